Source: an optimization exercise on an open RTL-to-GDS flow (aim: small area). Production flows keep margins and buffers that such runs may drop.
The RTL was checked by simulation tests, not by an equivalence proof against the original design.
Order is by start time. A run may have started before the one above it ended, and the first run may already hold edits.
The series may have gaps, and a smaller design here may also do less where the tests do not look.
The clock port is modelled as an ideal driver; clocking choices that lean on that would not hold on a real chip.
Power figures rest on the tool's default switching activity, not on a simulated workload.

==> design/flow/run.sh <==
#!/bin/bash
# synth_recipe.tcl (not shown) runs the flow's synth.tcl, then flattens the netlist and writes it again
# the make line also repeats each setting of config.mk as NAME=value (left out here)
make -C /OpenROAD-flow-scripts/flow DESIGN_CONFIG=/design/flow/config.mk WORK_HOME=/design/flow/orfs CLKGATE_MAP_FILE= SYNTH_SCRIPT=/design/flow/synth_recipe.tcl finish
==> design/flow/config.mk <==
export PLATFORM = sky130hd
export DESIGN_NAME = simon
export DESIGN_NICKNAME = simon
export VERILOG_FILES = /design/flow/design.v
export SDC_FILE = /design/flow/constraint.sdc
export NUM_CORES = 4
export LEC_CHECK = 0
export CAP_MARGIN = 20
export CORE_MARGIN = 2
export CORE_UTILIZATION = 40
export PLACE_DENSITY = 0.6
export SLEW_MARGIN = 20
==> design/flow/constraint.sdc <==
create_clock -name core_clock -period 12.0 [get_ports {clk}]
set_input_delay 2.4000 -clock core_clock [delete_from_list [all_inputs] [get_ports {clk}]]
set_output_delay 2.4000 -clock core_clock [all_outputs]
set_load 0.01 [all_outputs]
==> design/flow/design.v <==
`timescale 1ns / 1ps
module debounce(input [4:0] pb, input clk, input reset, output [4:0] pb_out);
    wire slow_clk_en;
    wire [4:0] Q1, Q2, Q2_bar, Q0;
    clock_enable u1(clk, reset, slow_clk_en);
    my_dff_en d0(clk, reset, slow_clk_en, pb[0], Q0[0]);
    my_dff_en d1(clk, reset, slow_clk_en, pb[1], Q0[1]);
    my_dff_en d2(clk, reset, slow_clk_en, pb[2], Q0[2]);
    my_dff_en d3(clk, reset, slow_clk_en, pb[3], Q0[3]);
    my_dff_en d12(clk, reset, slow_clk_en, pb[4], Q0[4]);
    my_dff_en d4(clk, reset, slow_clk_en, Q0[0], Q1[0]);
    my_dff_en d5(clk, reset, slow_clk_en, Q0[1], Q1[1]);
    my_dff_en d6(clk, reset, slow_clk_en, Q0[2], Q1[2]);
    my_dff_en d7(clk, reset, slow_clk_en, Q0[3], Q1[3]);
    my_dff_en d13(clk, reset, slow_clk_en, Q0[4], Q1[4]);
    my_dff_en d8(clk, reset, slow_clk_en, Q1[0], Q2[0]);
    my_dff_en d9(clk, reset, slow_clk_en, Q1[1], Q2[1]);
    my_dff_en d10(clk, reset, slow_clk_en,Q1[2], Q2[2]);
    my_dff_en d11(clk, reset, slow_clk_en,Q1[3], Q2[3]);
    my_dff_en d14(clk, reset, slow_clk_en,Q1[4], Q2[4]);
    assign Q2_bar = ~Q2;
    assign pb_out = Q1 & Q2_bar;
endmodule
module clock_enable(input Clk_100M, input reset, output slow_clk_en);
    localparam DB_PERIOD = 4;
    reg [26:0]counter;
    always @(posedge Clk_100M)
    begin
       if (reset)
          counter <= 0;
       else
          counter <= (counter>=DB_PERIOD-1)?0:counter+1;
    end
    assign slow_clk_en = (counter == DB_PERIOD-1)?1'b1:1'b0;
endmodule
module my_dff_en(input DFF_CLOCK, input reset, input clock_enable, input D, output reg Q);
    always @ (posedge DFF_CLOCK) begin
        if (reset)
           Q <= 1'b0;
        else if(clock_enable==1) 
           Q <= D;
    end
endmodule
`timescale 1ns / 1ps
module simon(
    input clk,
    input reset,
    input [4:0] buttons,
    output reg[3:0] led,
    output reg[5:0] state_led,
    output reg [6:0] out, 
    output reg [3:0] anod
    );
    integer i;
    integer j;
    reg [31:0] row_control;
    reg [31:0] counter;
    reg slow_clk;
    reg [3:0] matrix[31:0];
    reg [3:0] gamer_matrix[31:0];
    reg [31:0]user_index;
    wire [4:0]r_buttons;
    reg [31:0] random_counter;
    reg [1:0] rnd;
    reg [13:0] whichRow;
    reg isGameFinished;
    reg [31:0] inputControl;
    reg isPressed;
    reg buttons_any_q;
    reg r_buttons_any_q;
    reg [9:0] refresh_counter;
    reg [3:0] led_bcd;
    reg [13:0] checked_row;
    reg [3:0] a_bcd;
    reg [3:0] b_bcd;
    reg [3:0] c_bcd;
    reg [3:0] d_bcd;
    localparam b_down = 5'b01000, b_up = 5'b00001, b_left = 5'b00010, b_right = 5'b00100, b_start = 5'b10000;
    localparam ld6_down = 4'b0001, ld9_up = 4'b1000, ld8_left = 4'b0100, ld7_right = 4'b0010, reset_led = 4'b0000;
    localparam RANDOM_ON_STATE = 4'b0001;
    localparam RANDOM_OFF_STATE = 4'b0010;
    localparam INPUT_STATE = 4'b0011;
    localparam CHECK_STATE = 4'b0100;
    localparam LED_STATE = 4'b0110;
    localparam GAME_OVER_STATE = 4'b0101;
    localparam MATRIX_OFF_STATE = 4'b0111;
    localparam LED_OFF_STATE = 4'b1000;
    localparam SLOW_HALF = 16;
    localparam MAX_ROWS = 32;
    reg [3:0] STATE;
    reg [3:0] STATE_NEXT;
    debounce db(buttons,clk,reset,r_buttons);
    wire buttons_rise   = (|buttons) & ~buttons_any_q;
    wire r_buttons_rise = (|r_buttons) & ~r_buttons_any_q;
    wire slow_tick      = (counter == SLOW_HALF) && !slow_clk;
    wire [3:0] cur_state = (STATE == 0) ? STATE_NEXT : STATE;
    reg [3:0] new_row;
    always @(*) begin
        case(rnd)
            0: new_row = ld9_up;
            1: new_row = ld8_left;
            2: new_row = ld7_right;
            default: new_row = ld6_down;
        endcase
    end
    always @(*) begin
        isGameFinished = 0;
        for(i=0; i<32; i=i+1) begin
            if(matrix[i] != gamer_matrix[i])
                isGameFinished = 1;
        end
        checked_row = isGameFinished ? 14'd0 : whichRow;
    end
    wire [3:0] shown_row = matrix[row_control[4:0]];
    wire [31:0] next_row_control = row_control + 1;
    wire repeat_row = (row_control < 30) && (matrix[next_row_control[4:0]] == shown_row);
    wire [31:0] next_input_control = inputControl + 1;
    always @(posedge clk) begin
        if (reset) begin
            buttons_any_q <= 0;
            rnd <= 0;
        end
        else begin
            buttons_any_q <= |buttons;
            if (buttons_rise)
                rnd <= random_counter%4;
        end
    end
    always @(posedge clk) begin
        if (reset)
            isPressed <= 0;
        else if(buttons == b_start)
            isPressed <= 1;
        else
            isPressed <= 0;
    end
    always @(posedge clk) begin
        if (reset) begin
            r_buttons_any_q <= 0;
            STATE_NEXT <= 0;
            user_index <= 0;
            for(j=0; j<32; j=j+1)
                gamer_matrix[j] <= 0;
        end
        else begin
            r_buttons_any_q <= |r_buttons;
            if (r_buttons_rise) begin
                if(buttons == b_start && STATE == 0) begin
                    STATE_NEXT <= RANDOM_ON_STATE;
                end
                if(STATE == GAME_OVER_STATE && buttons == b_start) begin
                    user_index <= 0;
                    STATE_NEXT <= RANDOM_ON_STATE;
                    for(j=0; j<32; j=j+1) begin
                         gamer_matrix[j] <= 0;
                    end        
                end
                if(STATE == INPUT_STATE) begin
                    case(buttons)
                        b_down :  gamer_matrix[user_index[4:0]] <= ld6_down;
                        b_up :    gamer_matrix[user_index[4:0]] <= ld9_up;
                        b_left :  gamer_matrix[user_index[4:0]] <= ld8_left;
                        b_right : gamer_matrix[user_index[4:0]] <= ld7_right;
                        default : ;
                    endcase
                    if(user_index + 1 >= whichRow)
                        user_index <= 0;
                    else
                        user_index <= user_index + 1;
                end
            end
        end
    end
    always @(posedge clk) begin
        if (reset) begin
            STATE <= 0;
            state_led <= 0;
            led <= reset_led;
            whichRow <= 0;
            row_control <= 0;
            inputControl <= 0;
            a_bcd <= 0;
            b_bcd <= 0;
            c_bcd <= 0;
            d_bcd <= 0;
            for(i=0; i<32; i=i+1)
                matrix[i] <= 0;
        end
        else if (slow_tick) begin
            STATE <= cur_state;
            case(cur_state)
                RANDOM_ON_STATE :
                begin
                    state_led <= 6'b000001;
                    matrix[whichRow[4:0]] <= new_row;
                    led <= new_row;
                    whichRow <= whichRow + 1;
                    STATE <= RANDOM_OFF_STATE;
                end
                RANDOM_OFF_STATE :
                begin
                    state_led <= 6'b000010;
                    led <= reset_led;
                    STATE <= INPUT_STATE;
                end
                INPUT_STATE :
                begin                    
                    state_led <= 6'b000100;
                    if(next_input_control >= 2*whichRow) begin
                        STATE <= CHECK_STATE;
                        inputControl <= 0;
                    end
                    else
                        inputControl <= next_input_control;
                end
                CHECK_STATE :
                begin
                    state_led <= 6'b001000; 
                    if(isGameFinished == 1 || whichRow >= MAX_ROWS)
                        STATE <= GAME_OVER_STATE;
                    else
                        STATE <= LED_STATE; 
                    whichRow <= checked_row;
                    a_bcd <= checked_row % 10;
                    b_bcd <= (checked_row/10)%10;
                    c_bcd <= (checked_row/100) % 10;
                    d_bcd <= (checked_row/1000)%10;
                end
                GAME_OVER_STATE :
                begin
                    state_led <= 6'b010000;
                    whichRow <= 0;
                    for(i=0; i<32; i=i+1)
                        matrix[i] <= 0;  
                    if(isPressed)
                        STATE <= 0;     
                end
                LED_STATE :
                begin                   
                    led <= shown_row;
                    if(repeat_row) begin
                        STATE <= MATRIX_OFF_STATE;
                    end
                    else if(next_row_control >= whichRow) begin
                        row_control <= 0;
                        STATE <= LED_OFF_STATE;
                    end
                    else
                        row_control <= next_row_control;
                end
                MATRIX_OFF_STATE :
                begin                        
                    led <= reset_led;                        
                    row_control <= next_row_control;                        
                    STATE <= LED_STATE;                        
                end
                LED_OFF_STATE :
                begin                       
                    led <= reset_led;                        
                    STATE <= RANDOM_ON_STATE;                        
                end 
                default : ;
           endcase
        end
    end    
    always @(posedge clk) begin
        if (reset) begin
            random_counter <= 0;
            counter <= 0;
            slow_clk <= 0;
        end
        else begin
            random_counter <= random_counter + 1; 
            if(counter == SLOW_HALF) begin
                counter <= 1;
                slow_clk <= ~slow_clk;
            end
            else
                counter <= counter + 1;
        end
    end
    always @(*) begin
        case(refresh_counter[9:8])
        2'b00: begin
            anod = 4'b1110; 
            led_bcd = a_bcd;
        end
        2'b01: begin
            anod = 4'b1101; 
            led_bcd = b_bcd;
        end
        2'b10: begin
            anod = 4'b1011; 
            led_bcd = c_bcd;
        end
        default: begin
            anod = 4'b0111; 
            led_bcd = d_bcd;
        end
        endcase
    end
    always @(*) begin
        case(led_bcd)
            4'b0000: out = 7'b0000001;  
            4'b0001: out = 7'b1001111;  
            4'b0010: out = 7'b0010010;  
            4'b0011: out = 7'b0000110;  
            4'b0100: out = 7'b1001100;  
            4'b0101: out = 7'b0100100;  
            4'b0110: out = 7'b0100000;  
            4'b0111: out = 7'b0001111;  
            4'b1000: out = 7'b0000000;  
            4'b1001: out = 7'b0000100;  
            default: out = 7'b0000001;  
        endcase
    end
    always @(posedge clk) begin 
        if (reset)
            refresh_counter <= 0;
        else
            refresh_counter <= refresh_counter + 1;
    end 
endmodule
==> impl_results.html, run 1 <==
<table>
<tr><th>Metric</th><th>Value</th></tr>
<tr><th colspan="2">Global route</th></tr>
<tr><td>Wire length of the first global-routing pass</td><td>148000 um</td></tr>
<tr><td>Total gr overflow</td><td>0</td></tr>
<tr><td>Number of global-route vias before repair</td><td>24400</td></tr>
<tr><td>Maximum number of pins on one net before global-route repair</td><td>62</td></tr>
<tr><td>Number of antenna violations at the first check in global routing</td><td>1</td></tr>
<tr><td>Global-route usage over all layers</td><td>23.9%</td></tr>
<tr><th colspan="2">Route</th></tr>
<tr><td>Via density</td><td>5.96</td></tr>
<tr><td>Residual DRC</td><td>0</td></tr>
<tr><td>Top layer in use</td><td>met4</td></tr>
<tr><td>ANT nets after route</td><td>0</td></tr>
<tr><td>Drt first pass iters</td><td>6</td></tr>
<tr><td>Routed wire length</td><td>97200 um</td></tr>
<tr><td>Sum of met3 wire segment lengths after detailed routing</td><td>around 9300 um</td></tr>
<tr><td>Amount of wire on met2 after detailed routing</td><td>43000 um</td></tr>
<tr><td>Wire length the detailed router placed on met1</td><td>41300 um</td></tr>
<tr><td>Vias</td><td>26400</td></tr>
<tr><td>Starting DRT DRC Count</td><td>~3200</td></tr>
<tr><td>Average wire per cell in the routed design</td><td>about 22 um</td></tr>
<tr><th colspan="2">Yosys</th></tr>
<tr><td>Top flip-flop cell by instance count after synthesis</td><td>edfxtp_1</td></tr>
<tr><td>Yosys warning total</td><td>3</td></tr>
<tr><td>Number of flops mapped to enable cells by yosys</td><td>roughly 260</td></tr>
<tr><td>Cells after Synth</td><td>3407</td></tr>
<tr><td>Number of different library cells in the post-synthesis netlist</td><td>128</td></tr>
<tr><td>Async S/R FF share, synth</td><td>0%</td></tr>
<tr><td>Top cell type's share of synthesized area</td><td>24.8%</td></tr>
<tr><td>Most common cell in the netlist</td><td>nor2_1</td></tr>
<tr><td>Post-synthesis sequential element count</td><td>just under 500</td></tr>
<tr><td>Cell taking the most area after synthesis</td><td>edfxtp_1</td></tr>
<tr><td>Proportion of synthesized chip area in sequential cells</td><td>40.0%</td></tr>
<tr><td>Cells taking the most area after synthesis</td><td>edfxtp_1 (25%), dfxtp_1 (15%), mux4_2 (6.2%), nor2_1 (6.0%), xor2_1 (5.0%)</td></tr>
<tr><td>Leading cell types by count after synthesis</td><td>nor2_1 (493), nand2_1 (267), edfxtp_1 (256)</td></tr>
<tr><td>Syn avg cell area</td><td>9.12 um2</td></tr>
<tr><td>Area of the mapped netlist</td><td>31100 um2</td></tr>
<tr><th colspan="2">Timing</th></tr>
<tr><td>Period utilisation layout</td><td>94.4%</td></tr>
<tr><td>Headroom to the max-slew limit</td><td>between 15 and 20%</td></tr>
<tr><td>Number of pins exceeding their max-slew limit in the final report</td><td>0</td></tr>
<tr><td>Final TNS setup</td><td>0 ns</td></tr>
<tr><td>Peak clock frequency supported by timing</td><td>0.0883 GHz</td></tr>
<tr><td>Final critical path time including I/O delays and setup</td><td>between 10 and 15 ns</td></tr>
<tr><td>Setup Viol. Count Final</td><td>0</td></tr>
<tr><td>Unrepaired setup endpoints after global routing</td><td>false</td></tr>
<tr><td>Final setup skew</td><td>approximately 0.027 ns</td></tr>
<tr><td>Number of hold-slack violations in the final timing report</td><td>0</td></tr>
<tr><td>Worst-margin pin slew</td><td>1.21 ns</td></tr>
<tr><th colspan="2">Clock tree</th></tr>
<tr><td>Buffer levels on the longest clock path</td><td>3</td></tr>
<tr><td>CTS Hold Bufs</td><td>0</td></tr>
<tr><td>Deepest level of the CTS H-tree</td><td>2</td></tr>
<tr><td>Post-CTS resize count</td><td>0</td></tr>
<tr><td>TritonCTS Buffers</td><td>55</td></tr>
<tr><td>Clock latency of the later-clocked register in the worst-skew pair</td><td>0.64 ns</td></tr>
<tr><td>TritonCTS clock tree</td><td>done</td></tr>
<tr><td>Clock sink total</td><td>493</td></tr>
<tr><td>Setup fix buffers added after clock tree synthesis</td><td>0</td></tr>
<tr><td>Master cell of the clock root buffer</td><td>clkbuf_16</td></tr>
<tr><td>CTS clk-pin slew, worst paths</td><td>around 0.080 ns</td></tr>
<tr><th colspan="2">Setup path</th></tr>
<tr><td>Required time of the critical path</td><td>12.56 ns</td></tr>
<tr><td>CP Capture Type</td><td>flop</td></tr>
<tr><td>Endpoint of the worst register-to-register path</td><td>b_bcd[3]</td></tr>
<tr><td>Arrival time at the worst endpoint</td><td>11.89 ns</td></tr>
<tr><td>Critical Path Start Type</td><td>flop</td></tr>
<tr><td>Highest net fanout along the worst path</td><td>41</td></tr>
<tr><td>R2r startpoint</td><td>matrix[4][3]</td></tr>
<tr><td>Slowest CP cell</td><td>nor4_2</td></tr>
<tr><td>Worst-case register-to-register setup slack</td><td>0.67 ns</td></tr>
<tr><td>Peak per-stage delay on the critical path</td><td>0.80 ns</td></tr>
<tr><td>Crit path top cell by count</td><td>a211oi_2</td></tr>
<tr><td>Critical path type</td><td>flop to flop</td></tr>
<tr><td>R2r worst-path depth</td><td>32</td></tr>
<tr><th colspan="2">Pwr</th></tr>
<tr><td>Combinational cell fraction of total power</td><td>3.4%</td></tr>
<tr><td>Share of total power in sequential cells</td><td>49.3%</td></tr>
<tr><td>Largest vdd supply drop</td><td>0.000120 V</td></tr>
<tr><td>Clock network fraction of total power</td><td>47.4%</td></tr>
<tr><td>Pwr Total</td><td>0.00375 W</td></tr>
<tr><td>Leakage component of the power</td><td>11.7 nW</td></tr>
<tr><td>Power density relative to cell area</td><td>110 nW/um2</td></tr>
<tr><td>Switching power as a share of total power</td><td>23.0%</td></tr>
<tr><td>Switching pwr</td><td>0.000864 W</td></tr>
<tr><td>Design internal power</td><td>approximately 0.0029 W</td></tr>
<tr><th colspan="2">Hold path</th></tr>
<tr><td>Capture endpoint of the worst hold path</td><td>c_bcd[3]</td></tr>
<tr><td>Critical hold path startpoint</td><td>c_bcd[3]</td></tr>
<tr><td>Class of the most critical hold timing path</td><td>flop to flop</td></tr>
<tr><td>Hold Path Cell Cnt</td><td>2</td></tr>
<tr><th colspan="2">Cells and area</th></tr>
<tr><td>Area added between synthesis and finish</td><td>9.75%</td></tr>
<tr><td>Number of filler instances in the final layout</td><td>7515</td></tr>
<tr><td>N_diodes</td><td>0</td></tr>
<tr><td>Area taken by multi-input logic gates</td><td>17600 um2</td></tr>
<tr><td>Sequential cell area</td><td>12400 um2</td></tr>
<tr><td>Share of cells above drive strength 1</td><td>a little under a tenth</td></tr>
<tr><td>Number of nets at the end of the flow</td><td>3427</td></tr>
<tr><th colspan="2">Place</th></tr>
<tr><td>Port buffer count</td><td>26</td></tr>
<tr><td>Placer's final routability congestion estimate</td><td>1.05</td></tr>
<tr><td>DP HPWL</td><td>68300 um</td></tr>
<tr><th colspan="2">Die</th></tr>
<tr><td>Starting density of the core</td><td>approximately two fifths</td></tr>
<tr><td>Number of top-level design ports</td><td>28</td></tr>
<tr><td>Die Wd</td><td>between 200 and 300 um</td></tr>
<tr><td>Standard cell core area</td><td>a little under 80000 um2</td></tr>
<tr><td>Die area</td><td>roughly 80000 um2</td></tr>
<tr><td>Height of the die</td><td>283 um</td></tr>
<tr><td>Standard-cell row count</td><td>102</td></tr>
<tr><th colspan="2">Flow run</th></tr>
<tr><td>Number of maximum-capacitance constraint violations</td><td>0</td></tr>
<tr><th colspan="2">Run status</th></tr>
<tr><td>Result of the run</td><td>complete, no violations</td></tr>
</table>
==> flip-flops by register name (all words and copies together), names as in the netlist, 4 cells and up, named ones only <==
signal and count:
whichRow 14, db.u1.counter 27, inputControl 32, a_bcd 4, STATE 4, row_control 32
matrix 128, b_bcd 4, counter 32, refresh_counter 10, led 4, c_bcd 4
state_led 5, user_index 32, gamer_matrix 128, d_bcd 4
==> cell type report <==
class                      count  area share (%)
multi-input combinational   2648            51.6
clock inverter                31            1.03
sequential                   493            36.5
tap                         1040            3.82
inverter                      77           0.848
timing repair buffer          72            1.77
clock buffer                  69            4.50
==> cell usage in the layout (no fill, tap or decap), drive strengths merged, types with 38 or more instances in the layout <==
cell / instances
nor2b: 38
a22oi: 40
o21ai: 214
xnor2: 98
mux4: 85
clkbuf: 69
dfxtp: 237
xor2: 178
ha: 73
a21oi: 162
mux2i: 49
nor3: 146
edfxtp: 256
and2: 60
nand4: 60
inv: 74
and3: 42
buf: 47
nand3: 117
nor2: 500
nor4: 68
nand2: 268
==> layer usage <==
layer	track usage [%]	vias up
met5	0	-
met4	8.49	0
met3	4.92	209
met2	36.8	1271
met1	33.4	12600
li1	-	12300
==> per-stage QoR <==
| step | hold WS [ns] | std cells | util, % | worst slack, ns | cell area (um2) |
|---|---|---|---|---|---|
| 6_report | 0.449 | 4430 | 44.1 | 0.670 | 34100 |
| 5_1_grt | 0.479 | 4430 | 44.1 | 0.00594 | 34100 |
| 4_1_cts | 0.450 | 4430 | 44.1 | 0.797 | 34100 |
| 3_5_place_dp | 0.442 | 4330 | 41.7 | 0.864 | 32200 |
| 3_3_place_gp | 0.433 | 4330 | 41.7 | 1.06 | 32200 |
| 2_1_floorplan | 0.413 | 3432 | - | 2.65 | 31200 |
==> worst max path at each step <==
stage                     cells past startpoint        to          start  slack (ns)
after floorplan                              43  b_bcd[3]   matrix[2][3]        2.65
after global placement                       36  b_bcd[3]  matrix[12][2]        1.06
after detailed placement                     36  b_bcd[3]  matrix[12][2]        0.86
after CTS                                    36  b_bcd[3]  matrix[12][2]        0.80
after global routing                         36  b_bcd[2]   matrix[4][3]       0.006
final                                        32  b_bcd[3]   matrix[4][3]        0.67
==> power groups by stage <==
stage	clock (W)	sequential, W	combinational [W]
6_report	0.00178	0.00185	0.000127
5_1_grt	0.00186	0.00185	0.000132
4_1_cts	0.00180	0.00185	0.000122
3_5_place_dp	0	0.00188	0.000121
3_3_place_gp	0	0.00188	0.000122
2_1_floorplan	0	0.00187	0.0000746
==> cell families after synthesis <==
kind of cell,after synthesis,synth area share [%]
AO/OA/AOI/OAI,695,14.8
flip-flops,493,40.0
other,1,0.0121
AND/OR/NAND/NOR,1435,22.4
adder cells (fa/ha/maj),75,3.01
XOR/XNOR,277,7.93
multiplexers,140,7.97
buffers and inverters,291,3.80
==> critical path, delay by kind of cell (launching register included) <==
kind                     cells  cell delay [ns]
adder cells (fa/ha/maj)      1             0.35
flip-flops                   1             0.42
AND/OR/NAND/NOR             12             5.52
buffers and inverters        1             0.31
multiplexers                 1             0.20
AO/OA/AOI/OAI               15             3.75
XOR/XNOR                     2             0.66
==> run 2, diff against run 1 <==
==> design/flow/design.v (replaced) <==
`timescale 1ns / 1ps
module debounce(
    input [4:0] pb,
    input clk,
    input reset,
    input en,
    output any_out
    );
    reg [4:0] q0;
    reg r1;
    reg r2;
    always @(posedge clk) begin
        if (reset) begin
            q0 <= 0;
            r1 <= 0;
            r2 <= 0;
        end
        else if (en) begin
            q0 <= pb;
            r1 <= |(pb & ~q0);
            r2 <= r1;
        end
    end
    assign any_out = r2;
endmodule
`timescale 1ns / 1ps
module simon(
    input clk,
    input reset,
    input [4:0] buttons,
    output reg[3:0] led,
    output reg[5:0] state_led,
    output reg [6:0] out,
    output reg [3:0] anod
    );
    localparam [3:0] S_IDLE0  = 4'd0,    
                     S_IDLE1  = 4'd1,    
                     S_IDLEGO = 4'd2,    
                     S_RON    = 4'd3,    
                     S_ROFF   = 4'd4,    
                     S_IN1    = 4'd5,    
                     S_INE    = 4'd6,    
                     S_INO    = 4'd7,    
                     S_CHK    = 4'd8,    
                     S_GO1    = 4'd9,    
                     S_GO     = 4'd10,   
                     S_LED    = 4'd11,   
                     S_LEDON  = 4'd12,   
                     S_MOFF   = 4'd13,   
                     S_LOFF   = 4'd14;   
    reg [3:0] S;
    reg [4:0] j;
    reg [4:0] hi;
    always @(posedge clk) begin
        if (reset) begin
            j <= 5'd15;
            hi <= 0;
        end
        else begin
            j <= j + 1'b1;
            if (j == 5'd14)
                hi <= hi + 1'b1;
        end
    end
    wire tick = (j == 5'd31);
    wire db_en = (j[1:0] == 2'd2);
    wire [1:0] rnd_src = {j[1] ^ j[0], ~j[0]};
    wire r_any;
    debounce db(buttons, clk, reset, db_en, r_any);
    reg r_any_q;
    reg buttons_any_q;
    reg isPressed;
    reg [1:0] rnd;
    always @(posedge clk) begin
        r_any_q <= r_any;
        buttons_any_q <= |buttons;
        isPressed <= (buttons == 5'b10000);
        if (reset)
            rnd <= 0;
        else if ((|buttons) & ~buttons_any_q)
            rnd <= rnd_src;
    end
    wire r_rise = r_any & ~r_any_q;
    wire is_start = (buttons == 5'b10000);
    wire dir_ok = (buttons == 5'b00001) | (buttons == 5'b00010) |
                  (buttons == 5'b00100) | (buttons == 5'b01000);
    wire [1:0] benc = {buttons[2] | buttons[3], buttons[1] | buttons[3]};
    reg [5:0] wr;       
    reg [4:0] rc;       
    reg [4:0] ui;       
    reg [1:0] color;    
    reg [1:0] cur;      
    reg eq;             
    reg [3:0] sa;       
    reg [1:0] sb;       
    reg pend;
    reg [1:0] wbuf;
    reg clr_p;
    reg mm;
    reg [63:0] mr;
    reg [95:0] gr;
    wire inS = (S == S_IN1) | (S == S_INE) | (S == S_INO);
    wire goS = (S == S_GO1) | (S == S_GO);
    wire ledS = (S == S_LED) | (S == S_LEDON);
    wire req = r_rise & inS;
    wire wreq = req & dir_ok;
    wire pass = (j[2:0] == ui[2:0]);
    wire exec = (pend | wreq) & pass;
    wire [1:0] wcol = pend ? wbuf : benc;
    wire upd = (req & ~dir_ok) | exec;
    wire [5:0] ui1 = ui + 1'b1;
    wire goclr = r_rise & goS & is_start;
    wire clrwin = clr_p & (S == S_ROFF);
    wire [1:0] mhead = mr[1:0];
    wire mwe = (S == S_ROFF) & (j == wr[4:0]);
    wire [1:0] min = mwe ? color : mhead;
    wire [11:0] gin;
    genvar gb;
    generate
        for (gb = 0; gb < 4; gb = gb + 1) begin : lane
            wire we = exec & (ui[4:3] == gb);
            assign gin[gb*3 +: 3] = we ? {1'b1, wcol} : {gr[gb*24+2] & ~clrwin, gr[gb*24 +: 2]};
        end
    endgenerate
    wire [2:0] gsel = gin[j[4:3]*3 +: 3];
    wire mv = ({1'b0, j} < wr);
    wire mis = gsel[2] ? (~mv | (gsel[1:0] != mhead)) : mv;
    wire fin = mm | mis;
    wire [5:0] wr_ones = wr % 6'd10;
    wire [5:0] wr_tens = wr / 6'd10;
    wire [5:0] rc1 = rc + 1'b1;
    wire last = (rc1 >= wr);
    always @(posedge clk) begin
        mr <= {min, mr[63:2]};
        gr <= {gin[11:9], gr[95:75], gin[8:6], gr[71:51], gin[5:3], gr[47:27], gin[2:0], gr[23:3]};
        mm <= (S == S_CHK) & fin;
        if (j == rc) begin
            cur <= mr[1:0];
            eq <= (mr[3:2] == mr[1:0]);
        end
        wbuf <= wcol;
    end
    always @(posedge clk) begin
        if (reset) begin
            pend <= 0;
            ui <= 0;
            clr_p <= 1;
        end
        else begin
            pend <= (pend | wreq) & ~pass;
            if (goclr)
                ui <= 0;
            else if (upd)
                ui <= (ui1 >= wr) ? 5'd0 : ui1[4:0];
            if (goclr)
                clr_p <= 1;
            else if (tick && S == S_ROFF)
                clr_p <= 0;
        end
    end
    always @(posedge clk) begin
        if (reset) begin
            S <= S_IDLE0;
            wr <= 0;
            rc <= 0;
            sa <= 0;
            sb <= 0;
        end
        else begin
            if (tick) begin
                case (S)
                    S_IDLE1, S_IDLEGO, S_RON: begin
                        color <= rnd;
                        S <= S_ROFF;
                    end
                    S_ROFF: begin
                        wr <= wr + 1'b1;
                        S <= S_IN1;
                    end
                    S_IN1, S_INE: S <= S_INO;
                    S_INO: begin
                        if (last) begin
                            rc <= 0;
                            S <= S_CHK;
                        end
                        else begin
                            rc <= rc1[4:0];
                            S <= S_INE;
                        end
                    end
                    S_CHK: begin
                        if (fin || wr[5])
                            S <= S_GO1;
                        else
                            S <= S_LED;
                        if (fin) begin
                            wr <= 0;
                            sa <= 0;
                            sb <= 0;
                        end
                        else begin
                            sa <= wr_ones[3:0];
                            sb <= wr_tens[1:0];
                        end
                    end
                    S_GO1, S_GO: begin
                        wr <= 0;
                        S <= isPressed ? S_IDLEGO : S_GO;
                    end
                    S_LED, S_LEDON: begin
                        color <= cur;
                        if (last) begin
                            rc <= 0;
                            S <= S_LOFF;
                        end
                        else if (eq)
                            S <= S_MOFF;
                        else begin
                            rc <= rc1[4:0];
                            S <= S_LEDON;
                        end
                    end
                    S_MOFF: begin
                        rc <= rc1[4:0];
                        S <= S_LED;
                    end
                    S_LOFF: S <= S_RON;
                    default: ;
                endcase
            end
            if (S == S_IDLE0 && r_rise && is_start)
                S <= S_IDLE1;
        end
    end
    wire led_on = (S == S_ROFF) | (S == S_LEDON) | (S == S_MOFF) | (S == S_LOFF);
    always @(*) begin
        led = {led_on & (color == 2'd0), led_on & (color == 2'd1),
               led_on & (color == 2'd2), led_on & (color == 2'd3)};
        state_led = {1'b0,
                     (S == S_IDLEGO) | (S == S_GO),
                     (S == S_GO1) | (S == S_LED) | (S == S_LEDON) | (S == S_MOFF) | (S == S_LOFF) | (S == S_RON),
                     (S == S_INE) | (S == S_INO) | (S == S_CHK),
                     (S == S_IN1),
                     (S == S_ROFF)};
    end
    reg [3:0] led_bcd;
    always @(*) begin
        case (hi[4:3])
            2'b00: begin anod = 4'b1110; led_bcd = sa; end
            2'b01: begin anod = 4'b1101; led_bcd = {2'b00, sb}; end
            2'b10: begin anod = 4'b1011; led_bcd = 4'd0; end
            default: begin anod = 4'b0111; led_bcd = 4'd0; end
        endcase
    end
    always @(*) begin
        case (led_bcd)
            4'd0: out = 7'b0000001;
            4'd1: out = 7'b1001111;
            4'd2: out = 7'b0010010;
            4'd3: out = 7'b0000110;
            4'd4: out = 7'b1001100;
            4'd5: out = 7'b0100100;
            4'd6: out = 7'b0100000;
            4'd7: out = 7'b0001111;
            4'd8: out = 7'b0000000;
            4'd9: out = 7'b0000100;
            default: out = 7'b0000001;
        endcase
    end
endmodule
==> impl_results.html, run 2 <==
<table>
<tr><th>Metric</th><th>Value</th></tr>
<tr><th colspan="2">Route</th></tr>
<tr><td>Routed wire length</td><td>14800 um (was 97200 um)</td></tr>
<tr><td>Vias</td><td>5143 (was 26400)</td></tr>
<tr><td>Residual DRC</td><td>0 (unchanged)</td></tr>
<tr><td>Drt first pass iters</td><td>5 (was 6)</td></tr>
<tr><td>Via density</td><td>5.08 (was 5.96)</td></tr>
<tr><td>Average wire per cell in the routed design</td><td>14.6 um (was 21.9 um)</td></tr>
<tr><td>Starting DRT DRC Count</td><td>329 (was 3234)</td></tr>
<tr><td>ANT nets after route</td><td>0 (unchanged)</td></tr>
<tr><th colspan="2">Global route</th></tr>
<tr><td>Number of global-route vias before repair</td><td>4901 (was 24400)</td></tr>
<tr><td>Maximum number of pins on one net before global-route repair</td><td>34 (was 62)</td></tr>
<tr><td>Number of antenna violations at the first check in global routing</td><td>0 (was 1)</td></tr>
<tr><td>Total gr overflow</td><td>0 (unchanged)</td></tr>
<tr><td>Global-route usage over all layers</td><td>14.6% (was 23.9%)</td></tr>
<tr><td>Wire length of the first global-routing pass</td><td>24200 um (was 148000 um)</td></tr>
<tr><th colspan="2">Setup path</th></tr>
<tr><td>R2r worst-path depth</td><td>9 (was 32)</td></tr>
<tr><td>Required time of the critical path</td><td>12.44 ns (was 12.56 ns)</td></tr>
<tr><td>Critical path type</td><td>primary input to flop (was flop to flop)</td></tr>
<tr><td>Worst-case register-to-register setup slack</td><td>8.11 ns (was 0.67 ns)</td></tr>
<tr><td>Cell Chain, Critical Path</td><td>clkdlybuf4s50_1, nor4b_1, a211oi_2, o31a_1, nor2_1, mux2_2, a2111o_1, and3_4, o32a_4, o21ai_2</td></tr>
<tr><td>Slowest CP cell</td><td>clkdlybuf4s50_1 (was nor4_2)</td></tr>
<tr><td>CP Capture Type</td><td>flop (unchanged)</td></tr>
<tr><td>R2r startpoint</td><td>S[0] (was matrix[4][3])</td></tr>
<tr><td>Critical Path Start Type</td><td>primary input (was flop)</td></tr>
<tr><td>Arrival time at the worst endpoint</td><td>5.70 ns (was 11.89 ns)</td></tr>
<tr><td>Peak per-stage delay on the critical path</td><td>0.55 ns (was 0.80 ns)</td></tr>
<tr><td>Launch point of the worst path</td><td>buttons[3] (was matrix[4][3])</td></tr>
<tr><td>Highest net fanout along the worst path</td><td>11 (was 41)</td></tr>
<tr><th colspan="2">Clock tree</th></tr>
<tr><td>Master cell of the clock root buffer</td><td>clkbuf_16 (unchanged)</td></tr>
<tr><td>TritonCTS clock tree</td><td>done (unchanged)</td></tr>
<tr><td>Clock sink total</td><td>218 (was 493)</td></tr>
<tr><td>TritonCTS Buffers</td><td>22 (was 55)</td></tr>
<tr><td>Clock latency of the later-clocked register in the worst-skew pair</td><td>0.50 ns (was 0.64 ns)</td></tr>
<tr><td>Buffer levels on the longest clock path</td><td>3 (unchanged)</td></tr>
<tr><td>Deepest level of the CTS H-tree</td><td>1 (was 2)</td></tr>
<tr><td>Post-CTS resize count</td><td>0 (unchanged)</td></tr>
<tr><td>CTS clk-pin slew, worst paths</td><td>0.06 ns (was 0.08 ns)</td></tr>
<tr><td>Setup fix buffers added after clock tree synthesis</td><td>0 (unchanged)</td></tr>
<tr><td>CTS Hold Bufs</td><td>0 (unchanged)</td></tr>
<tr><th colspan="2">Yosys</th></tr>
<tr><td>Post-synthesis sequential element count</td><td>218 (was 493)</td></tr>
<tr><td>Number of different library cells in the post-synthesis netlist</td><td>70 (was 128)</td></tr>
<tr><td>Number of flops mapped to enable cells by yosys</td><td>5 (was 256)</td></tr>
<tr><td>Top cell type's share of synthesized area</td><td>55.3% (was 24.8%)</td></tr>
<tr><td>Async S/R FF share, synth</td><td>0% (unchanged)</td></tr>
<tr><td>Cells taking the most area after synthesis</td><td>dfxtp_1 (55%), ha_1 (5.4%), nor2_1 (3.0%), nand2_1 (2.5%), mux2i_1 (2.2%) (was edfxtp_1 (25%), dfxtp_1 (15%), mux4_2 (6.2%), nor2_1 (6.0%), xor2_1 (5.0%))</td></tr>
<tr><td>Most common cell in the netlist</td><td>dfxtp_1 (was nor2_1)</td></tr>
<tr><td>Top flip-flop cell by instance count after synthesis</td><td>dfxtp_1 (was edfxtp_1)</td></tr>
<tr><td>Cells after Synth</td><td>719 (was 3407)</td></tr>
<tr><td>Syn avg cell area</td><td>10.7 um2 (was 9.12 um2)</td></tr>
<tr><td>Area of the mapped netlist</td><td>7720 um2 (was 31100 um2)</td></tr>
<tr><td>Leading cell types by count after synthesis</td><td>dfxtp_1 (213), nor2_1 (62), nand2_1 (52) (was nor2_1 (493), nand2_1 (267), edfxtp_1 (256))</td></tr>
<tr><td>Yosys warning total</td><td>2 (was 3)</td></tr>
<tr><td>Proportion of synthesized chip area in sequential cells</td><td>57.2% (was 40.0%)</td></tr>
<tr><td>Cell taking the most area after synthesis</td><td>dfxtp_1 (was edfxtp_1)</td></tr>
<tr><th colspan="2">Cells and area</th></tr>
<tr><td>Number of filler instances in the final layout</td><td>1699 (was 7515)</td></tr>
<tr><td>Area added between synthesis and finish</td><td>15.4% (was 9.75%)</td></tr>
<tr><td>N_diodes</td><td>0 (unchanged)</td></tr>
<tr><td>Most flop-heavy register</td><td>gr</td></tr>
<tr><td>Largest registers</td><td>gr (96), mr (64), wr (6) (was gamer_matrix (128), matrix (128))</td></tr>
<tr><td>Largest register FFs</td><td>96</td></tr>
<tr><td>Most frequent cells in the layout</td><td>dfxtp_1 (213), nor2_1 (62), nand2_1 (52) (was nor2_1 (492), nand2_1 (266), edfxtp_1 (256))</td></tr>
<tr><td>Share of cells above drive strength 1</td><td>9.43% (was 9.26%)</td></tr>
<tr><td>Commonest non-fill, non-tap cell in the layout</td><td>dfxtp_1 (was nor2_1)</td></tr>
<tr><td>Area taken by multi-input logic gates</td><td>3050 um2 (was 17600 um2)</td></tr>
<tr><td>Cell Count, Final, Fillers Out</td><td>1013 (was 4430)</td></tr>
<tr><td>Number of nets at the end of the flow</td><td>778 (was 3427)</td></tr>
<tr><td>Sequential cell area</td><td>4410 um2 (was 12400 um2)</td></tr>
<tr><th colspan="2">Timing</th></tr>
<tr><td>Worst-margin pin slew</td><td>0.809 ns (was 1.21 ns)</td></tr>
<tr><td>Number of hold-slack violations in the final timing report</td><td>0 (unchanged)</td></tr>
<tr><td>Headroom to the max-slew limit</td><td>46.1% (was 19.3%)</td></tr>
<tr><td>Final TNS setup</td><td>0 ns (unchanged)</td></tr>
<tr><td>Final critical path time including I/O delays and setup</td><td>5.27 ns (was 11.33 ns)</td></tr>
<tr><td>Peak clock frequency supported by timing</td><td>0.190 GHz (was 0.0883 GHz)</td></tr>
<tr><td>Period utilisation layout</td><td>43.9% (was 94.4%)</td></tr>
<tr><td>Unrepaired setup endpoints after global routing</td><td>false (unchanged)</td></tr>
<tr><td>Setup Viol. Count Final</td><td>0 (unchanged)</td></tr>
<tr><td>Number of pins exceeding their max-slew limit in the final report</td><td>0 (unchanged)</td></tr>
<tr><td>Final setup skew</td><td>0.0232 ns (was 0.0275 ns)</td></tr>
<tr><th colspan="2">Hold path</th></tr>
<tr><td>Hold Path Cell Cnt</td><td>0 (was 2)</td></tr>
<tr><td>Class of the most critical hold timing path</td><td>flop to flop (unchanged)</td></tr>
<tr><td>Critical hold path startpoint</td><td>gr[9] (was c_bcd[3])</td></tr>
<tr><th colspan="2">Run status</th></tr>
<tr><td>Result of the run</td><td>complete, no violations (unchanged)</td></tr>
<tr><th colspan="2">Place</th></tr>
<tr><td>Port buffer count</td><td>26 (unchanged)</td></tr>
<tr><td>DP HPWL</td><td>9960 um (was 68300 um)</td></tr>
<tr><td>Placer's final routability congestion estimate</td><td>0.833 (was 1.05)</td></tr>
<tr><td>Placed cell count</td><td>974 (was 4330)</td></tr>
<tr><th colspan="2">Pwr</th></tr>
<tr><td>Largest vdd supply drop</td><td>0.000129 V (was 0.000120 V)</td></tr>
<tr><td>Leakage component of the power</td><td>3.44 nW (was 11.7 nW)</td></tr>
<tr><td>Power density relative to cell area</td><td>167 nW/um2 (was 110 nW/um2)</td></tr>
<tr><th colspan="2">Die</th></tr>
<tr><td>Standard cell core area</td><td>18800 um2 (was 77200 um2)</td></tr>
<tr><td>Number of top-level design ports</td><td>28 (unchanged)</td></tr>
<tr><td>Die area</td><td>20400 um2 (was 79900 um2)</td></tr>
<tr><td>Die Wd</td><td>143 um (was 283 um)</td></tr>
<tr><td>Starting density of the core</td><td>41.0% (was 40.2%)</td></tr>
<tr><td>Standard-cell row count</td><td>50 (was 102)</td></tr>
<tr><td>Height of the die</td><td>143 um (was 283 um)</td></tr>
<tr><th colspan="2">Flow run</th></tr>
<tr><td>Number of maximum-capacitance constraint violations</td><td>0 (unchanged)</td></tr>
</table>
## run 2: routing by layer
layer  GRT usage [%]  vias up  part of all wire, %
met5               0        -                    0
met4            5.99        0                  3.1
met1            19.6     2441                   48
met3            2.85       40                  4.5
met2            23.1      114                   45
li1                -     2548                    -
## run 2: logic make-up after synthesis
group | count (synthesis) | share of synthesized area (%)
XOR/XNOR | 27 | 3.06
multiplexers | 27 | 3.86
buffers and inverters | 59 | 3.32
other | 1 | 0.0486
AO/OA/AOI/OAI | 146 | 13.7
AND/OR/NAND/NOR | 208 | 13.5
adder cells (fa/ha/maj) | 33 | 5.35
flip-flops | 218 | 57.2
## run 2: worst max-delay path: cells and delay by family
family / cells / cell delay, ns
buffers and inverters: 1 / 0.55
AOI/OAI and AO/OA: 5 / 1.51
muxes: 1 / 0.39
and+or+nand+nor: 3 / 0.85
## run 2: path summary, 6_finish.rpt
kind | end
worst max-delay path | sa[1]
worst min-delay path | gr[6]
worst max register to register | sa[1]
worst min register to register | gr[6]
## run 2: area by class of cell
cell class	count	share of cell area (%)
Clock buffer	29	7.16
Clock inverter	10	1.14
Inverter	25	1.05
Multi-Input combinational cell	442	34.3
Sequential cell	218	49.6
Tap cell	260	3.65
Timing Repair Buffer	29	3.17
## run 2: power by group
part	total, W	leakage [nW]	switching (W)	internal, W
clock	0.000680	0.369	0.000278	0.000402
sequential	0.000749	1.77	0.0000157	0.000733
combinational	0.0000617	1.30	0.0000363	0.0000254
total	0.00149	3.44	0.000330	0.00116
## run 2: metrics by stage
step | cell area (um2) | setup WS (ns) | hold WS, ns | util [%] | total power (W)
4_1_cts | 8910 | 6.76 | 0.301 | 47.3 | 0.00151
2_1_floorplan | 7720 | 7.07 | 0.310 | - | 0.000809
6_report | 8910 | 6.73 | 0.306 | 47.3 | 0.00149
3_3_place_gp | 8170 | 6.33 | 0.310 | 43.4 | 0.000823
5_1_grt | 8910 | 6.62 | 0.312 | 47.3 | 0.00155
3_5_place_dp | 8170 | 6.26 | 0.312 | 43.4 | 0.000826
==> run 3, diff against run 2 <==
==> design/flow/design.v (replaced) <==
`timescale 1ns / 1ps
module debounce(
    input [4:0] pb,
    input clk,
    input reset,
    input en,
    output any_out
    );
    reg [4:0] q0;
    reg r1;
    reg r2;
    always @(posedge clk) begin
        if (reset) begin
            q0 <= 0;
            r1 <= 0;
            r2 <= 0;
        end
        else if (en) begin
            q0 <= pb;
            r1 <= |(pb & ~q0);
            r2 <= r1;
        end
    end
    assign any_out = r2;
endmodule
`timescale 1ns / 1ps
module simon(
    input clk,
    input reset,
    input [4:0] buttons,
    output reg[3:0] led,
    output reg[5:0] state_led,
    output reg [6:0] out,
    output reg [3:0] anod
    );
    localparam [3:0] S_IDLE0  = 4'd0,    
                     S_IDLE1  = 4'd1,    
                     S_IDLEGO = 4'd2,    
                     S_ROFF   = 4'd4,    
                     S_IN1    = 4'd5,    
                     S_INE    = 4'd6,    
                     S_INO    = 4'd7,    
                     S_CHK    = 4'd8,    
                     S_GO1    = 4'd9,    
                     S_GO     = 4'd10,   
                     S_LEDD   = 4'd11,   
                     S_LEDS   = 4'd12;   
    reg [3:0] S;
    reg [4:0] j;
    reg [4:0] hi;
    always @(posedge clk) begin
        if (reset) begin
            j <= 5'd15;
            hi <= 0;
        end
        else begin
            j <= j + 1'b1;
            if (j == 5'd14)
                hi <= hi + 1'b1;
        end
    end
    wire tick = (j == 5'd31);
    wire db_en = (j[1:0] == 2'd2);
    wire [1:0] rnd_src = {j[1] ^ j[0], ~j[0]};
    wire r_any;
    debounce db(buttons, clk, reset, db_en, r_any);
    reg r_any_q;
    reg buttons_any_q;
    reg isPressed;
    reg [1:0] rnd;
    always @(posedge clk) begin
        r_any_q <= r_any;
        buttons_any_q <= |buttons;
        isPressed <= (buttons == 5'b10000);
        if (reset)
            rnd <= 0;
        else if ((|buttons) & ~buttons_any_q)
            rnd <= rnd_src;
    end
    wire r_rise = r_any & ~r_any_q;
    wire is_start = (buttons == 5'b10000);
    wire dir_ok = (buttons == 5'b00001) | (buttons == 5'b00010) |
                  (buttons == 5'b00100) | (buttons == 5'b01000);
    wire [1:0] benc = {buttons[2] | buttons[3], buttons[1] | buttons[3]};
    reg [4:0] W;        
    reg f32;            
    reg [4:0] P;        
    reg [4:0] ui;       
    reg [1:0] color;    
    reg [1:0] cur;      
    reg pend;
    reg [1:0] wbuf;
    reg clr_p;
    reg mm;
    reg vf;
    reg [63:0] mr;
    reg [95:0] gr;
    wire inS = (S == S_IN1) | (S == S_INE) | (S == S_INO);
    wire goS = (S == S_GO1) | (S == S_GO);
    wire req = r_rise & inS;
    wire wreq = req & dir_ok;
    wire pass = (j[2:0] == ui[2:0]);
    wire exec = (pend | wreq) & pass;
    wire [1:0] wcol = pend ? wbuf : benc;
    wire upd = (req & ~dir_ok) | exec;
    wire goclr = r_rise & goS & is_start;
    wire clrwin = clr_p & (S == S_ROFF);
    wire [1:0] wpt = ui[4:3] - j[4:3];    
    wire eqW = (j == W);
    wire [1:0] mhead = mr[1:0];
    wire mwe = (S == S_ROFF) & eqW;
    wire [1:0] min = mwe ? color : mhead;
    wire [2:0] g_tail = (exec && wpt == 2'd0) ? {1'b1, wcol} : {gr[2] & ~clrwin, gr[1:0]};
    wire [2:0] g_8  = (exec && wpt == 2'd1) ? {1'b1, wcol} : gr[26:24];
    wire [2:0] g_16 = (exec && wpt == 2'd2) ? {1'b1, wcol} : gr[50:48];
    wire [2:0] g_24 = (exec && wpt == 2'd3) ? {1'b1, wcol} : gr[74:72];
    wire mis = g_tail[2] ? (~vf | (g_tail[1:0] != mhead)) : vf;
    wire fin = mm | mis;
    wire last = (P == W);
    wire [4:0] P1 = P + 1'b1;
    always @(posedge clk) begin
        mr <= {min, mr[63:2]};
        gr <= {g_tail, gr[95:75], g_24, gr[71:51], g_16, gr[47:27], g_8, gr[23:3]};
        mm <= (S == S_CHK) & fin;
        vf <= tick | (vf & ~eqW);
        if (j == P)
            cur <= mr[1:0];
        wbuf <= wcol;
    end
    always @(posedge clk) begin
        if (reset) begin
            pend <= 0;
            ui <= 0;
            clr_p <= 1;
        end
        else begin
            pend <= (pend | wreq) & ~pass;
            if (goclr)
                ui <= 0;
            else if (upd)
                ui <= (ui >= W) ? 5'd0 : ui + 1'b1;
            if (goclr)
                clr_p <= 1;
            else if (tick && S == S_ROFF)
                clr_p <= 0;
        end
    end
    always @(posedge clk) begin
        if (reset) begin
            S <= S_IDLE0;
            W <= 0;
            P <= 0;
            f32 <= 0;
        end
        else begin
            if (tick) begin
                case (S)
                    S_IDLE1, S_IDLEGO: begin
                        color <= rnd;
                        S <= S_ROFF;
                    end
                    S_ROFF: S <= S_IN1;
                    S_IN1, S_INE: S <= S_INO;
                    S_INO: begin
                        if (last) begin
                            P <= 0;
                            S <= S_CHK;
                        end
                        else begin
                            P <= P1;
                            S <= S_INE;
                        end
                    end
                    S_CHK: begin
                        if (fin) begin
                            W <= 0;
                            f32 <= 0;
                            S <= S_GO1;
                        end
                        else begin
                            W <= W + 1'b1;
                            f32 <= (W == 5'd31);
                            S <= (W == 5'd31) ? S_GO1 : S_LEDD;
                        end
                    end
                    S_GO1, S_GO: S <= isPressed ? S_IDLEGO : S_GO;
                    S_LEDD: begin
                        if (last) begin
                            color <= rnd;
                            P <= 0;
                            S <= S_ROFF;
                        end
                        else begin
                            color <= cur;
                            P <= P1;
                            S <= S_LEDS;
                        end
                    end
                    S_LEDS: begin
                        if (last || cur == color)
                            S <= S_LEDD;
                        else begin
                            color <= cur;
                            P <= P1;
                        end
                    end
                    default: ;
                endcase
            end
            if (S == S_IDLE0 && r_rise && is_start)
                S <= S_IDLE1;
        end
    end
    wire led_on = (S == S_ROFF) | (S == S_LEDS);
    always @(*) begin
        led = {led_on & (color == 2'd0), led_on & (color == 2'd1),
               led_on & (color == 2'd2), led_on & (color == 2'd3)};
        state_led = {1'b0,
                     (S == S_IDLEGO) | (S == S_GO),
                     (S == S_GO1) | (S == S_LEDD) | (S == S_LEDS),
                     (S == S_INE) | (S == S_INO) | (S == S_CHK),
                     (S == S_IN1),
                     (S == S_ROFF)};
    end
    wire [4:0] w_ones = W % 5'd10;
    wire [4:0] w_tens = W / 5'd10;
    reg [3:0] led_bcd;
    always @(*) begin
        case (hi[4:3])
            2'b00: begin anod = 4'b1110; led_bcd = f32 ? 4'd2 : w_ones[3:0]; end
            2'b01: begin anod = 4'b1101; led_bcd = f32 ? 4'd3 : {2'b00, w_tens[1:0]}; end
            2'b10: begin anod = 4'b1011; led_bcd = 4'd0; end
            default: begin anod = 4'b0111; led_bcd = 4'd0; end
        endcase
    end
    always @(*) begin
        case (led_bcd)
            4'd0: out = 7'b0000001;
            4'd1: out = 7'b1001111;
            4'd2: out = 7'b0010010;
            4'd3: out = 7'b0000110;
            4'd4: out = 7'b1001100;
            4'd5: out = 7'b0100100;
            4'd6: out = 7'b0100000;
            4'd7: out = 7'b0001111;
            4'd8: out = 7'b0000000;
            4'd9: out = 7'b0000100;
            default: out = 7'b0000001;
        endcase
    end
endmodule
==> impl_results.html, run 3 <==
<table>
<tr><th>Metric</th><th>Value</th></tr>
<tr><th colspan="2">Global route</th></tr>
<tr><td>Global routing met3 resource utilization</td><td>3.00% (was 2.85%)</td></tr>
<tr><td>Maximum number of pins on one net before global-route repair</td><td>34 (unchanged)</td></tr>
<tr><td>Global-route usage over all layers</td><td>13.7% (was 14.6%)</td></tr>
<tr><td>Total gr overflow</td><td>0 (unchanged)</td></tr>
<tr><td>Most congested layer reported by global routing</td><td>met2 (unchanged)</td></tr>
<tr><td>Number of global-route vias before repair</td><td>4162 (was 4901)</td></tr>
<tr><td>Number of antenna violations at the first check in global routing</td><td>0 (unchanged)</td></tr>
<tr><td>GR Layer Usage met2</td><td>21.8% (was 23.1%)</td></tr>
<tr><td>GRT met1 Usage</td><td>18.2% (was 19.6%)</td></tr>
<tr><td>Wire length of the first global-routing pass</td><td>20200 um (was 24200 um)</td></tr>
<tr><th colspan="2">Timing</th></tr>
<tr><td>Final TNS setup</td><td>0 ns (unchanged)</td></tr>
<tr><td>Period utilisation layout</td><td>58.0% (was 43.9%)</td></tr>
<tr><td>Setup Viol. Count Final</td><td>0 (unchanged)</td></tr>
<tr><td>Headroom to the max-slew limit</td><td>50.6% (was 46.1%)</td></tr>
<tr><td>Worst-margin pin slew</td><td>0.733 ns (was 0.809 ns)</td></tr>
<tr><td>Final setup skew</td><td>0.0259 ns (was 0.0232 ns)</td></tr>
<tr><td>Number of pins exceeding their max-slew limit in the final report</td><td>0 (unchanged)</td></tr>
<tr><td>Unrepaired setup endpoints after global routing</td><td>false (unchanged)</td></tr>
<tr><td>Final critical path time including I/O delays and setup</td><td>6.96 ns (was 5.27 ns)</td></tr>
<tr><td>Peak clock frequency supported by timing</td><td>0.144 GHz (was 0.190 GHz)</td></tr>
<tr><td>Number of hold-slack violations in the final timing report</td><td>0 (unchanged)</td></tr>
<tr><th colspan="2">Place</th></tr>
<tr><td>DP HPWL</td><td>8000 um (was 9960 um)</td></tr>
<tr><td>Cell area after placement</td><td>7300 um2 (was 8170 um2)</td></tr>
<tr><td>Port buffer count</td><td>26 (unchanged)</td></tr>
<tr><td>Placer's final routability congestion estimate</td><td>0.846 (was 0.833)</td></tr>
<tr><th colspan="2">Clock tree</th></tr>
<tr><td>Clock latency of the later-clocked register in the worst-skew pair</td><td>0.51 ns (was 0.50 ns)</td></tr>
<tr><td>Buffer levels on the longest clock path</td><td>3 (unchanged)</td></tr>
<tr><td>Clock sink total</td><td>212 (was 218)</td></tr>
<tr><td>Deepest level of the CTS H-tree</td><td>1 (unchanged)</td></tr>
<tr><td>CTS Hold Bufs</td><td>0 (unchanged)</td></tr>
<tr><td>Post-CTS resize count</td><td>0 (unchanged)</td></tr>
<tr><td>TritonCTS clock tree</td><td>done (unchanged)</td></tr>
<tr><td>TritonCTS Buffers</td><td>22 (unchanged)</td></tr>
<tr><td>Master cell of the clock root buffer</td><td>clkbuf_16 (unchanged)</td></tr>
<tr><td>CTS clk-pin slew, worst paths</td><td>0.06 ns (about the same)</td></tr>
<tr><td>Setup fix buffers added after clock tree synthesis</td><td>0 (unchanged)</td></tr>
<tr><th colspan="2">Route</th></tr>
<tr><td>Average wire per cell in the routed design</td><td>13.8 um (was 14.6 um)</td></tr>
<tr><td>Vias</td><td>4242 (was 5143)</td></tr>
<tr><td>Residual DRC</td><td>0 (unchanged)</td></tr>
<tr><td>Via density</td><td>4.86 (was 5.08)</td></tr>
<tr><td>Drt first pass iters</td><td>5 (unchanged)</td></tr>
<tr><td>ANT nets after route</td><td>0 (unchanged)</td></tr>
<tr><td>Starting DRT DRC Count</td><td>198 (was 329)</td></tr>
<tr><td>Routed wire length</td><td>12100 um (was 14800 um)</td></tr>
<tr><th colspan="2">Yosys</th></tr>
<tr><td>Number of flops mapped to enable cells by yosys</td><td>4 (was 5)</td></tr>
<tr><td>Syn avg cell area</td><td>11.2 um2 (was 10.7 um2)</td></tr>
<tr><td>Top cell type's share of synthesized area</td><td>60.6% (was 55.3%)</td></tr>
<tr><td>Most common cell in the netlist</td><td>dfxtp_1 (unchanged)</td></tr>
<tr><td>Cells taking the most area after synthesis</td><td>dfxtp_1 (61%), ha_1 (4.0%), nor2_1 (2.6%), xor2_1 (2.5%), xnor2_1 (2.3%) (was dfxtp_1 (55%), ha_1 (5.4%), nor2_1 (3.0%), nand2_1 (2.5%), mux2i_1 (2.2%))</td></tr>
<tr><td>Leading cell types by count after synthesis</td><td>dfxtp_1 (208), nor2_1 (48), nand2_1 (35) (was dfxtp_1 (213), nor2_1 (62), nand2_1 (52))</td></tr>
<tr><td>Top flip-flop cell by instance count after synthesis</td><td>dfxtp_1 (unchanged)</td></tr>
<tr><td>Number of different library cells in the post-synthesis netlist</td><td>62 (was 70)</td></tr>
<tr><td>Yosys warning total</td><td>2 (unchanged)</td></tr>
<tr><td>Cell taking the most area after synthesis</td><td>dfxtp_1 (unchanged)</td></tr>
<tr><td>Proportion of synthesized chip area in sequential cells</td><td>62.3% (was 57.2%)</td></tr>
<tr><td>Area of the mapped netlist</td><td>6880 um2 (was 7720 um2)</td></tr>
<tr><td>Cells after Synth</td><td>614 (was 719)</td></tr>
<tr><td>Post-synthesis sequential element count</td><td>212 (was 218)</td></tr>
<tr><td>Async S/R FF share, synth</td><td>0% (unchanged)</td></tr>
<tr><th colspan="2">Pwr</th></tr>
<tr><td>Clock network fraction of total power</td><td>47.1% (was 45.6%)</td></tr>
<tr><td>Largest vdd supply drop</td><td>0.000123 V (was 0.000129 V)</td></tr>
<tr><td>Share of total power in sequential cells</td><td>49.2% (was 50.2%)</td></tr>
<tr><td>Leakage component of the power</td><td>3.16 nW (was 3.44 nW)</td></tr>
<tr><td>Power density relative to cell area</td><td>183 nW/um2 (was 167 nW/um2)</td></tr>
<tr><td>Design internal power</td><td>0.00115 W (was 0.00116 W)</td></tr>
<tr><td>Pwr Total</td><td>0.00148 W (was 0.00149 W)</td></tr>
<tr><td>Switching power as a share of total power</td><td>21.9% (was 22.1%)</td></tr>
<tr><td>Combinational cell fraction of total power</td><td>3.8% (was 4.1%)</td></tr>
<tr><td>Switching pwr</td><td>0.000324 W (was 0.000330 W)</td></tr>
<tr><th colspan="2">Setup path</th></tr>
<tr><td>R2r startpoint</td><td>S[0] (unchanged)</td></tr>
<tr><td>Arrival time at the worst endpoint</td><td>4.56 ns (was 5.70 ns)</td></tr>
<tr><td>Endpoint of the worst register-to-register path</td><td>f32 (was sa[1])</td></tr>
<tr><td>Worst-case register-to-register setup slack</td><td>8.69 ns (was 8.11 ns)</td></tr>
<tr><td>Critical path type</td><td>flop to primary output (was primary input to flop)</td></tr>
<tr><td>Required time of the critical path</td><td>9.60 ns (was 12.44 ns)</td></tr>
<tr><td>Critical Path Start Type</td><td>flop (was primary input)</td></tr>
<tr><td>CP Capture Type</td><td>primary output (was flop)</td></tr>
<tr><td>Highest net fanout along the worst path</td><td>18 (was 11)</td></tr>
<tr><td>R2r worst-path depth</td><td>8 (was 9)</td></tr>
<tr><th colspan="2">Cells and area</th></tr>
<tr><td>Share of cells above drive strength 1</td><td>9.36% (was 9.43%)</td></tr>
<tr><td>Largest register FFs</td><td>96 (unchanged)</td></tr>
<tr><td>Area taken by multi-input logic gates</td><td>2390 um2 (was 3050 um2)</td></tr>
<tr><td>N_diodes</td><td>0 (unchanged)</td></tr>
<tr><td>Number of nets at the end of the flow</td><td>665 (was 778)</td></tr>
<tr><td>Most flop-heavy register</td><td>gr (unchanged)</td></tr>
<tr><td>Sequential cell area</td><td>4280 um2 (was 4410 um2)</td></tr>
<tr><td>Largest registers</td><td>gr (96), mr (64) (was gr (96), mr (64), wr (6))</td></tr>
<tr><td>Number of filler instances in the final layout</td><td>1514 (was 1699)</td></tr>
<tr><td>Summed area of non-filler cells in the final layout</td><td>8080 um2 (was 8910 um2)</td></tr>
<tr><td>Area added between synthesis and finish</td><td>17.5% (was 15.4%)</td></tr>
<tr><td>Most frequent cells in the layout</td><td>dfxtp_1 (208), nor2_1 (48), nand2_1 (35) (was dfxtp_1 (213), nor2_1 (62), nand2_1 (52))</td></tr>
<tr><td>Commonest non-fill, non-tap cell in the layout</td><td>dfxtp_1 (unchanged)</td></tr>
<tr><th colspan="2">Die</th></tr>
<tr><td>Standard-cell row count</td><td>47 (was 50)</td></tr>
<tr><td>Die area</td><td>18300 um2 (was 20400 um2)</td></tr>
<tr><td>Standard cell core area</td><td>16700 um2 (was 18800 um2)</td></tr>
<tr><td>Number of top-level design ports</td><td>28 (unchanged)</td></tr>
<tr><td>Die Wd</td><td>135 um (was 143 um)</td></tr>
<tr><td>Height of the die</td><td>135 um (was 143 um)</td></tr>
<tr><td>Starting density of the core</td><td>41.2% (was 41.0%)</td></tr>
<tr><th colspan="2">Run status</th></tr>
<tr><td>Result of the run</td><td>complete, no violations (unchanged)</td></tr>
<tr><th colspan="2">Hold path</th></tr>
<tr><td>Capture endpoint of the worst hold path</td><td>gr[12] (was gr[6])</td></tr>
<tr><td>Critical hold path startpoint</td><td>gr[15] (was gr[9])</td></tr>
<tr><td>Class of the most critical hold timing path</td><td>flop to flop (unchanged)</td></tr>
<tr><td>Hold Path Cell Cnt</td><td>0 (unchanged)</td></tr>
<tr><th colspan="2">Flow run</th></tr>
<tr><td>Number of maximum-capacitance constraint violations</td><td>0 (unchanged)</td></tr>
</table>
==> run 3: cell types whose count changed in the layout (fill, tap and decap cells not counted), sizes merged, moves of 6 or more <==
| cell | delta |
|---|---|
| nand2 | -17 |
| nor2 | -15 |
| nor3 | +7 |
| xnor2 | +6 |
| ha | -11 |
| a21o | -8 |
| o21ai | -17 |
| or2 | +6 |
| a21boi | -6 |
| nand3 | -7 |
==> run 3: worst max path at each step <==
stage | end | cells past startpoint | startpoint
final | out[2] | 15 | W[2]
after global routing | out[2] | 15 | W[2]
after CTS | out[2] | 15 | W[2]
after detailed placement | out[2] | 15 | W[2]
after global placement | out[2] | 15 | W[2]
after floorplan | out[2] | 16 | W[3]
==> run 3: cells by family after synthesis <==
kind of cell / after synthesis / synth area share [%]
buffers and inverters: 51 / 2.89
XOR/XNOR: 38 / 4.84
multiplexers: 25 / 3.84
AO/OA/AOI/OAI: 91 / 9.01
AND/OR/NAND/NOR: 174 / 13.0
other: 1 / 0.0545
adder cells (fa/ha/maj): 22 / 4.00
flip-flops: 212 / 62.3
==> run 3: final cells by class <==
type	count	area share, %
multi-input combinational	351	29.6
tap	220	3.41
timing repair buffer	27	3.32
clock inverter	12	2.00
clock buffer	28	7.59
inverter	22	1.02
sequential	212	53.0
==> run 3: stage by stage <==
stage | std cells | setup slack (ns) | utilization (%) | hold WS (ns)
floorplan | 614 | 6.51 | - | 0.310
global placement | 832 | 6.05 | 43.7 | 0.311
detailed placement | 832 | 5.68 | 43.7 | 0.312
CTS | 872 | 5.15 | 48.4 | 0.298
global route | 872 | 4.79 | 48.4 | 0.314
finish | 872 | 5.04 | 48.4 | 0.313
==> run 3: layer usage <==
layer  share of wire (%)  vias up
met5                   0        -
met4                 3.0        0
met3                 4.8       29
met2                  43      103
met1                  49     1966
li1                    -     2144
==> run 3: critical path: stages, from the launching register on <==
cell and delay, ns:
dfxtp_1 0.66, nor2b_1 0.32, a21oi_1 0.10, ha_1 0.24
or2_2 0.34, a311oi_1 0.38, a211oi_1 0.11, a21oi_1 0.16
a21oi_1 0.06, o21bai_1 0.34, inv_1 0.12, ha_1 0.21
nor3_1 0.20, a31oi_1 0.08, o22ai_1 0.18, clkdlybuf4s50_1 0.56
==> run 3: power groups by stage <==
stage / logic, W / registers [W] / clock network [W]
3_5_place_dp: 0.0000553 / 0.000741 / 0
6_report: 0.0000554 / 0.000725 / 0.000695
4_1_cts: 0.0000557 / 0.000725 / 0.000712
2_1_floorplan: 0.0000465 / 0.000735 / 0
3_3_place_gp: 0.0000537 / 0.000741 / 0
5_1_grt: 0.0000619 / 0.000726 / 0.000746
==> run 4, diff against run 3 <==
--- a/design/flow/config.mk
+++ b/design/flow/config.mk
@@ -9,4 +9,5 @@
 export CORE_MARGIN = 2
 export CORE_UTILIZATION = 40
+export CTS_BUF_LIST = sky130_fd_sc_hd__clkbuf_4
 export PLACE_DENSITY = 0.6
 export SLEW_MARGIN = 20
==> impl_results.html, run 4 <==
<table>
<tr><th>Metric</th><th>Value</th></tr>
<tr><th colspan="2">Global route</th></tr>
<tr><td>GRT met1 Usage</td><td>18.2% (about the same)</td></tr>
<tr><td>Number of antenna violations at the first check in global routing</td><td>1 (was 0)</td></tr>
<tr><td>Wire length of the first global-routing pass</td><td>20700 um (was 20200 um)</td></tr>
<tr><td>Maximum number of pins on one net before global-route repair</td><td>34 (unchanged)</td></tr>
<tr><td>GR Layer Usage met2</td><td>21.8% (about the same)</td></tr>
<tr><td>Global routing met3 resource utilization</td><td>3.94% (was 3.00%)</td></tr>
<tr><td>Global-route usage over all layers</td><td>14.1% (was 13.7%)</td></tr>
<tr><td>Number of global-route vias before repair</td><td>4363 (was 4162)</td></tr>
<tr><td>Most congested layer reported by global routing</td><td>met2 (unchanged)</td></tr>
<tr><td>Total gr overflow</td><td>0 (unchanged)</td></tr>
<tr><th colspan="2">Timing</th></tr>
<tr><td>Worst-margin pin slew</td><td>0.723 ns (was 0.733 ns)</td></tr>
<tr><td>Final critical path time including I/O delays and setup</td><td>7.11 ns (was 6.96 ns)</td></tr>
<tr><td>Headroom to the max-slew limit</td><td>51.3% (was 50.6%)</td></tr>
<tr><td>Period utilisation layout</td><td>59.3% (was 58.0%)</td></tr>
<tr><td>Peak clock frequency supported by timing</td><td>0.141 GHz (was 0.144 GHz)</td></tr>
<tr><td>Final setup skew</td><td>0.0490 ns (was 0.0259 ns)</td></tr>
<tr><td>Final critical-path setup slack</td><td>4.89 ns (was 5.04 ns)</td></tr>
<tr><td>Number of hold-slack violations in the final timing report</td><td>0 (unchanged)</td></tr>
<tr><td>Number of pins exceeding their max-slew limit in the final report</td><td>0 (unchanged)</td></tr>
<tr><td>Setup Viol. Count Final</td><td>0 (unchanged)</td></tr>
<tr><td>Unrepaired setup endpoints after global routing</td><td>false (unchanged)</td></tr>
<tr><td>Final TNS setup</td><td>0 ns (unchanged)</td></tr>
<tr><th colspan="2">Place</th></tr>
<tr><td>DP HPWL</td><td>8000 um (unchanged)</td></tr>
<tr><td>Cell area after placement</td><td>7300 um2 (unchanged)</td></tr>
<tr><td>Minimum setup slack after placement</td><td>5.68 ns (unchanged)</td></tr>
<tr><td>Placed cell count</td><td>832 (unchanged)</td></tr>
<tr><td>Placer's final routability congestion estimate</td><td>0.846 (unchanged)</td></tr>
<tr><td>Port buffer count</td><td>26 (unchanged)</td></tr>
<tr><th colspan="2">Cells and area</th></tr>
<tr><td>Commonest non-fill, non-tap cell in the layout</td><td>dfxtp_1 (unchanged)</td></tr>
<tr><td>Largest register FFs</td><td>96 (unchanged)</td></tr>
<tr><td>Share of cells above drive strength 1</td><td>13.9% (was 9.36%)</td></tr>
<tr><td>Cell Count, Final, Fillers Out</td><td>911 (was 872)</td></tr>
<tr><td>Most flop-heavy register</td><td>gr (unchanged)</td></tr>
<tr><td>Most frequent cells in the layout</td><td>dfxtp_1 (208), clkbuf_4 (70), nor2_1 (48) (was dfxtp_1 (208), nor2_1 (48), nand2_1 (35))</td></tr>
<tr><td>Summed area of non-filler cells in the final layout</td><td>7880 um2 (was 8080 um2)</td></tr>
<tr><td>Largest registers</td><td>gr (96), mr (64) (unchanged)</td></tr>
<tr><td>Area added between synthesis and finish</td><td>14.6% (was 17.5%)</td></tr>
<tr><td>Number of nets at the end of the flow</td><td>695 (was 665)</td></tr>
<tr><th colspan="2">Die</th></tr>
<tr><td>Height of the die</td><td>135 um (unchanged)</td></tr>
<tr><td>Standard-cell row count</td><td>47 (unchanged)</td></tr>
<tr><td>Die area</td><td>18300 um2 (unchanged)</td></tr>
<tr><td>Number of top-level design ports</td><td>28 (unchanged)</td></tr>
<tr><td>Die Wd</td><td>135 um (unchanged)</td></tr>
<tr><td>Starting density of the core</td><td>41.2% (unchanged)</td></tr>
<tr><td>Standard cell core area</td><td>16700 um2 (unchanged)</td></tr>
<tr><th colspan="2">Flow run</th></tr>
<tr><td>Number of maximum-capacitance constraint violations</td><td>0 (unchanged)</td></tr>
<tr><th colspan="2">Route</th></tr>
<tr><td>Via density</td><td>4.82 (was 4.86)</td></tr>
<tr><td>Drt first pass iters</td><td>5 (unchanged)</td></tr>
<tr><td>Average wire per cell in the routed design</td><td>13.7 um (was 13.8 um)</td></tr>
<tr><td>Routed wire length</td><td>12500 um (was 12100 um)</td></tr>
<tr><td>Vias</td><td>4394 (was 4242)</td></tr>
<tr><td>Starting DRT DRC Count</td><td>167 (was 198)</td></tr>
<tr><td>ANT nets after route</td><td>0 (unchanged)</td></tr>
<tr><td>Residual DRC</td><td>0 (unchanged)</td></tr>
<tr><th colspan="2">Pwr</th></tr>
<tr><td>Leakage component of the power</td><td>3.13 nW (was 3.16 nW)</td></tr>
<tr><td>Combinational cell fraction of total power</td><td>4.3% (was 3.8%)</td></tr>
<tr><td>Largest vdd supply drop</td><td>0.000109 V (was 0.000123 V)</td></tr>
<tr><td>Switching pwr</td><td>0.000302 W (was 0.000324 W)</td></tr>
<tr><td>Power density relative to cell area</td><td>166 nW/um2 (was 183 nW/um2)</td></tr>
<tr><td>Switching power as a share of total power</td><td>23.1% (was 21.9%)</td></tr>
<tr><td>Design internal power</td><td>0.00101 W (was 0.00115 W)</td></tr>
<tr><td>Clock network fraction of total power</td><td>40.3% (was 47.1%)</td></tr>
<tr><td>Share of total power in sequential cells</td><td>55.5% (was 49.2%)</td></tr>
<tr><th colspan="2">Yosys</th></tr>
<tr><td>Number of different library cells in the post-synthesis netlist</td><td>62 (unchanged)</td></tr>
<tr><td>Top flip-flop cell by instance count after synthesis</td><td>dfxtp_1 (unchanged)</td></tr>
<tr><td>Cell taking the most area after synthesis</td><td>dfxtp_1 (unchanged)</td></tr>
<tr><td>Leading cell types by count after synthesis</td><td>dfxtp_1 (208), nor2_1 (48), nand2_1 (35) (unchanged)</td></tr>
<tr><td>Cells after Synth</td><td>614 (unchanged)</td></tr>
<tr><td>Number of flops mapped to enable cells by yosys</td><td>4 (unchanged)</td></tr>
<tr><td>Yosys warning total</td><td>2 (unchanged)</td></tr>
<tr><td>Most common cell in the netlist</td><td>dfxtp_1 (unchanged)</td></tr>
<tr><td>Syn avg cell area</td><td>11.2 um2 (unchanged)</td></tr>
<tr><td>Proportion of synthesized chip area in sequential cells</td><td>62.3% (unchanged)</td></tr>
<tr><td>Top cell type's share of synthesized area</td><td>60.6% (unchanged)</td></tr>
<tr><td>Async S/R FF share, synth</td><td>0% (unchanged)</td></tr>
<tr><td>Area of the mapped netlist</td><td>6880 um2 (unchanged)</td></tr>
<tr><td>Post-synthesis sequential element count</td><td>212 (unchanged)</td></tr>
<tr><td>Cells taking the most area after synthesis</td><td>dfxtp_1 (61%), ha_1 (4.0%), nor2_1 (2.6%), xor2_1 (2.5%), xnor2_1 (2.3%) (unchanged)</td></tr>
<tr><th colspan="2">Hold path</th></tr>
<tr><td>Class of the most critical hold timing path</td><td>flop to flop (unchanged)</td></tr>
<tr><th colspan="2">Clock tree</th></tr>
<tr><td>Clock sink total</td><td>212 (unchanged)</td></tr>
<tr><td>Setup fix buffers added after clock tree synthesis</td><td>0 (unchanged)</td></tr>
<tr><td>Deepest level of the CTS H-tree</td><td>2 (was 1)</td></tr>
<tr><td>Buffer levels on the longest clock path</td><td>3 (unchanged)</td></tr>
<tr><td>Clock latency of the later-clocked register in the worst-skew pair</td><td>0.65 ns (was 0.51 ns)</td></tr>
<tr><td>Master cell of the clock root buffer</td><td>clkbuf_4 (was clkbuf_16)</td></tr>
<tr><td>TritonCTS Buffers</td><td>52 (was 22)</td></tr>
<tr><td>CTS Hold Bufs</td><td>0 (unchanged)</td></tr>
<tr><td>Post-CTS resize count</td><td>0 (unchanged)</td></tr>
<tr><td>CTS clk-pin slew, worst paths</td><td>0.06 ns (about the same)</td></tr>
<tr><td>TritonCTS clock tree</td><td>done (unchanged)</td></tr>
<tr><th colspan="2">Setup path</th></tr>
<tr><td>Critical path type</td><td>flop to primary output (unchanged)</td></tr>
<tr><td>Required time of the critical path</td><td>9.60 ns (about the same)</td></tr>
<tr><td>Arrival time at the worst endpoint</td><td>4.71 ns (was 4.56 ns)</td></tr>
<tr><td>Highest net fanout along the worst path</td><td>18 (unchanged)</td></tr>
<tr><td>CP Capture Type</td><td>primary output (unchanged)</td></tr>
<tr><td>Critical Path Start Type</td><td>flop (unchanged)</td></tr>
<tr><td>Cell Chain, Critical Path</td><td>nor2b_1, a21oi_1, ha_1, or2_2, a311oi_1, a211oi_1, a21oi_1, a21oi_1, o21bai_1, inv_1, ha_1, nor3_1, a31oi_1, o22ai_1, clkdlybuf4s50_1 (unchanged)</td></tr>
<tr><td>Crit-path leading delay family</td><td>compound AO/OA/AOI/OAI gates (unchanged)</td></tr>
<tr><td>Slowest CP cell</td><td>dfxtp_1 (unchanged)</td></tr>
<tr><td>Buf+Inv Stages, Crit Path</td><td>2 (unchanged)</td></tr>
<tr><td>Peak per-stage delay on the critical path</td><td>0.68 ns (was 0.66 ns)</td></tr>
<tr><td>Crit path top cell by count</td><td>a21oi_1 (unchanged)</td></tr>
<tr><th colspan="2">Run status</th></tr>
<tr><td>Result of the run</td><td>complete, no violations (unchanged)</td></tr>
</table>
==> run 4: cell counts after synthesis <==
Identical to the previous run, type by type.
==> run 4: final timing paths <==
kind | from | end | slack [ns] | cells past startpoint
max | W[2] | out[2] | 4.89 | 15
min | gr[17] | gr[14] | 0.31 | 0
max reg2reg | S[0] | f32 | 8.66 | 8
min reg2reg | gr[17] | gr[14] | 0.31 | 0
==> run 4: layout make-up <==
cell class / count / area, um2
Sequential cell: 212 / 4280
Multi-Input combinational cell: 351 / 2390
Tap cell: 220 / 275
Clock buffer: 70 / 526
Antenna cell: 2 / 5.00
Fill cell: 1556 / 8820
Timing Repair Buffer: 27 / 268
Clock inverter: 7 / 48.8
Inverter: 22 / 82.6
==> run 4: logic make-up (layout without fill, tap and decap cells) <==
| logic type | count (synthesis) | count (layout) | synth area share [%] |
|---|---|---|---|
| xor gates and xnor gates | 38 | 38 | 4.84 |
| adders and majority gates | 22 | 22 | 4.00 |
| and+or+nand+nor | 174 | 174 | 13.0 |
| DFF | 212 | 212 | 62.3 |
| muxes | 25 | 25 | 3.84 |
| buffers and inverters | 51 | 126 | 2.89 |
| other | 1 | 3 | 0.0545 |
| AOI/OAI and AO/OA | 91 | 91 | 9.01 |
==> run 4: power by group through the flow <==
stage | clock network [W] | logic, W | registers [W]
finish | 0.000527 | 0.0000556 | 0.000726
detailed placement | 0 | 0.0000553 | 0.000741
global placement | 0 | 0.0000537 | 0.000741
global route | 0.000593 | 0.0000617 | 0.000726
CTS | 0.000551 | 0.0000557 | 0.000725
floorplan | 0 | 0.0000465 | 0.000735
==> run 4: routing by layer <==
| layer | wire length (um) | up-vias | part of all wire (%) |
|---|---|---|---|
| met2 | 5570 | 114 | 45 |
| met4 | 273 | 0 | 2.2 |
| met5 | 0 | - | 0 |
| met3 | 623 | 29 | 5.0 |
| li1 | - | 2222 | - |
| met1 | 6030 | 2029 | 48 |
==> run 4: through the flow <==
step	utilization (%)	hold WS [ns]	total power, W
final	47.2	0.308	0.00131
after global routing	47.2	0.324	0.00138
after floorplan	-	0.310	0.000782
after detailed placement	43.7	0.312	0.000796
after global placement	43.7	0.311	0.000795
after CTS	47.2	0.315	0.00133
==> run 5, diff against run 4 <==
--- a/design/flow/design.v
+++ b/design/flow/design.v
@@ -91,9 +91,11 @@
     reg pend;
     reg [1:0] wbuf;
-    reg clr_p;
     reg mm;
     reg vf;
+    reg v0;             
+    reg [1:0] g0c;      
+    reg x1;             
     reg [63:0] mr;
-    reg [95:0] gr;
+    reg [31:0] br;
     wire inS = (S == S_IN1) | (S == S_INE) | (S == S_INO);
     wire goS = (S == S_GO1) | (S == S_GO);
@@ -105,5 +107,4 @@
     wire upd = (req & ~dir_ok) | exec;
     wire goclr = r_rise & goS & is_start;
-    wire clrwin = clr_p & (S == S_ROFF);
     wire [1:0] wpt = ui[4:3] - j[4:3];    
     wire eqW = (j == W);
@@ -111,16 +112,28 @@
     wire mwe = (S == S_ROFF) & eqW;
     wire [1:0] min = mwe ? color : mhead;
-    wire [2:0] g_tail = (exec && wpt == 2'd0) ? {1'b1, wcol} : {gr[2] & ~clrwin, gr[1:0]};
-    wire [2:0] g_8  = (exec && wpt == 2'd1) ? {1'b1, wcol} : gr[26:24];
-    wire [2:0] g_16 = (exec && wpt == 2'd2) ? {1'b1, wcol} : gr[50:48];
-    wire [2:0] g_24 = (exec && wpt == 2'd3) ? {1'b1, wcol} : gr[74:72];
-    wire mis = g_tail[2] ? (~vf | (g_tail[1:0] != mhead)) : vf;
-    wire fin = mm | mis;
+    reg [1:0] m_at;
+    always @(*) begin
+        case (wpt)
+            2'd0: m_at = mr[1:0];
+            2'd1: m_at = mr[17:16];
+            2'd2: m_at = mr[33:32];
+            default: m_at = mr[49:48];
+        endcase
+    end
+    wire wdiff = (wcol != m_at);
+    wire w0 = (W == 5'd0);
+    wire b_new = ~w0 | ~v0 | (g0c != color);
+    wire b_tail = (exec && wpt == 2'd0) ? wdiff : (mwe ? b_new : br[0]);
+    wire b_8  = (exec && wpt == 2'd1) ? wdiff : br[8];
+    wire b_16 = (exec && wpt == 2'd2) ? wdiff : br[16];
+    wire b_24 = (exec && wpt == 2'd3) ? wdiff : br[24];
+    wire mis = vf & b_tail;
+    wire fin = mm | mis | (w0 & x1);
     wire last = (P == W);
     wire [4:0] P1 = P + 1'b1;
     always @(posedge clk) begin
         mr <= {min, mr[63:2]};
-        gr <= {g_tail, gr[95:75], g_24, gr[71:51], g_16, gr[47:27], g_8, gr[23:3]};
-        mm <= (S == S_CHK) & fin;
+        br <= {b_tail, br[31:25], b_24, br[23:17], b_16, br[15:9], b_8, br[7:1]};
+        mm <= (S == S_CHK) & (mm | mis);
         vf <= tick | (vf & ~eqW);
         if (j == P)
@@ -132,5 +145,6 @@
             pend <= 0;
             ui <= 0;
-            clr_p <= 1;
+            v0 <= 0;
+            x1 <= 0;
         end
         else begin
@@ -140,9 +154,17 @@
             else if (upd)
                 ui <= (ui >= W) ? 5'd0 : ui + 1'b1;
-            if (goclr)
-                clr_p <= 1;
-            else if (tick && S == S_ROFF)
-                clr_p <= 0;
-        end
+            if (goclr) begin
+                v0 <= 0;
+                x1 <= 0;
+            end
+            else if (exec) begin
+                if (ui == 5'd0)
+                    v0 <= 1;
+                else
+                    x1 <= 1;
+            end
+        end
+        if (exec && ui == 5'd0)
+            g0c <= wcol;
     end
     always @(posedge clk) begin
--- a/design/flow/config.mk
+++ b/design/flow/config.mk
@@ -9,5 +9,4 @@
 export CORE_MARGIN = 2
 export CORE_UTILIZATION = 40
-export CTS_BUF_LIST = sky130_fd_sc_hd__clkbuf_4
 export PLACE_DENSITY = 0.6
 export SLEW_MARGIN = 20
==> impl_results.html, run 5 <==
<table>
<tr><th>Metric</th><th>Value</th></tr>
<tr><th colspan="2">Global route</th></tr>
<tr><td>Wire length of the first global-routing pass</td><td>17400 um (was 20700 um)</td></tr>
<tr><td>Global-route usage over all layers</td><td>14.9% (was 14.1%)</td></tr>
<tr><td>Number of global-route vias before repair</td><td>3606 (was 4363)</td></tr>
<tr><td>Total gr overflow</td><td>0 (unchanged)</td></tr>
<tr><td>Number of antenna violations at the first check in global routing</td><td>0 (was 1)</td></tr>
<tr><td>Maximum number of pins on one net before global-route repair</td><td>34 (unchanged)</td></tr>
<tr><th colspan="2">Timing</th></tr>
<tr><td>Final setup skew</td><td>0.00981 ns (was 0.0490 ns)</td></tr>
<tr><td>Peak clock frequency supported by timing</td><td>0.153 GHz (was 0.141 GHz)</td></tr>
<tr><td>Final TNS setup</td><td>0 ns (unchanged)</td></tr>
<tr><td>Period utilisation layout</td><td>54.5% (was 59.3%)</td></tr>
<tr><td>Worst hold slack</td><td>0.324 ns (was 0.308 ns)</td></tr>
<tr><td>Final critical path time including I/O delays and setup</td><td>6.53 ns (was 7.11 ns)</td></tr>
<tr><td>Worst-margin pin slew</td><td>0.670 ns (was 0.723 ns)</td></tr>
<tr><td>Setup Viol. Count Final</td><td>0 (unchanged)</td></tr>
<tr><td>Headroom to the max-slew limit</td><td>55.3% (was 51.3%)</td></tr>
<tr><td>Number of pins exceeding their max-slew limit in the final report</td><td>0 (unchanged)</td></tr>
<tr><td>Number of hold-slack violations in the final timing report</td><td>0 (unchanged)</td></tr>
<tr><td>Unrepaired setup endpoints after global routing</td><td>false (unchanged)</td></tr>
<tr><th colspan="2">Cells and area</th></tr>
<tr><td>Share of cells above drive strength 1</td><td>10.1% (was 13.9%)</td></tr>
<tr><td>Most flop-heavy register</td><td>mr (was gr)</td></tr>
<tr><td>Most frequent cells in the layout</td><td>dfxtp_1 (145), nor2_1 (48), nand2_1 (36) (was dfxtp_1 (208), clkbuf_4 (70), nor2_1 (48))</td></tr>
<tr><td>Cell Count, Final, Fillers Out</td><td>752 (was 911)</td></tr>
<tr><td>Commonest non-fill, non-tap cell in the layout</td><td>dfxtp_1 (unchanged)</td></tr>
<tr><td>Largest register FFs</td><td>64 (was 96)</td></tr>
<tr><td>N_diodes</td><td>0 (was 2)</td></tr>
<tr><td>Area added between synthesis and finish</td><td>16.3% (was 14.6%)</td></tr>
<tr><td>Post-Route Utilization</td><td>47.5% (was 47.2%)</td></tr>
<tr><td>Number of nets at the end of the flow</td><td>589 (was 695)</td></tr>
<tr><td>Largest registers</td><td>mr (64), br (32) (was gr (96), mr (64))</td></tr>
<tr><th colspan="2">Setup path</th></tr>
<tr><td>Crit-path leading delay family</td><td>compound AO/OA/AOI/OAI gates (unchanged)</td></tr>
<tr><td>R2r worst-path depth</td><td>9 (was 8)</td></tr>
<tr><td>Highest net fanout along the worst path</td><td>13 (was 18)</td></tr>
<tr><td>Critical Path Start Type</td><td>flop (unchanged)</td></tr>
<tr><td>Crit path top cell by count</td><td>a21oi_1 (unchanged)</td></tr>
<tr><td>Peak per-stage delay on the critical path</td><td>0.59 ns (was 0.68 ns)</td></tr>
<tr><td>CP Capture Type</td><td>primary output (unchanged)</td></tr>
<tr><td>Arrival time at the worst endpoint</td><td>4.13 ns (was 4.71 ns)</td></tr>
<tr><td>Slowest CP cell</td><td>dfxtp_1 (unchanged)</td></tr>
<tr><td>Critical path type</td><td>flop to primary output (unchanged)</td></tr>
<tr><td>Buf+Inv Stages, Crit Path</td><td>3 (was 2)</td></tr>
<tr><td>Stages on worst setup path</td><td>15 (unchanged)</td></tr>
<tr><td>Cell Chain, Critical Path</td><td>inv_1, nor2_1, a21oi_1, ha_1, or2_2, a311o_1, a21oi_1, a221oi_1, o21bai_1, inv_1, ha_1, nor2_1, a21oi_1, o22ai_1, clkdlybuf4s50_1 (was nor2b_1, a21oi_1, ha_1, or2_2, a311oi_1, a211oi_1, a21oi_1, a21oi_1, o21bai_1, inv_1, ha_1, nor3_1, a31oi_1, o22ai_1, clkdlybuf4s50_1)</td></tr>
<tr><td>Required time of the critical path</td><td>9.60 ns (about the same)</td></tr>
<tr><th colspan="2">Yosys</th></tr>
<tr><td>Async S/R FF share, synth</td><td>0% (unchanged)</td></tr>
<tr><td>Proportion of synthesized chip area in sequential cells</td><td>54.4% (was 62.3%)</td></tr>
<tr><td>Number of flops mapped to enable cells by yosys</td><td>6 (was 4)</td></tr>
<tr><td>Leading cell types by count after synthesis</td><td>dfxtp_1 (145), nor2_1 (48), nand2_1 (36) (was dfxtp_1 (208), nor2_1 (48), nand2_1 (35))</td></tr>
<tr><td>Cells after Synth</td><td>543 (was 614)</td></tr>
<tr><td>Most common cell in the netlist</td><td>dfxtp_1 (unchanged)</td></tr>
<tr><td>Top cell type's share of synthesized area</td><td>51.2% (was 60.6%)</td></tr>
<tr><td>Syn avg cell area</td><td>10.4 um2 (was 11.2 um2)</td></tr>
<tr><td>Cell taking the most area after synthesis</td><td>dfxtp_1 (unchanged)</td></tr>
<tr><td>Post-synthesis sequential element count</td><td>151 (was 212)</td></tr>
<tr><td>Area of the mapped netlist</td><td>5670 um2 (was 6880 um2)</td></tr>
<tr><td>Top flip-flop cell by instance count after synthesis</td><td>dfxtp_1 (unchanged)</td></tr>
<tr><td>Cells taking the most area after synthesis</td><td>dfxtp_1 (51%), ha_1 (5.1%), xor2_1 (3.9%), edfxtp_1 (3.2%), nor2_1 (3.2%) (was dfxtp_1 (61%), ha_1 (4.0%), nor2_1 (2.6%), xor2_1 (2.5%), xnor2_1 (2.3%))</td></tr>
<tr><td>Number of different library cells in the post-synthesis netlist</td><td>62 (unchanged)</td></tr>
<tr><td>Yosys warning total</td><td>2 (unchanged)</td></tr>
<tr><th colspan="2">Clock tree</th></tr>
<tr><td>Buffer levels on the longest clock path</td><td>2 (was 3)</td></tr>
<tr><td>Deepest level of the CTS H-tree</td><td>4 (was 2)</td></tr>
<tr><td>TritonCTS clock tree</td><td>done (unchanged)</td></tr>
<tr><td>CTS Hold Bufs</td><td>0 (unchanged)</td></tr>
<tr><td>Master cell of the clock root buffer</td><td>clkbuf_16 (was clkbuf_4)</td></tr>
<tr><td>TritonCTS Buffers</td><td>17 (was 52)</td></tr>
<tr><td>Post-CTS resize count</td><td>0 (unchanged)</td></tr>
<tr><td>Clock sink total</td><td>151 (was 212)</td></tr>
<tr><td>Setup fix buffers added after clock tree synthesis</td><td>0 (unchanged)</td></tr>
<tr><td>Clock latency of the later-clocked register in the worst-skew pair</td><td>0.42 ns (was 0.65 ns)</td></tr>
<tr><td>CTS clk-pin slew, worst paths</td><td>0.06 ns (about the same)</td></tr>
<tr><th colspan="2">Route</th></tr>
<tr><td>Average wire per cell in the routed design</td><td>13.8 um (was 13.7 um)</td></tr>
<tr><td>Drt first pass iters</td><td>6 (was 5)</td></tr>
<tr><td>Via density</td><td>4.97 (was 4.82)</td></tr>
<tr><td>Starting DRT DRC Count</td><td>242 (was 167)</td></tr>
<tr><td>Vias</td><td>3735 (was 4394)</td></tr>
<tr><td>Routed wire length</td><td>10400 um (was 12500 um)</td></tr>
<tr><td>Residual DRC</td><td>0 (unchanged)</td></tr>
<tr><td>ANT nets after route</td><td>0 (unchanged)</td></tr>
<tr><th colspan="2">Pwr</th></tr>
<tr><td>Share of total power in sequential cells</td><td>47.6% (was 55.5%)</td></tr>
<tr><td>Design internal power</td><td>0.000851 W (was 0.00101 W)</td></tr>
<tr><td>Pwr Total</td><td>0.00111 W (was 0.00131 W)</td></tr>
<tr><td>Switching pwr</td><td>0.000256 W (was 0.000302 W)</td></tr>
<tr><td>Power density relative to cell area</td><td>168 nW/um2 (was 166 nW/um2)</td></tr>
<tr><td>Largest vdd supply drop</td><td>0.000106 V (was 0.000109 V)</td></tr>
<tr><td>Switching power as a share of total power</td><td>23.1% (about the same)</td></tr>
<tr><td>Clock network fraction of total power</td><td>46.2% (was 40.3%)</td></tr>
<tr><td>Leakage component of the power</td><td>2.56 nW (was 3.13 nW)</td></tr>
<tr><td>Combinational cell fraction of total power</td><td>6.1% (was 4.3%)</td></tr>
<tr><th colspan="2">Die</th></tr>
<tr><td>Height of the die</td><td>123 um (was 135 um)</td></tr>
<tr><td>Die Wd</td><td>123 um (was 135 um)</td></tr>
<tr><td>Number of top-level design ports</td><td>28 (unchanged)</td></tr>
<tr><td>Standard-cell row count</td><td>43 (was 47)</td></tr>
<tr><td>Starting density of the core</td><td>40.9% (was 41.2%)</td></tr>
<tr><td>Standard cell core area</td><td>13900 um2 (was 16700 um2)</td></tr>
<tr><td>Die area</td><td>15100 um2 (was 18300 um2)</td></tr>
<tr><th colspan="2">Hold path</th></tr>
<tr><td>Hold Path Cell Cnt</td><td>0 (unchanged)</td></tr>
<tr><td>Class of the most critical hold timing path</td><td>flop to flop (unchanged)</td></tr>
<tr><th colspan="2">Place</th></tr>
<tr><td>DP HPWL</td><td>7040 um (was 8000 um)</td></tr>
<tr><td>Port buffer count</td><td>26 (unchanged)</td></tr>
<tr><td>Placer's final routability congestion estimate</td><td>0.789 (was 0.846)</td></tr>
<tr><td>Placed cell count</td><td>720 (was 832)</td></tr>
<tr><th colspan="2">Run status</th></tr>
<tr><td>Result of the run</td><td>complete, no violations (unchanged)</td></tr>
<tr><th colspan="2">Flow run</th></tr>
<tr><td>Number of maximum-capacitance constraint violations</td><td>0 (unchanged)</td></tr>
</table>
==> run 5: area by class of cell <==
class                      instances  area, um2
inverter                          20       75.1
fill                            1286       7290
multi-input combinational        342       2360
timing repair buffer              27        268
clock buffer                      21        470
clock inverter                    11        109
tap                              180        225
sequential                       151       3080
==> run 5: cell families after synthesis <==
logic type | Yosys count | share of synthesized area [%]
AOI/OAI and AO/OA | 79 | 9.27
adders and majority gates | 23 | 5.08
buffers and inverters | 50 | 3.93
muxes | 22 | 4.55
other | 1 | 0.0661
DFF | 151 | 54.4
and+or+nand+nor | 175 | 16.0
xor gates and xnor gates | 42 | 6.75
==> run 5: power groups by stage <==
stage | Clock, W | Combinational, W | Sequential, W
2_1_floorplan | 0 | 0.0000571 | 0.000530
3_3_place_gp | 0 | 0.0000658 | 0.000538
3_5_place_dp | 0 | 0.0000675 | 0.000538
4_1_cts | 0.000525 | 0.0000683 | 0.000527
5_1_grt | 0.000548 | 0.0000752 | 0.000528
6_report | 0.000512 | 0.0000679 | 0.000527
==> run 5: metrics by stage <==
step | setup WS (ns) | instance area, um2
5_1_grt | 5.14 | 6600
3_5_place_dp | 5.92 | 6020
2_1_floorplan | 6.64 | 5670
3_3_place_gp | 6.07 | 6020
4_1_cts | 5.46 | 6600
6_report | 5.47 | 6600
==> run 5: worst paths after layout <==
| check | startpoint | endpoint | slack [ns] |
|---|---|---|---|
| max | W[4] | out[2] | 5.47 |
| min | mr[22] | mr[20] | 0.32 |
| max reg2reg | ui[3] | W[2] | 9.18 |
| min reg2reg | mr[22] | mr[20] | 0.32 |
==> run 5: worst reg2reg max path, stage by stage, from the launching register on <==
cell and delay [ns]:
dfxtp_1 0.35, inv_1 0.11, ha_1 0.20, xnor3_2 0.32, mux4_2 0.53, xor2_1 0.17
or4_4 0.53, o211ai_4 0.18, nand4b_1 0.15, a31oi_1 0.20
==> run 5: per-layer routing <==
metal	GRT usage, %	wire length, um	vias to the layer above
li1	-	-	1896
met1	19.1	5160	1733
met5	0	0	-
met3	4.34	381	16
met2	23.3	4690	90
met4	7.03	172	0
==> run 6, diff against run 5 <==
==> design/flow/flow/run.sh (new file) <==
#!/bin/bash
# Standard ORFS layout (standard.sh), with two changes:
#  - ports are buffered with the smallest buffer (buf_1) instead of the default choice;
#  - clock tree: clkbuf_8 buffers, no dummy loads.
# make's output goes to standard.log; each ORFS step logs under orfs/logs/.
set -euo pipefail
export BUFFER_PORTS_ARGS="-buffer_cell sky130_fd_sc_hd__buf_1"
export CTS_ARGS="-sink_clustering_enable -repair_clock_nets -dont_use_dummy_load -buf_list sky130_fd_sc_hd__clkbuf_8 -sink_clustering_size 30 -sink_clustering_max_diameter 100"
bash standard.sh > standard.log 2>&1
==> design/flow/standard.sh (new file) <==
#!/bin/bash
# synth_recipe.tcl (not shown) runs the flow's synth.tcl, then flattens the netlist and writes it again
# the make line also repeats each setting of config.mk as NAME=value (left out here)
make -C /OpenROAD-flow-scripts/flow DESIGN_CONFIG=/design/flow/config.mk WORK_HOME=/design/flow/orfs CLKGATE_MAP_FILE= SYNTH_SCRIPT=/design/flow/synth_recipe.tcl "${@:-finish}"
--- a/design/flow/config.mk
+++ b/design/flow/config.mk
@@ -6,4 +6,5 @@
 export NUM_CORES = 4
 export LEC_CHECK = 0
+export ABC_AREA = 1
 export CAP_MARGIN = 20
 export CORE_MARGIN = 2
removed: design/flow/run.sh
==> impl_results.html, run 6 <==
<table>
<tr><th>Metric</th><th>Value</th></tr>
<tr><th colspan="2">Cells and area</th></tr>
<tr><td>Most flop-heavy register</td><td>mr (unchanged)</td></tr>
<tr><td>Commonest non-fill, non-tap cell in the layout</td><td>dfxtp_1 (unchanged)</td></tr>
<tr><td>Largest register FFs</td><td>64 (unchanged)</td></tr>
<tr><td>N_diodes</td><td>0 (unchanged)</td></tr>
<tr><td>Area added between synthesis and finish</td><td>9.19% (was 16.3%)</td></tr>
<tr><td>Number of nets at the end of the flow</td><td>684 (was 589)</td></tr>
<tr><td>Share of cells above drive strength 1</td><td>7.21% (was 10.1%)</td></tr>
<tr><td>Largest registers</td><td>mr (64), br (32) (unchanged)</td></tr>
<tr><td>Number of filler instances in the final layout</td><td>1370 (was 1286)</td></tr>
<tr><td>Most frequent cells in the layout</td><td>dfxtp_1 (145), nand2_1 (100), inv_1 (81) (was dfxtp_1 (145), nor2_1 (48), nand2_1 (36))</td></tr>
<tr><th colspan="2">Setup path</th></tr>
<tr><td>CP Capture Type</td><td>primary output (unchanged)</td></tr>
<tr><td>R2r worst-path depth</td><td>9 (unchanged)</td></tr>
<tr><td>Highest net fanout along the worst path</td><td>7 (was 13)</td></tr>
<tr><td>Required time of the critical path</td><td>9.60 ns (about the same)</td></tr>
<tr><td>Arrival time at the worst endpoint</td><td>3.32 ns (was 4.13 ns)</td></tr>
<tr><td>Critical Path Start Type</td><td>flop (unchanged)</td></tr>
<tr><td>Critical path type</td><td>flop to primary output (unchanged)</td></tr>
<tr><td>R2r startpoint</td><td>j[0] (was ui[3])</td></tr>
<tr><td>Endpoint of the worst register-to-register path</td><td>hi[4] (was W[2])</td></tr>
<tr><td>Worst-case register-to-register setup slack</td><td>9.42 ns (was 9.18 ns)</td></tr>
<tr><th colspan="2">Yosys</th></tr>
<tr><td>Leading cell types by count after synthesis</td><td>dfxtp_1 (145), nand2_1 (100), inv_1 (81) (was dfxtp_1 (145), nor2_1 (48), nand2_1 (36))</td></tr>
<tr><td>Cells taking the most area after synthesis</td><td>dfxtp_1 (52%), nand2_1 (6.8%), inv_1 (5.5%), ha_1 (5.2%), a21oi_1 (3.5%) (was dfxtp_1 (51%), ha_1 (5.1%), xor2_1 (3.9%), edfxtp_1 (3.2%), nor2_1 (3.2%))</td></tr>
<tr><td>Area of the mapped netlist</td><td>5540 um2 (was 5670 um2)</td></tr>
<tr><td>Proportion of synthesized chip area in sequential cells</td><td>55.6% (was 54.4%)</td></tr>
<tr><td>Cells after Synth</td><td>617 (was 543)</td></tr>
<tr><td>Top cell type's share of synthesized area</td><td>52.4% (was 51.2%)</td></tr>
<tr><td>Async S/R FF share, synth</td><td>0% (unchanged)</td></tr>
<tr><td>Number of flops mapped to enable cells by yosys</td><td>6 (unchanged)</td></tr>
<tr><td>Number of different library cells in the post-synthesis netlist</td><td>46 (was 62)</td></tr>
<tr><td>Top flip-flop cell by instance count after synthesis</td><td>dfxtp_1 (unchanged)</td></tr>
<tr><td>Syn avg cell area</td><td>8.99 um2 (was 10.4 um2)</td></tr>
<tr><td>Most common cell in the netlist</td><td>dfxtp_1 (unchanged)</td></tr>
<tr><td>Cell taking the most area after synthesis</td><td>dfxtp_1 (unchanged)</td></tr>
<tr><td>Yosys warning total</td><td>2 (unchanged)</td></tr>
<tr><td>Post-synthesis sequential element count</td><td>151 (unchanged)</td></tr>
<tr><th colspan="2">Pwr</th></tr>
<tr><td>Clock network fraction of total power</td><td>32.5% (was 46.2%)</td></tr>
<tr><td>Power density relative to cell area</td><td>141 nW/um2 (was 168 nW/um2)</td></tr>
<tr><td>Design internal power</td><td>0.000655 W (was 0.000851 W)</td></tr>
<tr><td>Largest vdd supply drop</td><td>0.000118 V (was 0.000106 V)</td></tr>
<tr><td>Leakage component of the power</td><td>2.54 nW (was 2.56 nW)</td></tr>
<tr><td>Switching pwr</td><td>0.000196 W (was 0.000256 W)</td></tr>
<tr><td>Combinational cell fraction of total power</td><td>6.2% (was 6.1%)</td></tr>
<tr><td>Share of total power in sequential cells</td><td>61.2% (was 47.6%)</td></tr>
<tr><td>Switching power as a share of total power</td><td>23.0% (was 23.1%)</td></tr>
<tr><th colspan="2">Die</th></tr>
<tr><td>Standard cell core area</td><td>13700 um2 (was 13900 um2)</td></tr>
<tr><td>Height of the die</td><td>122 um (was 123 um)</td></tr>
<tr><td>Starting density of the core</td><td>40.4% (was 40.9%)</td></tr>
<tr><td>Die Wd</td><td>122 um (was 123 um)</td></tr>
<tr><td>Die area</td><td>14800 um2 (was 15100 um2)</td></tr>
<tr><td>Standard-cell row count</td><td>43 (unchanged)</td></tr>
<tr><td>Number of top-level design ports</td><td>28 (unchanged)</td></tr>
<tr><th colspan="2">Route</th></tr>
<tr><td>Vias</td><td>4007 (was 3735)</td></tr>
<tr><td>Routed wire length</td><td>10800 um (was 10400 um)</td></tr>
<tr><td>Residual DRC</td><td>0 (unchanged)</td></tr>
<tr><td>Via density</td><td>4.82 (was 4.97)</td></tr>
<tr><td>Starting DRT DRC Count</td><td>220 (was 242)</td></tr>
<tr><td>Drt first pass iters</td><td>5 (was 6)</td></tr>
<tr><td>Average wire per cell in the routed design</td><td>13.0 um (was 13.8 um)</td></tr>
<tr><td>ANT nets after route</td><td>0 (unchanged)</td></tr>
<tr><th colspan="2">Place</th></tr>
<tr><td>Port buffer count</td><td>26 (unchanged)</td></tr>
<tr><td>DP HPWL</td><td>7940 um (was 7040 um)</td></tr>
<tr><td>Placer's final routability congestion estimate</td><td>0.916 (was 0.789)</td></tr>
<tr><td>Minimum setup slack after placement</td><td>6.75 ns (was 5.92 ns)</td></tr>
<tr><th colspan="2">Clock tree</th></tr>
<tr><td>CTS clk-pin slew, worst paths</td><td>0.08 ns (was 0.06 ns)</td></tr>
<tr><td>Clock latency of the later-clocked register in the worst-skew pair</td><td>0.45 ns (was 0.42 ns)</td></tr>
<tr><td>TritonCTS clock tree</td><td>done (unchanged)</td></tr>
<tr><td>Post-CTS resize count</td><td>0 (unchanged)</td></tr>
<tr><td>TritonCTS Buffers</td><td>17 (unchanged)</td></tr>
<tr><td>Setup fix buffers added after clock tree synthesis</td><td>0 (unchanged)</td></tr>
<tr><td>Buffer levels on the longest clock path</td><td>2 (unchanged)</td></tr>
<tr><td>Clock sink total</td><td>151 (unchanged)</td></tr>
<tr><td>CTS Hold Bufs</td><td>0 (unchanged)</td></tr>
<tr><td>Master cell of the clock root buffer</td><td>clkbuf_8 (was clkbuf_16)</td></tr>
<tr><td>Deepest level of the CTS H-tree</td><td>4 (unchanged)</td></tr>
<tr><th colspan="2">Global route</th></tr>
<tr><td>Total gr overflow</td><td>0 (unchanged)</td></tr>
<tr><td>Number of antenna violations at the first check in global routing</td><td>0 (unchanged)</td></tr>
<tr><td>Global-route usage over all layers</td><td>16.2% (was 14.9%)</td></tr>
<tr><td>Wire length of the first global-routing pass</td><td>18500 um (was 17400 um)</td></tr>
<tr><td>Number of global-route vias before repair</td><td>3969 (was 3606)</td></tr>
<tr><td>Maximum number of pins on one net before global-route repair</td><td>20 (was 34)</td></tr>
<tr><th colspan="2">Timing</th></tr>
<tr><td>Final critical path time including I/O delays and setup</td><td>5.72 ns (was 6.53 ns)</td></tr>
<tr><td>Number of hold-slack violations in the final timing report</td><td>0 (unchanged)</td></tr>
<tr><td>Unrepaired setup endpoints after global routing</td><td>false (unchanged)</td></tr>
<tr><td>Setup Viol. Count Final</td><td>0 (unchanged)</td></tr>
<tr><td>Final TNS setup</td><td>0 ns (unchanged)</td></tr>
<tr><td>Headroom to the max-slew limit</td><td>49.7% (was 55.3%)</td></tr>
<tr><td>Period utilisation layout</td><td>47.7% (was 54.5%)</td></tr>
<tr><td>Number of pins exceeding their max-slew limit in the final report</td><td>0 (unchanged)</td></tr>
<tr><td>Worst-margin pin slew</td><td>0.748 ns (was 0.670 ns)</td></tr>
<tr><td>Peak clock frequency supported by timing</td><td>0.175 GHz (was 0.153 GHz)</td></tr>
<tr><td>Final critical-path setup slack</td><td>6.28 ns (was 5.47 ns)</td></tr>
<tr><td>Final setup skew</td><td>0.0288 ns (was 0.00981 ns)</td></tr>
<tr><th colspan="2">Hold path</th></tr>
<tr><td>Hold Path Cell Cnt</td><td>0 (unchanged)</td></tr>
<tr><td>Critical hold path startpoint</td><td>br[6] (was mr[22])</td></tr>
<tr><td>Class of the most critical hold timing path</td><td>flop to flop (unchanged)</td></tr>
<tr><td>Capture endpoint of the worst hold path</td><td>br[5] (was mr[20])</td></tr>
<tr><th colspan="2">Run status</th></tr>
<tr><td>Result of the run</td><td>complete, no violations (unchanged)</td></tr>
<tr><th colspan="2">Flow run</th></tr>
<tr><td>Number of maximum-capacitance constraint violations</td><td>0 (unchanged)</td></tr>
</table>
## run 6: area by class of cell
| cell class | instances | area (um2) | share of cell area (%) |
|---|---|---|---|
| sequential | 151 | 3080 | 50.9 |
| multi-input combinational | 373 | 2090 | 34.6 |
| inverter | 85 | 319 | 5.27 |
| clock buffer | 17 | 234 | 3.87 |
| tap | 180 | 225 | 3.72 |
| timing repair buffer | 26 | 97.6 | 1.61 |
## run 6: how the worst max path moves through the flow
stage | start | endpoint | slack [ns] | depth (start not counted)
6_report | W[4] | out[3] | 6.28 | 15
3_5_place_dp | W[4] | out[3] | 6.75 | 15
5_1_grt | W[4] | out[3] | 5.97 | 15
3_3_place_gp | W[4] | out[3] | 7.02 | 15
2_1_floorplan | W[4] | out[3] | 7.24 | 14
4_1_cts | W[4] | out[3] | 6.25 | 15
## run 6: worst max-delay path, stage by stage, from the launching register on
cell and delay [ns]:
dfxtp_1 0.52, inv_2 0.08, nor2_1 0.14, nand2_1 0.10, o21ai_2 0.12, inv_1 0.09, ha_1 0.22, o31ai_4 0.27
a21oi_1 0.10, o31ai_1 0.33, nand2_1 0.16, inv_1 0.11, ha_1 0.18, o21ai_0 0.15, a21oi_1 0.15, buf_1 0.16
## run 6: kinds of logic (layout without fill, tap and decap cells)
family	count (synthesis)	in the layout	synth area share (%)
AND/OR/NAND/NOR	232	232	19.4
AO/OA/AOI/OAI	99	99	10.2
buffers and inverters	93	128	6.61
other	1	1	0.0676
multiplexers	2	2	0.406
XOR/XNOR	16	16	2.53
flip-flops	151	151	55.6
adder cells (fa/ha/maj)	23	23	5.19
## run 6: metal layers
metal	up-vias	part of all wire [%]	track usage (%)
li1	2059	-	-
met1	1841	48	20.7
met2	93	46	25.5
met3	14	4.4	4.21
met4	0	1.9	7.61
met5	-	0	0
## run 6: stage by stage
step / cell area, um2 / instances / util (%) / hold WS [ns] / power [W]
6_report: 6050 / 832 / 44.1 / 0.309 / 0.000851
2_1_floorplan: 5540 / 617 / - / 0.310 / 0.000573
5_1_grt: 6050 / 832 / 44.1 / 0.308 / 0.000890
3_5_place_dp: 5820 / 815 / 42.4 / 0.312 / 0.000585
3_3_place_gp: 5820 / 815 / 42.4 / 0.311 / 0.000584
4_1_cts: 6050 / 832 / 44.1 / 0.306 / 0.000863
## run 6: power groups by stage
stage	Sequential (W)	Combinational (W)	Clock, W
2_1_floorplan	0.000528	0.0000442	0
3_3_place_gp	0.000532	0.0000515	0
3_5_place_dp	0.000532	0.0000529	0
4_1_cts	0.000521	0.0000531	0.000288
5_1_grt	0.000522	0.0000608	0.000307
6_report	0.000521	0.0000531	0.000277
==> run 7, diff against run 6 <==
==> design/flow/flow/run.sh (replaced) <==
#!/bin/bash
# The standard layout (standard.sh) with these changes:
#  - synthesis: synth_recipe.tcl unchanged except for the ABC script used to map the
#    combinational logic (flow/area.abc, area-oriented); registers are mapped as before;
#  - ports are buffered with the smallest buffer (buf_1);
#  - clock tree: clkbuf_8 buffers, no dummy loads.
# make's output goes to standard.log; each ORFS step logs under orfs/logs/.
set -euo pipefail
W=$(pwd)
sed "s#SYNTH_SCRIPT=[^ ]*#SYNTH_SCRIPT=$W/flow/synth_wrap.tcl#" standard.sh > my_standard.sh
export MY_ABC_SCRIPT=$W/flow/area.abc
export FLOW_SYNTH_TCL=$W/synth_recipe.tcl
export BUFFER_PORTS_ARGS="-buffer_cell sky130_fd_sc_hd__buf_1"
export CTS_ARGS="-sink_clustering_enable -repair_clock_nets -dont_use_dummy_load -buf_list sky130_fd_sc_hd__clkbuf_8 -sink_clustering_size 30 -sink_clustering_max_diameter 100"
bash my_standard.sh > standard.log 2>&1
==> design/flow/flow/area.abc (new file) <==
strash
&get -n
&deepsyn -T 30
&put
dch -f
amap
==> design/flow/flow/synth_wrap.tcl (new file) <==
# synth_recipe.tcl (the standard flow's synthesis) with the ABC script for the combinational logic
# replaced by MY_ABC_SCRIPT; everything else, registers included, is unchanged.
# Re-run of the standard flow's synthesis with another ABC script for the combinational logic.
proc abc {args} {
  set new {}
  set skip 0
  foreach a $args {
    if {$skip} { set skip 0; lappend new $::env(MY_ABC_SCRIPT); continue }
    if {$a eq "-script"} { set skip 1 }
    lappend new $a
  }
  yosys abc {*}$new
}
source $::env(FLOW_SYNTH_TCL)
==> impl_results.html, run 7 <==
<table>
<tr><th>Metric</th><th>Value</th></tr>
<tr><th colspan="2">Run status</th></tr>
<tr><td>Result of the run</td><td>complete, no violations (unchanged)</td></tr>
<tr><th colspan="2">Clock tree</th></tr>
<tr><td>Master cell of the clock root buffer</td><td>clkbuf_8 (unchanged)</td></tr>
<tr><td>Clock latency of the later-clocked register in the worst-skew pair</td><td>0.44 ns (was 0.45 ns)</td></tr>
<tr><td>Clock sink total</td><td>151 (unchanged)</td></tr>
<tr><td>Buffer levels on the longest clock path</td><td>2 (unchanged)</td></tr>
<tr><td>CTS clk-pin slew, worst paths</td><td>0.09 ns (was 0.08 ns)</td></tr>
<tr><td>Post-CTS resize count</td><td>0 (unchanged)</td></tr>
<tr><td>CTS Hold Bufs</td><td>0 (unchanged)</td></tr>
<tr><td>Setup fix buffers added after clock tree synthesis</td><td>0 (unchanged)</td></tr>
<tr><td>TritonCTS clock tree</td><td>done (unchanged)</td></tr>
<tr><td>Deepest level of the CTS H-tree</td><td>4 (unchanged)</td></tr>
<tr><td>TritonCTS Buffers</td><td>17 (unchanged)</td></tr>
<tr><th colspan="2">Setup path</th></tr>
<tr><td>Cell Chain, Critical Path</td><td>clkinv_1, nor3_1, nor2_1, ha_1, nor4_1, nor2_1, o21ai_0, nor2_1, o32ai_1, clkinv_1, ha_1, o21ai_0, buf_1 (was inv_2, nor2_1, nand2_1, o21ai_2, inv_1, ha_1, o31ai_4, a21oi_1, o31ai_1, nand2_1, inv_1, ha_1, o21ai_0, a21oi_1, buf_1)</td></tr>
<tr><td>Highest net fanout along the worst path</td><td>8 (was 7)</td></tr>
<tr><td>Arrival time at the worst endpoint</td><td>3.84 ns (was 3.32 ns)</td></tr>
<tr><td>Crit-path leading delay family</td><td>simple AND/OR/NAND/NOR gates (was compound AO/OA/AOI/OAI gates)</td></tr>
<tr><td>Peak per-stage delay on the critical path</td><td>0.48 ns (was 0.52 ns)</td></tr>
<tr><td>Slowest CP cell</td><td>o32ai_1 (was dfxtp_1)</td></tr>
<tr><td>Crit path top cell by count</td><td>nor2_1</td></tr>
<tr><td>Critical path type</td><td>flop to primary output (unchanged)</td></tr>
<tr><td>Buf+Inv Stages, Crit Path</td><td>3 (was 4)</td></tr>
<tr><td>CP Capture Type</td><td>primary output (unchanged)</td></tr>
<tr><td>Critical Path Start Type</td><td>flop (unchanged)</td></tr>
<tr><td>Required time of the critical path</td><td>9.60 ns (about the same)</td></tr>
<tr><th colspan="2">Pwr</th></tr>
<tr><td>Clock network fraction of total power</td><td>32.7% (was 32.5%)</td></tr>
<tr><td>Combinational cell fraction of total power</td><td>5.7% (was 6.2%)</td></tr>
<tr><td>Largest vdd supply drop</td><td>0.0000730 V (was 0.000118 V)</td></tr>
<tr><td>Leakage component of the power</td><td>2.09 nW (was 2.54 nW)</td></tr>
<tr><td>Power density relative to cell area</td><td>148 nW/um2 (was 141 nW/um2)</td></tr>
<tr><td>Switching power as a share of total power</td><td>22.2% (was 23.0%)</td></tr>
<tr><td>Share of total power in sequential cells</td><td>61.5% (was 61.2%)</td></tr>
<tr><td>Switching pwr</td><td>0.000187 W (was 0.000196 W)</td></tr>
<tr><td>Design internal power</td><td>0.000653 W (was 0.000655 W)</td></tr>
<tr><th colspan="2">Yosys</th></tr>
<tr><td>Area of the mapped netlist</td><td>5110 um2 (was 5540 um2)</td></tr>
<tr><td>Async S/R FF share, synth</td><td>0% (unchanged)</td></tr>
<tr><td>Cells after Synth</td><td>512 (was 617)</td></tr>
<tr><td>Syn avg cell area</td><td>9.99 um2 (was 8.99 um2)</td></tr>
<tr><td>Cells taking the most area after synthesis</td><td>dfxtp_1 (57%), ha_1 (5.6%), clkinv_1 (5.1%), nor2_1 (5.0%), edfxtp_1 (3.5%) (was dfxtp_1 (52%), nand2_1 (6.8%), inv_1 (5.5%), ha_1 (5.2%), a21oi_1 (3.5%))</td></tr>
<tr><td>Top flip-flop cell by instance count after synthesis</td><td>dfxtp_1 (unchanged)</td></tr>
<tr><td>Post-synthesis sequential element count</td><td>151 (unchanged)</td></tr>
<tr><td>Most common cell in the netlist</td><td>dfxtp_1 (unchanged)</td></tr>
<tr><td>Cell taking the most area after synthesis</td><td>dfxtp_1 (unchanged)</td></tr>
<tr><td>Yosys warning total</td><td>2 (unchanged)</td></tr>
<tr><td>Proportion of synthesized chip area in sequential cells</td><td>60.3% (was 55.6%)</td></tr>
<tr><td>Leading cell types by count after synthesis</td><td>dfxtp_1 (145), clkinv_1 (70), nor2_1 (68) (was dfxtp_1 (145), nand2_1 (100), inv_1 (81))</td></tr>
<tr><td>Number of flops mapped to enable cells by yosys</td><td>6 (unchanged)</td></tr>
<tr><td>Number of different library cells in the post-synthesis netlist</td><td>41 (was 46)</td></tr>
<tr><td>Top cell type's share of synthesized area</td><td>56.8% (was 52.4%)</td></tr>
<tr><th colspan="2">Route</th></tr>
<tr><td>Drt first pass iters</td><td>5 (unchanged)</td></tr>
<tr><td>Vias</td><td>3596 (was 4007)</td></tr>
<tr><td>Average wire per cell in the routed design</td><td>13.6 um (was 13.0 um)</td></tr>
<tr><td>Starting DRT DRC Count</td><td>238 (was 220)</td></tr>
<tr><td>Residual DRC</td><td>0 (unchanged)</td></tr>
<tr><td>Routed wire length</td><td>9850 um (was 10800 um)</td></tr>
<tr><td>ANT nets after route</td><td>0 (unchanged)</td></tr>
<tr><td>Via density</td><td>4.95 (was 4.82)</td></tr>
<tr><th colspan="2">Cells and area</th></tr>
<tr><td>N_diodes</td><td>0 (unchanged)</td></tr>
<tr><td>Commonest non-fill, non-tap cell in the layout</td><td>dfxtp_1 (unchanged)</td></tr>
<tr><td>Number of nets at the end of the flow</td><td>587 (was 684)</td></tr>
<tr><td>Area added between synthesis and finish</td><td>10.7% (was 9.19%)</td></tr>
<tr><td>Most frequent cells in the layout</td><td>dfxtp_1 (145), clkinv_1 (70), nor2_1 (68) (was dfxtp_1 (145), nand2_1 (100), inv_1 (81))</td></tr>
<tr><td>Number of filler instances in the final layout</td><td>1209 (was 1370)</td></tr>
<tr><td>Share of cells above drive strength 1</td><td>3.24% (was 7.21%)</td></tr>
<tr><td>Most flop-heavy register</td><td>mr (unchanged)</td></tr>
<tr><td>Largest registers</td><td>mr (64), br (32) (unchanged)</td></tr>
<tr><td>Cell Count, Final, Fillers Out</td><td>727 (was 832)</td></tr>
<tr><td>Largest register FFs</td><td>64 (unchanged)</td></tr>
<tr><th colspan="2">Timing</th></tr>
<tr><td>Unrepaired setup endpoints after global routing</td><td>false (unchanged)</td></tr>
<tr><td>Period utilisation layout</td><td>52.0% (was 47.7%)</td></tr>
<tr><td>Peak clock frequency supported by timing</td><td>0.160 GHz (was 0.175 GHz)</td></tr>
<tr><td>Final TNS setup</td><td>0 ns (unchanged)</td></tr>
<tr><td>Number of hold-slack violations in the final timing report</td><td>0 (unchanged)</td></tr>
<tr><td>Final setup skew</td><td>0.0308 ns (was 0.0288 ns)</td></tr>
<tr><td>Number of pins exceeding their max-slew limit in the final report</td><td>0 (unchanged)</td></tr>
<tr><td>Final critical-path setup slack</td><td>5.76 ns (was 6.28 ns)</td></tr>
<tr><td>Final critical path time including I/O delays and setup</td><td>6.24 ns (was 5.72 ns)</td></tr>
<tr><td>Setup Viol. Count Final</td><td>0 (unchanged)</td></tr>
<tr><td>Worst-margin pin slew</td><td>0.715 ns (was 0.748 ns)</td></tr>
<tr><td>Headroom to the max-slew limit</td><td>51.8% (was 49.7%)</td></tr>
<tr><th colspan="2">Place</th></tr>
<tr><td>Port buffer count</td><td>26 (unchanged)</td></tr>
<tr><td>Minimum setup slack after placement</td><td>6.21 ns (was 6.75 ns)</td></tr>
<tr><td>Placer's final routability congestion estimate</td><td>0.827 (was 0.916)</td></tr>
<tr><td>Placed cell count</td><td>710 (was 815)</td></tr>
<tr><td>DP HPWL</td><td>7300 um (was 7940 um)</td></tr>
<tr><th colspan="2">Global route</th></tr>
<tr><td>Maximum number of pins on one net before global-route repair</td><td>17 (was 20)</td></tr>
<tr><td>Number of global-route vias before repair</td><td>3442 (was 3969)</td></tr>
<tr><td>Global-route usage over all layers</td><td>15.9% (was 16.2%)</td></tr>
<tr><td>Total gr overflow</td><td>0 (unchanged)</td></tr>
<tr><td>Wire length of the first global-routing pass</td><td>16400 um (was 18500 um)</td></tr>
<tr><td>Number of antenna violations at the first check in global routing</td><td>0 (unchanged)</td></tr>
<tr><th colspan="2">Die</th></tr>
<tr><td>Standard-cell row count</td><td>41 (was 43)</td></tr>
<tr><td>Die area</td><td>13700 um2 (was 14800 um2)</td></tr>
<tr><td>Standard cell core area</td><td>12600 um2 (was 13700 um2)</td></tr>
<tr><td>Number of top-level design ports</td><td>28 (unchanged)</td></tr>
<tr><td>Starting density of the core</td><td>40.7% (was 40.4%)</td></tr>
<tr><td>Height of the die</td><td>117 um (was 122 um)</td></tr>
<tr><td>Die Wd</td><td>117 um (was 122 um)</td></tr>
<tr><th colspan="2">Hold path</th></tr>
<tr><td>Class of the most critical hold timing path</td><td>flop to flop (unchanged)</td></tr>
<tr><th colspan="2">Flow run</th></tr>
<tr><td>Number of maximum-capacitance constraint violations</td><td>0 (unchanged)</td></tr>
</table>
==> run 7: final timing paths <==
kind / from / endpoint / cells after the start / slack (ns)
hold / removal: mr[40] / mr[38] / 0 / 0.30
hold reg to reg: mr[40] / mr[38] / 0 / 0.30
setup reg to reg: ui[3] / W[0] / 18 / 7.86
setup / recovery: W[3] / out[3] / 13 / 5.76
==> run 7: power groups by stage <==
stage               sequential (W)  combinational, W  clock (W)
floorplan                 0.000526         0.0000356          0
global placement          0.000528         0.0000470          0
detailed placement        0.000528         0.0000482          0
CTS                       0.000517         0.0000484   0.000284
global route              0.000518         0.0000558   0.000305
finish                    0.000517         0.0000480   0.000275
==> run 7: kinds of logic (layout without fill, tap and decap cells) <==
logic type               after synthesis  after routing  share of synthesized area (%)
flip-flops                           151            151                           60.3
AO/OA/AOI/OAI                        121            121                           16.1
buffers and inverters                 71            114                           5.29
other                                  1              1                         0.0734
adder cells (fa/ha/maj)               23             23                           5.63
AND/OR/NAND/NOR                      145            145                           12.6
==> run 7: per-stage QoR <==
stage | hold WS (ns) | utilization, % | cell area [um2] | total power, W
after global routing | 0.305 | 45.0 | 5660 | 0.000879
after CTS | 0.306 | 45.0 | 5660 | 0.000849
after global placement | 0.310 | 43.2 | 5430 | 0.000575
after detailed placement | 0.312 | 43.2 | 5430 | 0.000576
final | 0.301 | 45.0 | 5660 | 0.000840
after floorplan | 0.310 | - | 5110 | 0.000561
==> run 7: per-layer routing <==
metal	routed length [um]	track usage [%]	part of all wire [%]
met5	0	0	0
met4	144	7.37	1.5
met3	411	5.51	4.2
met2	4110	22.9	42
met1	5180	21.5	53
==> run 7: worst reg2reg max path: stages (launching register included) <==
cell and delay, ns:
dfxtp_1 0.35, clkinv_1 0.15, ha_1 0.23, a21oi_1 0.20, nor2_1 0.06, a21oi_1 0.29, clkinv_1 0.13, nand2_1 0.15
clkinv_1 0.07, a2111oi_0 0.58, nor2_1 0.08, a221oi_1 0.22, o211ai_1 0.21, o21a_1 0.25, a21oi_1 0.19, o211ai_1 0.15
nor3_1 0.41, clkinv_1 0.17, a22oi_1 0.18
==> run 7: area by class of cell <==
cell class                 count  area (um2)  share of cell area (%)
multi-input combinational    290        1760                    31.1
timing repair buffer          27         105                    1.86
tap                          172         215                    3.80
clock buffer                  17         234                    4.13
sequential                   151        3080                    54.5
inverter                      70         263                    4.64
==> run 8, diff against run 7 <==
--- a/design/flow/flow/run.sh
+++ b/design/flow/flow/run.sh
@@ -1,6 +1,7 @@
 #!/bin/bash
 # The standard layout (standard.sh) with these changes:
-#  - synthesis: synth_recipe.tcl unchanged except for the ABC script used to map the
-#    combinational logic (flow/area.abc, area-oriented); registers are mapped as before;
+#  - synthesis: synth_recipe.tcl, except that the combinational logic (adders and
+#    comparators included) is mapped by ABC with flow/area.abc (area-oriented); registers
+#    are mapped as before;
 #  - ports are buffered with the smallest buffer (buf_1);
 #  - clock tree: clkbuf_8 buffers, no dummy loads.
==> design/flow/flow/synth_wrap.tcl (replaced) <==
# synth_recipe.tcl (the standard flow's synthesis) with two changes for the combinational logic:
# adders and comparators are left to ABC instead of being mapped to half/full adder
# cells first, and ABC runs MY_ABC_SCRIPT (area-oriented).  Registers are mapped as
# before (same cells, same names).
proc abc {args} {
  set new {}
  set skip 0
  foreach a $args {
    if {$skip} { set skip 0; lappend new $::env(MY_ABC_SCRIPT); continue }
    if {$a eq "-script"} { set skip 1 }
    lappend new $a
  }
  yosys abc {*}$new
}
set ::env(ADDER_MAP_FILE) ""
source $::env(FLOW_SYNTH_TCL)
==> impl_results.html, run 8 <==
<table>
<tr><th>Metric</th><th>Value</th></tr>
<tr><th colspan="2">Clock tree</th></tr>
<tr><td>TritonCTS clock tree</td><td>done (unchanged)</td></tr>
<tr><td>TritonCTS Buffers</td><td>17 (unchanged)</td></tr>
<tr><td>Setup fix buffers added after clock tree synthesis</td><td>0 (unchanged)</td></tr>
<tr><td>CTS Hold Bufs</td><td>0 (unchanged)</td></tr>
<tr><td>Deepest level of the CTS H-tree</td><td>4 (unchanged)</td></tr>
<tr><td>Buffer levels on the longest clock path</td><td>2 (unchanged)</td></tr>
<tr><td>Clock latency of the later-clocked register in the worst-skew pair</td><td>0.43 ns (was 0.44 ns)</td></tr>
<tr><td>Post-CTS resize count</td><td>0 (unchanged)</td></tr>
<tr><td>Master cell of the clock root buffer</td><td>clkbuf_8 (unchanged)</td></tr>
<tr><td>Clock sink total</td><td>151 (unchanged)</td></tr>
<tr><td>CTS clk-pin slew, worst paths</td><td>0.07 ns (was 0.09 ns)</td></tr>
<tr><th colspan="2">Route</th></tr>
<tr><td>ANT nets after route</td><td>0 (unchanged)</td></tr>
<tr><td>Starting DRT DRC Count</td><td>206 (was 238)</td></tr>
<tr><td>Routed wire length</td><td>9610 um (was 9850 um)</td></tr>
<tr><td>Average wire per cell in the routed design</td><td>14.1 um (was 13.6 um)</td></tr>
<tr><td>Vias</td><td>3574 (was 3596)</td></tr>
<tr><td>Via density</td><td>5.26 (was 4.95)</td></tr>
<tr><td>Residual DRC</td><td>0 (unchanged)</td></tr>
<tr><td>Drt first pass iters</td><td>21 (was 5)</td></tr>
<tr><th colspan="2">Timing</th></tr>
<tr><td>Peak clock frequency supported by timing</td><td>0.168 GHz (was 0.160 GHz)</td></tr>
<tr><td>Number of hold-slack violations in the final timing report</td><td>0 (unchanged)</td></tr>
<tr><td>Headroom to the max-slew limit</td><td>49.4% (was 51.8%)</td></tr>
<tr><td>Final TNS setup</td><td>0 ns (unchanged)</td></tr>
<tr><td>Final setup skew</td><td>0.0296 ns (was 0.0308 ns)</td></tr>
<tr><td>Unrepaired setup endpoints after global routing</td><td>false (unchanged)</td></tr>
<tr><td>Setup Viol. Count Final</td><td>0 (unchanged)</td></tr>
<tr><td>Number of pins exceeding their max-slew limit in the final report</td><td>0 (unchanged)</td></tr>
<tr><td>Worst-margin pin slew</td><td>0.751 ns (was 0.715 ns)</td></tr>
<tr><td>Final critical path time including I/O delays and setup</td><td>5.94 ns (was 6.24 ns)</td></tr>
<tr><td>Period utilisation layout</td><td>49.5% (was 52.0%)</td></tr>
<tr><th colspan="2">Place</th></tr>
<tr><td>Port buffer count</td><td>26 (unchanged)</td></tr>
<tr><td>Placer's final routability congestion estimate</td><td>0.892 (was 0.827)</td></tr>
<tr><td>DP HPWL</td><td>7020 um (was 7300 um)</td></tr>
<tr><td>Cell area after placement</td><td>5020 um2 (was 5430 um2)</td></tr>
<tr><td>Placed cell count</td><td>663 (was 710)</td></tr>
<tr><th colspan="2">Pwr</th></tr>
<tr><td>Combinational cell fraction of total power</td><td>3.4% (was 5.7%)</td></tr>
<tr><td>Leakage component of the power</td><td>1.88 nW (was 2.09 nW)</td></tr>
<tr><td>Switching power as a share of total power</td><td>20.8% (was 22.2%)</td></tr>
<tr><td>Share of total power in sequential cells</td><td>63.4% (was 61.5%)</td></tr>
<tr><td>Design internal power</td><td>0.000642 W (was 0.000653 W)</td></tr>
<tr><td>Clock network fraction of total power</td><td>33.2% (was 32.7%)</td></tr>
<tr><td>Switching pwr</td><td>0.000169 W (was 0.000187 W)</td></tr>
<tr><td>Largest vdd supply drop</td><td>0.000132 V (was 0.0000730 V)</td></tr>
<tr><td>Power density relative to cell area</td><td>154 nW/um2 (was 148 nW/um2)</td></tr>
<tr><th colspan="2">Cells and area</th></tr>
<tr><td>Cell Count, Final, Fillers Out</td><td>680 (was 727)</td></tr>
<tr><td>Share of cells above drive strength 1</td><td>3.17% (was 3.24%)</td></tr>
<tr><td>Most frequent cells in the layout</td><td>dfxtp_1 (145), nor2_1 (72), clkinv_1 (70) (was dfxtp_1 (145), clkinv_1 (70), nor2_1 (68))</td></tr>
<tr><td>Largest registers</td><td>mr (64), br (32) (unchanged)</td></tr>
<tr><td>Area added between synthesis and finish</td><td>10.6% (was 10.7%)</td></tr>
<tr><td>N_diodes</td><td>0 (unchanged)</td></tr>
<tr><td>Most flop-heavy register</td><td>mr (unchanged)</td></tr>
<tr><td>Number of filler instances in the final layout</td><td>1127 (was 1209)</td></tr>
<tr><td>Number of nets at the end of the flow</td><td>546 (was 587)</td></tr>
<tr><td>Sequential cell area</td><td>3080 um2 (unchanged)</td></tr>
<tr><td>Area taken by multi-input logic gates</td><td>1400 um2 (was 1760 um2)</td></tr>
<tr><td>Largest register FFs</td><td>64 (unchanged)</td></tr>
<tr><td>Summed area of non-filler cells in the final layout</td><td>5260 um2 (was 5660 um2)</td></tr>
<tr><td>Commonest non-fill, non-tap cell in the layout</td><td>dfxtp_1 (unchanged)</td></tr>
<tr><th colspan="2">Global route</th></tr>
<tr><td>Number of global-route vias before repair</td><td>3224 (was 3442)</td></tr>
<tr><td>Number of antenna violations at the first check in global routing</td><td>0 (unchanged)</td></tr>
<tr><td>Maximum number of pins on one net before global-route repair</td><td>17 (unchanged)</td></tr>
<tr><td>Wire length of the first global-routing pass</td><td>15800 um (was 16400 um)</td></tr>
<tr><td>Global-route usage over all layers</td><td>16.0% (was 15.9%)</td></tr>
<tr><td>Total gr overflow</td><td>0 (unchanged)</td></tr>
<tr><th colspan="2">Die</th></tr>
<tr><td>Starting density of the core</td><td>41.3% (was 40.7%)</td></tr>
<tr><td>Height of the die</td><td>113 um (was 117 um)</td></tr>
<tr><td>Standard cell core area</td><td>11500 um2 (was 12600 um2)</td></tr>
<tr><td>Standard-cell row count</td><td>39 (was 41)</td></tr>
<tr><td>Die Wd</td><td>113 um (was 117 um)</td></tr>
<tr><td>Number of top-level design ports</td><td>28 (unchanged)</td></tr>
<tr><td>Die area</td><td>12800 um2 (was 13700 um2)</td></tr>
<tr><th colspan="2">Setup path</th></tr>
<tr><td>CP Capture Type</td><td>primary output (unchanged)</td></tr>
<tr><td>Critical Path Start Type</td><td>flop (unchanged)</td></tr>
<tr><td>Worst-case register-to-register setup slack</td><td>8.30 ns (was 7.86 ns)</td></tr>
<tr><td>Critical path type</td><td>flop to primary output (unchanged)</td></tr>
<tr><td>Highest net fanout along the worst path</td><td>6 (was 8)</td></tr>
<tr><td>Required time of the critical path</td><td>9.60 ns (about the same)</td></tr>
<tr><td>Arrival time at the worst endpoint</td><td>3.54 ns (was 3.84 ns)</td></tr>
<tr><th colspan="2">Yosys</th></tr>
<tr><td>Number of different library cells in the post-synthesis netlist</td><td>30 (was 41)</td></tr>
<tr><td>Cells taking the most area after synthesis</td><td>dfxtp_1 (61%), nor2_1 (5.7%), clkinv_1 (5.5%), edfxtp_1 (3.8%), o22ai_1 (3.6%) (was dfxtp_1 (57%), ha_1 (5.6%), clkinv_1 (5.1%), nor2_1 (5.0%), edfxtp_1 (3.5%))</td></tr>
<tr><td>Post-synthesis sequential element count</td><td>151 (unchanged)</td></tr>
<tr><td>Cell taking the most area after synthesis</td><td>dfxtp_1 (unchanged)</td></tr>
<tr><td>Most common cell in the netlist</td><td>dfxtp_1 (unchanged)</td></tr>
<tr><td>Top cell type's share of synthesized area</td><td>61.1% (was 56.8%)</td></tr>
<tr><td>Top flip-flop cell by instance count after synthesis</td><td>dfxtp_1 (unchanged)</td></tr>
<tr><td>Yosys warning total</td><td>2 (unchanged)</td></tr>
<tr><td>Number of flops mapped to enable cells by yosys</td><td>6 (unchanged)</td></tr>
<tr><td>Area of the mapped netlist</td><td>4750 um2 (was 5110 um2)</td></tr>
<tr><td>Leading cell types by count after synthesis</td><td>dfxtp_1 (145), nor2_1 (72), clkinv_1 (70) (was dfxtp_1 (145), clkinv_1 (70), nor2_1 (68))</td></tr>
<tr><td>Syn avg cell area</td><td>9.60 um2 (was 9.99 um2)</td></tr>
<tr><td>Cells after Synth</td><td>495 (was 512)</td></tr>
<tr><td>Proportion of synthesized chip area in sequential cells</td><td>64.9% (was 60.3%)</td></tr>
<tr><td>Async S/R FF share, synth</td><td>0% (unchanged)</td></tr>
<tr><th colspan="2">Flow run</th></tr>
<tr><td>Number of maximum-capacitance constraint violations</td><td>0 (unchanged)</td></tr>
<tr><th colspan="2">Hold path</th></tr>
<tr><td>Class of the most critical hold timing path</td><td>flop to flop (unchanged)</td></tr>
<tr><th colspan="2">Run status</th></tr>
<tr><td>Result of the run</td><td>complete, no violations (unchanged)</td></tr>
</table>
==> run 8: cell types whose count changed after synthesis, sizes merged, moves of 5 or more <==
cell   previous run  this run
o22a              5         0
ha               23         0
o21ai            24        31
a22oi             9         1
nand2            26        35
a21oi            17        31
o22ai            17        27
nor2b             9         3
o21a              8         2
==> run 8: power by group through the flow <==
stage          clock network (W)  registers, W   logic, W
6_report                0.000269      0.000514  0.0000274
5_1_grt                 0.000299      0.000514  0.0000312
4_1_cts                 0.000281      0.000514  0.0000273
3_5_place_dp                   0      0.000525  0.0000271
3_3_place_gp                   0      0.000525  0.0000267
2_1_floorplan                  0      0.000524  0.0000193
==> run 8: cell type report <==
class	instances	share of cell area [%]
clock buffer	17	4.45
inverter	70	5.00
multi-input combinational	273	26.6
sequential	151	58.7
tap	143	3.40
timing repair buffer	26	1.86
==> run 8: kinds of logic after synthesis <==
group / after synthesis / synth area share (%)
AO/OA/AOI/OAI: 125 / 16.3
AND/OR/NAND/NOR: 147 / 13.0
flip-flops: 151 / 64.9
buffers and inverters: 71 / 5.69
other: 1 / 0.0789
==> run 8: worst paths after layout <==
path         startpoint     end  cells past startpoint
max                W[4]  out[2]                     18
min              br[26]  br[25]                      0
max reg2reg        j[4]    W[3]                     13
min reg2reg      br[26]  br[25]                      0
==> run 8: per-layer routing <==
metal	vias up	track usage [%]	share of wire [%]
met3	17	5.09	6.5
met4	0	6.50	1.8
met5	-	0	0
li1	1779	-	-
met2	134	23.3	44
met1	1644	22.0	48
==> run 8: worst max-delay path, cell delays in order (launching register included) <==
cell      delay [ns]
dfxtp_1         0.45
clkinv_1        0.23
nor2_1          0.22
a21oi_1         0.13
o21ai_0         0.12
nor2b_1         0.21
a21oi_1         0.11
nor2_1          0.20
nor2_1          0.08
a21oi_1         0.18
clkinv_1        0.11
nor2_1          0.15
nor2_1          0.06
nor2_1          0.13
a21oi_1         0.08
o22ai_1         0.23
clkinv_1        0.12
or2_0           0.20
buf_1           0.13
==> run 8: metrics by stage <==
stage / total power, W / hold slack (ns) / setup WS, ns / util, %
5_1_grt: 0.000844 / 0.312 / 5.57 / 45.6
4_1_cts: 0.000821 / 0.310 / 6.00 / 45.6
3_3_place_gp: 0.000552 / 0.310 / 6.76 / 43.6
2_1_floorplan: 0.000543 / 0.310 / 6.81 / -
3_5_place_dp: 0.000552 / 0.312 / 6.49 / 43.6
6_report: 0.000811 / 0.306 / 6.06 / 45.6
==> run 9, diff against run 8 <==
--- a/design/flow/design.v
+++ b/design/flow/design.v
@@ -5,5 +5,6 @@
     input reset,
     input en,
-    output any_out
+    output any_out,
+    output [4:0] sample
     );
     reg [4:0] q0;
@@ -23,4 +24,5 @@
     end
     assign any_out = r2;
+    assign sample = q0;
 endmodule
 `timescale 1ns / 1ps
@@ -64,13 +66,13 @@
     wire [1:0] rnd_src = {j[1] ^ j[0], ~j[0]};
     wire r_any;
-    debounce db(buttons, clk, reset, db_en, r_any);
+    wire [4:0] sample;
+    debounce db(buttons, clk, reset, db_en, r_any, sample);
+    wire isPressed = (sample == 5'b10000);
     reg r_any_q;
     reg buttons_any_q;
-    reg isPressed;
     reg [1:0] rnd;
     always @(posedge clk) begin
         r_any_q <= r_any;
         buttons_any_q <= |buttons;
-        isPressed <= (buttons == 5'b10000);
         if (reset)
             rnd <= 0;
@@ -90,5 +92,4 @@
     reg [1:0] cur;      
     reg pend;
-    reg [1:0] wbuf;
     reg mm;
     reg vf;
@@ -104,5 +105,5 @@
     wire pass = (j[2:0] == ui[2:0]);
     wire exec = (pend | wreq) & pass;
-    wire [1:0] wcol = pend ? wbuf : benc;
+    wire [1:0] wcol = pend ? color : benc;
     wire upd = (req & ~dir_ok) | exec;
     wire goclr = r_rise & goS & is_start;
@@ -139,5 +140,4 @@
         if (j == P)
             cur <= mr[1:0];
-        wbuf <= wcol;
     end
     always @(posedge clk) begin
@@ -176,4 +176,6 @@
         end
         else begin
+            if (inS || S == S_CHK)
+                color <= wcol;
             if (tick) begin
                 case (S)
--- a/design/flow/flow/run.sh
+++ b/design/flow/flow/run.sh
@@ -5,5 +5,6 @@
 #    are mapped as before;
 #  - ports are buffered with the smallest buffer (buf_1);
-#  - clock tree: clkbuf_8 buffers, no dummy loads.
+#  - clock tree: clkbuf_4 buffers, no dummy loads; then (flow/post_cts.tcl) the
+#    buffers whose output slew is over 110 ps become clkbuf_8.
 # make's output goes to standard.log; each ORFS step logs under orfs/logs/.
 set -euo pipefail
@@ -13,4 +14,6 @@
 export FLOW_SYNTH_TCL=$W/synth_recipe.tcl
 export BUFFER_PORTS_ARGS="-buffer_cell sky130_fd_sc_hd__buf_1"
-export CTS_ARGS="-sink_clustering_enable -repair_clock_nets -dont_use_dummy_load -buf_list sky130_fd_sc_hd__clkbuf_8 -sink_clustering_size 30 -sink_clustering_max_diameter 100"
+export CTS_ARGS="-sink_clustering_enable -repair_clock_nets -dont_use_dummy_load -buf_list sky130_fd_sc_hd__clkbuf_4"
+export FLOW_DIR_OWN=$W/flow
+export POST_CTS_TCL=$W/flow/post_cts.tcl
 bash my_standard.sh > standard.log 2>&1
==> design/flow/flow/post_cts.tcl (new file) <==
# Sourced by ORFS's cts.tcl (POST_CTS_TCL) after clock tree synthesis: clock buffers
# whose output slew is over 110 ps are upsized from clkbuf_4 to clkbuf_8, then the
# placement is legalized again.
source $::env(FLOW_DIR_OWN)/upsize_clk.tcl
upsize_clock_buffers 0.110 sky130_fd_sc_hd__clkbuf_4 sky130_fd_sc_hd__clkbuf_8
==> design/flow/flow/upsize_clk.tcl (new file) <==
# Upsize clock buffers whose output slew (placement estimate) is over CLK_SLEW_LIMIT ns.
proc upsize_clock_buffers {limit from to} {
  set db [ord::get_db]
  set block [ord::get_db_block]
  set tomaster [$db findMaster $to]
  estimate_parasitics -placement
  set swapped {}
  foreach inst [$block getInsts] {
    if {[[$inst getMaster] getName] ne $from} { continue }
    set pin [get_pins [$inst getName]/X]
    set s [get_property $pin slew_max]
    if {$s > $limit} { lappend swapped [list [$inst getName] $s] }
  }
  foreach x $swapped {
    set inst [$block findInst [lindex $x 0]]
    $inst swapMaster $tomaster
  }
  puts "upsize_clock_buffers: [llength $swapped] of $from to $to: $swapped"
  if {[llength $swapped]} { detailed_placement; estimate_parasitics -placement }
}
==> impl_results.html, run 9 <==
<table>
<tr><th>Metric</th><th>Value</th></tr>
<tr><th colspan="2">Timing</th></tr>
<tr><td>Final TNS setup</td><td>0 ns (unchanged)</td></tr>
<tr><td>Final critical-path setup slack</td><td>6.50 ns (was 6.06 ns)</td></tr>
<tr><td>Worst-margin pin slew</td><td>0.807 ns (was 0.751 ns)</td></tr>
<tr><td>Final critical path time including I/O delays and setup</td><td>5.50 ns (was 5.94 ns)</td></tr>
<tr><td>Setup Viol. Count Final</td><td>0 (unchanged)</td></tr>
<tr><td>Unrepaired setup endpoints after global routing</td><td>false (unchanged)</td></tr>
<tr><td>Number of hold-slack violations in the final timing report</td><td>0 (unchanged)</td></tr>
<tr><td>Peak clock frequency supported by timing</td><td>0.182 GHz (was 0.168 GHz)</td></tr>
<tr><td>Period utilisation layout</td><td>45.8% (was 49.5%)</td></tr>
<tr><td>Final setup skew</td><td>0.0253 ns (was 0.0296 ns)</td></tr>
<tr><td>Number of pins exceeding their max-slew limit in the final report</td><td>0 (unchanged)</td></tr>
<tr><td>Headroom to the max-slew limit</td><td>44.8% (was 49.4%)</td></tr>
<tr><th colspan="2">Yosys</th></tr>
<tr><td>Number of flops mapped to enable cells by yosys</td><td>6 (unchanged)</td></tr>
<tr><td>Cells taking the most area after synthesis</td><td>dfxtp_1 (60%), nor2_1 (6.3%), clkinv_1 (5.4%), edfxtp_1 (3.8%), o22ai_1 (3.4%) (was dfxtp_1 (61%), nor2_1 (5.7%), clkinv_1 (5.5%), edfxtp_1 (3.8%), o22ai_1 (3.6%))</td></tr>
<tr><td>Leading cell types by count after synthesis</td><td>dfxtp_1 (142), nor2_1 (80), clkinv_1 (68) (was dfxtp_1 (145), nor2_1 (72), clkinv_1 (70))</td></tr>
<tr><td>Cell taking the most area after synthesis</td><td>dfxtp_1 (unchanged)</td></tr>
<tr><td>Most common cell in the netlist</td><td>dfxtp_1 (unchanged)</td></tr>
<tr><td>Area of the mapped netlist</td><td>4740 um2 (was 4750 um2)</td></tr>
<tr><td>Proportion of synthesized chip area in sequential cells</td><td>63.8% (was 64.9%)</td></tr>
<tr><td>Post-synthesis sequential element count</td><td>148 (was 151)</td></tr>
<tr><td>Top flip-flop cell by instance count after synthesis</td><td>dfxtp_1 (unchanged)</td></tr>
<tr><td>Async S/R FF share, synth</td><td>0% (unchanged)</td></tr>
<tr><td>Cells after Synth</td><td>490 (was 495)</td></tr>
<tr><td>Number of different library cells in the post-synthesis netlist</td><td>38 (was 30)</td></tr>
<tr><td>Syn avg cell area</td><td>9.67 um2 (was 9.60 um2)</td></tr>
<tr><td>Top cell type's share of synthesized area</td><td>60.0% (was 61.1%)</td></tr>
<tr><td>Yosys warning total</td><td>2 (unchanged)</td></tr>
<tr><th colspan="2">Setup path</th></tr>
<tr><td>Critical Path Start Type</td><td>flop (unchanged)</td></tr>
<tr><td>Slowest CP cell</td><td>dfxtp_1 (unchanged)</td></tr>
<tr><td>Required time of the critical path</td><td>9.60 ns (about the same)</td></tr>
<tr><td>Crit-path leading delay family</td><td>simple AND/OR/NAND/NOR gates (unchanged)</td></tr>
<tr><td>Cell Chain, Critical Path</td><td>clkinv_1, nor2_1, clkinv_1, nand2_1, nor2_1, a21oi_1, nor2_1, a311oi_1, or3_1, o21ai_0, o21ai_0, clkinv_1, or2_0, buf_1 (was clkinv_1, nor2_1, a21oi_1, o21ai_0, nor2b_1, a21oi_1, nor2_1, nor2_1, a21oi_1, clkinv_1, nor2_1, nor2_1, nor2_1, a21oi_1, o22ai_1, clkinv_1, or2_0, buf_1)</td></tr>
<tr><td>Peak per-stage delay on the critical path</td><td>0.43 ns (was 0.45 ns)</td></tr>
<tr><td>Critical path type</td><td>flop to primary output (unchanged)</td></tr>
<tr><td>Worst-case register-to-register setup slack</td><td>8.40 ns (was 8.30 ns)</td></tr>
<tr><td>CP Capture Type</td><td>primary output (unchanged)</td></tr>
<tr><td>Arrival time at the worst endpoint</td><td>3.10 ns (was 3.54 ns)</td></tr>
<tr><td>Highest net fanout along the worst path</td><td>9 (was 6)</td></tr>
<tr><td>Buf+Inv Stages, Crit Path</td><td>4 (unchanged)</td></tr>
<tr><th colspan="2">Global route</th></tr>
<tr><td>Maximum number of pins on one net before global-route repair</td><td>17 (unchanged)</td></tr>
<tr><td>Wire length of the first global-routing pass</td><td>16000 um (was 15800 um)</td></tr>
<tr><td>Number of global-route vias before repair</td><td>3332 (was 3224)</td></tr>
<tr><td>Global-route usage over all layers</td><td>16.0% (about the same)</td></tr>
<tr><td>Total gr overflow</td><td>0 (unchanged)</td></tr>
<tr><td>Number of antenna violations at the first check in global routing</td><td>0 (unchanged)</td></tr>
<tr><th colspan="2">Cells and area</th></tr>
<tr><td>Summed area of non-filler cells in the final layout</td><td>5180 um2 (was 5260 um2)</td></tr>
<tr><td>Largest registers</td><td>mr (64), br (32) (unchanged)</td></tr>
<tr><td>Most flop-heavy register</td><td>mr (unchanged)</td></tr>
<tr><td>Most frequent cells in the layout</td><td>dfxtp_1 (142), nor2_1 (80), clkinv_1 (68) (was dfxtp_1 (145), nor2_1 (72), clkinv_1 (70))</td></tr>
<tr><td>Largest register FFs</td><td>64 (unchanged)</td></tr>
<tr><td>Number of filler instances in the final layout</td><td>1124 (was 1127)</td></tr>
<tr><td>Number of nets at the end of the flow</td><td>541 (was 546)</td></tr>
<tr><td>Share of cells above drive strength 1</td><td>3.20% (was 3.17%)</td></tr>
<tr><td>N_diodes</td><td>0 (unchanged)</td></tr>
<tr><td>Cell Count, Final, Fillers Out</td><td>675 (was 680)</td></tr>
<tr><td>Area added between synthesis and finish</td><td>9.29% (was 10.6%)</td></tr>
<tr><td>Commonest non-fill, non-tap cell in the layout</td><td>dfxtp_1 (unchanged)</td></tr>
<tr><th colspan="2">Place</th></tr>
<tr><td>Port buffer count</td><td>26 (unchanged)</td></tr>
<tr><td>DP HPWL</td><td>6930 um (was 7020 um)</td></tr>
<tr><td>Cell area after placement</td><td>5010 um2 (was 5020 um2)</td></tr>
<tr><td>Placed cell count</td><td>658 (was 663)</td></tr>
<tr><td>Placer's final routability congestion estimate</td><td>0.888 (was 0.892)</td></tr>
<tr><td>Minimum setup slack after placement</td><td>6.72 ns (was 6.49 ns)</td></tr>
<tr><th colspan="2">Flow run</th></tr>
<tr><td>Number of maximum-capacitance constraint violations</td><td>0 (unchanged)</td></tr>
<tr><th colspan="2">Die</th></tr>
<tr><td>Die Wd</td><td>113 um (about the same)</td></tr>
<tr><td>Die area</td><td>12700 um2 (was 12800 um2)</td></tr>
<tr><td>Starting density of the core</td><td>41.3% (about the same)</td></tr>
<tr><td>Standard cell core area</td><td>11500 um2 (about the same)</td></tr>
<tr><td>Number of top-level design ports</td><td>28 (unchanged)</td></tr>
<tr><td>Height of the die</td><td>113 um (about the same)</td></tr>
<tr><td>Standard-cell row count</td><td>39 (unchanged)</td></tr>
<tr><th colspan="2">Clock tree</th></tr>
<tr><td>TritonCTS clock tree</td><td>done (unchanged)</td></tr>
<tr><td>Clock sink total</td><td>148 (was 151)</td></tr>
<tr><td>Clock latency of the later-clocked register in the worst-skew pair</td><td>0.40 ns (was 0.43 ns)</td></tr>
<tr><td>CTS clk-pin slew, worst paths</td><td>0.09 ns (was 0.07 ns)</td></tr>
<tr><th colspan="2">Route</th></tr>
<tr><td>Starting DRT DRC Count</td><td>242 (was 206)</td></tr>
<tr><td>Drt first pass iters</td><td>4 (was 21)</td></tr>
<tr><td>Average wire per cell in the routed design</td><td>14.0 um (was 14.1 um)</td></tr>
<tr><td>Residual DRC</td><td>0 (unchanged)</td></tr>
<tr><td>Via density</td><td>5.19 (was 5.26)</td></tr>
<tr><td>ANT nets after route</td><td>0 (unchanged)</td></tr>
<tr><td>Vias</td><td>3504 (was 3574)</td></tr>
<tr><td>Routed wire length</td><td>9450 um (was 9610 um)</td></tr>
<tr><th colspan="2">Pwr</th></tr>
<tr><td>Power density relative to cell area</td><td>148 nW/um2 (was 154 nW/um2)</td></tr>
<tr><td>Largest vdd supply drop</td><td>0.000122 V (was 0.000132 V)</td></tr>
<tr><td>Leakage component of the power</td><td>1.85 nW (was 1.88 nW)</td></tr>
<tr><th colspan="2">Hold path</th></tr>
<tr><td>Class of the most critical hold timing path</td><td>flop to flop (unchanged)</td></tr>
<tr><th colspan="2">Run status</th></tr>
<tr><td>Result of the run</td><td>complete, no violations (unchanged)</td></tr>
</table>
-- run 9: cell count changes after synthesis, moves of 3 or more --
cell	delta
nand2_1	-4
o21ai_0	-5
dfxtp_1	-3
nand3_1	+3
o32a_1	+3
nor2_1	+8
a22oi_1	+11
a222oi_1	-4
a21oi_1	-20
-- run 9: cell type report --
class / count / area, um2 / area share (%)
flip-flops and latches: 148 / 3020 / 58.4
multi-input cells: 273 / 1450 / 28.1
inverters: 68 / 255 / 4.93
well taps: 143 / 179 / 3.45
clock buffers: 17 / 171 / 3.31
repair buffers: 26 / 97.6 / 1.88
-- run 9: layer usage --
layer | wire length [um] | GRT usage [%]
met1 | 4650 | 21.5
met2 | 4210 | 24.4
met3 | 441 | 4.34
met4 | 148 | 6.59
met5 | 0 | 0
-- run 9: kinds of logic after synthesis --
| kind of cell | count (synthesis) | synth area share, % |
|---|---|---|
| buf+inv | 69 | 5.54 |
| compound gates | 115 | 16.4 |
| simple gates | 156 | 14.0 |
| other cells | 1 | 0.0791 |
| flops | 148 | 63.8 |
| xor+xnor | 1 | 0.185 |
-- run 9: final timing paths --
kind                            cells past startpoint   from  endpoint
worst max-delay path                               14   W[4]    out[2]
worst max register to register                     13   j[4]      S[1]
worst min register to register                      0  mr[6]     mr[4]
worst min-delay path                                0  mr[6]     mr[4]
-- run 9: worst register-to-register path, stage by stage, from the launching register on --
cell and delay (ns):
dfxtp_1 0.41, clkinv_1 0.22, o22ai_1 0.34, nor3_1 0.08, a31oi_1 0.42, nand2_1 0.22, o21ai_0 0.26, nor2_1 0.06
a211o_1 0.34, a32o_1 0.30, a21oi_1 0.18, o21ai_0 0.14, or4_1 0.40, a31oi_1 0.17
-- run 9: report_power, final --
part           internal [W]  switching, W  leakage [nW]   total, W
logic            0.00000846     0.0000206         0.548  0.0000290
clock network     0.0000908      0.000145        0.0963   0.000236
registers          0.000499    0.00000491          1.21   0.000504
total              0.000598      0.000171          1.85   0.000769
-- run 9: per-stage QoR --
step                      total power, W  utilization, %  hold WS (ns)
final                           0.000769            45.2         0.306
after global routing            0.000804            45.2         0.309
after detailed placement        0.000544            43.7         0.312
after global placement          0.000543            43.7         0.311
after floorplan                 0.000534               -         0.310
==> run 10, diff against run 9 <==
--- a/design/flow/design.v
+++ b/design/flow/design.v
@@ -74,8 +74,6 @@
     always @(posedge clk) begin
         r_any_q <= r_any;
-        buttons_any_q <= |buttons;
-        if (reset)
-            rnd <= 0;
-        else if ((|buttons) & ~buttons_any_q)
+        buttons_any_q <= ~reset & (|buttons);
+        if ((|buttons) & ~buttons_any_q)
             rnd <= rnd_src;
     end
@@ -92,6 +90,6 @@
     reg [1:0] cur;      
     reg pend;
-    reg mm;
-    reg vf;
+    wire mm = cur[0];   
+    wire vf = cur[1];   
     reg v0;             
     reg [1:0] g0c;      
@@ -136,7 +134,9 @@
         mr <= {min, mr[63:2]};
         br <= {b_tail, br[31:25], b_24, br[23:17], b_16, br[15:9], b_8, br[7:1]};
-        mm <= (S == S_CHK) & (mm | mis);
-        vf <= tick | (vf & ~eqW);
-        if (j == P)
+        if (tick)
+            cur <= 2'b10;
+        else if (S == S_CHK)
+            cur <= {vf & ~eqW, mm | mis};
+        else if (j == P)
             cur <= mr[1:0];
     end
--- a/design/flow/flow/run.sh
+++ b/design/flow/flow/run.sh
@@ -6,5 +6,5 @@
 #  - ports are buffered with the smallest buffer (buf_1);
 #  - clock tree: clkbuf_4 buffers, no dummy loads; then (flow/post_cts.tcl) the
-#    buffers whose output slew is over 110 ps become clkbuf_8.
+#    buffers whose output slew is over 125 ps become clkbuf_8.
 # make's output goes to standard.log; each ORFS step logs under orfs/logs/.
 set -euo pipefail
==> design/flow/flow/post_cts.tcl (replaced) <==
# Sourced by ORFS's cts.tcl (POST_CTS_TCL) after clock tree synthesis: clock buffers
# whose output slew is over 125 ps are upsized from clkbuf_4 to clkbuf_8, then the
# placement is legalized again.
source $::env(FLOW_DIR_OWN)/upsize_clk.tcl
upsize_clock_buffers 0.125 sky130_fd_sc_hd__clkbuf_4 sky130_fd_sc_hd__clkbuf_8
==> impl_results.html, run 10 <==
<table>
<tr><th>Metric</th><th>Value</th></tr>
<tr><th colspan="2">Yosys</th></tr>
<tr><td>Cells after Synth</td><td>485 (was 490)</td></tr>
<tr><td>Async S/R FF share, synth</td><td>0% (unchanged)</td></tr>
<tr><td>Cells taking the most area after synthesis</td><td>dfxtp_1 (60%), nor2_1 (6.4%), clkinv_1 (5.2%), edfxtp_1 (3.8%), o21ai_0 (3.2%) (was dfxtp_1 (60%), nor2_1 (6.3%), clkinv_1 (5.4%), edfxtp_1 (3.8%), o22ai_1 (3.4%))</td></tr>
<tr><td>Top flip-flop cell by instance count after synthesis</td><td>dfxtp_1 (unchanged)</td></tr>
<tr><td>Number of flops mapped to enable cells by yosys</td><td>6 (unchanged)</td></tr>
<tr><td>Top cell type's share of synthesized area</td><td>59.7% (was 60.0%)</td></tr>
<tr><td>Yosys warning total</td><td>2 (unchanged)</td></tr>
<tr><td>Syn avg cell area</td><td>9.68 um2 (was 9.67 um2)</td></tr>
<tr><td>Proportion of synthesized chip area in sequential cells</td><td>63.5% (was 63.8%)</td></tr>
<tr><td>Most common cell in the netlist</td><td>dfxtp_1 (unchanged)</td></tr>
<tr><td>Number of different library cells in the post-synthesis netlist</td><td>38 (unchanged)</td></tr>
<tr><td>Post-synthesis sequential element count</td><td>146 (was 148)</td></tr>
<tr><td>Leading cell types by count after synthesis</td><td>dfxtp_1 (140), nor2_1 (80), clkinv_1 (65) (was dfxtp_1 (142), nor2_1 (80), clkinv_1 (68))</td></tr>
<tr><td>Cell taking the most area after synthesis</td><td>dfxtp_1 (unchanged)</td></tr>
<tr><td>Area of the mapped netlist</td><td>4700 um2 (was 4740 um2)</td></tr>
<tr><th colspan="2">Global route</th></tr>
<tr><td>Number of antenna violations at the first check in global routing</td><td>0 (unchanged)</td></tr>
<tr><td>Global-route usage over all layers</td><td>15.8% (was 16.0%)</td></tr>
<tr><td>Number of global-route vias before repair</td><td>3237 (was 3332)</td></tr>
<tr><td>Maximum number of pins on one net before global-route repair</td><td>17 (unchanged)</td></tr>
<tr><td>Wire length of the first global-routing pass</td><td>15600 um (was 16000 um)</td></tr>
<tr><td>Total gr overflow</td><td>0 (unchanged)</td></tr>
<tr><th colspan="2">Setup path</th></tr>
<tr><td>Buf+Inv Stages, Crit Path</td><td>3 (was 4)</td></tr>
<tr><td>CP Capture Type</td><td>primary output (unchanged)</td></tr>
<tr><td>Critical Path Start Type</td><td>flop (unchanged)</td></tr>
<tr><td>Crit-path leading delay family</td><td>simple AND/OR/NAND/NOR gates (unchanged)</td></tr>
<tr><td>Crit path top cell by count</td><td>nor2_1</td></tr>
<tr><td>Required time of the critical path</td><td>9.60 ns (about the same)</td></tr>
<tr><td>Arrival time at the worst endpoint</td><td>3.07 ns (was 3.10 ns)</td></tr>
<tr><td>Slowest CP cell</td><td>dfxtp_1 (unchanged)</td></tr>
<tr><td>Critical path type</td><td>flop to primary output (unchanged)</td></tr>
<tr><td>Cell Chain, Critical Path</td><td>clkinv_1, nor2_1, o21ai_0, nor2_1, nor2_1, o32ai_1, clkinv_1, and3_1, or2_0, nor2_1, buf_1 (was clkinv_1, nor2_1, clkinv_1, nand2_1, nor2_1, a21oi_1, nor2_1, a311oi_1, or3_1, o21ai_0, o21ai_0, clkinv_1, or2_0, buf_1)</td></tr>
<tr><td>Peak per-stage delay on the critical path</td><td>0.47 ns (was 0.43 ns)</td></tr>
<tr><td>Highest net fanout along the worst path</td><td>7 (was 9)</td></tr>
<tr><th colspan="2">Cells and area</th></tr>
<tr><td>Share of cells above drive strength 1</td><td>3.23% (was 3.20%)</td></tr>
<tr><td>Commonest non-fill, non-tap cell in the layout</td><td>dfxtp_1 (unchanged)</td></tr>
<tr><td>Most flop-heavy register</td><td>mr (unchanged)</td></tr>
<tr><td>Number of filler instances in the final layout</td><td>1111 (was 1124)</td></tr>
<tr><td>Largest register FFs</td><td>64 (unchanged)</td></tr>
<tr><td>Number of nets at the end of the flow</td><td>536 (was 541)</td></tr>
<tr><td>Largest registers</td><td>mr (64), br (32) (unchanged)</td></tr>
<tr><td>Most frequent cells in the layout</td><td>dfxtp_1 (140), nor2_1 (80), clkinv_1 (65) (was dfxtp_1 (142), nor2_1 (80), clkinv_1 (68))</td></tr>
<tr><td>Area added between synthesis and finish</td><td>8.71% (was 9.29%)</td></tr>
<tr><td>Summed area of non-filler cells in the final layout</td><td>5100 um2 (was 5180 um2)</td></tr>
<tr><td>N_diodes</td><td>0 (unchanged)</td></tr>
<tr><th colspan="2">Timing</th></tr>
<tr><td>Final critical-path setup slack</td><td>6.53 ns (was 6.50 ns)</td></tr>
<tr><td>Headroom to the max-slew limit</td><td>33.0% (was 44.8%)</td></tr>
<tr><td>Unrepaired setup endpoints after global routing</td><td>false (unchanged)</td></tr>
<tr><td>Worst-margin pin slew</td><td>0.980 ns (was 0.807 ns)</td></tr>
<tr><td>Peak clock frequency supported by timing</td><td>0.183 GHz (was 0.182 GHz)</td></tr>
<tr><td>Period utilisation layout</td><td>45.6% (was 45.8%)</td></tr>
<tr><td>Number of hold-slack violations in the final timing report</td><td>0 (unchanged)</td></tr>
<tr><td>Final setup skew</td><td>0.0336 ns (was 0.0253 ns)</td></tr>
<tr><td>Final critical path time including I/O delays and setup</td><td>5.47 ns (was 5.50 ns)</td></tr>
<tr><td>Final TNS setup</td><td>0 ns (unchanged)</td></tr>
<tr><td>Setup Viol. Count Final</td><td>0 (unchanged)</td></tr>
<tr><td>Number of pins exceeding their max-slew limit in the final report</td><td>0 (unchanged)</td></tr>
<tr><th colspan="2">Route</th></tr>
<tr><td>Starting DRT DRC Count</td><td>281 (was 242)</td></tr>
<tr><td>Drt first pass iters</td><td>5 (was 4)</td></tr>
<tr><td>Average wire per cell in the routed design</td><td>13.9 um (was 14.0 um)</td></tr>
<tr><td>Via density</td><td>5.20 (was 5.19)</td></tr>
<tr><td>Routed wire length</td><td>9310 um (was 9450 um)</td></tr>
<tr><td>Vias</td><td>3487 (was 3504)</td></tr>
<tr><td>ANT nets after route</td><td>0 (unchanged)</td></tr>
<tr><td>Residual DRC</td><td>0 (unchanged)</td></tr>
<tr><th colspan="2">Die</th></tr>
<tr><td>Number of top-level design ports</td><td>28 (unchanged)</td></tr>
<tr><td>Standard cell core area</td><td>11400 um2 (was 11500 um2)</td></tr>
<tr><td>Starting density of the core</td><td>41.1% (was 41.3%)</td></tr>
<tr><td>Die area</td><td>12600 um2 (was 12700 um2)</td></tr>
<tr><td>Standard-cell row count</td><td>39 (unchanged)</td></tr>
<tr><td>Die Wd</td><td>112 um (was 113 um)</td></tr>
<tr><td>Height of the die</td><td>112 um (was 113 um)</td></tr>
<tr><th colspan="2">Clock tree</th></tr>
<tr><td>CTS clk-pin slew, worst paths</td><td>0.11 ns (was 0.09 ns)</td></tr>
<tr><td>Clock latency of the later-clocked register in the worst-skew pair</td><td>0.41 ns (was 0.40 ns)</td></tr>
<tr><td>Clock sink total</td><td>146 (was 148)</td></tr>
<tr><td>TritonCTS clock tree</td><td>done (unchanged)</td></tr>
<tr><th colspan="2">Hold path</th></tr>
<tr><td>Class of the most critical hold timing path</td><td>flop to flop (unchanged)</td></tr>
<tr><th colspan="2">Run status</th></tr>
<tr><td>Result of the run</td><td>complete, no violations (unchanged)</td></tr>
<tr><th colspan="2">Place</th></tr>
<tr><td>Port buffer count</td><td>26 (unchanged)</td></tr>
<tr><td>Minimum setup slack after placement</td><td>6.79 ns (was 6.72 ns)</td></tr>
<tr><td>Cell area after placement</td><td>4960 um2 (was 5010 um2)</td></tr>
<tr><td>Placer's final routability congestion estimate</td><td>0.865 (was 0.888)</td></tr>
<tr><td>DP HPWL</td><td>6950 um (was 6930 um)</td></tr>
<tr><th colspan="2">Pwr</th></tr>
<tr><td>Power density relative to cell area</td><td>146 nW/um2 (was 148 nW/um2)</td></tr>
<tr><td>Largest vdd supply drop</td><td>0.0000953 V (was 0.000122 V)</td></tr>
<tr><td>Leakage component of the power</td><td>1.81 nW (was 1.85 nW)</td></tr>
<tr><th colspan="2">Flow run</th></tr>
<tr><td>Number of maximum-capacitance constraint violations</td><td>0 (unchanged)</td></tr>
</table>
[run 10: cell count changes after synthesis, moves of 4 or more]
cell      previous run  this run
a22oi_1             12         3
a211oi_1            13         7
a21oi_1             11        16
o22ai_1             26        21
nor3_1              19        14
nand3_1              9         5
o22a_1               1         6
o21ai_0             26        30
[run 10: layout make-up]
type | count | area [um2] | area share (%)
flip-flops and latches | 146 | 2980 | 58.4
multi-input cells | 273 | 1460 | 28.6
inverters | 65 | 244 | 4.78
well taps | 143 | 179 | 3.50
clock buffers | 17 | 140 | 2.75
repair buffers | 26 | 97.6 | 1.91
[run 10: worst reg2reg max path: cells and delay by family (launching register included)]
kind / cells / cell delay [ns]
and+or+nand+nor: 3 / 0.46
buffers and inverters: 2 / 0.45
DFF: 1 / 0.45
AOI/OAI and AO/OA: 8 / 2.38
[run 10: cells by family after synthesis]
kind of cell,Yosys count,synth area share (%)
AOI/OAI and AO/OA,121,17.3
and+or+nand+nor,151,13.7
DFF,146,63.5
other,1,0.0799
buffers and inverters,66,5.36
[run 10: power by group]
group / switching [W] / internal (W)
clock network: 0.000134 / 0.0000731
logic: 0.0000243 / 0.0000115
registers: 0.00000607 / 0.000494
[run 10: layer usage]
layer | up-vias | part of all wire [%] | track usage, %
met5 | - | 0 | 0
met4 | 0 | 1.8 | 6.02
met3 | 17 | 5.3 | 5.62
met2 | 98 | 44 | 23.6
met1 | 1610 | 48 | 21.2
li1 | 1762 | - | -
[run 10: final timing paths]
check	slack, ns	cells past startpoint	end	start
max reg2reg	8.13	13	W[3]	W[2]
min reg2reg	0.30	0	mr[36]	mr[38]
min	0.30	0	mr[36]	mr[38]
max	6.53	11	out[5]	W[4]
[run 10: stage by stage]
step           utilization [%]  instances  hold slack, ns  total power (W)
3_5_place_dp              43.5        653           0.312         0.000547
5_1_grt                   44.7        670           0.303         0.000781
2_1_floorplan                -        485           0.310         0.000536
3_3_place_gp              43.5        653           0.310         0.000546
6_report                  44.7        670           0.302         0.000743
==> run 11, diff against run 10 <==
--- a/design/flow/config.mk
+++ b/design/flow/config.mk
@@ -9,5 +9,5 @@
 export CAP_MARGIN = 20
 export CORE_MARGIN = 2
-export CORE_UTILIZATION = 40
-export PLACE_DENSITY = 0.6
+export CORE_UTILIZATION = 65
+export PLACE_DENSITY = 0.8
 export SLEW_MARGIN = 20
==> impl_results.html, run 11 <==
<table>
<tr><th>Metric</th><th>Value</th></tr>
<tr><th colspan="2">Setup path</th></tr>
<tr><td>Cell Chain, Critical Path</td><td>clkinv_1, nor2_1, o21ai_0, nor2_1, nor2_1, o32ai_1, clkinv_1, and3_1, or2_0, nor2_1, buf_1 (unchanged)</td></tr>
<tr><td>Slowest CP cell</td><td>dfxtp_1 (unchanged)</td></tr>
<tr><td>Crit path top cell by count</td><td>nor2_1 (unchanged)</td></tr>
<tr><td>Launch point of the worst path</td><td>W[4] (unchanged)</td></tr>
<tr><td>Required time of the critical path</td><td>9.60 ns (about the same)</td></tr>
<tr><td>CP Capture Type</td><td>primary output (unchanged)</td></tr>
<tr><td>Critical path type</td><td>flop to primary output (unchanged)</td></tr>
<tr><td>Worst-case register-to-register setup slack</td><td>8.08 ns (was 8.13 ns)</td></tr>
<tr><td>Arrival time at the worst endpoint</td><td>2.99 ns (was 3.07 ns)</td></tr>
<tr><td>Peak per-stage delay on the critical path</td><td>0.46 ns (was 0.47 ns)</td></tr>
<tr><td>R2r startpoint</td><td>W[2] (unchanged)</td></tr>
<tr><td>Critical Path Start Type</td><td>flop (unchanged)</td></tr>
<tr><td>Highest net fanout along the worst path</td><td>7 (unchanged)</td></tr>
<tr><th colspan="2">Run status</th></tr>
<tr><td>Result of the run</td><td>complete, no violations (unchanged)</td></tr>
<tr><th colspan="2">Timing</th></tr>
<tr><td>Peak clock frequency supported by timing</td><td>0.185 GHz (was 0.183 GHz)</td></tr>
<tr><td>Period utilisation layout</td><td>44.9% (was 45.6%)</td></tr>
<tr><td>Setup Viol. Count Final</td><td>0 (unchanged)</td></tr>
<tr><td>Headroom to the max-slew limit</td><td>29.3% (was 33.0%)</td></tr>
<tr><td>Final setup skew</td><td>0.0246 ns (was 0.0336 ns)</td></tr>
<tr><td>Unrepaired setup endpoints after global routing</td><td>false (unchanged)</td></tr>
<tr><td>Final TNS setup</td><td>0 ns (unchanged)</td></tr>
<tr><td>Number of hold-slack violations in the final timing report</td><td>0 (unchanged)</td></tr>
<tr><td>Number of pins exceeding their max-slew limit in the final report</td><td>0 (unchanged)</td></tr>
<tr><td>Final critical path time including I/O delays and setup</td><td>5.39 ns (was 5.47 ns)</td></tr>
<tr><td>Worst-margin pin slew</td><td>1.03 ns (was 0.980 ns)</td></tr>
<tr><th colspan="2">Hold path</th></tr>
<tr><td>Class of the most critical hold timing path</td><td>flop to flop (unchanged)</td></tr>
<tr><td>Critical hold path startpoint</td><td>br[5] (was mr[38])</td></tr>
<tr><th colspan="2">Die</th></tr>
<tr><td>Standard-cell row count</td><td>30 (was 39)</td></tr>
<tr><td>Die area</td><td>7920 um2 (was 12600 um2)</td></tr>
<tr><td>Number of top-level design ports</td><td>28 (unchanged)</td></tr>
<tr><td>Starting density of the core</td><td>68.0% (was 41.1%)</td></tr>
<tr><td>Die Wd</td><td>89.0 um (was 112 um)</td></tr>
<tr><td>Height of the die</td><td>89.0 um (was 112 um)</td></tr>
<tr><td>Standard cell core area</td><td>6910 um2 (was 11400 um2)</td></tr>
<tr><th colspan="2">Cells and area</th></tr>
<tr><td>Number of nets at the end of the flow</td><td>536 (unchanged)</td></tr>
<tr><td>Post-Route Utilization</td><td>73.2% (was 44.7%)</td></tr>
<tr><td>Cell Count, Final, Fillers Out</td><td>623 (was 670)</td></tr>
<tr><td>Share of cells above drive strength 1</td><td>3.23% (unchanged)</td></tr>
<tr><td>Commonest non-fill, non-tap cell in the layout</td><td>dfxtp_1 (unchanged)</td></tr>
<tr><td>Number of filler instances in the final layout</td><td>519 (was 1111)</td></tr>
<tr><td>Most flop-heavy register</td><td>mr (unchanged)</td></tr>
<tr><td>Most frequent cells in the layout</td><td>dfxtp_1 (140), nor2_1 (80), clkinv_1 (65) (unchanged)</td></tr>
<tr><td>N_diodes</td><td>0 (unchanged)</td></tr>
<tr><td>Largest registers</td><td>mr (64), br (32) (unchanged)</td></tr>
<tr><td>Area added between synthesis and finish</td><td>7.62% (was 8.71%)</td></tr>
<tr><td>Largest register FFs</td><td>64 (unchanged)</td></tr>
<tr><th colspan="2">Route</th></tr>
<tr><td>Routed wire length</td><td>9210 um (was 9310 um)</td></tr>
<tr><td>ANT nets after route</td><td>0 (unchanged)</td></tr>
<tr><td>Drt first pass iters</td><td>5 (unchanged)</td></tr>
<tr><td>Average wire per cell in the routed design</td><td>14.8 um (was 13.9 um)</td></tr>
<tr><td>Residual DRC</td><td>0 (unchanged)</td></tr>
<tr><td>Starting DRT DRC Count</td><td>232 (was 281)</td></tr>
<tr><td>Via density</td><td>5.74 (was 5.20)</td></tr>
<tr><td>Vias</td><td>3578 (was 3487)</td></tr>
<tr><th colspan="2">Clock tree</th></tr>
<tr><td>TritonCTS clock tree</td><td>done (unchanged)</td></tr>
<tr><td>Clock sink total</td><td>146 (unchanged)</td></tr>
<tr><td>CTS clk-pin slew, worst paths</td><td>0.10 ns (was 0.11 ns)</td></tr>
<tr><td>Clock latency of the later-clocked register in the worst-skew pair</td><td>0.40 ns (was 0.41 ns)</td></tr>
<tr><th colspan="2">Yosys</th></tr>
<tr><td>Syn avg cell area</td><td>9.68 um2 (unchanged)</td></tr>
<tr><td>Leading cell types by count after synthesis</td><td>dfxtp_1 (140), nor2_1 (80), clkinv_1 (65) (unchanged)</td></tr>
<tr><td>Post-synthesis sequential element count</td><td>146 (unchanged)</td></tr>
<tr><td>Yosys warning total</td><td>2 (unchanged)</td></tr>
<tr><td>Proportion of synthesized chip area in sequential cells</td><td>63.5% (unchanged)</td></tr>
<tr><td>Number of flops mapped to enable cells by yosys</td><td>6 (unchanged)</td></tr>
<tr><td>Number of different library cells in the post-synthesis netlist</td><td>38 (unchanged)</td></tr>
<tr><td>Top cell type's share of synthesized area</td><td>59.7% (unchanged)</td></tr>
<tr><td>Cells after Synth</td><td>485 (unchanged)</td></tr>
<tr><td>Cells taking the most area after synthesis</td><td>dfxtp_1 (60%), nor2_1 (6.4%), clkinv_1 (5.2%), edfxtp_1 (3.8%), o21ai_0 (3.2%) (unchanged)</td></tr>
<tr><td>Cell taking the most area after synthesis</td><td>dfxtp_1 (unchanged)</td></tr>
<tr><td>Top flip-flop cell by instance count after synthesis</td><td>dfxtp_1 (unchanged)</td></tr>
<tr><td>Most common cell in the netlist</td><td>dfxtp_1 (unchanged)</td></tr>
<tr><td>Area of the mapped netlist</td><td>4700 um2 (unchanged)</td></tr>
<tr><td>Async S/R FF share, synth</td><td>0% (unchanged)</td></tr>
<tr><th colspan="2">Global route</th></tr>
<tr><td>Number of antenna violations at the first check in global routing</td><td>0 (unchanged)</td></tr>
<tr><td>Global-route usage over all layers</td><td>25.2% (was 15.8%)</td></tr>
<tr><td>Number of global-route vias before repair</td><td>3163 (was 3237)</td></tr>
<tr><td>Wire length of the first global-routing pass</td><td>14800 um (was 15600 um)</td></tr>
<tr><td>Maximum number of pins on one net before global-route repair</td><td>17 (unchanged)</td></tr>
<tr><td>Total gr overflow</td><td>0 (unchanged)</td></tr>
<tr><th colspan="2">Flow run</th></tr>
<tr><td>Number of maximum-capacitance constraint violations</td><td>0 (unchanged)</td></tr>
<tr><th colspan="2">Pwr</th></tr>
<tr><td>Power density relative to cell area</td><td>148 nW/um2 (was 146 nW/um2)</td></tr>
<tr><td>Leakage component of the power</td><td>1.81 nW (about the same)</td></tr>
<tr><td>Largest vdd supply drop</td><td>0.000143 V (was 0.0000953 V)</td></tr>
<tr><th colspan="2">Place</th></tr>
<tr><td>Port buffer count</td><td>26 (unchanged)</td></tr>
<tr><td>DP HPWL</td><td>6670 um (was 6950 um)</td></tr>
<tr><td>Placed cell count</td><td>606 (was 653)</td></tr>
<tr><td>Placer's final routability congestion estimate</td><td>0.941 (was 0.865)</td></tr>
</table>
[run 11: path summary, 6_finish.rpt]
kind,endpoint,cells after the start
setup / recovery,out[5],11
hold / removal,br[4],0
setup reg to reg,W[3],13
hold reg to reg,br[4],0
[run 11: stage by stage]
step	area, um2	worst slack [ns]	total power, W	hold WS, ns
2_1_floorplan	4700	7.34	0.000536	0.310
3_3_place_gp	4910	6.99	0.000545	0.310
3_5_place_dp	4910	6.80	0.000546	0.312
5_1_grt	5050	6.23	0.000775	0.305
6_report	5050	6.61	0.000750	0.309
[run 11: cells by family (layout without fill, tap and decap cells)]
group           Yosys count  count (layout)  share of synthesized area [%]
simple gates            151             151                           13.7
flops                   146             146                           63.5
buf+inv                  66             108                           5.36
other cells               1               1                         0.0799
compound gates          121             121                           17.3
[run 11: final cells by class]
cell class | instances | area [um2] | area share, %
Sequential cell | 146 | 2980 | 59.0
Multi-Input combinational cell | 273 | 1460 | 28.9
Inverter | 65 | 244 | 4.83
Clock buffer | 17 | 146 | 2.90
Tap cell | 96 | 120 | 2.38
Timing Repair Buffer | 26 | 97.6 | 1.93
[run 11: metal layers]
metal	up-vias	GRT usage, %	wire length [um]
met2	144	39.6	4150
met5	-	0	0
met1	1644	33.8	4210
met4	0	8.96	189
met3	20	7.20	657
li1	1770	-	-
[run 11: where the power goes]
part           internal [W]  switching (W)
clock             0.0000767       0.000137
combinational     0.0000115      0.0000245
sequential         0.000494     0.00000622
total              0.000582       0.000168
[run 11: worst max-delay path: cells and delay by family (launching register included)]
family                 cells  cell delay [ns]
buffers and inverters      3             0.58
DFF                        1             0.46
and+or+nand+nor            6             0.99
AOI/OAI and AO/OA          2             0.54
==> run 12, diff against run 11 <==
--- a/design/flow/design.v
+++ b/design/flow/design.v
@@ -107,7 +107,7 @@
     wire goclr = r_rise & goS & is_start;
     wire [1:0] wpt = ui[4:3] - j[4:3];    
-    wire eqW = (j == W);
+    wire eqP = (j == P);
     wire [1:0] mhead = mr[1:0];
-    wire mwe = (S == S_ROFF) & eqW;
+    wire mwe = (S == S_ROFF) & eqP;
     wire [1:0] min = mwe ? color : mhead;
     reg [1:0] m_at;
@@ -137,6 +137,6 @@
             cur <= 2'b10;
         else if (S == S_CHK)
-            cur <= {vf & ~eqW, mm | mis};
-        else if (j == P)
+            cur <= {vf & ~eqP, mm | mis};
+        else if (eqP)
             cur <= mr[1:0];
     end
@@ -184,11 +184,12 @@
                         S <= S_ROFF;
                     end
-                    S_ROFF: S <= S_IN1;
+                    S_ROFF: begin
+                        P <= 0;
+                        S <= S_IN1;
+                    end
                     S_IN1, S_INE: S <= S_INO;
                     S_INO: begin
-                        if (last) begin
-                            P <= 0;
+                        if (last)
                             S <= S_CHK;
-                        end
                         else begin
                             P <= P1;
@@ -197,4 +198,5 @@
                     end
                     S_CHK: begin
+                        P <= 0;
                         if (fin) begin
                             W <= 0;
@@ -212,5 +214,4 @@
                         if (last) begin
                             color <= rnd;
-                            P <= 0;
                             S <= S_ROFF;
                         end
--- a/design/flow/config.mk
+++ b/design/flow/config.mk
@@ -9,5 +9,5 @@
 export CAP_MARGIN = 20
 export CORE_MARGIN = 2
-export CORE_UTILIZATION = 65
-export PLACE_DENSITY = 0.8
+export CORE_UTILIZATION = 40
+export PLACE_DENSITY = 0.6
 export SLEW_MARGIN = 20
==> impl_results.html, run 12 <==
<table>
<tr><th>Metric</th><th>Value</th></tr>
<tr><th colspan="2">Run status</th></tr>
<tr><td>Result of the run</td><td>complete, no violations (unchanged)</td></tr>
<tr><th colspan="2">Cells and area</th></tr>
<tr><td>Number of nets at the end of the flow</td><td>540 (was 536)</td></tr>
<tr><td>Area added between synthesis and finish</td><td>8.78% (was 7.62%)</td></tr>
<tr><td>Summed area of non-filler cells in the final layout</td><td>5080 um2 (was 5050 um2)</td></tr>
<tr><td>Largest registers</td><td>mr (64), br (32) (unchanged)</td></tr>
<tr><td>N_diodes</td><td>0 (unchanged)</td></tr>
<tr><td>Commonest non-fill, non-tap cell in the layout</td><td>dfxtp_1 (unchanged)</td></tr>
<tr><td>Most flop-heavy register</td><td>mr (unchanged)</td></tr>
<tr><td>Share of cells above drive strength 1</td><td>3.20% (was 3.23%)</td></tr>
<tr><td>Largest register FFs</td><td>64 (unchanged)</td></tr>
<tr><td>Most frequent cells in the layout</td><td>dfxtp_1 (140), clkinv_1 (78), nor2_1 (73) (was dfxtp_1 (140), nor2_1 (80), clkinv_1 (65))</td></tr>
<tr><th colspan="2">Yosys</th></tr>
<tr><td>Cell taking the most area after synthesis</td><td>dfxtp_1 (unchanged)</td></tr>
<tr><td>Number of flops mapped to enable cells by yosys</td><td>6 (unchanged)</td></tr>
<tr><td>Top flip-flop cell by instance count after synthesis</td><td>dfxtp_1 (unchanged)</td></tr>
<tr><td>Number of different library cells in the post-synthesis netlist</td><td>38 (unchanged)</td></tr>
<tr><td>Leading cell types by count after synthesis</td><td>dfxtp_1 (140), clkinv_1 (78), nor2_1 (73) (was dfxtp_1 (140), nor2_1 (80), clkinv_1 (65))</td></tr>
<tr><td>Top cell type's share of synthesized area</td><td>60.0% (was 59.7%)</td></tr>
<tr><td>Area of the mapped netlist</td><td>4670 um2 (was 4700 um2)</td></tr>
<tr><td>Cells taking the most area after synthesis</td><td>dfxtp_1 (60%), clkinv_1 (6.3%), nor2_1 (5.9%), o22ai_1 (4.0%), edfxtp_1 (3.9%) (was dfxtp_1 (60%), nor2_1 (6.4%), clkinv_1 (5.2%), edfxtp_1 (3.8%), o21ai_0 (3.2%))</td></tr>
<tr><td>Post-synthesis sequential element count</td><td>146 (unchanged)</td></tr>
<tr><td>Cells after Synth</td><td>489 (was 485)</td></tr>
<tr><td>Syn avg cell area</td><td>9.56 um2 (was 9.68 um2)</td></tr>
<tr><td>Most common cell in the netlist</td><td>dfxtp_1 (unchanged)</td></tr>
<tr><td>Proportion of synthesized chip area in sequential cells</td><td>63.8% (was 63.5%)</td></tr>
<tr><td>Async S/R FF share, synth</td><td>0% (unchanged)</td></tr>
<tr><td>Yosys warning total</td><td>2 (unchanged)</td></tr>
<tr><th colspan="2">Clock tree</th></tr>
<tr><td>CTS clk-pin slew, worst paths</td><td>0.11 ns (was 0.10 ns)</td></tr>
<tr><td>Clock sink total</td><td>146 (unchanged)</td></tr>
<tr><td>TritonCTS clock tree</td><td>done (unchanged)</td></tr>
<tr><td>Clock latency of the later-clocked register in the worst-skew pair</td><td>0.41 ns (was 0.40 ns)</td></tr>
<tr><th colspan="2">Hold path</th></tr>
<tr><td>Capture endpoint of the worst hold path</td><td>mr[48] (was br[4])</td></tr>
<tr><td>Critical hold path startpoint</td><td>mr[50] (was br[5])</td></tr>
<tr><td>Class of the most critical hold timing path</td><td>flop to flop (unchanged)</td></tr>
<tr><td>Hold Path Cell Cnt</td><td>0 (unchanged)</td></tr>
<tr><th colspan="2">Place</th></tr>
<tr><td>Placer's final routability congestion estimate</td><td>0.891 (was 0.941)</td></tr>
<tr><td>DP HPWL</td><td>6970 um (was 6670 um)</td></tr>
<tr><td>Cell area after placement</td><td>4940 um2 (was 4910 um2)</td></tr>
<tr><td>Port buffer count</td><td>26 (unchanged)</td></tr>
<tr><th colspan="2">Pwr</th></tr>
<tr><td>Power density relative to cell area</td><td>148 nW/um2 (about the same)</td></tr>
<tr><td>Largest vdd supply drop</td><td>0.0000968 V (was 0.000143 V)</td></tr>
<tr><td>Leakage component of the power</td><td>1.82 nW (was 1.81 nW)</td></tr>
<tr><th colspan="2">Setup path</th></tr>
<tr><td>R2r startpoint</td><td>ui[4] (was W[2])</td></tr>
<tr><td>CP Capture Type</td><td>primary output (unchanged)</td></tr>
<tr><td>Worst-case register-to-register setup slack</td><td>8.29 ns (was 8.08 ns)</td></tr>
<tr><td>Required time of the critical path</td><td>9.60 ns (about the same)</td></tr>
<tr><td>Endpoint of the worst register-to-register path</td><td>W[0] (was W[3])</td></tr>
<tr><td>Highest net fanout along the worst path</td><td>8 (was 7)</td></tr>
<tr><td>R2r worst-path depth</td><td>15 (was 13)</td></tr>
<tr><td>Critical Path Start Type</td><td>flop (unchanged)</td></tr>
<tr><td>Critical path type</td><td>flop to primary output (unchanged)</td></tr>
<tr><td>Arrival time at the worst endpoint</td><td>2.90 ns (was 2.99 ns)</td></tr>
<tr><th colspan="2">Timing</th></tr>
<tr><td>Number of pins exceeding their max-slew limit in the final report</td><td>0 (unchanged)</td></tr>
<tr><td>Headroom to the max-slew limit</td><td>38.6% (was 29.3%)</td></tr>
<tr><td>Final TNS setup</td><td>0 ns (unchanged)</td></tr>
<tr><td>Final setup skew</td><td>0.0404 ns (was 0.0246 ns)</td></tr>
<tr><td>Worst-margin pin slew</td><td>0.919 ns (was 1.03 ns)</td></tr>
<tr><td>Setup Viol. Count Final</td><td>0 (unchanged)</td></tr>
<tr><td>Final critical path time including I/O delays and setup</td><td>5.30 ns (was 5.39 ns)</td></tr>
<tr><td>Period utilisation layout</td><td>44.2% (was 44.9%)</td></tr>
<tr><td>Peak clock frequency supported by timing</td><td>0.189 GHz (was 0.185 GHz)</td></tr>
<tr><td>Number of hold-slack violations in the final timing report</td><td>0 (unchanged)</td></tr>
<tr><td>Unrepaired setup endpoints after global routing</td><td>false (unchanged)</td></tr>
<tr><th colspan="2">Route</th></tr>
<tr><td>Routed wire length</td><td>9590 um (was 9210 um)</td></tr>
<tr><td>Via density</td><td>5.33 (was 5.74)</td></tr>
<tr><td>Starting DRT DRC Count</td><td>182 (was 232)</td></tr>
<tr><td>Drt first pass iters</td><td>5 (unchanged)</td></tr>
<tr><td>Vias</td><td>3590 (was 3578)</td></tr>
<tr><td>Average wire per cell in the routed design</td><td>14.2 um (was 14.8 um)</td></tr>
<tr><td>ANT nets after route</td><td>0 (unchanged)</td></tr>
<tr><td>Residual DRC</td><td>0 (unchanged)</td></tr>
<tr><th colspan="2">Global route</th></tr>
<tr><td>Total gr overflow</td><td>0 (unchanged)</td></tr>
<tr><td>Maximum number of pins on one net before global-route repair</td><td>19 (was 17)</td></tr>
<tr><td>Number of global-route vias before repair</td><td>3223 (was 3163)</td></tr>
<tr><td>GR Layer Usage met2</td><td>24.0% (was 39.6%)</td></tr>
<tr><td>Global routing met3 resource utilization</td><td>4.27% (was 7.20%)</td></tr>
<tr><td>GRT met1 Usage</td><td>21.3% (was 33.8%)</td></tr>
<tr><td>Wire length of the first global-routing pass</td><td>15600 um (was 14800 um)</td></tr>
<tr><td>Number of antenna violations at the first check in global routing</td><td>0 (unchanged)</td></tr>
<tr><td>Most congested layer reported by global routing</td><td>met2 (unchanged)</td></tr>
<tr><td>Global-route usage over all layers</td><td>15.7% (was 25.2%)</td></tr>
<tr><th colspan="2">Flow run</th></tr>
<tr><td>Number of maximum-capacitance constraint violations</td><td>0 (unchanged)</td></tr>
<tr><th colspan="2">Die</th></tr>
<tr><td>Die area</td><td>12600 um2 (was 7920 um2)</td></tr>
<tr><td>Die Wd</td><td>112 um (was 89.0 um)</td></tr>
<tr><td>Standard cell core area</td><td>11400 um2 (was 6910 um2)</td></tr>
<tr><td>Height of the die</td><td>112 um (was 89.0 um)</td></tr>
<tr><td>Number of top-level design ports</td><td>28 (unchanged)</td></tr>
<tr><td>Starting density of the core</td><td>40.9% (was 68.0%)</td></tr>
<tr><td>Standard-cell row count</td><td>39 (was 30)</td></tr>
</table>
## run 12: changes by cell type in the layout (fill, tap and decap cells not counted), moves of 5 or more
cell      change
clkinv_1     +13
nor2_1        -7
nor3_1        +8
o21ai_0       -5
o22a_1        -6
o22ai_1       +9
## run 12: worst max path at each step
stage	from	to	slack (ns)	cells after the start
after global routing	W[4]	out[5]	6.37	13
after detailed placement	buttons[3]	W[3]	7.00	11
after floorplan	W[3]	out[5]	7.28	12
final	W[3]	out[5]	6.70	13
after global placement	buttons[3]	W[3]	7.14	11
## run 12: power breakdown
group | internal, W | switching, W | leakage, nW
clock network | 0.0000732 | 0.000140 | 0.0834
registers | 0.000494 | 0.00000532 | 1.19
logic | 0.0000127 | 0.0000262 | 0.550
total | 0.000580 | 0.000171 | 1.82
## run 12: metrics by stage
stage / setup slack (ns) / power [W] / util (%) / cells / hold WS, ns
floorplan: 7.28 / 0.000537 / - / 489 / 0.310
finish: 6.70 / 0.000751 / 44.5 / 674 / 0.303
global placement: 7.14 / 0.000547 / 43.3 / 657 / 0.310
detailed placement: 7.00 / 0.000549 / 43.3 / 657 / 0.312
global route: 6.37 / 0.000787 / 44.5 / 674 / 0.299
## run 12: critical path, cell delays in order, from the launching register on
cell,delay (ns)
dfxtp_1,0.48
clkinv_1,0.26
o22ai_1,0.24
nor2_1,0.08
nor2_1,0.12
nor2_1,0.05
nor3_1,0.25
or2_0,0.22
nor2_1,0.07
nor3_1,0.26
clkinv_1,0.09
o21ai_0,0.21
nor2_1,0.06
buf_1,0.12
## run 12: final cells by class
| cell class | count | area (um2) |
|---|---|---|
| fill | 1132 | 6330 |
| sequential | 146 | 2980 |
| multi-input combinational | 264 | 1390 |
| clock buffer | 17 | 140 |
| tap | 143 | 179 |
| inverter | 78 | 293 |
| timing repair buffer | 26 | 97.6 |
## run 12: cell families (layout without fill, tap and decap cells)
family | Yosys count | after routing | share of synthesized area, %
AO/OA/AOI/OAI | 116 | 116 | 16.4
other | 1 | 1 | 0.0802
buffers and inverters | 79 | 121 | 6.42
flip-flops | 146 | 146 | 63.8
AND/OR/NAND/NOR | 147 | 147 | 13.3
## run 12: metal layers
layer,part of all wire (%),vias up
met5,0,-
met4,1.8,0
met3,6.5,19
met2,45,134
met1,47,1674
li1,-,1763
==> run 13, diff against run 12 <==
--- a/design/flow/design.v
+++ b/design/flow/design.v
@@ -36,17 +36,19 @@
     output reg [3:0] anod
     );
-    localparam [3:0] S_IDLE0  = 4'd0,    
-                     S_IDLE1  = 4'd1,    
-                     S_IDLEGO = 4'd2,    
-                     S_ROFF   = 4'd4,    
-                     S_IN1    = 4'd5,    
-                     S_INE    = 4'd6,    
-                     S_INO    = 4'd7,    
-                     S_CHK    = 4'd8,    
-                     S_GO1    = 4'd9,    
-                     S_GO     = 4'd10,   
-                     S_LEDD   = 4'd11,   
-                     S_LEDS   = 4'd12;   
-    reg [3:0] S;
+    localparam [3:0] S_IDLE0  = 4'b0001,   
+                     S_IDLE1  = 4'b0000,   
+                     S_IDLEGO = 4'b0010,   
+                     S_ROFF   = 4'b0101,   
+                     S_GO1    = 4'b0011,   
+                     S_GO     = 4'b0100,   
+                     S_LEDD   = 4'b0110,   
+                     S_LEDS   = 4'b0111,   
+                     S_IN1    = 4'b1000,   
+                     S_INE    = 4'b1011,   
+                     S_INO    = 4'b1010,   
+                     S_CHK    = 4'b1001;   
+    reg [3:0] Sr;
+    wire [3:0] S = {Sr[3], Sr[2] & ~Sr[3], Sr[1:0]};
+    wire pend = Sr[3] & Sr[2];
     reg [4:0] j;
     reg [4:0] hi;
@@ -89,5 +91,4 @@
     reg [1:0] color;    
     reg [1:0] cur;      
-    reg pend;
     wire mm = cur[0];   
     wire vf = cur[1];   
@@ -143,5 +144,4 @@
     always @(posedge clk) begin
         if (reset) begin
-            pend <= 0;
             ui <= 0;
             v0 <= 0;
@@ -149,5 +149,4 @@
         end
         else begin
-            pend <= (pend | wreq) & ~pass;
             if (goclr)
                 ui <= 0;
@@ -170,5 +169,5 @@
     always @(posedge clk) begin
         if (reset) begin
-            S <= S_IDLE0;
+            Sr <= S_IDLE0;
             W <= 0;
             P <= 0;
@@ -182,17 +181,17 @@
                     S_IDLE1, S_IDLEGO: begin
                         color <= rnd;
-                        S <= S_ROFF;
+                        Sr <= S_ROFF;
                     end
                     S_ROFF: begin
                         P <= 0;
-                        S <= S_IN1;
-                    end
-                    S_IN1, S_INE: S <= S_INO;
+                        Sr <= S_IN1;
+                    end
+                    S_IN1, S_INE: Sr <= S_INO;
                     S_INO: begin
                         if (last)
-                            S <= S_CHK;
+                            Sr <= S_CHK;
                         else begin
                             P <= P1;
-                            S <= S_INE;
+                            Sr <= S_INE;
                         end
                     end
@@ -202,27 +201,27 @@
                             W <= 0;
                             f32 <= 0;
-                            S <= S_GO1;
+                            Sr <= S_GO1;
                         end
                         else begin
                             W <= W + 1'b1;
                             f32 <= (W == 5'd31);
-                            S <= (W == 5'd31) ? S_GO1 : S_LEDD;
-                        end
-                    end
-                    S_GO1, S_GO: S <= isPressed ? S_IDLEGO : S_GO;
+                            Sr <= (W == 5'd31) ? S_GO1 : S_LEDD;
+                        end
+                    end
+                    S_GO1, S_GO: Sr <= isPressed ? S_IDLEGO : S_GO;
                     S_LEDD: begin
                         if (last) begin
                             color <= rnd;
-                            S <= S_ROFF;
+                            Sr <= S_ROFF;
                         end
                         else begin
                             color <= cur;
                             P <= P1;
-                            S <= S_LEDS;
+                            Sr <= S_LEDS;
                         end
                     end
                     S_LEDS: begin
                         if (last || cur == color)
-                            S <= S_LEDD;
+                            Sr <= S_LEDD;
                         else begin
                             color <= cur;
@@ -234,5 +233,7 @@
             end
             if (S == S_IDLE0 && r_rise && is_start)
-                S <= S_IDLE1;
+                Sr <= S_IDLE1;
+            if (Sr[3] && !(tick && S == S_CHK))
+                Sr[2] <= (pend | wreq) & ~pass;
         end
     end
==> impl_results.html, run 13 <==
<table>
<tr><th>Metric</th><th>Value</th></tr>
<tr><th colspan="2">Yosys</th></tr>
<tr><td>Number of flops mapped to enable cells by yosys</td><td>6 (unchanged)</td></tr>
<tr><td>Yosys warning total</td><td>2 (unchanged)</td></tr>
<tr><td>Most common cell in the netlist</td><td>dfxtp_1 (unchanged)</td></tr>
<tr><td>Top flip-flop cell by instance count after synthesis</td><td>dfxtp_1 (unchanged)</td></tr>
<tr><td>Async S/R FF share, synth</td><td>0% (unchanged)</td></tr>
<tr><td>Leading cell types by count after synthesis</td><td>dfxtp_1 (139), nor2_1 (82), clkinv_1 (55) (was dfxtp_1 (140), clkinv_1 (78), nor2_1 (73))</td></tr>
<tr><td>Proportion of synthesized chip area in sequential cells</td><td>64.4% (was 63.8%)</td></tr>
<tr><td>Cell taking the most area after synthesis</td><td>dfxtp_1 (unchanged)</td></tr>
<tr><td>Syn avg cell area</td><td>9.76 um2 (was 9.56 um2)</td></tr>
<tr><td>Cells taking the most area after synthesis</td><td>dfxtp_1 (61%), nor2_1 (6.7%), clkinv_1 (4.5%), edfxtp_1 (3.9%), o22ai_1 (3.8%) (was dfxtp_1 (60%), clkinv_1 (6.3%), nor2_1 (5.9%), o22ai_1 (4.0%), edfxtp_1 (3.9%))</td></tr>
<tr><td>Area of the mapped netlist</td><td>4600 um2 (was 4670 um2)</td></tr>
<tr><td>Number of different library cells in the post-synthesis netlist</td><td>35 (was 38)</td></tr>
<tr><td>Top cell type's share of synthesized area</td><td>60.5% (was 60.0%)</td></tr>
<tr><td>Post-synthesis sequential element count</td><td>145 (was 146)</td></tr>
<tr><td>Cells after Synth</td><td>471 (was 489)</td></tr>
<tr><th colspan="2">Setup path</th></tr>
<tr><td>Critical Path Start Type</td><td>flop (unchanged)</td></tr>
<tr><td>Launch point of the worst path</td><td>W[4] (was W[3])</td></tr>
<tr><td>Slowest CP cell</td><td>dfxtp_1 (unchanged)</td></tr>
<tr><td>Worst-case register-to-register setup slack</td><td>7.79 ns (was 8.29 ns)</td></tr>
<tr><td>Cell Chain, Critical Path</td><td>clkinv_1, a22oi_1, nor2_1, a2111oi_0, nor2_1, clkinv_1, o21ai_0, o21a_1, or2_0, o21a_1, buf_1 (was clkinv_1, o22ai_1, nor2_1, nor2_1, nor2_1, nor3_1, or2_0, nor2_1, nor3_1, clkinv_1, o21ai_0, nor2_1, buf_1)</td></tr>
<tr><td>CP Capture Type</td><td>primary output (unchanged)</td></tr>
<tr><td>Peak per-stage delay on the critical path</td><td>0.50 ns (was 0.48 ns)</td></tr>
<tr><td>Arrival time at the worst endpoint</td><td>2.84 ns (was 2.90 ns)</td></tr>
<tr><td>Critical path type</td><td>flop to primary output (unchanged)</td></tr>
<tr><td>Crit-path leading delay family</td><td>compound AO/OA/AOI/OAI gates (was simple AND/OR/NAND/NOR gates)</td></tr>
<tr><td>Highest net fanout along the worst path</td><td>8 (unchanged)</td></tr>
<tr><td>Endpoint of the worst register-to-register path</td><td>W[2] (was W[0])</td></tr>
<tr><td>R2r startpoint</td><td>ui[4] (unchanged)</td></tr>
<tr><td>Stages on worst setup path</td><td>11 (was 13)</td></tr>
<tr><td>Required time of the critical path</td><td>9.60 ns (about the same)</td></tr>
<tr><td>Worst setup path end</td><td>out[1] (was out[5])</td></tr>
<tr><td>R2r worst-path depth</td><td>13 (was 15)</td></tr>
<tr><td>Buf+Inv Stages, Crit Path</td><td>3 (unchanged)</td></tr>
<tr><th colspan="2">Cells and area</th></tr>
<tr><td>Sequential cell area</td><td>2960 um2 (was 2980 um2)</td></tr>
<tr><td>Share of cells above drive strength 1</td><td>3.31% (was 3.20%)</td></tr>
<tr><td>Area added between synthesis and finish</td><td>8.90% (was 8.78%)</td></tr>
<tr><td>Largest registers</td><td>mr (64), br (32) (unchanged)</td></tr>
<tr><td>Area taken by multi-input logic gates</td><td>1420 um2 (was 1390 um2)</td></tr>
<tr><td>Number of filler instances in the final layout</td><td>1110 (was 1132)</td></tr>
<tr><td>Largest register FFs</td><td>64 (unchanged)</td></tr>
<tr><td>Number of nets at the end of the flow</td><td>522 (was 540)</td></tr>
<tr><td>Most frequent cells in the layout</td><td>dfxtp_1 (139), nor2_1 (82), clkinv_1 (55) (was dfxtp_1 (140), clkinv_1 (78), nor2_1 (73))</td></tr>
<tr><td>N_diodes</td><td>0 (unchanged)</td></tr>
<tr><td>Most flop-heavy register</td><td>mr (unchanged)</td></tr>
<tr><td>Commonest non-fill, non-tap cell in the layout</td><td>dfxtp_1 (unchanged)</td></tr>
<tr><th colspan="2">Route</th></tr>
<tr><td>Residual DRC</td><td>0 (unchanged)</td></tr>
<tr><td>ANT nets after route</td><td>0 (unchanged)</td></tr>
<tr><td>Vias</td><td>3447 (was 3590)</td></tr>
<tr><td>Via density</td><td>5.25 (was 5.33)</td></tr>
<tr><td>Wire length the detailed router placed on met1</td><td>4460 um (was 4470 um)</td></tr>
<tr><td>Amount of wire on met2 after detailed routing</td><td>4150 um (was 4320 um)</td></tr>
<tr><td>Top layer in use</td><td>met4 (unchanged)</td></tr>
<tr><td>Starting DRT DRC Count</td><td>227 (was 182)</td></tr>
<tr><td>Average wire per cell in the routed design</td><td>14.2 um (about the same)</td></tr>
<tr><td>Sum of met3 wire segment lengths after detailed routing</td><td>572 um (was 621 um)</td></tr>
<tr><td>Routed wire length</td><td>9330 um (was 9590 um)</td></tr>
<tr><td>Drt first pass iters</td><td>5 (unchanged)</td></tr>
<tr><th colspan="2">Timing</th></tr>
<tr><td>Final setup skew</td><td>0.0343 ns (was 0.0404 ns)</td></tr>
<tr><td>Period utilisation layout</td><td>43.6% (was 44.2%)</td></tr>
<tr><td>Final critical-path setup slack</td><td>6.76 ns (was 6.70 ns)</td></tr>
<tr><td>Number of hold-slack violations in the final timing report</td><td>0 (unchanged)</td></tr>
<tr><td>Unrepaired setup endpoints after global routing</td><td>false (unchanged)</td></tr>
<tr><td>Number of pins exceeding their max-slew limit in the final report</td><td>0 (unchanged)</td></tr>
<tr><td>Peak clock frequency supported by timing</td><td>0.191 GHz (was 0.189 GHz)</td></tr>
<tr><td>Final TNS setup</td><td>0 ns (unchanged)</td></tr>
<tr><td>Setup Viol. Count Final</td><td>0 (unchanged)</td></tr>
<tr><td>Headroom to the max-slew limit</td><td>61.0% (was 38.6%)</td></tr>
<tr><td>Final critical path time including I/O delays and setup</td><td>5.24 ns (was 5.30 ns)</td></tr>
<tr><td>Worst-margin pin slew</td><td>0.585 ns (was 0.919 ns)</td></tr>
<tr><th colspan="2">Clock tree</th></tr>
<tr><td>TritonCTS clock tree</td><td>done (unchanged)</td></tr>
<tr><td>Clock sink total</td><td>145 (was 146)</td></tr>
<tr><td>CTS clk-pin slew, worst paths</td><td>0.11 ns (about the same)</td></tr>
<tr><td>Clock latency of the later-clocked register in the worst-skew pair</td><td>0.41 ns (about the same)</td></tr>
<tr><th colspan="2">Pwr</th></tr>
<tr><td>Pwr Total</td><td>0.000741 W (was 0.000751 W)</td></tr>
<tr><td>Leakage component of the power</td><td>1.77 nW (was 1.82 nW)</td></tr>
<tr><td>Largest vdd supply drop</td><td>0.0000773 V (was 0.0000968 V)</td></tr>
<tr><td>Power density relative to cell area</td><td>148 nW/um2 (about the same)</td></tr>
<tr><th colspan="2">Die</th></tr>
<tr><td>Standard-cell row count</td><td>39 (unchanged)</td></tr>
<tr><td>Number of top-level design ports</td><td>28 (unchanged)</td></tr>
<tr><td>Starting density of the core</td><td>40.6% (was 40.9%)</td></tr>
<tr><td>Die area</td><td>12400 um2 (was 12600 um2)</td></tr>
<tr><td>Height of the die</td><td>111 um (was 112 um)</td></tr>
<tr><td>Standard cell core area</td><td>11300 um2 (was 11400 um2)</td></tr>
<tr><td>Die Wd</td><td>111 um (was 112 um)</td></tr>
<tr><th colspan="2">Place</th></tr>
<tr><td>Minimum setup slack after placement</td><td>6.87 ns (was 7.00 ns)</td></tr>
<tr><td>DP HPWL</td><td>6770 um (was 6970 um)</td></tr>
<tr><td>Port buffer count</td><td>26 (unchanged)</td></tr>
<tr><td>Placer's final routability congestion estimate</td><td>0.919 (was 0.891)</td></tr>
<tr><th colspan="2">Global route</th></tr>
<tr><td>Number of antenna violations at the first check in global routing</td><td>0 (unchanged)</td></tr>
<tr><td>Number of global-route vias before repair</td><td>3196 (was 3223)</td></tr>
<tr><td>Maximum number of pins on one net before global-route repair</td><td>17 (was 19)</td></tr>
<tr><td>Total gr overflow</td><td>0 (unchanged)</td></tr>
<tr><td>Wire length of the first global-routing pass</td><td>15300 um (was 15600 um)</td></tr>
<tr><td>Global-route usage over all layers</td><td>15.5% (was 15.7%)</td></tr>
<tr><th colspan="2">Hold path</th></tr>
<tr><td>Class of the most critical hold timing path</td><td>flop to flop (unchanged)</td></tr>
<tr><th colspan="2">Run status</th></tr>
<tr><td>Result of the run</td><td>complete, no violations (unchanged)</td></tr>
<tr><th colspan="2">Flow run</th></tr>
<tr><td>Number of maximum-capacitance constraint violations</td><td>0 (unchanged)</td></tr>
</table>
## run 13: changes by cell type in the layout (fill, tap and decap cells not counted), moves of 4 or more
cell      previous run  this run
o21a_1               1         8
nor3_1              22        13
clkinv_1            78        55
nand2_1             33        29
nor2_1              73        82
a221oi_1             3         7
## run 13: where the power goes
| group | leakage [nW] | switching, W | internal [W] | total [W] |
|---|---|---|---|---|
| Clock | 0.0834 | 0.000135 | 0.0000731 | 0.000208 |
| Combinational | 0.503 | 0.0000249 | 0.0000114 | 0.0000364 |
| Sequential | 1.18 | 0.00000608 | 0.000491 | 0.000497 |
## run 13: cell type report
type	count	share of cell area, %
inverters	55	4.12
multi-input cells	270	28.4
well taps	143	3.57
repair buffers	26	1.95
clock buffers	17	2.80
flip-flops and latches	145	59.2
## run 13: routing by layer
layer	global-route usage, %	vias to the layer above
li1	-	1722
met1	20.9	1602
met2	23.7	107
met3	4.43	16
met4	6.26	0
met5	0	-
## run 13: cell families after synthesis
group	Yosys count	share of synthesized area [%]
DFF	145	64.4
AOI/OAI and AO/OA	121	17.1
xor gates and xnor gates	1	0.191
buffers and inverters	56	4.65
and+or+nand+nor	147	13.5
other	1	0.0816
## run 13: how the worst min path moves through the flow
| stage | from | end | slack [ns] | cells after the start |
|---|---|---|---|---|
| global placement | mr[11] | mr[9] | 0.31 | 0 |
| floorplan | br[1] | br[0] | 0.31 | 0 |
| finish | br[28] | br[27] | 0.30 | 0 |
| global route | mr[24] | mr[22] | 0.31 | 0 |
| detailed placement | mr[30] | mr[28] | 0.31 | 0 |
## run 13: metrics by stage
step,instance area (um2),std cells,hold slack (ns),utilization [%]
6_report,5010,656,0.304,44.2
5_1_grt,5010,656,0.309,44.2
3_5_place_dp,4870,639,0.312,43.0
3_3_place_gp,4870,639,0.310,43.0
2_1_floorplan,4600,471,0.310,-
## run 13: worst register-to-register path: stages, from the launching register on
cell and delay [ns]:
dfxtp_1 0.43, clkinv_1 0.15, o22ai_1 0.47, clkinv_1 0.24, o22ai_1 0.30, clkinv_1 0.18, a222oi_1 0.54, nor2_1 0.08
a211oi_1 0.51, o32ai_1 0.17, a21oi_1 0.21, o21ai_0 0.14, or3_1 0.41, a221oi_1 0.29

## re-timing with driven ports
Ports are ideal in the flow. The routed layouts listed here were re-timed in OpenROAD.
Step 1: set_driving_cell puts a clkbuf_16 on clk and a buf_2 on each other input, an assumption about the parent block.
Step 2, shift: input delay + t, output delay - t, t = (earliest + latest rising clock arrival at the registers) / 2. This alone moves slack from input paths to output paths.
a / b / c = ideal / step 1 / step 2; a / b = the first two.
run | shift t [ns] | setup slack, ns | worst setup path after step 2 | clock arrival spread, ns | pins driven straight from the clock port
run 1 | 0.683 | 0.670 / 0.670 / 0.670 | register to register | 0.030 / 0.029 | 1
run 2 | 0.526 | 6.733 / 6.750 / 6.224 | input to register | 0.023 / 0.023 | 1
run 3 | 0.542 | 5.035 / 4.993 / 5.535 | register to output | 0.025 / 0.025 | 1
run 4 | 0.659 | 4.887 / 4.850 / 5.509 | register to output | 0.049 / 0.049 | 1
run 5 | 0.448 | 5.466 / 5.429 / 5.876 | register to output | 0.011 / 0.011 | 1
run 6 | 0.468 | 6.282 / 6.247 / 6.715 | register to output | 0.029 / 0.029 | 1
run 7 | 0.456 | 5.762 / 5.727 / 6.182 | register to output | 0.031 / 0.031 | 1
run 8 | 0.449 | 6.057 / 6.023 / 6.472 | register to output | 0.029 / 0.029 | 1
run 9 | 0.426 | 6.502 / 6.468 / 6.696 | input to register | 0.026 / 0.026 | 1
run 10 | 0.425 | 6.529 / 6.495 / 6.783 | input to register | 0.034 / 0.034 | 1
run 11 | 0.421 | 6.606 / 6.575 / 6.758 | input to register | 0.025 / 0.025 | 1
run 12 | 0.420 | 6.695 / 6.663 / 6.961 | input to register | 0.041 / 0.041 | 1
run 13 | 0.423 | 6.764 / 6.733 / 6.775 | input to register | 0.035 / 0.035 | 1
After both steps setup and hold are still met in every run listed. The setup slack of run 2, which loses most, moves by +0.017 ns with the drivers and by -0.509 ns with both steps.
